Background: an optimization exercise with open tools, aiming at small area. Do not read the settings as production practice. Where RTL was checked, it was by simulation tests only, not by an equivalence proof against the original. Runs are listed by start time; runs that overlapped did not see each other's results, and the first one shown may already differ from the original design. Some runs may be left out. An edit can pass the tests and still lose a function that they never use. The RTL of runs 3, 4 and 9 was laid out without a check of its function. Power figures rest on the tool's default switching activity, not on a simulated workload.

## run.sh

```bash
#!/bin/bash
# synth_recipe.tcl (not shown) runs the flow's synth.tcl, then flattens the netlist and writes it again
# the make line also repeats each setting of config.mk as NAME=value (left out here)
make -C /OpenROAD-flow-scripts/flow DESIGN_CONFIG=/design/flow/config.mk WORK_HOME=/design/flow/orfs CLKGATE_MAP_FILE= SYNTH_SCRIPT=/design/flow/synth_recipe.tcl finish
```

## config.mk

```make
export PLATFORM = sky130hd
export DESIGN_NAME = cpu_core
export DESIGN_NICKNAME = cpu_core
export VERILOG_FILES = /design/flow/design.v
export SDC_FILE = /design/flow/constraint.sdc
export NUM_CORES = 4
export LEC_CHECK = 0
export CAP_MARGIN = 20
export CORE_MARGIN = 2
export CORE_UTILIZATION = 40
export SLEW_MARGIN = 20
```

## constraint.sdc

```tcl
create_clock -name core_clock -period 11.0 [get_ports {clk}]
set_input_delay 2.2000 -clock core_clock [delete_from_list [all_inputs] [get_ports {clk}]]
set_output_delay 2.2000 -clock core_clock [all_outputs]
set_load 0.01 [all_outputs]
```

## design.v

```verilog
`timescale 1ns / 1ps
module MUX2x1(
    input [15:0] ch1,
    input [15:0] ch2,
    input sel,
    output reg [15:0] out
    );
	 always @(sel or ch1 or ch2) begin
		case(sel)
			1'b0 : out  = ch1;
			1'b1 : out  = ch2;
		endcase
	 end
endmodule
`timescale 1ns / 1ps
module MUX2x1_Br(
    input [5:0] ch1,
    input [5:0] ch2,
    input sel,
    output reg [5:0] out
    );
	 always @(sel or ch1 or ch2) begin
		case(sel)
			1'b0 : out  = ch1;
			1'b1 : out  = ch2;
		endcase
	 end
endmodule
`timescale 1ns / 1ps
module Program_Counter(
    input clk,
	 input rst,
	 input [5:0] target,
    output reg [5:0] pc_out
    );
	 always @(posedge clk or posedge rst)
		if(rst)begin
			pc_out <= 0;
		end
		else begin
			pc_out <= target;
	 end
endmodule
`timescale 1ns/1ps
module Register_File_main(
					input clk,
					input rst,
					input [3:0] read_add_1,
					input [3:0] read_add_2,
					input [3:0] wr_reg_add,
					input wr_en,
					input [15:0] wr_data,
					output [15:0] read_data_1,
					output [15:0] read_data_2
					);
					reg [15:0] reg_file [15:0];
					always @ (posedge clk or posedge rst) begin 
						if(rst) begin
							reg_file[0]  = 0;
							reg_file[1]  = 0;
							reg_file[2]  = 0;
							reg_file[3]  = 0;
							reg_file[4]  = 0;
							reg_file[5]  = 0;
							reg_file[6]  = 0;
							reg_file[7]  = 0;
							reg_file[8]  = 0;
							reg_file[9]  = 0;
							reg_file[10] = 0;
							reg_file[11] = 0;
							reg_file[12] = 0;
							reg_file[13] = 0;
							reg_file[14] = 0;
							reg_file[15] = 0;
						end
						else if (wr_en == 1) begin
							reg_file[wr_reg_add] = wr_data;
						end
					end
					assign read_data_1 = reg_file[read_add_1];
					assign read_data_2 = reg_file[read_add_2];
endmodule			
`timescale 1ns / 1ps
   module Control_Unit(
    input [3:0] opcode,
    output reg [2:0] alu_op,
    output reg reg_wr,
    output reg reg_dst,
    output reg alu_src,
    output reg jump,
	 output reg jeq,
	 output reg jr,
    output reg cmp,
	 output reg mov,
	 output reg li,
    output reg mem_rd,
    output reg mem_wr,
    output reg mem_to_reg
    );
	 always @(opcode)begin
		case(opcode)
			4'b0000 :	begin 
				alu_op		<= 3'b111;
				reg_wr 		<= 1'b0 ;	
				reg_dst 		<= 1'b0 ;	
				alu_src 		<= 1'b0 ;	
				jump	 		<= 1'b0 ;	
				jeq	 		<= 1'b0 ;
				jr		 		<= 1'b0 ;
				cmp	 		<= 1'b0 ;	
				mov 			<= 1'b0 ;
				li 			<= 1'b0 ;
				mem_rd 		<= 1'b0 ;	
				mem_wr 		<= 1'b0 ;	
				mem_to_reg 	<= 1'b0 ;	
				end
			4'b0001 :	begin	 
				alu_op		<= 3'b000;
				reg_wr 		<= 1'b1 ;	
				reg_dst 		<= 1'b0 ;	
				alu_src 		<= 1'b0 ;	
				jump	 		<= 1'b0 ;	
				jeq	 		<= 1'b0 ;
				jr		 		<= 1'b0 ;
				cmp	 		<= 1'b0 ;	
				mov 			<= 1'b0 ;
				li 			<= 1'b0 ;
				mem_rd 		<= 1'b0 ;	
				mem_wr 		<= 1'b0 ;	
				mem_to_reg 	<= 1'b0 ;	
				end
			4'b0010 :	begin	 
				alu_op		<= 3'b000;	
				reg_wr 		<= 1'b1 ;		
				reg_dst 		<= 1'b0 ;		
				alu_src 		<= 1'b1 ;		
				jump	 		<= 1'b0 ;		
				jeq	 		<= 1'b0 ;
				jr		 		<= 1'b0 ;
				cmp	 		<= 1'b0 ;	
				mov 			<= 1'b0 ;
				li 			<= 1'b0 ;
				mem_rd 		<= 1'b0 ;		
				mem_wr 		<= 1'b0 ;		
				mem_to_reg 	<= 1'b0 ;	
				end
			4'b0011 :	begin  
				alu_op		<= 3'b001;	
				reg_wr 		<= 1'b1 ;		
				reg_dst 		<= 1'b0 ;		
				alu_src 		<= 1'b0 ;		
				jump	 		<= 1'b0 ;		
				jeq	 		<= 1'b0 ;
				jr		 		<= 1'b0 ;
				cmp	 		<= 1'b0 ;	
				mov 			<= 1'b0 ;
				li 			<= 1'b0 ;
				mem_rd 		<= 1'b0 ;		
				mem_wr 		<= 1'b0 ;		
				mem_to_reg 	<= 1'b0 ;	
				end
			4'b0100 :   begin  
				alu_op		<= 3'b010;	
				reg_wr 		<= 1'b1 ;		
				reg_dst 		<= 1'b0 ;		
				alu_src 		<= 1'b0 ;		
				jump	 		<= 1'b0 ;		
				jeq	 		<= 1'b0 ;
				jr		 		<= 1'b0 ;
				cmp	 		<= 1'b0 ;	
				mov 			<= 1'b0 ;
				li 			<= 1'b0 ;				
				mem_rd 		<= 1'b0 ;		
				mem_wr 		<= 1'b0 ;		
				mem_to_reg 	<= 1'b0 ;	
				end
			4'b0101 :   begin  
				alu_op		<= 3'b011;
				reg_wr 		<= 1'b1 ;	
				reg_dst 		<= 1'b0 ;	
				alu_src 		<= 1'b0 ;	
				jump	 		<= 1'b0 ;	
				jeq	 		<= 1'b0 ;
				jr		 		<= 1'b0 ;
				cmp	 		<= 1'b0 ;	
				mov 			<= 1'b0 ;
				li 			<= 1'b0 ;
				mem_rd 		<= 1'b0 ;	
				mem_wr 		<= 1'b0 ;	
				mem_to_reg 	<= 1'b0 ;	
				end
			4'b0110 :	begin  
				alu_op		<= 3'b100;	
				reg_wr 		<= 1'b1 ;		
				reg_dst 		<= 1'b0 ;		
				alu_src 		<= 1'b0 ;		
				jump	 		<= 1'b0 ;		
				jeq	 		<= 1'b0 ;
				jr		 		<= 1'b0 ;
				cmp	 		<= 1'b0 ;	
				mov 			<= 1'b0 ;
				li 			<= 1'b0 ;				
				mem_rd 		<= 1'b0 ;		
				mem_wr 		<= 1'b0 ;		
				mem_to_reg 	<= 1'b0 ;		
				end
			4'b0111 :   begin  
				alu_op		<= 3'b111;
				reg_wr 		<= 1'b0 ;	
				reg_dst 		<= 1'b0 ;	
				alu_src 		<= 1'b0 ;	
				jump	 		<= 1'b0 ;	
				jeq	 		<= 1'b1 ;
				jr		 		<= 1'b0 ;
				cmp	 		<= 1'b0 ;	
				mov 			<= 1'b0 ;
				li 			<= 1'b0 ;
				mem_rd 		<= 1'b0 ;	
				mem_wr 		<= 1'b0 ;	
				mem_to_reg 	<= 1'b0 ;	
				end
			4'b1000 :   begin  
				alu_op		<= 3'b111;
				reg_wr 		<= 1'b1 ;	
				reg_dst 		<= 1'b0 ;	
				alu_src 		<= 1'b0 ;	
				jump	 		<= 1'b0 ;	
				jeq	 		<= 1'b0 ;
				jr		 		<= 1'b0 ;
				cmp	 		<= 1'b1 ;	
				mov 			<= 1'b0 ;
				li 			<= 1'b0 ;
				mem_rd 		<= 1'b0 ;	
				mem_wr 		<= 1'b0 ;	
				mem_to_reg 	<= 1'b0 ;	
				end
			4'b1001 :	begin  
				alu_op		<= 3'b111;
				reg_wr 		<= 1'b1 ;	
				reg_dst 		<= 1'b0 ;	
				alu_src 		<= 1'b0 ;	
				jump	 		<= 1'b0 ;	
				jeq	 		<= 1'b0 ;
				jr		 		<= 1'b0 ;
				cmp	 		<= 1'b0 ;	
				mov 			<= 1'b1 ;
				li 			<= 1'b0 ;
				mem_rd 		<= 1'b0 ;	
				mem_wr 		<= 1'b0 ;	
				mem_to_reg 	<= 1'b0 ;	
				end
			4'b1010 :   begin  
				alu_op		<= 3'b111;
				reg_wr 		<= 1'b0 ;	
				reg_dst 		<= 1'b0 ;	
				alu_src 		<= 1'b0 ;	
				jump	 		<= 1'b1 ;	
				jeq	 		<= 1'b0 ;	
				jr		 		<= 1'b0 ;
				cmp	 		<= 1'b0 ;
				mov 			<= 1'b0 ;
				li 			<= 1'b0 ;
				mem_rd 		<= 1'b0 ;	
				mem_wr 		<= 1'b0 ;	
				mem_to_reg 	<= 1'b0 ;	
				end
			4'b1011 :   begin  
				alu_op		<= 3'b111;
				reg_wr 		<= 1'b0 ;	
				reg_dst 		<= 1'b0 ;	
				alu_src 		<= 1'b0 ;	
				jump	 		<= 1'b0 ;	
				jeq	 		<= 1'b0 ;	
				jr		 		<= 1'b1 ;
				cmp	 		<= 1'b0 ;	
				mov 			<= 1'b0 ;
				li 			<= 1'b0 ;
				mem_rd 		<= 1'b0 ;	
				mem_wr 		<= 1'b0 ;	
				mem_to_reg 	<= 1'b0 ;	
				end
			4'b1100 :	begin  
				alu_op		<= 3'b000;
				reg_wr 		<= 1'b1 ;	
				reg_dst 		<= 1'b0 ;	
				alu_src 		<= 1'b1 ;	
				jump	 		<= 1'b0 ;	
				jeq	 		<= 1'b0 ;	
				jr		 		<= 1'b0 ;
				cmp	 		<= 1'b0 ;	
				mov 			<= 1'b0 ;
				li 			<= 1'b0 ;
				mem_rd 		<= 1'b1 ;	
				mem_wr 		<= 1'b0 ;	
				mem_to_reg 	<= 1'b1 ;	
				end
			4'b1101 :   begin  
				alu_op		<= 3'b000;
				reg_wr 		<= 1'b0 ;	
				reg_dst 		<= 1'b0 ;	
				alu_src 		<= 1'b1 ;	
				jump	 		<= 1'b0 ;	
				jeq	 		<= 1'b0 ;
				jr		 		<= 1'b0 ;
				cmp	 		<= 1'b0 ;	
				mov 			<= 1'b0 ;
				li 			<= 1'b0 ;
				mem_rd 		<= 1'b0 ;	
				mem_wr 		<= 1'b1 ;	
				mem_to_reg 	<= 1'b0 ;	
				end
			4'b1110 :   begin  
				alu_op		<= 3'b111;
				reg_wr 		<= 1'b1 ;	
				reg_dst 		<= 1'b0 ;	
				alu_src 		<= 1'b1 ;	
				jump	 		<= 1'b0 ;	
				jeq	 		<= 1'b0 ;
				jr		 		<= 1'b0 ;
				cmp	 		<= 1'b0 ;	
				mov 			<= 1'b0 ;
				li 			<= 1'b1 ;
				mem_rd 		<= 1'b0 ;	
				mem_wr 		<= 1'b0 ;	
				mem_to_reg 	<= 1'b0 ;	
				end
			4'b1111 :	begin  
				alu_op		<= 3'b111;
				reg_wr 		<= 1'b1 ;	
				reg_dst 		<= 1'b0 ;	
				alu_src 		<= 1'b0 ;	
				jump	 		<= 1'b0 ;	
				jeq	 		<= 1'b0 ;
				jr		 		<= 1'b0 ;
				cmp	 		<= 1'b0 ;	
				mov 			<= 1'b0 ;
				li 			<= 1'b0 ;
				mem_rd 		<= 1'b0 ;	
				mem_wr 		<= 1'b0 ;	
				mem_to_reg 	<= 1'b0 ;	
				end
			default :   begin 
				alu_op		<= 3'b111;	
				reg_wr 		<= 1'b0 ;	
				reg_dst 		<= 1'b0 ;	
				alu_src 		<= 1'b0 ;	
				jump	 		<= 1'b0 ;	
				jeq	 		<= 1'b0 ;
				jr		 		<= 1'b0 ;
				cmp	 		<= 1'b0 ;	
				mov 			<= 1'b0 ;
				li 			<= 1'b0 ;
				mem_rd 		<= 1'b0 ;	
				mem_wr 		<= 1'b0 ;	
				mem_to_reg 	<= 1'b0 ;	
				end        
		endcase
	 end
endmodule
`timescale 1ns / 1ps
module ALU_Main(
    input [15:0] d_in_1,
    input [15:0] d_in_2,
    input [2:0] alu_op,
    output reg z_flag,
    output reg [15:0] alu_out,
    output reg a_grt_b,
    output reg b_grt_a
    );
	 wire [15:0] d_out1;
	 wire [15:0] d_out2;
	 wire [15:0] d_out3; 
	 wire [15:0] d_out4; 
	 wire [15:0] d_out5; 
	 wire d_out6; 
	 wire d_out7; 
	 wire [15:0] d_out8; 
	 always @(d_in_1, d_in_2, alu_op,d_out1, d_out2, d_out3, d_out4, d_out5, d_out6, d_out7, d_out8) begin
			case(alu_op)
				3'b000 : begin 	alu_out[15:0] 	= d_out1	;  end
				3'b001 : begin 	alu_out 			= d_out2 ;	end
				3'b010 : begin 	alu_out[15:0] 	= d_out3 ;  end
				3'b011 : begin 	alu_out[15:0] 	= d_out4 ;  end
				3'b100 : begin 	alu_out[15:0] 	= d_out5 ;  end
				3'b101 : begin 	alu_out[0] 		= d_out6 ; alu_out[15:1]  = 0; end
				3'b110 : begin 	alu_out[0] 		= d_out7 ; alu_out[15:1]  = 0; end
				3'b111 : begin 	alu_out[15:0] 	= d_out8 ;  end
				default: begin 	alu_out[15:0] 	= 16'h0000;	end
			endcase 
		end
		assign d_out1 = d_in_1 + d_in_2;
		assign d_out2 = d_in_1 * d_in_2;
		assign d_out3 = d_in_1 & d_in_2;
		assign d_out4 = d_in_1 | d_in_2;
		assign d_out5 = d_in_1 / 2;
		assign d_out6 = d_in_1 > d_in_2;
		assign d_out7 = d_in_1 < d_in_2;
		assign d_out8 = d_in_1 - d_in_2;
		always @(d_out6 or d_out7) begin 
			if(d_out6 == 1)begin
				a_grt_b <= 1;
				b_grt_a <=0;
				z_flag <= 0;
			end
			else if(d_out7  == 1) begin
					a_grt_b <= 0;
					b_grt_a <=1;
					z_flag <= 0;
			end
			else begin
				a_grt_b <= 0;
				b_grt_a <=0;
				z_flag <= 1;
			end
		end
endmodule
`timescale 1ns / 1ps
module cpu_core(
    input clk,
    input rst,
	 output [5:0] pc_out,
	 input [15:0] instr_out,
	 input [15:0] mem_Data_in,
	 output mem_wr,
	 output mem_rd,
	 output [15:0] reg_Data_2,
	 output [5:0] data_mem_address
    );
	 wire [5:0] pc_target;
	 Program_Counter pc(clk,	rst,		pc_target,		pc_out);
	 wire  [5:0] pc_next;
	 assign pc_next = pc_out + 1;
	 wire [3:0] opcode,		reg_Rs,		reg_Rt,		reg_Rd;
	 wire [15:0] imm_offset;
	 wire [5:0] j_offset;
	 wire [3:0] jeq_offset;
	 wire [7:0] li_offset;
	 assign opcode 		=		instr_out	[15:12];
	 assign reg_Rd 		=		instr_out	[11:8];
	 assign reg_Rs 		=		instr_out	[7:4];
	 assign reg_Rt 		=		instr_out	[3:0];
	 assign imm_offset 	=		instr_out	[3:0]; 
	 assign li_offset		=		instr_out	[7:0];
	 assign j_offset 		=		instr_out	[5:0];
	 assign jeq_offset   = 		instr_out	[11:8];
	 reg [3:0] reg_Rd_mxd;
	 wire reg_dest;
	 wire [15:0] reg_write_Data, reg_Data_1, reg_Write_D, reg_Write_s1, reg_Write_s2;
	 always @(reg_dest or reg_Rd or reg_Rt) begin
		case(reg_dest)
			1'b0 : reg_Rd_mxd  = reg_Rd;
			1'b1 : reg_Rd_mxd  = reg_Rt;
		endcase
	 end
	 Register_File_main reg_file (clk,		rst,		reg_Rs,		reg_Rt,		reg_Rd_mxd,		reg_wr,		reg_Write_D,		reg_Data_1,		reg_Data_2);
	 wire [2:0] alu_op;
	 wire alu_src, op_jump, op_jeq, op_jr, op_cmp, op_mov, op_li, m2r;
	 Control_Unit cu(opcode,		alu_op,		reg_wr,		reg_dest,		alu_src,		op_jump,		op_jeq,		op_jr,	op_cmp,	op_mov,	op_li, 	mem_rd,		mem_wr,		m2r);
	 wire z_flag, agb, bga;
	 reg [15:0] imm_offset_se;
	 always @ (imm_offset) begin
		if(imm_offset[3] == 0) begin
			imm_offset_se <= {12'b000000000000,imm_offset};		 
			end
			else begin 
				imm_offset_se <= {12'b111111111111,imm_offset};	 
			end
	end
	 wire [15:0] alu_Out;
	 assign data_mem_address = alu_Out[5:0];
	 wire [15:0] alu_src_2;
	 MUX2x1 mxalusrc (reg_Data_2,	imm_offset_se,	alu_src,	alu_src_2);
	 ALU_Main alu ( reg_Data_1,	alu_src_2,		alu_op,	z_flag,	alu_Out,		agb,	bga);
	wire [5:0] jr_target, mxj_return;
	assign jr_target = reg_Data_1[5:0];  
	wire j_control;
	assign j_control = op_jump;
	wire [5:0] j_target;
	assign j_target = j_offset[5:0];
	wire jeq_ok;
	wire [5:0] mxjr_return;
	assign jeq_ok = op_jeq & z_flag;
	wire [5:0] jeq_target;
	assign jeq_target = {2'b00,jeq_offset};
	MUX2x1_Br mx_j_pc (pc_next, j_target, j_control, mxj_return);
	MUX2x1_Br mx_jr (mxj_return,	jr_target,	op_jr,	mxjr_return);
	MUX2x1_Br mx_jeq (mxjr_return,	jeq_target,	jeq_ok,	pc_target);
	MUX2x1 mxm2r (alu_Out,	mem_Data_in,	m2r,	reg_write_Data);
	reg [15:0] cmp_DS;
	always @(op_cmp or z_flag or agb or bga)begin
		if(z_flag)begin
			cmp_DS <= 16'hffff;
		end
		else if(agb)begin
			cmp_DS <= 16'h00ff;
		end
		else if(bga) begin
			cmp_DS <= 16'hff00;
		end
		else 
			cmp_DS <= 16'h0000;
	end
	MUX2x1 mxcmp (reg_write_Data,	cmp_DS,	op_cmp,	reg_Write_s1);
	reg  [15:0] li_offset_se;
	always @ (li_offset) begin
		if(li_offset[7] == 0) begin
			li_offset_se <= {4'b0000,li_offset};		 
			end
			else begin 
				li_offset_se <= {4'b1111,li_offset};	 
			end
	end
	MUX2x1 mxli (reg_Write_s1,	li_offset_se,	op_li,	reg_Write_s2);
	MUX2x1 mxmov (reg_Write_s2,	reg_Data_1,	op_mov,	reg_Write_D);
endmodule
```

==> summary.txt, run 1 <==
Run status: timing/DRC/antenna clean
Detail Route Antenna Nets: 0
Num ports: 64
H-tree level count: 1
Y dimension of the die: 240 µm
Layout Nets: 2864
Clock Latency Late Sink: 0.59 ns
Final worst path period need: 10.82 ns
Sort of element at the start of the critical path: primary input
Relative slew margins: 18.3%
TritonCTS clock tree: yes
GR Overflow Total: 0
Power density of the placed cells: 306 mW/mm²
Worst Path Max Fanout: 39
Max Fclk: 92.4 MHz
Multi-input combinational cell area: 0.0141 mm²
Wire length on met3: 9020 µm
Number of antenna violations at the first check in global routing: 1
Peak ir drop on the vdd network: 0.197 mV
Iteration-0 DRC count of the detailed router: 2368
Clock sink count: 262
Die X-Extent: 240 µm
Clock-pin slew of the registers on the worst-case setup and hold paths: 0.07 ns
Drt first pass iters: 5
Required time reported for the critical path endpoint: 8.80 ns
Sequential area share after synthesis: 29.4%
List of cells traversed by the critical path: buf_2 -> buf_12 -> nor3b_1 -> a32oi_1 -> o22ai_1 -> o32a_1 -> a21oi_4 -> inv_2 -> ha_1 -> fa_1 -> ha_1 -> ha_1 -> inv_1 -> fa_1 -> fa_1 -> o21ai_0 -> a221oi_1 -> o21ai_0 -> a21oi_1 -> nor2_1 -> clkdlybuf4s50_1
Hold Path Stages: 2
First-pass GRT wire length: 148000 µm
Synth Warn #: 9
Maximum number of buffers from clock root to sink: 3
Fraction of synthesis flops using an asynchronous set or reset pin: 100%
Placed Instances: 3356
Yosys top cell area share: 29.4%
Wire length the detailed router placed on met1: 40800 µm
Relative area change from synthesis to final layout: 13.2%
Core area: 0.0551 mm²
Total of endpoints with negative setup slack in the final report: 0
Worst r2r path cells: 31
WL per Instance: 29.7 µm
CTS buffer count: 30
Number of rows in the core area: 86
Post-layout instance count excluding filler cells: 3417
Skew final: 0.0156 ns
Footprint of the flip-flops and latches: 0.00656 mm²
Synth area leader: sky130_fd_sc_hd__dfrtp_1
Routed via count divided by cell count: 6.31
Overall fraction of global-route tracks in use: 35.2%
Count of flip-flops with a built-in enable after synthesis: 0
Filler Cells Inserted: 5431
Top sig layer: met4
Number of distinct standard cells referenced by the synthesized netlist: 108
Count of max-cap constraint violations: 0
RSZ-0062 raised after global routing: false
Overall die area: 0.0576 mm²
Number of global-route vias before repair: 21200
Routed Wire Length: 102000 µm
Average instance area after synthesis: 8.63 µm²
Max-slew violation count: 0
Total via count in the routed design: 21500
Final design instance area without fill: 0.0252 mm²
Number of standard cells after synthesis: 2583
Proportion of layout cells with a drive suffix above 1: 14.7%
Summed instance area of the synthesized netlist: 0.0223 mm²
Transition time at the pin with the least slew margin: 1.22 ns
Most common flop cell mapped by yosys: sky130_fd_sc_hd__dfrtp_1
Crit end category: output pin
Fin. Hold Viols: 0
Standby leakage power: 11.0 nW
Data arrival time at the worst-slack endpoint: 8.62 ns
Routability cong.: 0.984
Flip-flop and latch count after synthesis: 262
Final HPWL DP: 75700 µm
Hold bufs inserted after CTS: 0
Tightest Hold Check Type: reg -> reg
WS Path Type: in -> out
Largest cells by area after synthesis: sky130_fd_sc_hd__dfrtp_1 29%, sky130_fd_sc_hd__fa_1 7.4%, sky130_fd_sc_hd__ha_1 5.7%
TNS Setup: 0 ns
DRC: 0
Share of the clock period used by the worst path: 98.3%
Maximum number of pins on one net before global-route repair: 170
Total placed instance area: 0.0241 mm²
Initial core utilization: 40.5%
Cell with the largest stage delay on the worst path: sky130_fd_sc_hd__nor3b_1
Master cell of the clock root buffer: sky130_fd_sc_hd__clkbuf_16
Highest cell delay on the worst timing path: 0.68 ns
Count of port buffers added during placement: 63
Met2 routed WL: 44900 µm
==> critical path: cells and delay by family <==
family / cells / cell delay, ns
adder cells (fa/ha/maj): 6 / 2.31
buffers and inverters: 5 / 1.47
AND/OR/NAND/NOR: 2 / 0.88
AO/OA/AOI/OAI: 8 / 1.71
==> cell usage in the layout, fill, tap and decap left out, drive strengths merged, types with 11 or more instances in the layout <==
cell / instances
nand3: 46
nand2b: 25
o22ai: 17
nand3b: 12
and3: 12
clkbuf: 43
o211ai: 17
clkdlybuf4s50: 55
nand2: 302
a21o: 15
nor3: 32
o2bb2ai: 12
o31ai: 40
a21oi: 143
o21a: 15
a211oi: 11
ha: 102
xor2: 11
xnor2: 29
fa: 82
inv: 184
o21ai: 227
a32oi: 19
buf: 165
mux2: 101
and2: 22
a22o: 17
mux2i: 65
nor4: 14
or3: 15
dfrtp: 262
nor2: 247
a22oi: 42
a221oi: 36
a31oi: 25
nor2b: 33
==> cells in the mapped netlist, types with 17 or more instances <==
library cell / n
sky130_fd_sc_hd__nand2_1: 301
sky130_fd_sc_hd__dfrtp_1: 262
sky130_fd_sc_hd__nor2_1: 244
sky130_fd_sc_hd__o21ai_0: 217
sky130_fd_sc_hd__inv_1: 177
sky130_fd_sc_hd__a21oi_1: 139
sky130_fd_sc_hd__clkbuf_1: 110
sky130_fd_sc_hd__ha_1: 102
sky130_fd_sc_hd__mux2_2: 99
sky130_fd_sc_hd__fa_1: 82
sky130_fd_sc_hd__mux2i_1: 65
sky130_fd_sc_hd__nand3_1: 46
sky130_fd_sc_hd__a22oi_1: 42
sky130_fd_sc_hd__buf_2: 37
sky130_fd_sc_hd__a221oi_1: 35
sky130_fd_sc_hd__nor2b_1: 32
sky130_fd_sc_hd__nor3_1: 29
sky130_fd_sc_hd__o31ai_1: 29
sky130_fd_sc_hd__xnor2_1: 29
sky130_fd_sc_hd__nand2b_1: 25
sky130_fd_sc_hd__a31oi_1: 24
sky130_fd_sc_hd__buf_4: 22
sky130_fd_sc_hd__a32oi_1: 19
sky130_fd_sc_hd__and2_1: 19
sky130_fd_sc_hd__a22o_1: 17
sky130_fd_sc_hd__buf_6: 17
sky130_fd_sc_hd__o211ai_1: 17
sky130_fd_sc_hd__o22ai_1: 17
==> power breakdown <==
group | leakage (nW) | internal [mW] | switching [mW]
Combinational | 7.25 | 2.03 | 2.73
Sequential | 3.28 | 1.41 | 0.471
Clock | 0.509 | 0.646 | 0.438
==> layer usage <==
layer  vias up  GRT usage [%]
li1       9269              -
met5         -              0
met3       327           6.14
met4         0           20.8
met1     10700           45.4
met2      1257           55.4
==> cell families (layout without fill, tap and decap cells) <==
family	Yosys count	in the layout	synth area share (%)
and+or+nand+nor	815	815	17.1
AOI/OAI and AO/OA	726	726	22.0
buffers and inverters	377	462	7.55
DFF	262	262	29.4
adders and majority gates	184	184	13.1
muxes	174	174	8.83
xor gates and xnor gates	45	45	2.09
other	0	1	0
==> through the flow <==
step | worst slack [ns] | hold slack, ns | utilization [%] | total power [mW]
floorplan | 1.59 | 0.454 | - | 4.98
global placement | 0.232 | 0.483 | 43.7 | 6.46
detailed placement | 0.227 | 0.482 | 43.8 | 6.53
CTS | 0.247 | 0.497 | 45.7 | 7.64
global route | 0.0104 | 0.517 | 45.8 | 8.30
finish | 0.182 | 0.499 | 45.8 | 7.72
==> registers in the layout (all words and copies together), names as in the netlist <==
signal	cells
reg_file.reg_file	256
pc.pc_out	6
==> final timing paths <==
path / start / to / slack [ns]
max: instr_out[2] / data_mem_address[4] / 0.18
min: reg_file.reg_file[8][15]$_DFFE_PP0P_ / reg_file.reg_file[8][15]$_DFFE_PP0P_ / 0.50
max reg2reg: reg_file.reg_file[5][3]$_DFFE_PP0P_ / reg_file.reg_file[1][15]$_DFFE_PP0P_ / 3.00
min reg2reg: reg_file.reg_file[8][15]$_DFFE_PP0P_ / reg_file.reg_file[8][15]$_DFFE_PP0P_ / 0.50
max in group asynchronous: rst / reg_file.reg_file[0][12]$_DFFE_PP0P_ / 7.41
min in group asynchronous: rst / reg_file.reg_file[13][8]$_DFFE_PP0P_ / 2.13
==> what timing repair did <==
action	CTS	global route
gates resized for setup	0	1
buffers inserted	0	3
endpoints found under the setup margin	0	2
==> cell type report <==
cell class / count / share of cell area (%)
Clock buffer: 43 / 3.49
Antenna cell: 1 / 0.00992
Multi-Input combinational cell: 1944 / 55.9
Clock inverter: 11 / 0.650
Timing Repair Buffer: 220 / 7.36
Inverter: 188 / 2.88
Tap cell: 748 / 3.71
Sequential cell: 262 / 26.0
==> run 2: changes to the inputs <==
==> design.v (replaced) <==
module cpu_core(
    input clk,
    input rst,
    output [5:0] pc_out,
    input [15:0] instr_out,
    input [15:0] mem_Data_in,
    output mem_wr,
    output mem_rd,
    output [15:0] reg_Data_2,
    output [5:0] data_mem_address
    );
    wire [3:0] op = instr_out[15:12];
    wire [3:0] rd = instr_out[11:8];
    wire [3:0] rs = instr_out[7:4];
    wire [3:0] rt = instr_out[3:0];
    reg [5:0] pc;
    assign pc_out = pc;
    reg [15:0] rf [0:15];
    reg [15:0] valid;
    reg [15:0] A, B;
    integer i;
    always @* begin
        A = 16'h0000;
        B = 16'h0000;
        for (i = 0; i < 16; i = i + 1) begin
            A = A | ({16{valid[i] & (rs == i)}} & rf[i]);
            B = B | ({16{valid[i] & (rt == i)}} & rf[i]);
        end
    end
    wire op_add  = (op == 4'h1);
    wire op_addi = (op == 4'h2);
    wire op_mul  = (op == 4'h3);
    wire op_and  = (op == 4'h4);
    wire op_or   = (op == 4'h5);
    wire op_div  = (op == 4'h6);
    wire op_jeq  = (op == 4'h7);
    wire op_cmp  = (op == 4'h8);
    wire op_mov  = (op == 4'h9);
    wire op_jmp  = (op == 4'hA);
    wire op_jr   = (op == 4'hB);
    wire op_lw   = (op == 4'hC);
    wire op_sw   = (op == 4'hD);
    wire op_li   = (op == 4'hE);
    wire op_sub  = (op == 4'hF);
    wire use_imm = op_addi | op_lw | op_sw;
    wire do_sub  = op_sub | op_cmp | op_jeq;
    wire reg_wr  = op_add | op_addi | op_mul | op_and | op_or | op_div |
                   op_cmp | op_mov | op_lw | op_li | op_sub;
    wire [15:0] Y0 = use_imm ? {12'h000, rt} : B;
    wire [15:0] Y  = Y0 ^ {16{do_sub}};
    wire [16:0] S  = {1'b0, A} + {1'b0, Y} + {16'h0000, do_sub};
    wire eq = (S[15:0] == 16'h0000);    
    wire ge = S[16];                     
    wire gt = ge & ~eq;
    wire [15:0] P = A * B;
    reg [15:0] wd;
    always @* begin
        case (op)
            4'h1, 4'h2, 4'hF: wd = S[15:0];
            4'h3: wd = P;
            4'h4: wd = A & B;
            4'h5: wd = A | B;
            4'h6: wd = {1'b0, A[15:1]};
            4'h8: wd = {{8{eq | ~gt}}, {8{eq | gt}}};
            4'h9: wd = A;
            4'hC: wd = mem_Data_in;
            4'hE: wd = {4'h0, {4{instr_out[7]}}, instr_out[7:0]};
            default: wd = 16'hxxxx;
        endcase
    end
    always @(posedge clk) begin
        for (i = 0; i < 16; i = i + 1)
            if (reg_wr && rd == i) rf[i] <= wd;
    end
    always @(posedge clk or posedge rst) begin
        if (rst) valid <= 16'h0000;
        else if (reg_wr) valid[rd] <= 1'b1;
    end
    wire [5:0] pc_inc = pc + 6'd1;
    wire [5:0] pc_nx = (op_jeq & eq) ? {2'b00, rd} :
                       op_jr         ? A[5:0] :
                       op_jmp        ? instr_out[5:0] :
                                       pc_inc;
    always @(posedge clk or posedge rst) begin
        if (rst) pc <= 6'd0;
        else     pc <= pc_nx;
    end
    assign mem_rd = op_lw;
    assign mem_wr = op_sw;
    assign data_mem_address = S[5:0];
    assign reg_Data_2 = B;
endmodule
==> run 2 against run 1 <==
Final area decreased by 12%. Clock skew grew 0.027 ns. Still clean on timing, DRC and antenna. Critical path type is now in -> reg. Via count fell by 22%.
==> summary.txt, run 2 <==
Number of flip-flops under the largest register name: 256 (unchanged)
Standby leakage power: 8.68 nW (-21%)
Most frequent cell after synthesis: sky130_fd_sc_hd__edfxtp_1
Power density of the placed cells: 191 mW/mm² (-37%)
WL per Instance: 31.6 µm (+6.4%)
Number of standard cells after synthesis: 1781 (-31%)
Clock sink count: 278 (+6.1%)
Relative slew margins: 35.3% (+17 points)
Bufs and invs on worst path: 7 (+2)
Wire length the detailed router placed on met1: 31100 µm (-24%)
Number of buffers added for setup after CTS: 0 (unchanged)
Max-slew violation count: 0 (unchanged)
Maximum number of pins on one net before global-route repair: 30 (-82%)
Final HPWL DP: 58400 µm (-23%)
Overall fraction of global-route tracks in use: 33.5% (-1.7 points)
Placed Instances: 2511 (-25%)
Core area: 0.0457 mm² (-17%)
Crit end category: flop
Initial core utilization: 40.7% (+0.23 points)
Relative area change from synthesis to final layout: 19.1%
Wire length on met3: 9730 µm (+7.9%)
Clock-pin slew of the registers on the worst-case setup and hold paths: 0.06 ns (about the same)
H-tree level count: 1 (unchanged)
Total of endpoints with negative setup slack in the final report: 0 (unchanged)
Synth area leader: sky130_fd_sc_hd__edfxtp_1
Tightest Hold Check Type: reg -> reg
Final worst path period need: 10.42 ns (-0.397 ns)
Most common flop cell mapped by yosys: sky130_fd_sc_hd__edfxtp_1
Routed Wire Length: 81200 µm (-20%)
Master cell of the clock root buffer: sky130_fd_sc_hd__clkbuf_16
Die X-Extent: 220 µm (-8.5%)
Fraction of synthesis flops using an asynchronous set or reset pin: 7.91% (-92 points)
TritonCTS clock tree: yes
Total placed instance area: 0.0210 mm² (-13%)
Cell type with the highest occurrence count on the critical path: sky130_fd_sc_hd__fa_1
Number of gates resized after cts: 0 (unchanged)
Overall die area: 0.0482 mm² (-16%)
Average instance area after synthesis: 10.4 µm² (+21%)
Commonest cells post-synth: 256 x sky130_fd_sc_hd__edfxtp_1, 167 x sky130_fd_sc_hd__nand2_1, 156 x sky130_fd_sc_hd__inv_1, 143 x sky130_fd_sc_hd__a22oi_1, 126 x sky130_fd_sc_hd__nor2_1
Fin. Hold Viols: 0 (unchanged)
Flip-flop and latch count after synthesis: 278 (+6.1%)
Worst Path Max Fanout: 17 (-56%)
Worst slack on hold paths: 0.628 ns (+0.129 ns)
Clock Latency Late Sink: 0.61 ns (+0.02 ns)
RSZ-0062 raised after global routing: false
Routability cong.: 1.05 (+6.4%)
Detail Route Antenna Nets: 0 (unchanged)
Max Fclk: 96.0 MHz (+3.8%)
Summed instance area of the synthesized netlist: 0.0186 mm² (-17%)
Sort of element at the start of the critical path: primary input
Family with the most delay on the worst path: adder cells
Count of port buffers added during placement: 63 (unchanged)
DRC: 0 (unchanged)
TNS Setup: 0 ns (unchanged)
Run status: timing/DRC/antenna clean
Met2 routed WL: 34300 µm (-24%)
Number of distinct standard cells referenced by the synthesized netlist: 80 (-26%)
Y dimension of the die: 220 µm (-8.5%)
Routed via count divided by cell count: 6.59 (+4.4%)
Data arrival time at the worst-slack endpoint: 10.86 ns (+2.24 ns)
First-pass GRT wire length: 115000 µm (-22%)
Hold bufs inserted after CTS: 0 (unchanged)
Commonest non-fill, non-tap cell in the layout: sky130_fd_sc_hd__edfxtp_1
Reg-to-reg slack, setup: 2.73 ns (-0.27 ns)
Drt first pass iters: 8 (+3)
Transition time at the pin with the least slew margin: 0.968 ns (-0.253 ns)
Layout Nets: 2127 (-26%)
Iteration-0 DRC count of the detailed router: 2728 (+15%)
Highest cell delay on the worst timing path: 0.88 ns (+0.20 ns)
Final design instance area without fill: 0.0221 mm² (-12%)
Post-layout instance count excluding filler cells: 2568 (-25%)
Top sig layer: met4
CTS buffer count: 30 (unchanged)
Number of antenna violations at the first check in global routing: 1 (unchanged)
Largest cells by area after synthesis: sky130_fd_sc_hd__edfxtp_1 41%, sky130_fd_sc_hd__fa_1 8.7%, sky130_fd_sc_hd__a22oi_1 5.8%
Maximum number of buffers from clock root to sink: 3 (unchanged)
Total via count in the routed design: 16900 (-22%)
Share of the clock period used by the worst path: 94.7% (-3.6 points)
Commonest cells after routing, fill and taps aside: 256 x sky130_fd_sc_hd__edfxtp_1, 167 x sky130_fd_sc_hd__nand2_1, 161 x sky130_fd_sc_hd__buf_4
Synth Warn #: 2 (-7)
Sequential area share after synthesis: 44.3% (+15 points)
Number of global-route vias before repair: 16500 (-22%)
Required time reported for the critical path endpoint: 11.43 ns (+2.63 ns)
Filler Cells Inserted: 4204 (-23%)
Count of max-cap constraint violations: 0 (unchanged)
Proportion of layout cells with a drive suffix above 1: 13.2% (-1.4 points)
WS Path Type: in -> reg
Skew final: 0.0424 ns (+0.0269 ns)
Yosys top cell area share: 41.3% (+12 points)
Num ports: 64 (unchanged)
Final Util: 48.5% (+2.7 points)
Peak ir drop on the vdd network: 0.202 mV (+2.3%)
Count of flip-flops with a built-in enable after synthesis: 256 (+256)
GR Overflow Total: 0 (unchanged)
Cell with the largest stage delay on the worst path: sky130_fd_sc_hd__clkdlybuf4s50_1
Number of rows in the core area: 78 (-9.3%)
run 2: report_power, final:
group / switching [mW] / total [mW] / leakage (nW) / internal, mW
registers: 0.0789 / 1.38 / 2.56 / 1.30
logic: 1.06 / 1.74 / 5.60 / 0.678
clock network: 0.447 / 1.12 / 0.511 / 0.671
total: 1.59 / 4.24 / 8.68 / 2.65
run 2: area by class of cell:
cell class | count | area, µm² | share of cell area (%)
sequential | 278 | 8240 | 37.2
tap | 600 | 751 | 3.39
timing repair buffer | 228 | 1920 | 8.67
inverter | 163 | 612 | 2.76
clock inverter | 24 | 353 | 1.59
antenna | 1 | 2.50 | 0.0113
clock buffer | 32 | 758 | 3.42
multi-input combinational | 1242 | 9510 | 42.9
run 2: cells by family (layout without fill, tap and decap cells):
kind of cell	count (synthesis)	after routing	synth area share (%)
AND/OR/NAND/NOR	610	610	16.9
AO/OA/AOI/OAI	413	413	16.5
flip-flops	278	278	44.3
buffers and inverters	261	447	5.32
adder cells (fa/ha/maj)	150	150	13.4
XOR/XNOR	63	63	3.27
multiplexers	6	6	0.336
other	0	1	0
run 2: final timing paths:
kind                                            from                   end  cells past startpoint
worst max-delay path                    instr_out[3]   rf[7][15]$_DFFE_PP_                     29
worst min-delay path            valid[3]$_DFFE_PP0P_  valid[3]$_DFFE_PP0P_                      1
worst max register to register  valid[8]$_DFFE_PP0P_   rf[7][15]$_DFFE_PP_                     26
worst min register to register  valid[3]$_DFFE_PP0P_  valid[3]$_DFFE_PP0P_                      1
max in group asynchronous                        rst       pc[1]$_DFF_PP0_                      2
min in group asynchronous                        rst  valid[4]$_DFFE_PP0P_                      2
run 2: worst register-to-register path: cells and delay by family, from the launching register on:
family,cells,cell delay (ns)
xor gates and xnor gates,8,1.72
AOI/OAI and AO/OA,2,0.37
DFF,1,0.63
adders and majority gates,6,2.71
buffers and inverters,5,1.19
and+or+nand+nor,5,1.51
run 2: per-layer routing:
| layer | global-route usage, % | up-vias |
|---|---|---|
| li1 | - | 6945 |
| met3 | 9.04 | 358 |
| met5 | 0 | - |
| met2 | 50.1 | 1397 |
| met1 | 43.4 | 8211 |
| met4 | 20.4 | 0 |
run 2: through the flow:
| step | power, mW | worst slack [ns] |
|---|---|---|
| 5_1_grt | 4.43 | 0.293 |
| 4_1_cts | 4.22 | 0.731 |
| 3_3_place_gp | 3.08 | 0.201 |
| 3_5_place_dp | 3.10 | 0.118 |
| 6_report | 4.24 | 0.579 |
| 2_1_floorplan | 2.37 | 1.04 |
==> run 3: changes to the inputs <==
==> design.v (replaced) <==
module fa1(input a, input b, input c, output s, output co);
    assign s = a ^ b ^ c;
    assign co = (a & b) | (a & c) | (b & c);
endmodule
module aoi222(input a1, input a2, input b1, input b2, input c1, input c2, output y);
    assign y = ~((a1 & a2) | (b1 & b2) | (c1 & c2));
endmodule
module aoi22(input a1, input a2, input b1, input b2, output y);
    assign y = ~((a1 & a2) | (b1 & b2));
endmodule
module nand2m(input a, input b, output y);
    assign y = ~(a & b);
endmodule
module nand3m(input a, input b, input c, output y);
    assign y = ~(a & b & c);
endmodule
module and3m(input a, input b, input c, output y);
    assign y = a & b & c;
endmodule
module nand4m(input a, input b, input c, input d, output y);
    assign y = ~(a & b & c & d);
endmodule
module a21o(input a1, input a2, input b1, output y);
    assign y = (a1 & a2) | b1;
endmodule
module rd16(input [15:0] s, input [15:0] d, output y);
    wire t0, t1, t2, t3, t4, t5, v;
    aoi222 g0 (.a1(s[0]),  .a2(d[0]),  .b1(s[1]),  .b2(d[1]),  .c1(s[2]),  .c2(d[2]),  .y(t0));
    aoi222 g1 (.a1(s[3]),  .a2(d[3]),  .b1(s[4]),  .b2(d[4]),  .c1(s[5]),  .c2(d[5]),  .y(t1));
    aoi222 g2 (.a1(s[6]),  .a2(d[6]),  .b1(s[7]),  .b2(d[7]),  .c1(s[8]),  .c2(d[8]),  .y(t2));
    aoi222 g3 (.a1(s[9]),  .a2(d[9]),  .b1(s[10]), .b2(d[10]), .c1(s[11]), .c2(d[11]), .y(t3));
    aoi222 g4 (.a1(s[12]), .a2(d[12]), .b1(s[13]), .b2(d[13]), .c1(s[14]), .c2(d[14]), .y(t4));
    nand2m g5 (.a(s[15]), .b(d[15]), .y(t5));
    and3m  g6 (.a(t0), .b(t1), .c(t2), .y(v));
    nand4m g7 (.a(v), .b(t3), .c(t4), .d(t5), .y(y));
endmodule
module mul16lo(input [15:0] a, input [15:0] b, output [15:0] p);
    wire pp1 = ~(a[0] & b[0]);
    wire pp2 = ~(a[0] & b[1]);
    wire pp3 = ~(a[0] & b[2]);
    wire pp4 = ~(a[0] & b[3]);
    wire pp5 = ~(a[0] & b[4]);
    wire pp6 = ~(a[0] & b[5]);
    wire pp7 = ~(a[0] & b[6]);
    wire pp8 = ~(a[0] & b[7]);
    wire pp9 = ~(a[0] & b[8]);
    wire pp10 = ~(a[0] & b[9]);
    wire pp11 = ~(a[0] & b[10]);
    wire pp12 = ~(a[0] & b[11]);
    wire pp13 = ~(a[0] & b[12]);
    wire pp14 = ~(a[0] & b[13]);
    wire pp15 = ~(a[0] & b[14]);
    wire pp16 = ~(a[0] & b[15]);
    wire pp17 = ~(a[1] & b[0]);
    wire pp18 = ~(a[1] & b[1]);
    wire pp19 = ~(a[1] & b[2]);
    wire pp20 = ~(a[1] & b[3]);
    wire pp21 = ~(a[1] & b[4]);
    wire pp22 = ~(a[1] & b[5]);
    wire pp23 = ~(a[1] & b[6]);
    wire pp24 = ~(a[1] & b[7]);
    wire pp25 = ~(a[1] & b[8]);
    wire pp26 = ~(a[1] & b[9]);
    wire pp27 = ~(a[1] & b[10]);
    wire pp28 = ~(a[1] & b[11]);
    wire pp29 = ~(a[1] & b[12]);
    wire pp30 = ~(a[1] & b[13]);
    wire pp31 = ~(a[1] & b[14]);
    wire pp32 = ~(a[2] & b[0]);
    wire pp33 = ~(a[2] & b[1]);
    wire pp34 = ~(a[2] & b[2]);
    wire pp35 = ~(a[2] & b[3]);
    wire pp36 = ~(a[2] & b[4]);
    wire pp37 = ~(a[2] & b[5]);
    wire pp38 = ~(a[2] & b[6]);
    wire pp39 = ~(a[2] & b[7]);
    wire pp40 = ~(a[2] & b[8]);
    wire pp41 = ~(a[2] & b[9]);
    wire pp42 = ~(a[2] & b[10]);
    wire pp43 = ~(a[2] & b[11]);
    wire pp44 = ~(a[2] & b[12]);
    wire pp45 = ~(a[2] & b[13]);
    wire pp46 = ~(a[3] & b[0]);
    wire pp47 = ~(a[3] & b[1]);
    wire pp48 = ~(a[3] & b[2]);
    wire pp49 = ~(a[3] & b[3]);
    wire pp50 = ~(a[3] & b[4]);
    wire pp51 = ~(a[3] & b[5]);
    wire pp52 = ~(a[3] & b[6]);
    wire pp53 = ~(a[3] & b[7]);
    wire pp54 = ~(a[3] & b[8]);
    wire pp55 = ~(a[3] & b[9]);
    wire pp56 = ~(a[3] & b[10]);
    wire pp57 = ~(a[3] & b[11]);
    wire pp58 = ~(a[3] & b[12]);
    wire pp59 = ~(a[4] & b[0]);
    wire pp60 = ~(a[4] & b[1]);
    wire pp61 = ~(a[4] & b[2]);
    wire pp62 = ~(a[4] & b[3]);
    wire pp63 = ~(a[4] & b[4]);
    wire pp64 = ~(a[4] & b[5]);
    wire pp65 = ~(a[4] & b[6]);
    wire pp66 = ~(a[4] & b[7]);
    wire pp67 = ~(a[4] & b[8]);
    wire pp68 = ~(a[4] & b[9]);
    wire pp69 = ~(a[4] & b[10]);
    wire pp70 = ~(a[4] & b[11]);
    wire pp71 = ~(a[5] & b[0]);
    wire pp72 = ~(a[5] & b[1]);
    wire pp73 = ~(a[5] & b[2]);
    wire pp74 = ~(a[5] & b[3]);
    wire pp75 = ~(a[5] & b[4]);
    wire pp76 = ~(a[5] & b[5]);
    wire pp77 = ~(a[5] & b[6]);
    wire pp78 = ~(a[5] & b[7]);
    wire pp79 = ~(a[5] & b[8]);
    wire pp80 = ~(a[5] & b[9]);
    wire pp81 = ~(a[5] & b[10]);
    wire pp82 = ~(a[6] & b[0]);
    wire pp83 = ~(a[6] & b[1]);
    wire pp84 = ~(a[6] & b[2]);
    wire pp85 = ~(a[6] & b[3]);
    wire pp86 = ~(a[6] & b[4]);
    wire pp87 = ~(a[6] & b[5]);
    wire pp88 = ~(a[6] & b[6]);
    wire pp89 = ~(a[6] & b[7]);
    wire pp90 = ~(a[6] & b[8]);
    wire pp91 = ~(a[6] & b[9]);
    wire pp92 = ~(a[7] & b[0]);
    wire pp93 = ~(a[7] & b[1]);
    wire pp94 = ~(a[7] & b[2]);
    wire pp95 = ~(a[7] & b[3]);
    wire pp96 = ~(a[7] & b[4]);
    wire pp97 = ~(a[7] & b[5]);
    wire pp98 = ~(a[7] & b[6]);
    wire pp99 = ~(a[7] & b[7]);
    wire pp100 = ~(a[7] & b[8]);
    wire pp101 = ~(a[8] & b[0]);
    wire pp102 = ~(a[8] & b[1]);
    wire pp103 = ~(a[8] & b[2]);
    wire pp104 = ~(a[8] & b[3]);
    wire pp105 = ~(a[8] & b[4]);
    wire pp106 = ~(a[8] & b[5]);
    wire pp107 = ~(a[8] & b[6]);
    wire pp108 = ~(a[8] & b[7]);
    wire pp109 = ~(a[9] & b[0]);
    wire pp110 = ~(a[9] & b[1]);
    wire pp111 = ~(a[9] & b[2]);
    wire pp112 = ~(a[9] & b[3]);
    wire pp113 = ~(a[9] & b[4]);
    wire pp114 = ~(a[9] & b[5]);
    wire pp115 = ~(a[9] & b[6]);
    wire pp116 = ~(a[10] & b[0]);
    wire pp117 = ~(a[10] & b[1]);
    wire pp118 = ~(a[10] & b[2]);
    wire pp119 = ~(a[10] & b[3]);
    wire pp120 = ~(a[10] & b[4]);
    wire pp121 = ~(a[10] & b[5]);
    wire pp122 = ~(a[11] & b[0]);
    wire pp123 = ~(a[11] & b[1]);
    wire pp124 = ~(a[11] & b[2]);
    wire pp125 = ~(a[11] & b[3]);
    wire pp126 = ~(a[11] & b[4]);
    wire pp127 = ~(a[12] & b[0]);
    wire pp128 = ~(a[12] & b[1]);
    wire pp129 = ~(a[12] & b[2]);
    wire pp130 = ~(a[12] & b[3]);
    wire pp131 = ~(a[13] & b[0]);
    wire pp132 = ~(a[13] & b[1]);
    wire pp133 = ~(a[13] & b[2]);
    wire pp134 = ~(a[14] & b[0]);
    wire pp135 = ~(a[14] & b[1]);
    wire pp136 = ~(a[15] & b[0]);
    wire s137 = pp17 ^ pp2;
    wire c138 = pp17 | pp2;
    wire s139, c140;
    fa1 us139 (.a(pp18), .b(pp3), .c(pp32), .s(s139), .co(c140));
    wire s141 = c138 ^ s139;
    wire c142 = c138 | s139;
    wire s143, c144;
    fa1 us143 (.a(pp19), .b(pp33), .c(pp4), .s(s143), .co(c144));
    wire s145, c146;
    fa1 us145 (.a(pp46), .b(c140), .c(s143), .s(s145), .co(c146));
    wire s147 = c142 ^ s145;
    wire c148 = c142 | s145;
    wire s149, c150;
    fa1 us149 (.a(pp20), .b(pp34), .c(pp47), .s(s149), .co(c150));
    wire s151, c152;
    fa1 us151 (.a(pp5), .b(pp59), .c(c144), .s(s151), .co(c152));
    wire s153, c154;
    fa1 us153 (.a(s149), .b(c146), .c(s151), .s(s153), .co(c154));
    wire s155 = c148 ^ s153;
    wire c156 = c148 | s153;
    wire s157, c158;
    fa1 us157 (.a(pp21), .b(pp35), .c(pp48), .s(s157), .co(c158));
    wire s159, c160;
    fa1 us159 (.a(pp6), .b(pp60), .c(pp71), .s(s159), .co(c160));
    wire s161, c162;
    fa1 us161 (.a(c150), .b(s157), .c(s159), .s(s161), .co(c162));
    wire s163, c164;
    fa1 us163 (.a(c152), .b(s161), .c(c154), .s(s163), .co(c164));
    wire s165 = c156 ^ s163;
    wire c166 = c156 | s163;
    wire s167, c168;
    fa1 us167 (.a(pp22), .b(pp36), .c(pp49), .s(s167), .co(c168));
    wire s169, c170;
    fa1 us169 (.a(pp61), .b(pp7), .c(pp72), .s(s169), .co(c170));
    wire s171, c172;
    fa1 us171 (.a(pp82), .b(c158), .c(c160), .s(s171), .co(c172));
    wire s173, c174;
    fa1 us173 (.a(s167), .b(s169), .c(c162), .s(s173), .co(c174));
    wire s175, c176;
    fa1 us175 (.a(s171), .b(s173), .c(c164), .s(s175), .co(c176));
    wire s177 = c166 ^ s175;
    wire c178 = c166 | s175;
    wire s179, c180;
    fa1 us179 (.a(pp23), .b(pp37), .c(pp50), .s(s179), .co(c180));
    wire s181, c182;
    fa1 us181 (.a(pp62), .b(pp73), .c(pp8), .s(s181), .co(c182));
    wire s183, c184;
    fa1 us183 (.a(pp83), .b(pp92), .c(c168), .s(s183), .co(c184));
    wire s185, c186;
    fa1 us185 (.a(c170), .b(s179), .c(s181), .s(s185), .co(c186));
    wire s187, c188;
    fa1 us187 (.a(c172), .b(s183), .c(s185), .s(s187), .co(c188));
    wire s189, c190;
    fa1 us189 (.a(c174), .b(s187), .c(c176), .s(s189), .co(c190));
    wire s191 = c178 ^ s189;
    wire c192 = c178 | s189;
    wire s193, c194;
    fa1 us193 (.a(pp101), .b(pp24), .c(pp38), .s(s193), .co(c194));
    wire s195, c196;
    fa1 us195 (.a(pp51), .b(pp63), .c(pp74), .s(s195), .co(c196));
    wire s197, c198;
    fa1 us197 (.a(pp84), .b(pp9), .c(pp93), .s(s197), .co(c198));
    wire s199, c200;
    fa1 us199 (.a(c180), .b(c182), .c(s193), .s(s199), .co(c200));
    wire s201, c202;
    fa1 us201 (.a(s195), .b(s197), .c(c184), .s(s201), .co(c202));
    wire s203, c204;
    fa1 us203 (.a(c186), .b(s199), .c(c188), .s(s203), .co(c204));
    wire s205, c206;
    fa1 us205 (.a(s201), .b(s203), .c(c190), .s(s205), .co(c206));
    wire s207 = c192 ^ s205;
    wire c208 = c192 | s205;
    wire s209, c210;
    fa1 us209 (.a(pp10), .b(pp102), .c(pp109), .s(s209), .co(c210));
    wire s211, c212;
    fa1 us211 (.a(pp25), .b(pp39), .c(pp52), .s(s211), .co(c212));
    wire s213, c214;
    fa1 us213 (.a(pp64), .b(pp75), .c(pp85), .s(s213), .co(c214));
    wire s215, c216;
    fa1 us215 (.a(pp94), .b(c194), .c(c196), .s(s215), .co(c216));
    wire s217, c218;
    fa1 us217 (.a(c198), .b(s209), .c(s211), .s(s217), .co(c218));
    wire s219, c220;
    fa1 us219 (.a(s213), .b(c200), .c(s215), .s(s219), .co(c220));
    wire s221, c222;
    fa1 us221 (.a(s217), .b(c202), .c(s219), .s(s221), .co(c222));
    wire s223, c224;
    fa1 us223 (.a(c204), .b(s221), .c(c206), .s(s223), .co(c224));
    wire s225 = c208 ^ s223;
    wire c226 = c208 | s223;
    wire s227, c228;
    fa1 us227 (.a(pp103), .b(pp11), .c(pp110), .s(s227), .co(c228));
    wire s229, c230;
    fa1 us229 (.a(pp116), .b(pp26), .c(pp40), .s(s229), .co(c230));
    wire s231, c232;
    fa1 us231 (.a(pp53), .b(pp65), .c(pp76), .s(s231), .co(c232));
    wire s233, c234;
    fa1 us233 (.a(pp86), .b(pp95), .c(c210), .s(s233), .co(c234));
    wire s235, c236;
    fa1 us235 (.a(c212), .b(c214), .c(s227), .s(s235), .co(c236));
    wire s237, c238;
    fa1 us237 (.a(s229), .b(s231), .c(c216), .s(s237), .co(c238));
    wire s239, c240;
    fa1 us239 (.a(c218), .b(s233), .c(s235), .s(s239), .co(c240));
    wire s241, c242;
    fa1 us241 (.a(c220), .b(s237), .c(s239), .s(s241), .co(c242));
    wire s243, c244;
    fa1 us243 (.a(c222), .b(s241), .c(c224), .s(s243), .co(c244));
    wire s245 = c226 ^ s243;
    wire c246 = c226 | s243;
    wire s247, c248;
    fa1 us247 (.a(pp104), .b(pp111), .c(pp117), .s(s247), .co(c248));
    wire s249, c250;
    fa1 us249 (.a(pp12), .b(pp122), .c(pp27), .s(s249), .co(c250));
    wire s251, c252;
    fa1 us251 (.a(pp41), .b(pp54), .c(pp66), .s(s251), .co(c252));
    wire s253, c254;
    fa1 us253 (.a(pp77), .b(pp87), .c(pp96), .s(s253), .co(c254));
    wire s255, c256;
    fa1 us255 (.a(c228), .b(c230), .c(c232), .s(s255), .co(c256));
    wire s257, c258;
    fa1 us257 (.a(s247), .b(s249), .c(s251), .s(s257), .co(c258));
    wire s259, c260;
    fa1 us259 (.a(s253), .b(c234), .c(c236), .s(s259), .co(c260));
    wire s261, c262;
    fa1 us261 (.a(s255), .b(s257), .c(c238), .s(s261), .co(c262));
    wire s263, c264;
    fa1 us263 (.a(c240), .b(s259), .c(c242), .s(s263), .co(c264));
    wire s265, c266;
    fa1 us265 (.a(s261), .b(s263), .c(c244), .s(s265), .co(c266));
    wire s267 = c246 ^ s265;
    wire c268 = c246 | s265;
    wire s269, c270;
    fa1 us269 (.a(pp105), .b(pp112), .c(pp118), .s(s269), .co(c270));
    wire s271, c272;
    fa1 us271 (.a(pp123), .b(pp127), .c(pp13), .s(s271), .co(c272));
    wire s273, c274;
    fa1 us273 (.a(pp28), .b(pp42), .c(pp55), .s(s273), .co(c274));
    wire s275, c276;
    fa1 us275 (.a(pp67), .b(pp78), .c(pp88), .s(s275), .co(c276));
    wire s277, c278;
    fa1 us277 (.a(pp97), .b(c248), .c(c250), .s(s277), .co(c278));
    wire s279, c280;
    fa1 us279 (.a(c252), .b(c254), .c(s269), .s(s279), .co(c280));
    wire s281, c282;
    fa1 us281 (.a(s271), .b(s273), .c(s275), .s(s281), .co(c282));
    wire s283, c284;
    fa1 us283 (.a(c256), .b(c258), .c(s277), .s(s283), .co(c284));
    wire s285, c286;
    fa1 us285 (.a(s279), .b(s281), .c(c260), .s(s285), .co(c286));
    wire s287, c288;
    fa1 us287 (.a(s283), .b(c262), .c(s285), .s(s287), .co(c288));
    wire s289, c290;
    fa1 us289 (.a(c264), .b(s287), .c(c266), .s(s289), .co(c290));
    wire s291 = c268 ^ s289;
    wire c292 = c268 | s289;
    wire s293, c294;
    fa1 us293 (.a(pp106), .b(pp113), .c(pp119), .s(s293), .co(c294));
    wire s295, c296;
    fa1 us295 (.a(pp124), .b(pp128), .c(pp131), .s(s295), .co(c296));
    wire s297, c298;
    fa1 us297 (.a(pp14), .b(pp29), .c(pp43), .s(s297), .co(c298));
    wire s299, c300;
    fa1 us299 (.a(pp56), .b(pp68), .c(pp79), .s(s299), .co(c300));
    wire s301, c302;
    fa1 us301 (.a(pp89), .b(pp98), .c(c270), .s(s301), .co(c302));
    wire s303, c304;
    fa1 us303 (.a(c272), .b(c274), .c(c276), .s(s303), .co(c304));
    wire s305, c306;
    fa1 us305 (.a(s293), .b(s295), .c(s297), .s(s305), .co(c306));
    wire s307, c308;
    fa1 us307 (.a(s299), .b(c278), .c(c280), .s(s307), .co(c308));
    wire s309, c310;
    fa1 us309 (.a(c282), .b(s301), .c(s303), .s(s309), .co(c310));
    wire s311, c312;
    fa1 us311 (.a(s305), .b(c284), .c(s307), .s(s311), .co(c312));
    wire s313, c314;
    fa1 us313 (.a(s309), .b(c286), .c(s311), .s(s313), .co(c314));
    wire s315, c316;
    fa1 us315 (.a(c288), .b(s313), .c(c290), .s(s315), .co(c316));
    wire s317 = c292 ^ s315;
    wire c318 = c292 | s315;
    wire s319, c320;
    fa1 us319 (.a(pp107), .b(pp114), .c(pp120), .s(s319), .co(c320));
    wire s321, c322;
    fa1 us321 (.a(pp125), .b(pp129), .c(pp132), .s(s321), .co(c322));
    wire s323, c324;
    fa1 us323 (.a(pp134), .b(pp15), .c(pp30), .s(s323), .co(c324));
    wire s325, c326;
    fa1 us325 (.a(pp44), .b(pp57), .c(pp69), .s(s325), .co(c326));
    wire s327, c328;
    fa1 us327 (.a(pp80), .b(pp90), .c(pp99), .s(s327), .co(c328));
    wire s329, c330;
    fa1 us329 (.a(c294), .b(c296), .c(c298), .s(s329), .co(c330));
    wire s331, c332;
    fa1 us331 (.a(c300), .b(s319), .c(s321), .s(s331), .co(c332));
    wire s333, c334;
    fa1 us333 (.a(s323), .b(s325), .c(s327), .s(s333), .co(c334));
    wire s335, c336;
    fa1 us335 (.a(c302), .b(c304), .c(c306), .s(s335), .co(c336));
    wire s337, c338;
    fa1 us337 (.a(s329), .b(s331), .c(s333), .s(s337), .co(c338));
    wire s339, c340;
    fa1 us339 (.a(c308), .b(c310), .c(s335), .s(s339), .co(c340));
    wire s341, c342;
    fa1 us341 (.a(s337), .b(c312), .c(s339), .s(s341), .co(c342));
    wire s343, c344;
    fa1 us343 (.a(c314), .b(s341), .c(c316), .s(s343), .co(c344));
    wire s345 = c318 ^ s343;
    wire c346 = c318 | s343;
    wire x347 = pp100 ^ pp108;
    wire x348 = pp115 ^ pp121;
    wire x349 = pp126 ^ pp130;
    wire x350 = pp133 ^ pp135;
    wire x351 = pp136 ^ pp16;
    wire x352 = pp31 ^ pp45;
    wire x353 = pp58 ^ pp70;
    wire x354 = pp81 ^ pp91;
    wire x355 = x347 ^ x348;
    wire x356 = x349 ^ x350;
    wire x357 = x351 ^ x352;
    wire x358 = x353 ^ x354;
    wire x359 = c320 ^ c322;
    wire x360 = c324 ^ c326;
    wire x361 = c328 ^ x355;
    wire x362 = x356 ^ x357;
    wire x363 = x358 ^ x359;
    wire x364 = x360 ^ x361;
    wire x365 = x362 ^ c330;
    wire x366 = c332 ^ c334;
    wire x367 = x363 ^ x364;
    wire x368 = x365 ^ x366;
    wire x369 = x367 ^ c336;
    wire x370 = c338 ^ x368;
    wire x371 = x369 ^ x370;
    wire x372 = c340 ^ x371;
    wire x373 = x372 ^ c342;
    wire x374 = x373 ^ c344;
    wire x375 = x374 ^ c346;
    assign p = {x375, s345, s317, s291, s267, s245, s225, s207, s191, s177, s165, s155, s147, s141, s137, ~pp1};
endmodule
module cpu_core(
    input clk,
    input rst,
    output [5:0] pc_out,
    input [15:0] instr_out,
    input [15:0] mem_Data_in,
    output mem_wr,
    output mem_rd,
    output [15:0] reg_Data_2,
    output [5:0] data_mem_address
    );
    wire [3:0] op = instr_out[15:12];
    wire [3:0] rd = instr_out[11:8];
    wire [3:0] rs = instr_out[7:4];
    wire [3:0] rt = instr_out[3:0];
    genvar g, k;
    wire op_add  = (op == 4'h1);
    wire op_addi = (op == 4'h2);
    wire op_mul  = (op == 4'h3);
    wire op_and  = (op == 4'h4);
    wire op_or   = (op == 4'h5);
    wire op_div  = (op == 4'h6);
    wire op_jeq  = (op == 4'h7);
    wire op_cmp  = (op == 4'h8);
    wire op_mov  = (op == 4'h9);
    wire op_jmp  = (op == 4'hA);
    wire op_jr   = (op == 4'hB);
    wire op_lw   = (op == 4'hC);
    wire op_sw   = (op == 4'hD);
    wire op_li   = (op == 4'hE);
    wire op_sub  = (op == 4'hF);
    wire use_imm = op_addi | op_lw | op_sw;
    wire do_sub  = op_sub | op_cmp | op_jeq;
    wire reg_wr  = op_add | op_addi | op_mul | op_and | op_or | op_div |
                   op_cmp | op_mov | op_lw | op_li | op_sub;
    reg [15:0] rf [0:15];
    reg [15:0] valid;
    wire [15:0] sa, sb, we;
    generate for (g = 0; g < 16; g = g + 1) begin : dec
        assign sa[g] = valid[g] & (rs == g);
        assign sb[g] = valid[g] & (rt == g);
        assign we[g] = reg_wr & (rd == g);
    end endgenerate
    wire [15:0] A, B;
    generate for (k = 0; k < 16; k = k + 1) begin : rp
        wire [15:0] col;
        for (g = 0; g < 16; g = g + 1) begin : c
            assign col[g] = rf[g][k];
        end
        rd16 ra (.s(sa), .d(col), .y(A[k]));
        rd16 rb (.s(sb), .d(col), .y(B[k]));
    end endgenerate
    wire [15:0] Y;
    assign Y[3:0]  = use_imm ? rt : (B[3:0] ^ {4{do_sub}});
    assign Y[15:4] = use_imm ? 12'h000 : (B[15:4] ^ {12{do_sub}});
    wire [16:0] C;
    wire [15:0] S;
    assign C[0] = do_sub;
    generate for (g = 0; g < 16; g = g + 1) begin : add
        fa1 u (.a(A[g]), .b(Y[g]), .c(C[g]), .s(S[g]), .co(C[g+1]));
    end endgenerate
    wire eq = ~|S;           
    wire ge = C[16];         
    wire [15:0] P;
    mul16lo mu (.a(A), .b(B), .p(P));
    wire c_s   = op_add | op_addi | op_sub;
    wire c_and = op_and;
    wire c_x   = op_or | op_mov;       
    wire [15:0] K;                     
    assign K[7:0]   = ({8{op_li}} & instr_out[7:0]) | {8{op_cmp & ge}};
    assign K[11:8]  = {4{(op_li & instr_out[7]) | (op_cmp & (eq | ~ge))}};
    assign K[15:12] = {4{op_cmp & (eq | ~ge)}};
    wire [15:0] nK = ~K;
    wire [15:0] wd;
    generate for (k = 0; k < 16; k = k + 1) begin : wb
        wire t, u, v, w;
        a21o   ga (.a1(B[k]), .a2(c_and), .b1(c_x), .y(t));
        aoi222 gb (.a1(c_s), .a2(S[k]), .b1(op_mul), .b2(P[k]), .c1(op_lw), .c2(mem_Data_in[k]), .y(u));
        if (k < 15) begin : h
            aoi222 gc (.a1(op_div), .a2(A[k+1]), .b1(A[k]), .b2(t), .c1(op_or), .c2(B[k]), .y(v));
        end else begin : l
            aoi22  gc (.a1(A[k]), .a2(t), .b1(op_or), .b2(B[k]), .y(v));
        end
        nand3m gd (.a(u), .b(v), .c(nK[k]), .y(wd[k]));
    end endgenerate
    integer i;
    always @(posedge clk) begin
        for (i = 0; i < 16; i = i + 1)
            if (we[i]) rf[i] <= wd;
    end
    always @(posedge clk or posedge rst) begin
        if (rst) valid <= 16'h0000;
        else     valid <= valid | we;
    end
    reg [5:0] pc;
    assign pc_out = pc;
    wire [5:0] pc_inc = pc + 6'd1;
    wire s_jeq = op_jeq & eq;
    wire s_inc = ~(s_jeq | op_jr | op_jmp);
    wire [5:0] pc_nx = ({6{s_jeq}} & {2'b00, rd}) | ({6{op_jr}} & A[5:0]) |
                       ({6{op_jmp}} & instr_out[5:0]) | ({6{s_inc}} & pc_inc);
    always @(posedge clk or posedge rst) begin
        if (rst) pc <= 6'd0;
        else     pc <= pc_nx;
    end
    assign mem_rd = op_lw;
    assign mem_wr = op_sw;
    assign data_mem_address = S[5:0];
    assign reg_Data_2 = B;
endmodule
--- a/config.mk
+++ b/config.mk
@@ -10,2 +10,4 @@
 export CORE_UTILIZATION = 40
 export SLEW_MARGIN = 20
+export SYNTH_HIERARCHICAL = 1
+export SYNTH_MINIMUM_KEEP_SIZE = 0
==> run 3 against run 2 <==
Via count is 27% lower. Register-to-register slack worse by 0.79 ns. Final area decreased by 13%. Largest cell class is now sequential cells. Final cell count shrank 26%. First-iteration DRC count decreased by 16%. Sequential power fell by 4%. Die area down 15%. Synthesized area fell by 15%. Worst setup slack got worse by 0.33 ns. Synthesized cell count is 35% lower.
==> summary.txt, run 3 <==
Run status: timing/DRC/antenna clean
Drt first pass iters: 11 (+3)
Required time reported for the critical path endpoint: 11.19 ns (-0.24 ns)
Clock sink count: 278 (unchanged)
CTS buffer count: 29 (-3.3%)
GR Overflow Total: 0 (unchanged)
Num ports: 64 (unchanged)
Clock-pin slew of the registers on the worst-case setup and hold paths: 0.06 ns (about the same)
Summed instance area of the synthesized netlist: 0.0158 mm² (-15%)
Detail Route Antenna Nets: 0 (unchanged)
Transition time at the pin with the least slew margin: 1.11 ns (+0.146 ns)
Proportion of layout cells with a drive suffix above 1: 21.2% (+8.0 points)
Routability cong.: 0.933 (-11%)
Hold Crit Endpoint: valid[9]$_DFF_PP0_
GR Util met2: 38.1% (-12 points)
Initial core utilization: 40.7% (about the same)
Highest cell delay on the worst timing path: 0.56 ns (-0.32 ns)
Maximum number of pins on one net before global-route repair: 23 (-23%)
Crit end category: flop
Commonest non-fill, non-tap cell in the layout: sky130_fd_sc_hd__edfxtp_1
Commonest cells after routing, fill and taps aside: 256 x sky130_fd_sc_hd__edfxtp_1, 191 x sky130_fd_sc_hd__a222oi_1, 179 x sky130_fd_sc_hd__nand2_1
Routed via count divided by cell count: 6.46 (-1.9%)
Fin. Hold Viols: 0 (unchanged)
Synth area leader: sky130_fd_sc_hd__edfxtp_1
H-tree level count: 1 (unchanged)
Relative area change from synthesis to final layout: 21.5%
Max Fclk: 93.0 MHz (-3.0%)
Average instance area after synthesis: 13.5 µm² (+30%)
Total of endpoints with negative setup slack in the final report: 0 (unchanged)
Die X-Extent: 202 µm (-7.8%)
Final worst path period need: 10.75 ns (+0.327 ns)
Peak ir drop on the vdd network: 0.107 mV (-47%)
Count of flip-flops with a built-in enable after synthesis: 256 (unchanged)
Sort of element at the start of the critical path: primary input
Power density of the placed cells: 185 mW/mm² (-3.4%)
Y dimension of the die: 202 µm (-7.8%)
Overall die area: 0.0410 mm² (-15%)
Synth Warn #: 8 (+6)
Skew final: 0.0176 ns (-0.0248 ns)
Layout Nets: 1526 (-28%)
Antenna diodes: 0 (-1)
Relative slew margins: 25.5% (-9.8 points)
Max-slew violation count: 0 (unchanged)
Hold Crit Start: valid[9]$_DFF_PP0_
Fraction of synthesis flops using an asynchronous set or reset pin: 7.91% (unchanged)
Maximum number of buffers from clock root to sink: 3 (unchanged)
Yosys top cell area share: 48.8% (+7.4 points)
Flip-flop and latch count after synthesis: 278 (unchanged)
Hold Path Stages: 1 (unchanged)
Total placed instance area: 0.0182 mm² (-14%)
Reg-to-reg slack, setup: 1.94 ns (-0.79 ns)
Commonest cells post-synth: 256 x sky130_fd_sc_hd__edfxtp_1, 191 x sky130_fd_sc_hd__a222oi_1, 179 x sky130_fd_sc_hd__nand2_1, 107 x sky130_fd_sc_hd__fa_1, 71 x sky130_fd_sc_hd__and3_1
Master cell of the clock root buffer: sky130_fd_sc_hd__clkbuf_16
RSZ-0062 raised after global routing: false
Met3 track demand over resource in global routing: 4.19% (-4.9 points)
WS Path Type: in -> reg
Core area: 0.0387 mm² (-15%)
TritonCTS clock tree: yes
Count of max-cap constraint violations: 0 (unchanged)
Number of rows in the core area: 72 (-7.7%)
Beginning of the worst register-to-register path: valid[0]$_DFF_PP0_
Cell type with the highest occurrence count on the critical path: sky130_fd_sc_hd__fa_2
Final HPWL DP: 36200 µm (-38%)
Met1 Usage GRT: 33.8% (-9.6 points)
Iteration-0 DRC count of the detailed router: 2298 (-16%)
Overall fraction of global-route tracks in use: 24.1% (-9.5 points)
Largest cells by area after synthesis: sky130_fd_sc_hd__edfxtp_1 49%, sky130_fd_sc_hd__fa_1 14%, sky130_fd_sc_hd__a222oi_1 12%
Number of distinct standard cells referenced by the synthesized netlist: 51 (-36%)
Worst slack on hold paths: 0.485 ns (-0.142 ns)
Number of standard cells after synthesis: 1164 (-35%)
Number of global-route vias before repair: 12400 (-25%)
Tightest Hold Check Type: reg -> reg
Worst flop-to-flop path endpoint: rf[5][9]$_DFFE_PP_
Final design instance area without fill: 0.0192 mm² (-13%)
Share of the clock period used by the worst path: 97.7% (+3.0 points)
Sequential area share after synthesis: 52.3% (+8.0 points)
First-pass GRT wire length: 75900 µm (-34%)
Cell with the largest stage delay on the worst path: sky130_fd_sc_hd__fa_1
Worst r2r path cells: 29 (+12%)
Worst Path Max Fanout: 16 (-1)
Most congested layer reported by global routing: met2
Count of port buffers added during placement: 63 (unchanged)
Clock Latency Late Sink: 0.54 ns (-0.07 ns)
Most frequent cell after synthesis: sky130_fd_sc_hd__edfxtp_1
Most common flop cell mapped by yosys: sky130_fd_sc_hd__edfxtp_1
Total via count in the routed design: 12300 (-27%)
DRC: 0 (unchanged)
Standby leakage power: 6.40 nW (-26%)
Data arrival time at the worst-slack endpoint: 10.94 ns (+0.08 ns)
Number of flip-flops under the largest register name: 256 (unchanged)
Routed Wire Length: 49800 µm (-39%)
Number of antenna violations at the first check in global routing: 0 (-1)
WL per Instance: 26.1 µm (-17%)
[run 3: final cells by class]
| class | instances | area, µm² |
|---|---|---|
| Fill cell | 3354 | 19600 |
| Clock inverter | 16 | 138 |
| Tap cell | 518 | 648 |
| Timing Repair Buffer | 232 | 1980 |
| Inverter | 17 | 63.8 |
| Clock buffer | 33 | 741 |
| Multi-Input combinational cell | 812 | 7350 |
| Sequential cell | 278 | 8240 |
[run 3: power breakdown]
part	internal, mW	leakage [nW]	switching [mW]
Sequential	1.29	2.58	0.0336
Combinational	0.575	3.39	0.735
Clock	0.526	0.429	0.388
[run 3: critical path: cells and delay by family]
kind                     cells  cell delay [ns]
adder cells (fa/ha/maj)     16             5.92
XOR/XNOR                     1             0.22
AO/OA/AOI/OAI                3             0.65
AND/OR/NAND/NOR              8             1.36
buffers and inverters        3             0.57
[run 3: worst max path at each step]
stage / endpoint / from
CTS: rf[11][11]$_DFFE_PP_ / instr_out[6]
global placement: rf[3][11]$_DFFE_PP_ / instr_out[0]
finish: rf[5][9]$_DFFE_PP_ / instr_out[2]
detailed placement: rf[4][11]$_DFFE_PP_ / instr_out[1]
floorplan: rf[0][15]$_DFFE_PP_ / instr_out[5]
global route: rf[9][11]$_DFFE_PP_ / instr_out[2]
[run 3: through the flow]
step	power (mW)	TNS [ns]	setup slack [ns]	std cells	utilization [%]
2_1_floorplan	2.29	0	0.000661	1164	-
3_3_place_gp	2.60	-144.53	-0.697	1854	46.9
3_5_place_dp	2.62	-168.58	-0.817	1854	46.9
4_1_cts	3.55	0	0.000253	1905	49.3
5_1_grt	3.73	0	0.0197	1906	49.5
6_report	3.54	0	0.251	1906	49.5
[run 3: logic make-up after synthesis]
group / count (synthesis) / share of synthesized area, %
AND/OR/NAND/NOR: 382 / 11.9
multiplexers: 6 / 0.389
adder cells (fa/ha/maj): 122 / 14.8
AO/OA/AOI/OAI: 252 / 15.1
buffers and inverters: 75 / 2.75
XOR/XNOR: 49 / 2.81
flip-flops: 278 / 52.3
[run 3: modules after synthesis (local to each module, per instance), excerpt]
module    times used  area (µm²)  cells inside
a21o              16        7.51             1
nand2m            32        3.75             1
aoi22              1        12.5             1
mul16lo            1        1190           224
and3m             32        6.26             1
fa1              107        20.0             1
nand4m            32        6.26             1
nand3m            16        5.00             1
cpu_core           1        9780           513
aoi222           191        10.0             1
[run 3: timing repair]
| action | 4_1_cts | 5_1_grt |
|---|---|---|
| endpoints found under the setup margin | 182 | 166 |
| pin swaps | 14 | 13 |
| hold buffers | 0 | 0 |
| setup buffers | 1 | 0 |
| gates cloned | 1 | 0 |
| gates resized for setup | 21 | 17 |
[run 3: metal layers]
layer / part of all wire, % / vias up
met4: 2.7 / 0
li1: - / 5195
met5: 0 / -
met3: 10 / 119
met2: 46 / 775
met1: 41 / 6228
==> run 4: changes to the inputs <==
--- a/design.v
+++ b/design.v
@@ -470,9 +470,19 @@
     wire [16:0] C;
     wire [15:0] S;
+    wire [16:8] C0, C1;
+    wire [15:8] S0, S1;
     assign C[0] = do_sub;
-    generate for (g = 0; g < 16; g = g + 1) begin : add
+    assign C0[8] = 1'b0;
+    assign C1[8] = 1'b1;
+    generate for (g = 0; g < 8; g = g + 1) begin : addl
         fa1 u (.a(A[g]), .b(Y[g]), .c(C[g]), .s(S[g]), .co(C[g+1]));
     end endgenerate
-    wire eq = ~|S;           
+    generate for (g = 8; g < 16; g = g + 1) begin : addh
+        fa1 u0 (.a(A[g]), .b(Y[g]), .c(C0[g]), .s(S0[g]), .co(C0[g+1]));
+        fa1 u1 (.a(A[g]), .b(Y[g]), .c(C1[g]), .s(S1[g]), .co(C1[g+1]));
+    end endgenerate
+    assign S[15:8] = C[8] ? S1 : S0;
+    assign C[16]   = C[8] ? C1[16] : C0[16];
+    wire eq = (A == B);      
     wire ge = C[16];         
     wire [15:0] P;
--- a/config.mk
+++ b/config.mk
@@ -8,5 +8,8 @@
 export CAP_MARGIN = 20
 export CORE_MARGIN = 2
-export CORE_UTILIZATION = 40
+export CORE_UTILIZATION = 50
+export CTS_CLUSTER_DIAMETER = 80
+export CTS_CLUSTER_SIZE = 30
+export GPL_TIMING_DRIVEN = 0
 export SLEW_MARGIN = 20
 export SYNTH_HIERARCHICAL = 1
==> run 4 against run 3 <==
Still clean on timing, DRC and antenna. Synthesized cell count increased by 1.8%. Clock skew increased by 0.038 ns. Sequential share of layout area increased by 0.35 points. Global-route usage increased by 7.4 points. Routed wire length increased by 6.3%. Final cell count decreased by 6.9%. Critical path type unchanged.
==> summary.txt, run 4 <==
Overall fraction of global-route tracks in use: 31.5% (+7.4 points)
Clock-pin slew of the registers on the worst-case setup and hold paths: 0.11 ns (+0.05 ns)
Clock Latency Late Sink: 0.53 ns (about the same)
H-tree level count: 1 (unchanged)
Antenna diodes: 0 (unchanged)
Flip-flop and latch count after synthesis: 278 (unchanged)
Final HPWL DP: 35200 µm (-2.8%)
Relative slew margins: 24.2% (-1.3 points)
Count of port buffers added during placement: 63 (unchanged)
Drt first pass iters: 8 (-3)
Layout Nets: 1529 (+0.20%)
Share of the clock period used by the worst path: 98.3% (+0.62 points)
Highest cell delay on the worst timing path: 0.53 ns (-0.03 ns)
Routed via count divided by cell count: 7.04 (+9.0%)
Count of flip-flops with a built-in enable after synthesis: 256 (unchanged)
Worst slack on hold paths: 0.515 ns (+0.0296 ns)
Initial core utilization: 50.8% (+10 points)
Crit end category: flop
Number of distinct standard cells referenced by the synthesized netlist: 47 (-7.8%)
Max-slew violation count: 0 (unchanged)
Commonest cells after routing, fill and taps aside: 256 x sky130_fd_sc_hd__edfxtp_1, 191 x sky130_fd_sc_hd__a222oi_1, 174 x sky130_fd_sc_hd__nand2_1
Detail Route Antenna Nets: 0 (unchanged)
Data arrival time at the worst-slack endpoint: 11.11 ns (+0.17 ns)
Number of rows in the core area: 65 (-9.7%)
TritonCTS clock tree: yes
Overall die area: 0.0335 mm² (-18%)
Commonest cells post-synth: 256 x sky130_fd_sc_hd__edfxtp_1, 191 x sky130_fd_sc_hd__a222oi_1, 175 x sky130_fd_sc_hd__nand2_1, 115 x sky130_fd_sc_hd__fa_1, 62 x sky130_fd_sc_hd__and3_1
Worst flop-to-flop path endpoint: rf[3][15]$_DFFE_PP_
Maximum number of pins on one net before global-route repair: 32 (+39%)
Sequential area share after synthesis: 51.4% (-0.84 points)
Number of standard cells after synthesis: 1185 (+1.8%)
Routability cong.: 0.839 (-10%)
Yosys top cell area share: 48.0% (-0.78 points)
Total placed instance area: 0.0175 mm² (-3.6%)
Beginning of the worst register-to-register path: valid[0]$_DFF_PP0_
Run status: timing/DRC/antenna clean
Summed instance area of the synthesized netlist: 0.0160 mm² (+1.6%)
Count of max-cap constraint violations: 0 (unchanged)
Most common flop cell mapped by yosys: sky130_fd_sc_hd__edfxtp_1
Standby leakage power: 6.26 nW (-2.3%)
Power density of the placed cells: 186 mW/mm² (+0.78%)
Worst Path Max Fanout: 8 (-8)
TNS Setup: 0 ns (unchanged)
Post-layout instance count excluding filler cells: 1775 (-6.9%)
Num ports: 64 (unchanged)
Routed Wire Length: 53000 µm (+6.3%)
Maximum number of buffers from clock root to sink: 3 (unchanged)
WL per Instance: 29.8 µm (+14%)
Tightest Hold Check Type: reg -> reg
Synth area leader: sky130_fd_sc_hd__edfxtp_1
Clock sink count: 278 (unchanged)
Reg-to-reg slack, setup: 1.77 ns (-0.17 ns)
Final worst path period need: 10.82 ns (+0.0678 ns)
Average instance area after synthesis: 13.5 µm² (-0.17%)
Fraction of synthesis flops using an asynchronous set or reset pin: 7.91% (unchanged)
DRC: 0 (unchanged)
Y dimension of the die: 183 µm (-9.6%)
End point of the critical path: rf[3][15]$_DFFE_PP_
Largest cells by area after synthesis: sky130_fd_sc_hd__edfxtp_1 48%, sky130_fd_sc_hd__fa_1 14%, sky130_fd_sc_hd__a222oi_1 12%
Total of endpoints with negative setup slack in the final report: 0 (unchanged)
Synth Warn #: 8 (unchanged)
Number of global-route vias before repair: 12300 (-1.0%)
CTS buffer count: 15 (-48%)
Number of flip-flops under the largest register name: 256 (unchanged)
Transition time at the pin with the least slew margin: 1.13 ns (+0.0196 ns)
Number of antenna violations at the first check in global routing: 0 (unchanged)
Cell type with the highest occurrence count on the critical path: sky130_fd_sc_hd__fa_2
Fin. Hold Viols: 0 (unchanged)
Most frequent cell after synthesis: sky130_fd_sc_hd__edfxtp_1
Max Fclk: 92.5 MHz (-0.63%)
WS Path Type: in -> reg
Filler Cells Inserted: 2539 (-24%)
Skew final: 0.0556 ns (+0.0379 ns)
Die X-Extent: 183 µm (-9.6%)
Core area: 0.0316 mm² (-19%)
GR Overflow Total: 0 (unchanged)
Relative area change from synthesis to final layout: 18.6%
Final design instance area without fill: 0.0190 mm² (-0.80%)
Proportion of layout cells with a drive suffix above 1: 20.3% (-0.86 points)
Cell with the largest stage delay on the worst path: sky130_fd_sc_hd__fa_1
Required time reported for the critical path endpoint: 11.29 ns (+0.10 ns)
Sort of element at the start of the critical path: primary input
Commonest non-fill, non-tap cell in the layout: sky130_fd_sc_hd__edfxtp_1
Final Util: 60.2% (+11 points)
Worst setup path startpoint: instr_out[0]
Worst r2r path cells: 30 (+3.4%)
First-pass GRT wire length: 77100 µm (+1.5%)
Peak ir drop on the vdd network: 0.130 mV (+21%)
Placed Instances: 1671 (-9.9%)
Master cell of the clock root buffer: sky130_fd_sc_hd__clkbuf_16
Total via count in the routed design: 12500 (+1.5%)
Iteration-0 DRC count of the detailed router: 2306 (+0.35%)
run 4: cell types whose count changed after synthesis, moves of 5 or more:
cell	delta
sky130_fd_sc_hd__a41o_1	-6
sky130_fd_sc_hd__mux2_2	+7
sky130_fd_sc_hd__o21ai_1	+5
sky130_fd_sc_hd__and4_1	+5
sky130_fd_sc_hd__a31o_2	-9
sky130_fd_sc_hd__o21bai_1	+12
sky130_fd_sc_hd__and3_1	-9
sky130_fd_sc_hd__xor2_1	+15
sky130_fd_sc_hd__buf_2	-8
sky130_fd_sc_hd__nor2_1	+11
sky130_fd_sc_hd__nor3_1	-6
sky130_fd_sc_hd__fa_1	+8
run 4: critical path: cells and delay by family:
kind	cells	cell delay, ns
xor gates and xnor gates	5	0.93
and+or+nand+nor	6	1.18
adders and majority gates	14	5.22
AOI/OAI and AO/OA	2	0.77
buffers and inverters	5	0.79
run 4: what timing repair did:
item	CTS	global route
gates cloned	1	0
pin swaps	47	41
hold buffers	0	0
setup buffers	67	14
gates resized for setup	111	47
setup endpoints to repair	80	16
run 4: through the flow:
stage                     power [mW]  worst slack (ns)
after floorplan                 2.32            0.0878
after global placement          2.79             -2.42
after detailed placement        2.82             -2.36
after CTS                       3.55          0.000325
after global routing            3.74           -0.0439
final                           3.54             0.184
run 4: worst min path at each step:
stage	startpoint	to	slack, ns	cells past startpoint
floorplan	valid[10]$_DFF_PP0_	valid[10]$_DFF_PP0_	0.44	1
global placement	valid[15]$_DFF_PP0_	valid[15]$_DFF_PP0_	0.47	1
detailed placement	valid[14]$_DFF_PP0_	valid[14]$_DFF_PP0_	0.46	1
CTS	valid[14]$_DFF_PP0_	valid[14]$_DFF_PP0_	0.50	1
global route	valid[15]$_DFF_PP0_	valid[15]$_DFF_PP0_	0.53	1
finish	valid[14]$_DFF_PP0_	valid[14]$_DFF_PP0_	0.52	1
run 4: area by class of cell:
cell class / instances / area, µm² / share of cell area [%]
buffer: 48 / 373 / 1.96
multi-input combinational: 841 / 7780 / 40.9
clock buffer: 17 / 383 / 2.01
clock inverter: 8 / 138 / 0.724
sequential: 278 / 8240 / 43.4
tap: 402 / 503 / 2.65
timing repair buffer: 166 / 1540 / 8.08
inverter: 15 / 56.3 / 0.296
run 4: metal layers:
metal  share of wire [%]  global-route usage (%)  vias to the layer above
met4                 2.9                    11.3                        0
met5                   0                       0                        -
met3                  11                    4.03                      112
met2                  49                    52.7                      862
met1                  38                    42.6                     6343
li1                    -                       -                     5184
run 4: Yosys stat by module (local to each module, per instance), excerpt:
| module | cell area, µm² | copies in the design | flops+latches |
|---|---|---|---|
| a21o | 7.51 | 16 | 0 |
| and3m | 6.26 | 32 | 0 |
| aoi222 | 10.0 | 191 | 0 |
| cpu_core | 9880 | 1 | 278 |
| fa1 | 20.0 | 115 | 0 |
| mul16lo | 1190 | 1 | 0 |
| nand3m | 5.00 | 16 | 0 |
run 4: cell families after synthesis:
| logic type | synth area share (%) |
|---|---|
| AND/OR/NAND/NOR | 11.7 |
| flip-flops | 51.4 |
| AO/OA/AOI/OAI | 14.3 |
| adder cells (fa/ha/maj) | 15.5 |
| buffers and inverters | 2.28 |
| XOR/XNOR | 3.64 |
| multiplexers | 1.00 |
| other | 0.0469 |
run 4: report_power, final:
part           switching, mW  internal [mW]  leakage, nW  total, mW
sequential            0.0304           1.29         2.58       1.32
combinational          0.855          0.704         3.42       1.56
clock                  0.365          0.296        0.251      0.661
total                   1.25           2.29         6.26       3.54
==> run 5: changes to the inputs <==
--- a/design.v
+++ b/design.v
@@ -172,244 +172,315 @@
     wire pp135 = ~(a[14] & b[1]);
     wire pp136 = ~(a[15] & b[0]);
-    wire s137 = pp17 ^ pp2;
-    wire c138 = pp17 | pp2;
+    wire hs137 = ~(pp106 ^ pp113);
+    wire hc138 = pp106 | pp113;
     wire s139, c140;
-    fa1 us139 (.a(pp18), .b(pp3), .c(pp32), .s(s139), .co(c140));
-    wire s141 = c138 ^ s139;
-    wire c142 = c138 | s139;
-    wire s143, c144;
-    fa1 us143 (.a(pp19), .b(pp33), .c(pp4), .s(s143), .co(c144));
+    fa1 us139 (.a(pp107), .b(pp114), .c(pp120), .s(s139), .co(c140));
+    wire hs141 = ~(pp125 ^ pp129);
+    wire hc142 = pp125 | pp129;
+    wire hs143 = ~(pp10 ^ pp102);
+    wire hc144 = pp10 | pp102;
     wire s145, c146;
-    fa1 us145 (.a(pp46), .b(c140), .c(s143), .s(s145), .co(c146));
-    wire s147 = c142 ^ s145;
-    wire c148 = c142 | s145;
+    fa1 us145 (.a(pp103), .b(pp11), .c(pp110), .s(s145), .co(c146));
+    wire hs147 = ~(pp116 ^ pp26);
+    wire hc148 = pp116 | pp26;
     wire s149, c150;
-    fa1 us149 (.a(pp20), .b(pp34), .c(pp47), .s(s149), .co(c150));
+    fa1 us149 (.a(pp104), .b(pp111), .c(pp117), .s(s149), .co(c150));
     wire s151, c152;
-    fa1 us151 (.a(pp5), .b(pp59), .c(c144), .s(s151), .co(c152));
-    wire s153, c154;
-    fa1 us153 (.a(s149), .b(c146), .c(s151), .s(s153), .co(c154));
-    wire s155 = c148 ^ s153;
-    wire c156 = c148 | s153;
+    fa1 us151 (.a(pp12), .b(pp122), .c(pp27), .s(s151), .co(c152));
+    wire hs153 = ~(pp41 ^ pp54);
+    wire hc154 = pp41 | pp54;
+    wire s155, c156;
+    fa1 us155 (.a(pp105), .b(pp112), .c(pp118), .s(s155), .co(c156));
     wire s157, c158;
-    fa1 us157 (.a(pp21), .b(pp35), .c(pp48), .s(s157), .co(c158));
+    fa1 us157 (.a(pp123), .b(pp127), .c(pp13), .s(s157), .co(c158));
     wire s159, c160;
-    fa1 us159 (.a(pp6), .b(pp60), .c(pp71), .s(s159), .co(c160));
-    wire s161, c162;
-    fa1 us161 (.a(c150), .b(s157), .c(s159), .s(s161), .co(c162));
+    fa1 us159 (.a(pp28), .b(pp42), .c(pp55), .s(s159), .co(c160));
+    wire hs161 = ~(pp67 ^ pp78);
+    wire hc162 = pp67 | pp78;
     wire s163, c164;
-    fa1 us163 (.a(c152), .b(s161), .c(c154), .s(s163), .co(c164));
-    wire s165 = c156 ^ s163;
-    wire c166 = c156 | s163;
+    fa1 us163 (.a(pp119), .b(pp124), .c(pp128), .s(s163), .co(c164));
+    wire s165, c166;
+    fa1 us165 (.a(pp131), .b(pp14), .c(pp29), .s(s165), .co(c166));
     wire s167, c168;
-    fa1 us167 (.a(pp22), .b(pp36), .c(pp49), .s(s167), .co(c168));
+    fa1 us167 (.a(pp43), .b(pp56), .c(pp68), .s(s167), .co(c168));
     wire s169, c170;
-    fa1 us169 (.a(pp61), .b(pp7), .c(pp72), .s(s169), .co(c170));
+    fa1 us169 (.a(pp79), .b(pp89), .c(pp98), .s(s169), .co(c170));
     wire s171, c172;
-    fa1 us171 (.a(pp82), .b(c158), .c(c160), .s(s171), .co(c172));
+    fa1 us171 (.a(pp132), .b(pp134), .c(pp15), .s(s171), .co(c172));
     wire s173, c174;
-    fa1 us173 (.a(s167), .b(s169), .c(c162), .s(s173), .co(c174));
+    fa1 us173 (.a(pp30), .b(pp44), .c(pp57), .s(s173), .co(c174));
     wire s175, c176;
-    fa1 us175 (.a(s171), .b(s173), .c(c164), .s(s175), .co(c176));
-    wire s177 = c166 ^ s175;
-    wire c178 = c166 | s175;
-    wire s179, c180;
-    fa1 us179 (.a(pp23), .b(pp37), .c(pp50), .s(s179), .co(c180));
+    fa1 us175 (.a(pp69), .b(pp80), .c(pp90), .s(s175), .co(c176));
+    wire s177, c178;
+    fa1 us177 (.a(pp99), .b(hs141), .c(hc138), .s(s177), .co(c178));
+    wire hs179 = ~(pp22 ^ pp36);
+    wire hc180 = pp22 | pp36;
     wire s181, c182;
-    fa1 us181 (.a(pp62), .b(pp73), .c(pp8), .s(s181), .co(c182));
-    wire s183, c184;
-    fa1 us183 (.a(pp83), .b(pp92), .c(c168), .s(s183), .co(c184));
+    fa1 us181 (.a(pp23), .b(pp37), .c(pp50), .s(s181), .co(c182));
+    wire hs183 = ~(pp62 ^ pp73);
+    wire hc184 = pp62 | pp73;
     wire s185, c186;
-    fa1 us185 (.a(c170), .b(s179), .c(s181), .s(s185), .co(c186));
+    fa1 us185 (.a(pp101), .b(pp24), .c(pp38), .s(s185), .co(c186));
     wire s187, c188;
-    fa1 us187 (.a(c172), .b(s183), .c(s185), .s(s187), .co(c188));
-    wire s189, c190;
-    fa1 us189 (.a(c174), .b(s187), .c(c176), .s(s189), .co(c190));
-    wire s191 = c178 ^ s189;
-    wire c192 = c178 | s189;
+    fa1 us187 (.a(pp51), .b(pp63), .c(pp74), .s(s187), .co(c188));
+    wire hs189 = ~(pp84 ^ pp9);
+    wire hc190 = pp84 | pp9;
+    wire s191, c192;
+    fa1 us191 (.a(pp109), .b(pp25), .c(pp39), .s(s191), .co(c192));
     wire s193, c194;
-    fa1 us193 (.a(pp101), .b(pp24), .c(pp38), .s(s193), .co(c194));
+    fa1 us193 (.a(pp52), .b(pp64), .c(pp75), .s(s193), .co(c194));
     wire s195, c196;
-    fa1 us195 (.a(pp51), .b(pp63), .c(pp74), .s(s195), .co(c196));
+    fa1 us195 (.a(pp85), .b(pp94), .c(hs143), .s(s195), .co(c196));
     wire s197, c198;
-    fa1 us197 (.a(pp84), .b(pp9), .c(pp93), .s(s197), .co(c198));
+    fa1 us197 (.a(pp40), .b(pp53), .c(pp65), .s(s197), .co(c198));
     wire s199, c200;
-    fa1 us199 (.a(c180), .b(c182), .c(s193), .s(s199), .co(c200));
+    fa1 us199 (.a(pp76), .b(pp86), .c(pp95), .s(s199), .co(c200));
     wire s201, c202;
-    fa1 us201 (.a(s195), .b(s197), .c(c184), .s(s201), .co(c202));
+    fa1 us201 (.a(hs147), .b(hc144), .c(s145), .s(s201), .co(c202));
     wire s203, c204;
-    fa1 us203 (.a(c186), .b(s199), .c(c188), .s(s203), .co(c204));
+    fa1 us203 (.a(pp66), .b(pp77), .c(pp87), .s(s203), .co(c204));
     wire s205, c206;
-    fa1 us205 (.a(s201), .b(s203), .c(c190), .s(s205), .co(c206));
-    wire s207 = c192 ^ s205;
-    wire c208 = c192 | s205;
+    fa1 us205 (.a(pp96), .b(hs153), .c(hc148), .s(s205), .co(c206));
+    wire s207, c208;
+    fa1 us207 (.a(c146), .b(s149), .c(s151), .s(s207), .co(c208));
     wire s209, c210;
-    fa1 us209 (.a(pp10), .b(pp102), .c(pp109), .s(s209), .co(c210));
+    fa1 us209 (.a(pp88), .b(pp97), .c(hs161), .s(s209), .co(c210));
     wire s211, c212;
-    fa1 us211 (.a(pp25), .b(pp39), .c(pp52), .s(s211), .co(c212));
+    fa1 us211 (.a(hc154), .b(c150), .c(c152), .s(s211), .co(c212));
     wire s213, c214;
-    fa1 us213 (.a(pp64), .b(pp75), .c(pp85), .s(s213), .co(c214));
+    fa1 us213 (.a(s155), .b(s157), .c(s159), .s(s213), .co(c214));
     wire s215, c216;
-    fa1 us215 (.a(pp94), .b(c194), .c(c196), .s(s215), .co(c216));
+    fa1 us215 (.a(hs137), .b(hc162), .c(c156), .s(s215), .co(c216));
     wire s217, c218;
-    fa1 us217 (.a(c198), .b(s209), .c(s211), .s(s217), .co(c218));
+    fa1 us217 (.a(c158), .b(c160), .c(s163), .s(s217), .co(c218));
     wire s219, c220;
-    fa1 us219 (.a(s213), .b(c200), .c(s215), .s(s219), .co(c220));
+    fa1 us219 (.a(s165), .b(s167), .c(s169), .s(s219), .co(c220));
     wire s221, c222;
-    fa1 us221 (.a(s217), .b(c202), .c(s219), .s(s221), .co(c222));
+    fa1 us221 (.a(c164), .b(c166), .c(c168), .s(s221), .co(c222));
     wire s223, c224;
-    fa1 us223 (.a(c204), .b(s221), .c(c206), .s(s223), .co(c224));
-    wire s225 = c208 ^ s223;
-    wire c226 = c208 | s223;
-    wire s227, c228;
-    fa1 us227 (.a(pp103), .b(pp11), .c(pp110), .s(s227), .co(c228));
+    fa1 us223 (.a(c170), .b(s139), .c(s171), .s(s223), .co(c224));
+    wire s225, c226;
+    fa1 us225 (.a(s173), .b(s175), .c(s177), .s(s225), .co(c226));
+    wire hs227 = ~(pp20 ^ pp34);
+    wire hc228 = pp20 | pp34;
     wire s229, c230;
-    fa1 us229 (.a(pp116), .b(pp26), .c(pp40), .s(s229), .co(c230));
-    wire s231, c232;
-    fa1 us231 (.a(pp53), .b(pp65), .c(pp76), .s(s231), .co(c232));
+    fa1 us229 (.a(pp21), .b(pp35), .c(pp48), .s(s229), .co(c230));
+    wire hs231 = ~(pp6 ^ pp60);
+    wire hc232 = pp6 | pp60;
     wire s233, c234;
-    fa1 us233 (.a(pp86), .b(pp95), .c(c210), .s(s233), .co(c234));
+    fa1 us233 (.a(pp49), .b(pp61), .c(pp7), .s(s233), .co(c234));
     wire s235, c236;
-    fa1 us235 (.a(c212), .b(c214), .c(s227), .s(s235), .co(c236));
+    fa1 us235 (.a(pp72), .b(pp82), .c(hs179), .s(s235), .co(c236));
     wire s237, c238;
-    fa1 us237 (.a(s229), .b(s231), .c(c216), .s(s237), .co(c238));
+    fa1 us237 (.a(pp8), .b(pp83), .c(pp92), .s(s237), .co(c238));
     wire s239, c240;
-    fa1 us239 (.a(c218), .b(s233), .c(s235), .s(s239), .co(c240));
+    fa1 us239 (.a(hs183), .b(hc180), .c(s181), .s(s239), .co(c240));
     wire s241, c242;
-    fa1 us241 (.a(c220), .b(s237), .c(s239), .s(s241), .co(c242));
+    fa1 us241 (.a(pp93), .b(hs189), .c(hc184), .s(s241), .co(c242));
     wire s243, c244;
-    fa1 us243 (.a(c222), .b(s241), .c(c224), .s(s243), .co(c244));
-    wire s245 = c226 ^ s243;
-    wire c246 = c226 | s243;
+    fa1 us243 (.a(c182), .b(s185), .c(s187), .s(s243), .co(c244));
+    wire s245, c246;
+    fa1 us245 (.a(hc190), .b(c186), .c(c188), .s(s245), .co(c246));
     wire s247, c248;
-    fa1 us247 (.a(pp104), .b(pp111), .c(pp117), .s(s247), .co(c248));
+    fa1 us247 (.a(s191), .b(s193), .c(s195), .s(s247), .co(c248));
     wire s249, c250;
-    fa1 us249 (.a(pp12), .b(pp122), .c(pp27), .s(s249), .co(c250));
+    fa1 us249 (.a(c192), .b(c194), .c(s197), .s(s249), .co(c250));
     wire s251, c252;
-    fa1 us251 (.a(pp41), .b(pp54), .c(pp66), .s(s251), .co(c252));
+    fa1 us251 (.a(s199), .b(c196), .c(s201), .s(s251), .co(c252));
     wire s253, c254;
-    fa1 us253 (.a(pp77), .b(pp87), .c(pp96), .s(s253), .co(c254));
+    fa1 us253 (.a(c198), .b(c200), .c(s203), .s(s253), .co(c254));
     wire s255, c256;
-    fa1 us255 (.a(c228), .b(c230), .c(c232), .s(s255), .co(c256));
+    fa1 us255 (.a(s205), .b(c202), .c(s207), .s(s255), .co(c256));
     wire s257, c258;
-    fa1 us257 (.a(s247), .b(s249), .c(s251), .s(s257), .co(c258));
+    fa1 us257 (.a(c204), .b(c206), .c(s209), .s(s257), .co(c258));
     wire s259, c260;
-    fa1 us259 (.a(s253), .b(c234), .c(c236), .s(s259), .co(c260));
+    fa1 us259 (.a(s211), .b(c208), .c(s213), .s(s259), .co(c260));
     wire s261, c262;
-    fa1 us261 (.a(s255), .b(s257), .c(c238), .s(s261), .co(c262));
+    fa1 us261 (.a(c210), .b(c212), .c(s215), .s(s261), .co(c262));
     wire s263, c264;
-    fa1 us263 (.a(c240), .b(s259), .c(c242), .s(s263), .co(c264));
+    fa1 us263 (.a(c214), .b(s217), .c(s219), .s(s263), .co(c264));
     wire s265, c266;
-    fa1 us265 (.a(s261), .b(s263), .c(c244), .s(s265), .co(c266));
-    wire s267 = c246 ^ s265;
-    wire c268 = c246 | s265;
-    wire s269, c270;
-    fa1 us269 (.a(pp105), .b(pp112), .c(pp118), .s(s269), .co(c270));
+    fa1 us265 (.a(c216), .b(s221), .c(c218), .s(s265), .co(c266));
+    wire s267, c268;
+    fa1 us267 (.a(c220), .b(s223), .c(s225), .s(s267), .co(c268));
+    wire hs269 = ~(pp19 ^ pp33);
+    wire hc270 = pp19 | pp33;
     wire s271, c272;
-    fa1 us271 (.a(pp123), .b(pp127), .c(pp13), .s(s271), .co(c272));
+    fa1 us271 (.a(pp47), .b(pp5), .c(pp59), .s(s271), .co(c272));
     wire s273, c274;
-    fa1 us273 (.a(pp28), .b(pp42), .c(pp55), .s(s273), .co(c274));
+    fa1 us273 (.a(pp71), .b(hs231), .c(hc228), .s(s273), .co(c274));
     wire s275, c276;
-    fa1 us275 (.a(pp67), .b(pp78), .c(pp88), .s(s275), .co(c276));
+    fa1 us275 (.a(hc232), .b(c230), .c(s233), .s(s275), .co(c276));
     wire s277, c278;
-    fa1 us277 (.a(pp97), .b(c248), .c(c250), .s(s277), .co(c278));
+    fa1 us277 (.a(c234), .b(s237), .c(c236), .s(s277), .co(c278));
     wire s279, c280;
-    fa1 us279 (.a(c252), .b(c254), .c(s269), .s(s279), .co(c280));
+    fa1 us279 (.a(c238), .b(s241), .c(c240), .s(s279), .co(c280));
     wire s281, c282;
-    fa1 us281 (.a(s271), .b(s273), .c(s275), .s(s281), .co(c282));
+    fa1 us281 (.a(c242), .b(s245), .c(c244), .s(s281), .co(c282));
     wire s283, c284;
-    fa1 us283 (.a(c256), .b(c258), .c(s277), .s(s283), .co(c284));
+    fa1 us283 (.a(c246), .b(s249), .c(c248), .s(s283), .co(c284));
     wire s285, c286;
-    fa1 us285 (.a(s279), .b(s281), .c(c260), .s(s285), .co(c286));
+    fa1 us285 (.a(c250), .b(s253), .c(c252), .s(s285), .co(c286));
     wire s287, c288;
-    fa1 us287 (.a(s283), .b(c262), .c(s285), .s(s287), .co(c288));
+    fa1 us287 (.a(c254), .b(s257), .c(c256), .s(s287), .co(c288));
     wire s289, c290;
-    fa1 us289 (.a(c264), .b(s287), .c(c266), .s(s289), .co(c290));
-    wire s291 = c268 ^ s289;
-    wire c292 = c268 | s289;
-    wire s293, c294;
-    fa1 us293 (.a(pp106), .b(pp113), .c(pp119), .s(s293), .co(c294));
+    fa1 us289 (.a(c258), .b(c260), .c(s261), .s(s289), .co(c290));
+    wire s291, c292;
+    fa1 us291 (.a(c262), .b(c264), .c(s265), .s(s291), .co(c292));
+    wire hs293 = ~(pp18 ^ pp3);
+    wire hc294 = pp18 | pp3;
     wire s295, c296;
-    fa1 us295 (.a(pp124), .b(pp128), .c(pp131), .s(s295), .co(c296));
+    fa1 us295 (.a(pp4), .b(pp46), .c(hs269), .s(s295), .co(c296));
     wire s297, c298;
-    fa1 us297 (.a(pp14), .b(pp29), .c(pp43), .s(s297), .co(c298));
+    fa1 us297 (.a(hs227), .b(hc270), .c(s271), .s(s297), .co(c298));
     wire s299, c300;
-    fa1 us299 (.a(pp56), .b(pp68), .c(pp79), .s(s299), .co(c300));
+    fa1 us299 (.a(c272), .b(s229), .c(s273), .s(s299), .co(c300));
     wire s301, c302;
-    fa1 us301 (.a(pp89), .b(pp98), .c(c270), .s(s301), .co(c302));
+    fa1 us301 (.a(c274), .b(s235), .c(s275), .s(s301), .co(c302));
     wire s303, c304;
-    fa1 us303 (.a(c272), .b(c274), .c(c276), .s(s303), .co(c304));
+    fa1 us303 (.a(c276), .b(s239), .c(s277), .s(s303), .co(c304));
     wire s305, c306;
-    fa1 us305 (.a(s293), .b(s295), .c(s297), .s(s305), .co(c306));
+    fa1 us305 (.a(s243), .b(c278), .c(s279), .s(s305), .co(c306));
     wire s307, c308;
-    fa1 us307 (.a(s299), .b(c278), .c(c280), .s(s307), .co(c308));
+    fa1 us307 (.a(s247), .b(c280), .c(s281), .s(s307), .co(c308));
     wire s309, c310;
-    fa1 us309 (.a(c282), .b(s301), .c(s303), .s(s309), .co(c310));
+    fa1 us309 (.a(c282), .b(s251), .c(s283), .s(s309), .co(c310));
     wire s311, c312;
-    fa1 us311 (.a(s305), .b(c284), .c(s307), .s(s311), .co(c312));
+    fa1 us311 (.a(s255), .b(c284), .c(s285), .s(s311), .co(c312));
     wire s313, c314;
-    fa1 us313 (.a(s309), .b(c286), .c(s311), .s(s313), .co(c314));
+    fa1 us313 (.a(s259), .b(c286), .c(s287), .s(s313), .co(c314));
     wire s315, c316;
-    fa1 us315 (.a(c288), .b(s313), .c(c290), .s(s315), .co(c316));
-    wire s317 = c292 ^ s315;
-    wire c318 = c292 | s315;
-    wire s319, c320;
-    fa1 us319 (.a(pp107), .b(pp114), .c(pp120), .s(s319), .co(c320));
-    wire s321, c322;
-    fa1 us321 (.a(pp125), .b(pp129), .c(pp132), .s(s321), .co(c322));
-    wire s323, c324;
-    fa1 us323 (.a(pp134), .b(pp15), .c(pp30), .s(s323), .co(c324));
-    wire s325, c326;
-    fa1 us325 (.a(pp44), .b(pp57), .c(pp69), .s(s325), .co(c326));
-    wire s327, c328;
-    fa1 us327 (.a(pp80), .b(pp90), .c(pp99), .s(s327), .co(c328));
-    wire s329, c330;
-    fa1 us329 (.a(c294), .b(c296), .c(c298), .s(s329), .co(c330));
-    wire s331, c332;
-    fa1 us331 (.a(c300), .b(s319), .c(s321), .s(s331), .co(c332));
-    wire s333, c334;
-    fa1 us333 (.a(s323), .b(s325), .c(s327), .s(s333), .co(c334));
-    wire s335, c336;
-    fa1 us335 (.a(c302), .b(c304), .c(c306), .s(s335), .co(c336));
-    wire s337, c338;
-    fa1 us337 (.a(s329), .b(s331), .c(s333), .s(s337), .co(c338));
-    wire s339, c340;
-    fa1 us339 (.a(c308), .b(c310), .c(s335), .s(s339), .co(c340));
-    wire s341, c342;
-    fa1 us341 (.a(s337), .b(c312), .c(s339), .s(s341), .co(c342));
-    wire s343, c344;
-    fa1 us343 (.a(c314), .b(s341), .c(c316), .s(s343), .co(c344));
-    wire s345 = c318 ^ s343;
-    wire c346 = c318 | s343;
-    wire x347 = pp100 ^ pp108;
-    wire x348 = pp115 ^ pp121;
-    wire x349 = pp126 ^ pp130;
-    wire x350 = pp133 ^ pp135;
-    wire x351 = pp136 ^ pp16;
-    wire x352 = pp31 ^ pp45;
-    wire x353 = pp58 ^ pp70;
-    wire x354 = pp81 ^ pp91;
-    wire x355 = x347 ^ x348;
-    wire x356 = x349 ^ x350;
-    wire x357 = x351 ^ x352;
-    wire x358 = x353 ^ x354;
-    wire x359 = c320 ^ c322;
-    wire x360 = c324 ^ c326;
-    wire x361 = c328 ^ x355;
-    wire x362 = x356 ^ x357;
-    wire x363 = x358 ^ x359;
-    wire x364 = x360 ^ x361;
-    wire x365 = x362 ^ c330;
-    wire x366 = c332 ^ c334;
-    wire x367 = x363 ^ x364;
-    wire x368 = x365 ^ x366;
-    wire x369 = x367 ^ c336;
-    wire x370 = c338 ^ x368;
-    wire x371 = x369 ^ x370;
-    wire x372 = c340 ^ x371;
-    wire x373 = x372 ^ c342;
-    wire x374 = x373 ^ c344;
-    wire x375 = x374 ^ c346;
-    assign p = {x375, s345, s317, s291, s267, s245, s225, s207, s191, s177, s165, s155, s147, s141, s137, ~pp1};
+    fa1 us315 (.a(s263), .b(c288), .c(s289), .s(s315), .co(c316));
+    wire s317, c318;
+    fa1 us317 (.a(s267), .b(c290), .c(s291), .s(s317), .co(c318));
+    wire p319 = ~pp1;
+    wire g320 = ~(pp17 | pp2);
+    wire p321 = pp17 ^ pp2;
+    wire g322 = ~(pp32 | hs293);
+    wire p323 = pp32 ^ hs293;
+    wire g324 = ~(hc294 | s295);
+    wire p325 = hc294 ^ s295;
+    wire g326 = ~(c296 | s297);
+    wire p327 = c296 ^ s297;
+    wire g328 = ~(c298 | s299);
+    wire p329 = c298 ^ s299;
+    wire g330 = ~(c300 | s301);
+    wire p331 = c300 ^ s301;
+    wire g332 = ~(c302 | s303);
+    wire p333 = c302 ^ s303;
+    wire g334 = ~(c304 | s305);
+    wire p335 = c304 ^ s305;
+    wire g336 = ~(c306 | s307);
+    wire p337 = c306 ^ s307;
+    wire g338 = ~(c308 | s309);
+    wire p339 = c308 ^ s309;
+    wire g340 = ~(c310 | s311);
+    wire p341 = c310 ^ s311;
+    wire g342 = ~(c312 | s313);
+    wire p343 = c312 ^ s313;
+    wire g344 = ~(c314 | s315);
+    wire p345 = c314 ^ s315;
+    wire g346 = ~(c316 | s317);
+    wire p347 = c316 ^ s317;
+    wire G348 = g320 | (p321 & 1'b0);
+    wire P349 = p321 & p319;
+    wire G350 = g324 | (p325 & g322);
+    wire P351 = p325 & p323;
+    wire G352 = g328 | (p329 & g326);
+    wire P353 = p329 & p327;
+    wire G354 = g332 | (p333 & g330);
+    wire P355 = p333 & p331;
+    wire G356 = g336 | (p337 & g334);
+    wire P357 = p337 & p335;
+    wire G358 = g340 | (p341 & g338);
+    wire P359 = p341 & p339;
+    wire G360 = g344 | (p345 & g342);
+    wire P361 = p345 & p343;
+    wire G362 = g322 | (p323 & G348);
+    wire P363 = p323 & P349;
+    wire G364 = G350 | (P351 & G348);
+    wire P365 = P351 & P349;
+    wire G366 = g330 | (p331 & G352);
+    wire P367 = p331 & P353;
+    wire G368 = G354 | (P355 & G352);
+    wire P369 = P355 & P353;
+    wire G370 = g338 | (p339 & G356);
+    wire P371 = p339 & P357;
+    wire G372 = G358 | (P359 & G356);
+    wire P373 = P359 & P357;
+    wire G374 = g346 | (p347 & G360);
+    wire P375 = p347 & P361;
+    wire G376 = g326 | (p327 & G364);
+    wire P377 = p327 & P365;
+    wire G378 = G352 | (P353 & G364);
+    wire P379 = P353 & P365;
+    wire G380 = G366 | (P367 & G364);
+    wire P381 = P367 & P365;
+    wire G382 = G368 | (P369 & G364);
+    wire P383 = P369 & P365;
+    wire G384 = g342 | (p343 & G372);
+    wire P385 = p343 & P373;
+    wire G386 = G360 | (P361 & G372);
+    wire P387 = P361 & P373;
+    wire G388 = G374 | (P375 & G372);
+    wire P389 = P375 & P373;
+    wire G390 = g334 | (p335 & G382);
+    wire P391 = p335 & P383;
+    wire G392 = G356 | (P357 & G382);
+    wire P393 = P357 & P383;
+    wire G394 = G370 | (P371 & G382);
+    wire P395 = P371 & P383;
+    wire G396 = G372 | (P373 & G382);
+    wire P397 = P373 & P383;
+    wire G398 = G384 | (P385 & G382);
+    wire P399 = P385 & P383;
+    wire G400 = G386 | (P387 & G382);
+    wire P401 = P387 & P383;
+    wire G402 = G388 | (P389 & G382);
+    wire P403 = P389 & P383;
+    wire sum404 = p321 ^ 1'b0;
+    wire sum405 = p323 ^ G348;
+    wire sum406 = p325 ^ G362;
+    wire sum407 = p327 ^ G364;
+    wire sum408 = p329 ^ G376;
+    wire sum409 = p331 ^ G378;
+    wire sum410 = p333 ^ G380;
+    wire sum411 = p335 ^ G382;
+    wire sum412 = p337 ^ G390;
+    wire sum413 = p339 ^ G392;
+    wire sum414 = p341 ^ G394;
+    wire sum415 = p343 ^ G396;
+    wire sum416 = p345 ^ G398;
+    wire sum417 = p347 ^ G400;
+    wire x418 = pp100 ^ pp108;
+    wire x419 = pp115 ^ pp121;
+    wire x420 = pp126 ^ pp130;
+    wire x421 = pp133 ^ pp135;
+    wire x422 = pp136 ^ pp16;
+    wire x423 = pp31 ^ pp45;
+    wire x424 = pp58 ^ pp70;
+    wire x425 = pp81 ^ pp91;
+    wire x426 = x418 ^ x419;
+    wire x427 = x420 ^ x421;
+    wire x428 = x422 ^ x423;
+    wire x429 = x424 ^ x425;
+    wire x430 = hc142 ^ c140;
+    wire x431 = c172 ^ c174;
+    wire x432 = c176 ^ x426;
+    wire x433 = x427 ^ x428;
+    wire x434 = x429 ^ x430;
+    wire x435 = x431 ^ c178;
+    wire x436 = x432 ^ x433;
+    wire x437 = c222 ^ x434;
+    wire x438 = c224 ^ x435;
+    wire x439 = x436 ^ x437;
+    wire x440 = x438 ^ c226;
+    wire x441 = c266 ^ x439;
+    wire x442 = x440 ^ x441;
+    wire x443 = c268 ^ c292;
+    wire x444 = x442 ^ x443;
+    wire x445 = x444 ^ c318;
+    wire x446 = x445 ^ G402;
+    assign p = {~x446, sum417, sum416, sum415, sum414, sum413, sum412, sum411, sum410, sum409, sum408, sum407, sum406, sum405, sum404, p319};
 endmodule
 module cpu_core(
==> flow/run.sh (new file) <==
#!/bin/bash
set -euo pipefail
export BUFFER_PORTS_ARGS="-buffer_cell sky130_fd_sc_hd__buf_1"
export RECOVER_POWER=100
bash standard.sh > standard_flow.log 2>&1
==> standard.sh (new file) <==
#!/bin/bash
# synth_recipe.tcl (not shown) runs the flow's synth.tcl, then flattens the netlist and writes it again
# the make line also repeats each setting of config.mk as NAME=value (left out here)
make -C /OpenROAD-flow-scripts/flow DESIGN_CONFIG=/design/flow/config.mk WORK_HOME=/design/flow/orfs CLKGATE_MAP_FILE= SYNTH_SCRIPT=/design/flow/synth_recipe.tcl "${@:-finish}"
removed: run.sh
==> run 5 against run 4 <==
The layout now fails its checks (capacitance limit, slew limit). Register-to-register slack better by 0.41 ns. Global-route usage fell by 1.3 points. Die area up 2.5%. Synthesized cell count rose by 6.4%. Critical endpoint is now rf[3][9]$_DFFE_PP_. Largest cell class unchanged.
==> summary.txt, run 5 <==
Clock Latency Late Sink: 0.50 ns (-0.03 ns)
Final design instance area without fill: 0.0178 mm² (-6.5%)
Family with the most delay on the worst path: adder cells
Commonest cells post-synth: 256 x sky130_fd_sc_hd__edfxtp_1, 191 x sky130_fd_sc_hd__a222oi_1, 150 x sky130_fd_sc_hd__nand2_1, 105 x sky130_fd_sc_hd__fa_1, 64 x sky130_fd_sc_hd__and3_1
Transition time at the pin with the least slew margin: 2.10 ns (+0.962 ns)
Most frequent cell after synthesis: sky130_fd_sc_hd__edfxtp_1
Total power of the final layout: 3.38 mW (-4.6%)
Maximum number of buffers from clock root to sink: 3 (unchanged)
Relative slew margins: -40.2% (-64 points)
Core area: 0.0325 mm² (+2.8%)
Number of antenna violations at the first check in global routing: 1 (+1)
Final setup slack of the worst path: 0.261 ns (+0.0777 ns)
Number of flip-flops under the largest register name: 256 (unchanged)
Overall fraction of global-route tracks in use: 30.1% (-1.3 points)
DRC: 0 (unchanged)
Met1 Usage GRT: 40.1% (-2.5 points)
Crit end category: flop
Average instance area after synthesis: 13.0 µm² (-3.6%)
Number of gates resized after cts: 0 (-100%)
Cell with the largest stage delay on the worst path: sky130_fd_sc_hd__nand3_1
Y dimension of the die: 185 µm (+1.3%)
Layout Nets: 1528 (-0.065%)
Proportion of layout cells with a drive suffix above 1: 5.20% (-15 points)
Number of standard cells after synthesis: 1261 (+6.4%)
H-tree level count: 1 (unchanged)
Footprint of the flip-flops and latches: 0.00824 mm² (unchanged)
Hold bufs inserted after CTS: 0 (unchanged)
Relative area change from synthesis to final layout: 8.09%
TNS Setup: 0 ns (unchanged)
GR Overflow Total: 0 (unchanged)
Total of endpoints with negative setup slack in the final report: 0 (unchanged)
Placed Instances: 1787 (+6.9%)
Final HPWL DP: 35600 µm (+1.2%)
Standby leakage power: 5.88 nW (-6.1%)
Final Util: 54.7% (-5.5 points)
Number of global-route vias before repair: 12400 (+0.85%)
Synth area leader: sky130_fd_sc_hd__edfxtp_1
Max-slew violation count: 34 (+34)
Most common flop cell mapped by yosys: sky130_fd_sc_hd__edfxtp_1
Routed Wire Length: 51800 µm (-2.3%)
Most congested layer reported by global routing: met2
Met3 track demand over resource in global routing: 4.11% (+0.078 points)
Total via count in the routed design: 12400 (-0.66%)
Num ports: 64 (unchanged)
Worst slack on hold paths: 0.494 ns (-0.0212 ns)
Skew final: 0.0112 ns (-0.0443 ns)
Worst setup slack before clock tree synthesis: -0.0398 ns (+2.32 ns)
Clock-pin slew of the registers on the worst-case setup and hold paths: 0.10 ns (about the same)
Highest cell delay on the worst timing path: 0.74 ns (+0.21 ns)
Tightest Hold Check Type: reg -> reg
Post-layout instance count excluding filler cells: 1809 (+1.9%)
Summed instance area of the synthesized netlist: 0.0164 mm² (+2.6%)
Maximum number of pins on one net before global-route repair: 31 (-3.1%)
Data arrival time at the worst-slack endpoint: 10.74 ns (-0.37 ns)
Fin. Hold Viols: 0 (unchanged)
Iteration-0 DRC count of the detailed router: 2486 (+7.8%)
Hold Path Stages: 1 (unchanged)
GR Util met2: 50.6% (-2.0 points)
Run status: finished with violations
Worst Path Max Fanout: 16 (+8)
Max Fclk: 93.1 MHz (+0.72%)
Worst setup path startpoint: instr_out[0]
Largest cells by area after synthesis: sky130_fd_sc_hd__edfxtp_1 47%, sky130_fd_sc_hd__fa_1 13%, sky130_fd_sc_hd__a222oi_1 12%
Beginning of the worst register-to-register path: valid[3]$_DFF_PP0_
Master cell of the clock root buffer: sky130_fd_sc_hd__clkbuf_16
Fraction of synthesis flops using an asynchronous set or reset pin: 7.91% (unchanged)
Detail Route Antenna Nets: 0 (unchanged)
Sort of element at the start of the critical path: primary input
Commonest non-fill, non-tap cell in the layout: sky130_fd_sc_hd__edfxtp_1
Number of distinct standard cells referenced by the synthesized netlist: 50 (+6.4%)
Filler Cells Inserted: 2859 (+13%)
Share of the clock period used by the worst path: 97.6% (-0.71 points)
Count of max-cap constraint violations: 2 (+2)
Number of buffers added for setup after CTS: 0 (-100%)
Total placed instance area: 0.0175 mm² (about the same)
Worst r2r path cells: 19 (-37%)
Count of flip-flops with a built-in enable after synthesis: 256 (unchanged)
Sequential area share after synthesis: 50.1% (-1.3 points)
Number of rows in the core area: 66 (+1.5%)
WS Path Type: in -> reg
Hold Crit Endpoint: valid[2]$_DFF_PP0_
WL per Instance: 28.6 µm (-4.1%)
CTS buffer count: 14 (-1)
Synth Warn #: 8 (unchanged)
Count of port buffers added during placement: 63 (unchanged)
Initial core utilization: 50.6% (-0.13 points)
Peak ir drop on the vdd network: 0.126 mV (-2.6%)
RSZ-0062 raised after global routing: false
Worst flop-to-flop path endpoint: rf[3][9]$_DFFE_PP_
Die X-Extent: 185 µm (+1.3%)
First-pass GRT wire length: 75200 µm (-2.4%)
Final worst path period need: 10.74 ns (-0.0777 ns)
TritonCTS clock tree: yes
Hold Crit Start: valid[2]$_DFF_PP0_
Flip-flop and latch count after synthesis: 278 (unchanged)
Power density of the placed cells: 190 mW/mm² (+2.1%)
Required time reported for the critical path endpoint: 11.00 ns (-0.29 ns)
List of cells traversed by the critical path: clkbuf_1 -> nor2_1 -> and3_1 -> a222oi_1 -> and3_1 -> nand4_1 -> xnor2_1 -> o21ai_1 -> fa_1 -> fa_1 -> fa_1 -> fa_1 -> fa_1 -> fa_1 -> fa_1 -> fa_1 -> clkbuf_1 -> mux2i_1 -> o21bai_1 -> a21boi_0 -> nand3_1
Cell type with the highest occurrence count on the critical path: sky130_fd_sc_hd__fa_1
Multi-input combinational cell area: 0.00770 mm² (-0.92%)
Bufs and invs on worst path: 2 (-3)
Routed via count divided by cell count: 6.86 (-2.5%)
Layout check failures: capacitance limit, slew limit
Routability cong.: 0.872 (+3.9%)
Clock sink count: 278 (unchanged)
Commonest cells after routing, fill and taps aside: 256 x sky130_fd_sc_hd__edfxtp_1, 191 x sky130_fd_sc_hd__a222oi_1, 150 x sky130_fd_sc_hd__nand2_1
Drt first pass iters: 9 (+1)
Reg-to-reg slack, setup: 2.18 ns (+0.41 ns)
Overall die area: 0.0343 mm² (+2.5%)
Yosys top cell area share: 46.8% (-1.2 points)
[run 5: cell count changes after synthesis, sizes merged, moves of 6 or more]
cell	previous run	this run
ha	15	28
a21o	16	22
and2	6	33
xnor2	42	49
nand2	177	151
fa	115	105
inv	15	52
[run 5: power by group]
| group | internal (mW) | total, mW | leakage (nW) | switching [mW] |
|---|---|---|---|---|
| Clock | 0.262 | 0.603 | 0.217 | 0.341 |
| Combinational | 0.600 | 1.46 | 3.07 | 0.856 |
| Sequential | 1.29 | 1.32 | 2.58 | 0.0293 |
| Total | 2.15 | 3.38 | 5.88 | 1.23 |
[run 5: how the worst max path moves through the flow]
stage | cells after the start | slack [ns] | end
3_5_place_dp | 20 | -0.04 | rf[5][9]$_DFFE_PP_
6_report | 21 | 0.26 | rf[3][9]$_DFFE_PP_
5_1_grt | 20 | 0.06 | rf[8][9]$_DFFE_PP_
3_3_place_gp | 21 | 0.03 | rf[4][9]$_DFFE_PP_
2_1_floorplan | 14 | 2.36 | data_mem_address[5]
4_1_cts | 20 | 0.46 | rf[0][9]$_DFFE_PP_
[run 5: final cells by class]
cell class                      count  share of cell area [%]
Antenna cell                        1                  0.0141
Clock inverter                      5                   0.359
Inverter                           52                    1.10
Timing Repair Buffer               84                    1.86
Sequential cell                   278                    46.4
Tap cell                          442                    3.11
Buffer                             49                    1.66
Multi-Input combinational cell    882                    43.4
Clock buffer                       16                    2.13
[run 5: cell families after synthesis]
family | count (synthesis) | synth area share (%)
AND/OR/NAND/NOR | 390 | 12.0
flip-flops | 278 | 50.1
XOR/XNOR | 76 | 4.05
other | 2 | 0.0457
buffers and inverters | 101 | 2.98
AO/OA/AOI/OAI | 266 | 14.8
multiplexers | 15 | 0.975
adder cells (fa/ha/maj) | 133 | 14.9
[run 5: layer usage]
layer | part of all wire (%) | wire, µm | up-vias
met3 | 10 | 5340 | 123
met5 | 0 | 0 | -
met2 | 48 | 24900 | 746
met1 | 38 | 19900 | 6301
li1 | - | - | 5248
met4 | 3.1 | 1600 | 0
[run 5: per-module statistics from Yosys (local to each module, per instance), excerpt]
module,times used,flip-flops and latches,area [µm²]
nand2m,32,0,3.75
mul16lo,1,0,1870
nand3m,16,0,5.00
cpu_core,1,278,9880
a21o,16,0,7.51
and3m,32,0,6.26
aoi222,191,0,10.0
nand4m,32,0,6.26
aoi22,1,0,12.5
fa1,102,0,20.0
==> run 6: changes to the inputs <==
==> run.sh (new file) <==
#!/bin/bash
# synth_recipe.tcl (not shown) runs the flow's synth.tcl, then flattens the netlist and writes it again
# the make line also repeats each setting of config.mk as NAME=value (left out here)
make -C /OpenROAD-flow-scripts/flow DESIGN_CONFIG=/design/flow/config.mk WORK_HOME=/design/flow/orfs CLKGATE_MAP_FILE= SYNTH_SCRIPT=/design/flow/synth_recipe.tcl finish
removed: flow/run.sh
removed: standard.sh
==> run 6 against run 5 <==
Now clean on timing, DRC and antenna. Non-clock buffer count is 6 higher. Clock skew grew 0.0057 ns. Total power rose by 1.2%. Synthesized area unchanged. Hold slack improved by 0.0066 ns. Critical endpoint is now data_mem_address[5].
==> summary.txt, run 6 <==
Largest family of logic cells by synthesized area: adder cells
Initial core utilization: 50.6% (unchanged)
TritonCTS clock tree: yes
Number of antenna violations at the first check in global routing: 0 (-1)
DRC: 0 (unchanged)
Master cell of the clock root buffer: sky130_fd_sc_hd__clkbuf_16
Peak ir drop on the vdd network: 0.126 mV (about the same)
Drt first pass iters: 11 (+2)
Clock sink count: 278 (unchanged)
List of cells traversed by the critical path: clkdlybuf4s50_1 -> clkbuf_1 -> nor2_1 -> and3_1 -> a222oi_1 -> and3_1 -> nand4_1 -> fa_1 -> fa_1 -> fa_1 -> fa_1 -> fa_1 -> buf_4 -> clkdlybuf4s50_1
Final worst path period need: 10.70 ns (-0.0410 ns)
Count of flip-flops with a built-in enable after synthesis: 256 (unchanged)
Most common flop cell mapped by yosys: sky130_fd_sc_hd__edfxtp_1
Final setup slack of the worst path: 0.302 ns (+0.0410 ns)
Share of the clock period used by the worst path: 97.3% (-0.37 points)
Power density of the placed cells: 186 mW/mm² (-2.5%)
Fraction of synthesis flops using an asynchronous set or reset pin: 7.91% (unchanged)
Core area: 0.0325 mm² (unchanged)
Antenna diodes: 0 (-1)
CTS buffer count: 14 (unchanged)
Number of flip-flops under the largest register name: 256 (unchanged)
Cell with the largest stage delay on the worst path: sky130_fd_sc_hd__nand4_1
Clock Latency Late Sink: 0.50 ns (about the same)
Proportion of layout cells with a drive suffix above 1: 8.74% (+3.5 points)
Worst Path Max Fanout: 16 (unchanged)
Routability cong.: 0.867 (-0.62%)
GR Overflow Total: 0 (unchanged)
Routed via count divided by cell count: 6.83 (-0.50%)
Total via count in the routed design: 12400 (-0.17%)
Commonest cells after routing, fill and taps aside: 256 x sky130_fd_sc_hd__edfxtp_1, 191 x sky130_fd_sc_hd__a222oi_1, 150 x sky130_fd_sc_hd__nand2_1
H-tree level count: 1 (unchanged)
Relative slew margins: 25.9% (+66 points)
Number of standard cells after synthesis: 1261 (unchanged)
TNS Setup: 0 ns (unchanged)
Skew final: 0.0169 ns (+0.00569 ns)
Tightest Hold Check Type: reg -> reg
Number of rows in the core area: 66 (unchanged)
Overall fraction of global-route tracks in use: 30.2% (+0.11 points)
Most frequent cell after synthesis: sky130_fd_sc_hd__edfxtp_1
Post-Synth Simple-Gate Area: 12.0% (unchanged)
Relative area change from synthesis to final layout: 12.2%
Flip-flop and latch count after synthesis: 278 (unchanged)
Yosys top cell area share: 46.8% (unchanged)
Cell type with the highest occurrence count on the critical path: sky130_fd_sc_hd__fa_1
Highest cell delay on the worst timing path: 0.73 ns (about the same)
Detail Route Antenna Nets: 0 (unchanged)
Commonest cells post-synth: 256 x sky130_fd_sc_hd__edfxtp_1, 191 x sky130_fd_sc_hd__a222oi_1, 150 x sky130_fd_sc_hd__nand2_1, 105 x sky130_fd_sc_hd__fa_1, 64 x sky130_fd_sc_hd__and3_1
Number of global-route vias before repair: 12500 (+0.95%)
Synth area leader: sky130_fd_sc_hd__edfxtp_1
Post-synthesis adder-cell area fraction: 14.9% (unchanged)
Maximum number of pins on one net before global-route repair: 31 (unchanged)
Final design instance area without fill: 0.0184 mm² (+3.8%)
Y dimension of the die: 185 µm (unchanged)
Clock-pin slew of the registers on the worst-case setup and hold paths: 0.10 ns (about the same)
WL per Instance: 28.4 µm (-0.76%)
Max-slew violation count: 0 (-100%)
Multiplexer area fraction after synthesis: 0.975% (unchanged)
Maximum number of buffers from clock root to sink: 3 (unchanged)
Overall die area: 0.0343 mm² (unchanged)
Number of distinct standard cells referenced by the synthesized netlist: 50 (unchanged)
Average instance area after synthesis: 13.0 µm² (unchanged)
Iteration-0 DRC count of the detailed router: 2176 (-12%)
Transition time at the pin with the least slew margin: 1.11 ns (-0.983 ns)
Synth Warn #: 8 (unchanged)
Commonest non-fill, non-tap cell in the layout: sky130_fd_sc_hd__edfxtp_1
Sort of element at the start of the critical path: primary input
Worst slack on hold paths: 0.500 ns (+0.00660 ns)
Hold bufs inserted after CTS: 0 (unchanged)
Placed Instances: 1786 (-0.056%)
Routed Wire Length: 51500 µm (-0.43%)
Max Fclk: 93.5 MHz (+0.38%)
Layout Nets: 1534 (+0.39%)
Count of port buffers added during placement: 63 (unchanged)
Summed instance area of the synthesized netlist: 0.0164 mm² (unchanged)
Standby leakage power: 6.19 nW (+5.3%)
Final HPWL DP: 35900 µm (+0.71%)
Largest cells by area after synthesis: sky130_fd_sc_hd__edfxtp_1 47%, sky130_fd_sc_hd__fa_1 13%, sky130_fd_sc_hd__a222oi_1 12%
First-pass GRT wire length: 76200 µm (+1.3%)
Count of max-cap constraint violations: 0 (-2)
Required time reported for the critical path endpoint: 8.80 ns (-2.20 ns)
Compound-Gate Fraction of Synth Area: 14.8% (unchanged)
Crit end category: output pin
Total of endpoints with negative setup slack in the final report: 0 (unchanged)
Run status: timing/DRC/antenna clean
Num ports: 64 (unchanged)
Worst setup slack before clock tree synthesis: -0.348 ns (-0.308 ns)
Data arrival time at the worst-slack endpoint: 8.50 ns (-2.24 ns)
Total placed instance area: 0.0179 mm² (+2.3%)
Sequential area share after synthesis: 50.1% (unchanged)
Die X-Extent: 185 µm (unchanged)
WS Path Type: in -> out
Xor and xnor area share after synthesis: 4.05% (unchanged)
Fin. Hold Viols: 0 (unchanged)
Post-layout instance count excluding filler cells: 1815 (+0.33%)
RSZ-0062 raised after global routing: false
## run 6: worst paths after layout
| kind | startpoint | to | slack [ns] | cells past startpoint |
|---|---|---|---|---|
| max | instr_out[5] | data_mem_address[5] | 0.30 | 14 |
| min | valid[14]$_DFF_PP0_ | valid[14]$_DFF_PP0_ | 0.50 | 1 |
| max reg2reg | valid[6]$_DFF_PP0_ | rf[3][9]$_DFFE_PP_ | 2.76 | 18 |
| min reg2reg | valid[14]$_DFF_PP0_ | valid[14]$_DFF_PP0_ | 0.50 | 1 |
| max in group asynchronous | rst | valid[2]$_DFF_PP0_ | 8.23 | 2 |
| min in group asynchronous | rst | valid[10]$_DFF_PP0_ | 2.20 | 2 |
## run 6: Yosys stat by module (local to each module, per instance), excerpt
module / cell area (µm²) / copies in the design / flops+latches
aoi222: 10.0 / 191 / 0
a21o: 7.51 / 16 / 0
aoi22: 12.5 / 1 / 0
and3m: 6.26 / 32 / 0
nand4m: 6.26 / 32 / 0
nand2m: 3.75 / 32 / 0
fa1: 20.0 / 102 / 0
cpu_core: 9880 / 1 / 278
mul16lo: 1870 / 1 / 0
nand3m: 5.00 / 16 / 0
## run 6: metal layers
metal	wire length (µm)	share of wire [%]	global-route usage [%]	vias to the layer above
met5	0	0	0	-
met4	1630	3.2	11.0	0
met3	4640	9.0	3.48	115
met2	24800	48	51.0	727
met1	20400	40	40.5	6291
li1	-	-	-	5264
## run 6: where the power goes
group          leakage (nW)  switching [mW]  total [mW]  internal (mW)
logic                  3.39           0.849        1.51          0.661
clock network         0.213           0.331       0.589          0.258
registers              2.58          0.0294        1.32           1.29
total                  6.19            1.21        3.42           2.21
## run 6: metrics by stage
stage | util, % | power [mW]
3_3_place_gp | 54.3 | 2.82
2_1_floorplan | - | 2.38
5_1_grt | 56.8 | 3.61
4_1_cts | 56.6 | 3.42
3_5_place_dp | 55.2 | 2.84
6_report | 56.8 | 3.42
## run 6: kinds of logic after synthesis
group	Yosys count
simple gates	390
flops	278
compound gates	266
fa+ha+maj	133
buf+inv	101
xor+xnor	76
mux	15
other cells	2
## run 6: cell type report
class | instances | area (µm²)
fill | 2731 | 14000
sequential | 278 | 8240
multi-input combinational | 882 | 7810
timing repair buffer | 90 | 897
tap | 442 | 553
clock buffer | 15 | 375
buffer | 49 | 294
inverter | 52 | 195
clock inverter | 7 | 70.1
## run 6: repair_timing
action	4_1_cts	5_1_grt
setup endpoints to repair	0	65
resized for setup	0	4
setup buffers	0	7
## run 6: critical path: cells and delay by family
| family | cells | cell delay (ns) |
|---|---|---|
| fa+ha+maj | 5 | 2.44 |
| compound gates | 1 | 0.45 |
| simple gates | 4 | 1.77 |
| buf+inv | 4 | 1.63 |
==> run 7: changes to the inputs <==
--- a/design.v
+++ b/design.v
@@ -213,5 +213,5 @@
     fa1 us175 (.a(pp69), .b(pp80), .c(pp90), .s(s175), .co(c176));
     wire s177, c178;
-    fa1 us177 (.a(pp99), .b(hs141), .c(hc138), .s(s177), .co(c178));
+    fa1 us177 (.a(pp99), .b(hc138), .c(hs141), .s(s177), .co(c178));
     wire hs179 = ~(pp22 ^ pp36);
     wire hc180 = pp22 | pp36;
@@ -237,19 +237,19 @@
     fa1 us199 (.a(pp76), .b(pp86), .c(pp95), .s(s199), .co(c200));
     wire s201, c202;
-    fa1 us201 (.a(hs147), .b(hc144), .c(s145), .s(s201), .co(c202));
+    fa1 us201 (.a(hc144), .b(hs147), .c(s145), .s(s201), .co(c202));
     wire s203, c204;
     fa1 us203 (.a(pp66), .b(pp77), .c(pp87), .s(s203), .co(c204));
     wire s205, c206;
-    fa1 us205 (.a(pp96), .b(hs153), .c(hc148), .s(s205), .co(c206));
+    fa1 us205 (.a(pp96), .b(hc148), .c(hs153), .s(s205), .co(c206));
     wire s207, c208;
     fa1 us207 (.a(c146), .b(s149), .c(s151), .s(s207), .co(c208));
     wire s209, c210;
-    fa1 us209 (.a(pp88), .b(pp97), .c(hs161), .s(s209), .co(c210));
+    fa1 us209 (.a(pp88), .b(pp97), .c(hc154), .s(s209), .co(c210));
     wire s211, c212;
-    fa1 us211 (.a(hc154), .b(c150), .c(c152), .s(s211), .co(c212));
+    fa1 us211 (.a(hs161), .b(c150), .c(c152), .s(s211), .co(c212));
     wire s213, c214;
     fa1 us213 (.a(s155), .b(s157), .c(s159), .s(s213), .co(c214));
     wire s215, c216;
-    fa1 us215 (.a(hs137), .b(hc162), .c(c156), .s(s215), .co(c216));
+    fa1 us215 (.a(hc162), .b(hs137), .c(c156), .s(s215), .co(c216));
     wire s217, c218;
     fa1 us217 (.a(c158), .b(c160), .c(s163), .s(s217), .co(c218));
@@ -275,7 +275,7 @@
     fa1 us237 (.a(pp8), .b(pp83), .c(pp92), .s(s237), .co(c238));
     wire s239, c240;
-    fa1 us239 (.a(hs183), .b(hc180), .c(s181), .s(s239), .co(c240));
+    fa1 us239 (.a(hc180), .b(hs183), .c(s181), .s(s239), .co(c240));
     wire s241, c242;
-    fa1 us241 (.a(pp93), .b(hs189), .c(hc184), .s(s241), .co(c242));
+    fa1 us241 (.a(pp93), .b(hc184), .c(hs189), .s(s241), .co(c242));
     wire s243, c244;
     fa1 us243 (.a(c182), .b(s185), .c(s187), .s(s243), .co(c244));
@@ -309,5 +309,5 @@
     fa1 us271 (.a(pp47), .b(pp5), .c(pp59), .s(s271), .co(c272));
     wire s273, c274;
-    fa1 us273 (.a(pp71), .b(hs231), .c(hc228), .s(s273), .co(c274));
+    fa1 us273 (.a(pp71), .b(hc228), .c(hs231), .s(s273), .co(c274));
     wire s275, c276;
     fa1 us275 (.a(hc232), .b(c230), .c(s233), .s(s275), .co(c276));
@@ -333,5 +333,5 @@
     fa1 us295 (.a(pp4), .b(pp46), .c(hs269), .s(s295), .co(c296));
     wire s297, c298;
-    fa1 us297 (.a(hs227), .b(hc270), .c(s271), .s(s297), .co(c298));
+    fa1 us297 (.a(hc270), .b(hs227), .c(s271), .s(s297), .co(c298));
     wire s299, c300;
     fa1 us299 (.a(c272), .b(s229), .c(s273), .s(s299), .co(c300));
@@ -354,133 +354,82 @@
     wire s317, c318;
     fa1 us317 (.a(s267), .b(c290), .c(s291), .s(s317), .co(c318));
-    wire p319 = ~pp1;
-    wire g320 = ~(pp17 | pp2);
-    wire p321 = pp17 ^ pp2;
-    wire g322 = ~(pp32 | hs293);
-    wire p323 = pp32 ^ hs293;
-    wire g324 = ~(hc294 | s295);
-    wire p325 = hc294 ^ s295;
-    wire g326 = ~(c296 | s297);
-    wire p327 = c296 ^ s297;
-    wire g328 = ~(c298 | s299);
-    wire p329 = c298 ^ s299;
-    wire g330 = ~(c300 | s301);
-    wire p331 = c300 ^ s301;
-    wire g332 = ~(c302 | s303);
-    wire p333 = c302 ^ s303;
-    wire g334 = ~(c304 | s305);
-    wire p335 = c304 ^ s305;
-    wire g336 = ~(c306 | s307);
-    wire p337 = c306 ^ s307;
-    wire g338 = ~(c308 | s309);
-    wire p339 = c308 ^ s309;
-    wire g340 = ~(c310 | s311);
-    wire p341 = c310 ^ s311;
-    wire g342 = ~(c312 | s313);
-    wire p343 = c312 ^ s313;
-    wire g344 = ~(c314 | s315);
-    wire p345 = c314 ^ s315;
-    wire g346 = ~(c316 | s317);
-    wire p347 = c316 ^ s317;
-    wire G348 = g320 | (p321 & 1'b0);
-    wire P349 = p321 & p319;
-    wire G350 = g324 | (p325 & g322);
-    wire P351 = p325 & p323;
-    wire G352 = g328 | (p329 & g326);
-    wire P353 = p329 & p327;
-    wire G354 = g332 | (p333 & g330);
-    wire P355 = p333 & p331;
-    wire G356 = g336 | (p337 & g334);
-    wire P357 = p337 & p335;
-    wire G358 = g340 | (p341 & g338);
-    wire P359 = p341 & p339;
-    wire G360 = g344 | (p345 & g342);
-    wire P361 = p345 & p343;
-    wire G362 = g322 | (p323 & G348);
-    wire P363 = p323 & P349;
-    wire G364 = G350 | (P351 & G348);
-    wire P365 = P351 & P349;
-    wire G366 = g330 | (p331 & G352);
-    wire P367 = p331 & P353;
-    wire G368 = G354 | (P355 & G352);
-    wire P369 = P355 & P353;
-    wire G370 = g338 | (p339 & G356);
-    wire P371 = p339 & P357;
-    wire G372 = G358 | (P359 & G356);
-    wire P373 = P359 & P357;
-    wire G374 = g346 | (p347 & G360);
-    wire P375 = p347 & P361;
-    wire G376 = g326 | (p327 & G364);
-    wire P377 = p327 & P365;
-    wire G378 = G352 | (P353 & G364);
-    wire P379 = P353 & P365;
-    wire G380 = G366 | (P367 & G364);
-    wire P381 = P367 & P365;
-    wire G382 = G368 | (P369 & G364);
-    wire P383 = P369 & P365;
-    wire G384 = g342 | (p343 & G372);
-    wire P385 = p343 & P373;
-    wire G386 = G360 | (P361 & G372);
-    wire P387 = P361 & P373;
-    wire G388 = G374 | (P375 & G372);
-    wire P389 = P375 & P373;
-    wire G390 = g334 | (p335 & G382);
-    wire P391 = p335 & P383;
-    wire G392 = G356 | (P357 & G382);
-    wire P393 = P357 & P383;
-    wire G394 = G370 | (P371 & G382);
-    wire P395 = P371 & P383;
-    wire G396 = G372 | (P373 & G382);
-    wire P397 = P373 & P383;
-    wire G398 = G384 | (P385 & G382);
-    wire P399 = P385 & P383;
-    wire G400 = G386 | (P387 & G382);
-    wire P401 = P387 & P383;
-    wire G402 = G388 | (P389 & G382);
-    wire P403 = P389 & P383;
-    wire sum404 = p321 ^ 1'b0;
-    wire sum405 = p323 ^ G348;
-    wire sum406 = p325 ^ G362;
-    wire sum407 = p327 ^ G364;
-    wire sum408 = p329 ^ G376;
-    wire sum409 = p331 ^ G378;
-    wire sum410 = p333 ^ G380;
-    wire sum411 = p335 ^ G382;
-    wire sum412 = p337 ^ G390;
-    wire sum413 = p339 ^ G392;
-    wire sum414 = p341 ^ G394;
-    wire sum415 = p343 ^ G396;
-    wire sum416 = p345 ^ G398;
-    wire sum417 = p347 ^ G400;
-    wire x418 = pp100 ^ pp108;
-    wire x419 = pp115 ^ pp121;
-    wire x420 = pp126 ^ pp130;
-    wire x421 = pp133 ^ pp135;
-    wire x422 = pp136 ^ pp16;
-    wire x423 = pp31 ^ pp45;
-    wire x424 = pp58 ^ pp70;
-    wire x425 = pp81 ^ pp91;
-    wire x426 = x418 ^ x419;
-    wire x427 = x420 ^ x421;
-    wire x428 = x422 ^ x423;
-    wire x429 = x424 ^ x425;
-    wire x430 = hc142 ^ c140;
-    wire x431 = c172 ^ c174;
-    wire x432 = c176 ^ x426;
-    wire x433 = x427 ^ x428;
-    wire x434 = x429 ^ x430;
-    wire x435 = x431 ^ c178;
-    wire x436 = x432 ^ x433;
-    wire x437 = c222 ^ x434;
-    wire x438 = c224 ^ x435;
-    wire x439 = x436 ^ x437;
-    wire x440 = x438 ^ c226;
-    wire x441 = c266 ^ x439;
-    wire x442 = x440 ^ x441;
-    wire x443 = c268 ^ c292;
-    wire x444 = x442 ^ x443;
-    wire x445 = x444 ^ c318;
-    wire x446 = x445 ^ G402;
-    assign p = {~x446, sum417, sum416, sum415, sum414, sum413, sum412, sum411, sum410, sum409, sum408, sum407, sum406, sum405, sum404, p319};
+    wire hs319 = ~(pp17 ^ pp2);
+    wire hc320 = pp17 | pp2;
+    wire s321, c322;
+    fa1 us321 (.a(pp32), .b(hs293), .c(hc320), .s(s321), .co(c322));
+    wire s323, c324;
+    fa1 us323 (.a(hc294), .b(s295), .c(c322), .s(s323), .co(c324));
+    wire s325, c326;
+    fa1 us325 (.a(c296), .b(s297), .c(c324), .s(s325), .co(c326));
+    wire s327, c328;
+    fa1 us327 (.a(c298), .b(s299), .c(c326), .s(s327), .co(c328));
+    wire s329, c330;
+    fa1 us329 (.a(c300), .b(s301), .c(c328), .s(s329), .co(c330));
+    wire s331, c332;
+    fa1 us331 (.a(c302), .b(s303), .c(c330), .s(s331), .co(c332));
+    wire s333, c334;
+    fa1 us333 (.a(c304), .b(s305), .c(c332), .s(s333), .co(c334));
+    wire hs335 = ~(c306 ^ s307);
+    wire hc336 = c306 | s307;
+    wire s337, c338;
+    fa1 us337 (.a(c308), .b(s309), .c(hc336), .s(s337), .co(c338));
+    wire s339, c340;
+    fa1 us339 (.a(c310), .b(s311), .c(c338), .s(s339), .co(c340));
+    wire hs341 = c306 ^ s307;
+    wire hc342 = c306 & s307;
+    wire s343, c344;
+    fa1 us343 (.a(c308), .b(s309), .c(hc342), .s(s343), .co(c344));
+    wire s345, c346;
+    fa1 us345 (.a(c310), .b(s311), .c(c344), .s(s345), .co(c346));
+    wire ms347 = c334 ? hs335 : hs341;
+    wire ms348 = c334 ? s337 : s343;
+    wire ms349 = c334 ? s339 : s345;
+    wire mc350 = c334 ? c340 : c346;
+    wire hs351 = ~(c312 ^ s313);
+    wire hc352 = c312 | s313;
+    wire s353, c354;
+    fa1 us353 (.a(c314), .b(s315), .c(hc352), .s(s353), .co(c354));
+    wire s355, c356;
+    fa1 us355 (.a(c316), .b(s317), .c(c354), .s(s355), .co(c356));
+    wire hs357 = c312 ^ s313;
+    wire hc358 = c312 & s313;
+    wire s359, c360;
+    fa1 us359 (.a(c314), .b(s315), .c(hc358), .s(s359), .co(c360));
+    wire s361, c362;
+    fa1 us361 (.a(c316), .b(s317), .c(c360), .s(s361), .co(c362));
+    wire ms363 = mc350 ? hs351 : hs357;
+    wire ms364 = mc350 ? s353 : s359;
+    wire ms365 = mc350 ? s355 : s361;
+    wire mc366 = mc350 ? c356 : c362;
+    wire x367 = pp100 ^ pp108;
+    wire x368 = pp115 ^ pp121;
+    wire x369 = pp126 ^ pp130;
+    wire x370 = pp133 ^ pp135;
+    wire x371 = pp136 ^ pp16;
+    wire x372 = pp31 ^ pp45;
+    wire x373 = pp58 ^ pp70;
+    wire x374 = pp81 ^ pp91;
+    wire x375 = hc142 ^ x367;
+    wire x376 = x368 ^ x369;
+    wire x377 = x370 ^ x371;
+    wire x378 = x372 ^ x373;
+    wire x379 = x374 ^ c140;
+    wire x380 = c172 ^ c174;
+    wire x381 = c176 ^ x375;
+    wire x382 = x376 ^ x377;
+    wire x383 = x378 ^ c178;
+    wire x384 = x379 ^ x380;
+    wire x385 = x381 ^ x382;
+    wire x386 = c222 ^ x383;
+    wire x387 = x384 ^ c224;
+    wire x388 = x385 ^ x386;
+    wire x389 = c226 ^ x387;
+    wire x390 = c266 ^ x388;
+    wire x391 = x389 ^ x390;
+    wire x392 = c268 ^ c292;
+    wire x393 = x391 ^ x392;
+    wire x394 = x393 ^ c318;
+    wire x395 = x394 ^ mc366;
+    assign p = {x395, ~ms365, ~ms364, ~ms363, ~ms349, ~ms348, ~ms347, ~s333, ~s331, ~s329, ~s327, ~s325, ~s323, ~s321, ~hs319, ~pp1};
 endmodule
 module cpu_core(
@@ -555,5 +504,5 @@
     assign S[15:8] = C[8] ? S1 : S0;
     assign C[16]   = C[8] ? C1[16] : C0[16];
-    wire eq = (A == B);      
+    wire eq = ~|S;           
     wire ge = C[16];         
     wire [15:0] P;
==> flow/run.sh (new file) <==
#!/bin/bash
set -euo pipefail
export BUFFER_PORTS_ARGS="-buffer_cell sky130_fd_sc_hd__buf_1"
export RECOVER_POWER=100
export POST_GLOBAL_ROUTE_TCL="$PWD/flow/post_grt.tcl"
bash standard.sh > standard_flow.log 2>&1
==> flow/post_grt.tcl (new file) <==
# Runs at the end of global routing, after power recovery: repair the slew and
# capacitance limits again, then setup and hold, and write the route guides anew.
global_route -start_incremental
repair_design_helper
detailed_placement
global_route -end_incremental
estimate_parasitics -global_routing
global_route -start_incremental
repair_timing_helper
detailed_placement
global_route -end_incremental
estimate_parasitics -global_routing
report_check_types -max_slew -max_capacitance
report_worst_slack
write_guides $::env(RESULTS_DIR)/route.guide
==> standard.sh (new file) <==
#!/bin/bash
# synth_recipe.tcl (not shown) runs the flow's synth.tcl, then flattens the netlist and writes it again
# the make line also repeats each setting of config.mk as NAME=value (left out here)
make -C /OpenROAD-flow-scripts/flow DESIGN_CONFIG=/design/flow/config.mk WORK_HOME=/design/flow/orfs CLKGATE_MAP_FILE= SYNTH_SCRIPT=/design/flow/synth_recipe.tcl "${@:-finish}"
removed: run.sh
==> run 7 against run 6 <==
Still clean on timing, DRC and antenna. Via count fell by 1.9%. Largest cell class unchanged. Final area fell by 5.1%. Total power fell by 2.4%. Sequential cell count did not move. Synthesized cell count fell by 4.2%. First-iteration DRC count fell by 4.2%. Clock power rose by 2%. Synthesized area fell by 1.5%.
==> summary.txt, run 7 <==
Required time reported for the critical path endpoint: 11.14 ns (+2.34 ns)
Die X-Extent: 184 µm (-0.74%)
Sort of element at the start of the critical path: primary input
Max Fclk: 93.1 MHz (-0.43%)
Number of buffers added for setup after CTS: 0 (unchanged)
Fraction of synthesis flops using an asynchronous set or reset pin: 7.91% (unchanged)
Cell type with the highest occurrence count on the critical path: sky130_fd_sc_hd__fa_1
Standby leakage power: 5.52 nW (-11%)
Overall fraction of global-route tracks in use: 30.7% (+0.43 points)
Final worst path period need: 10.74 ns (+0.0465 ns)
Clk pwr share: 18.0% (+0.8 points)
Total via count in the routed design: 12200 (-1.9%)
Cell with the largest stage delay on the worst path: sky130_fd_sc_hd__clkbuf_1
Transition time at the pin with the least slew margin: 1.11 ns (+0.00202 ns)
Maximum number of buffers from clock root to sink: 3 (unchanged)
Initial core utilization: 51.0% (+0.40 points)
Sequential area share after synthesis: 50.9% (+0.76 points)
First-pass GRT wire length: 75900 µm (-0.39%)
Relative slew margins: 25.4% (-0.41 points)
Number of gates resized after cts: 7 (+7)
Skew final: 0.0229 ns (+0.00594 ns)
DRC: 0 (unchanged)
Master cell of the clock root buffer: sky130_fd_sc_hd__clkbuf_16
Multi-input combinational cell area: 0.00765 mm² (-2.1%)
Highest cell delay on the worst timing path: 0.63 ns (-0.10 ns)
Clock-pin slew of the registers on the worst-case setup and hold paths: 0.10 ns (about the same)
Count of max-cap constraint violations: 0 (unchanged)
Final design instance area without fill: 0.0175 mm² (-5.1%)
Routed via count divided by cell count: 7.11 (+4.1%)
Power density of the placed cells: 191 mW/mm² (+2.8%)
Clock sink count: 278 (unchanged)
Worst Path Max Fanout: 16 (unchanged)
Max-slew violation count: 0 (unchanged)
Summed instance area of the synthesized netlist: 0.0162 mm² (-1.5%)
TritonCTS clock tree: yes
Final setup slack of the worst path: 0.256 ns (-0.0465 ns)
TNS Setup: 0 ns (unchanged)
Total of endpoints with negative setup slack in the final report: 0 (unchanged)
Worst setup slack before clock tree synthesis: -0.653 ns (-0.306 ns)
Flip-flop and latch count after synthesis: 278 (unchanged)
Switching power share of the total: 36.8% (+1.4 points)
Data arrival time at the worst-slack endpoint: 10.88 ns (+2.38 ns)
Worst slack on hold paths: 0.507 ns (+0.00706 ns)
Detail Route Antenna Nets: 0 (unchanged)
H-tree level count: 1 (unchanged)
Sequential share of power: 39.6% (+1.0 points)
Number of flip-flops under the largest register name: 256 (unchanged)
Number of global-route vias before repair: 12300 (-1.7%)
GR Overflow Total: 0 (unchanged)
Count of flip-flops with a built-in enable after synthesis: 256 (unchanged)
Synth area leader: sky130_fd_sc_hd__edfxtp_1
Share of the clock period used by the worst path: 97.7% (+0.42 points)
Commonest cells after routing, fill and taps aside: 256 x sky130_fd_sc_hd__edfxtp_1, 191 x sky130_fd_sc_hd__a222oi_1, 147 x sky130_fd_sc_hd__nand2_1
Drt first pass iters: 9 (-2)
Commonest non-fill, non-tap cell in the layout: sky130_fd_sc_hd__edfxtp_1
Yosys top cell area share: 47.5% (+0.71 points)
Number of antenna violations at the first check in global routing: 0 (unchanged)
Total internal power: 2.11 mW (-4.6%)
Footprint of the flip-flops and latches: 0.00824 mm² (unchanged)
Final Util: 55.2% (-1.6 points)
Num ports: 64 (unchanged)
Largest cells by area after synthesis: sky130_fd_sc_hd__edfxtp_1 47%, sky130_fd_sc_hd__fa_1 14%, sky130_fd_sc_hd__a222oi_1 12%
Most common flop cell mapped by yosys: sky130_fd_sc_hd__edfxtp_1
Synth Warn #: 8 (unchanged)
Commonest cells post-synth: 256 x sky130_fd_sc_hd__edfxtp_1, 191 x sky130_fd_sc_hd__a222oi_1, 147 x sky130_fd_sc_hd__nand2_1, 117 x sky130_fd_sc_hd__fa_1, 62 x sky130_fd_sc_hd__and3_1
Overall die area: 0.0338 mm² (-1.5%)
Net switching power: 1.23 mW (+1.6%)
Combinational share of power: 42.4% (-1.8 points)
Number of distinct standard cells referenced by the synthesized netlist: 56 (+12%)
Relative area change from synthesis to final layout: 8.14%
Most frequent cell after synthesis: sky130_fd_sc_hd__edfxtp_1
Layout Nets: 1473 (-4.0%)
Count of port buffers added during placement: 63 (unchanged)
Routed Wire Length: 52000 µm (+0.98%)
Hold bufs inserted after CTS: 0 (unchanged)
Filler Cells Inserted: 2674 (-2.1%)
Final HPWL DP: 35800 µm (-0.14%)
Number of rows in the core area: 65 (-1.5%)
Y dimension of the die: 184 µm (-0.74%)
Total placed instance area: 0.0172 mm² (-4.0%)
Average instance area after synthesis: 13.4 µm² (+2.8%)
Iteration-0 DRC count of the detailed router: 2085 (-4.2%)
Peak ir drop on the vdd network: 0.135 mV (+6.5%)
WS Path Type: in -> reg
Core area: 0.0317 mm² (-2.3%)
Crit end category: flop
Tightest Hold Check Type: reg -> reg
Fin. Hold Viols: 0 (unchanged)
Routability cong.: 0.922 (+6.4%)
Maximum number of pins on one net before global-route repair: 32 (+3.2%)
Run status: timing/DRC/antenna clean
CTS buffer count: 14 (unchanged)
WL per Instance: 30.4 µm (+7.1%)
Proportion of layout cells with a drive suffix above 1: 6.65% (-2.1 points)
Antenna diodes: 0 (unchanged)
Number of standard cells after synthesis: 1208 (-4.2%)
Clock Latency Late Sink: 0.51 ns (about the same)
run 7: changes by cell type after synthesis, moves of 5 or more:
cell and delta:
sky130_fd_sc_hd__fa_1 +12, sky130_fd_sc_hd__ha_1 -9, sky130_fd_sc_hd__buf_4 -10, sky130_fd_sc_hd__xnor2_1 -13, sky130_fd_sc_hd__xor2_1 -16, sky130_fd_sc_hd__mux2i_1 +5
sky130_fd_sc_hd__a21o_1 -5, sky130_fd_sc_hd__nor2_1 +5, sky130_fd_sc_hd__inv_1 -11
run 7: logic make-up (layout without fill, tap and decap cells):
logic type,Yosys count,after routing,share of synthesized area [%]
compound gates,253,253,14.5
xor+xnor,50,50,2.93
fa+ha+maj,136,136,15.9
buf+inv,80,181,2.25
flops,278,278,50.9
mux,21,21,1.44
other cells,2,2,0.0464
simple gates,388,388,12.0
run 7: worst max-delay path: cells and delay by family:
family	cells	cell delay [ns]
XOR/XNOR	2	0.53
AO/OA/AOI/OAI	2	0.57
AND/OR/NAND/NOR	6	2.37
multiplexers	2	0.70
adder cells (fa/ha/maj)	8	3.15
buffers and inverters	5	1.33
run 7: metal layers:
layer  vias to the layer above  global-route usage, %  wire, µm
met3                       138                   4.99      4860
met4                         0                   11.5      1890
li1                       5073                      -         -
met2                       735                   52.7     25600
met5                         -                      0         0
met1                      6214                   39.2     19600
run 7: layout make-up:
class | count | share of cell area, %
inverters | 41 | 0.879
multi-input cells | 850 | 43.7
repair buffers | 79 | 1.78
clock buffers | 17 | 2.19
clock inverters | 5 | 0.365
flip-flops and latches | 278 | 47.1
plain buffers | 39 | 1.16
well taps | 402 | 2.87
run 7: through the flow:
stage | instances | total power, mW
2_1_floorplan | 1208 | 2.31
3_3_place_gp | 1673 | 2.72
3_5_place_dp | 1689 | 2.76
4_1_cts | 1711 | 3.36
6_report | 1711 | 3.34
run 7: worst paths after layout:
| kind | from | end | slack, ns | depth (start not counted) |
|---|---|---|---|---|
| setup / recovery | instr_out[1] | rf[15][15]$_DFFE_PP_ | 0.26 | 25 |
| hold / removal | valid[0]$_DFF_PP0_ | valid[0]$_DFF_PP0_ | 0.51 | 1 |
| setup reg to reg | valid[3]$_DFF_PP0_ | rf[15][15]$_DFFE_PP_ | 2.21 | 23 |
| hold reg to reg | valid[0]$_DFF_PP0_ | valid[0]$_DFF_PP0_ | 0.51 | 1 |
| max in group asynchronous | rst | valid[0]$_DFF_PP0_ | 8.59 | 2 |
| min in group asynchronous | rst | valid[12]$_DFF_PP0_ | 1.85 | 2 |
run 7: per-module statistics from Yosys, one instance, submodules excluded, excerpt:
module | cells | copies in the design | area (µm²)
aoi22 | 1 | 1 | 12.5
nand2m | 1 | 32 | 3.75
fa1 | 1 | 117 | 20.0
nand3m | 1 | 16 | 5.00
mul16lo | 246 | 1 | 1410
cpu_core | 525 | 1 | 9780
aoi222 | 1 | 191 | 10.0
and3m | 1 | 32 | 6.26
run 7: power by group through the flow:
| stage | Sequential [mW] | Combinational, mW | Clock, mW |
|---|---|---|---|
| 2_1_floorplan | 1.34 | 0.970 | 0 |
| 3_3_place_gp | 1.34 | 1.38 | 0 |
| 3_5_place_dp | 1.34 | 1.42 | 0 |
| 4_1_cts | 1.32 | 1.43 | 0.609 |
| 6_report | 1.32 | 1.42 | 0.601 |
==> run 8: changes to the inputs <==
==> flow/run.sh (replaced) <==
#!/bin/bash
set -euo pipefail
export BUFFER_PORTS_ARGS="-buffer_cell sky130_fd_sc_hd__buf_1"
export RECOVER_POWER=100
export REMOVE_ABC_BUFFERS=1
export POST_GLOBAL_ROUTE_TCL="$PWD/flow/post_grt.tcl"
bash standard.sh > standard_flow.log 2>&1
==> run 8 against run 7 <==
Final cell count down 1.6%. Sequential share of layout area grew 0.084 points. Sequential cell count stayed put. Routed wire length shrank 3.9%. Worst setup slack worse by 0.024 ns. Largest power group unchanged. Utilization fell by 0.099 points. Highest routed layer unchanged. Via count fell by 1.3%. Clock power up 2%.
==> summary.txt, run 8 <==
Run status: timing/DRC/antenna clean
Detail Route Antenna Nets: 0 (unchanged)
Die X-Extent: 184 µm (unchanged)
Routability cong.: 0.863 (-6.4%)
Routed via count divided by cell count: 7.13 (+0.38%)
Peak ir drop on the vdd network: 0.145 mV (+7.9%)
Overall fraction of global-route tracks in use: 29.7% (-0.97 points)
WL per Instance: 29.7 µm (-2.3%)
Post-Synth Simple-Gate Area: 12.0% (unchanged)
Total of endpoints with negative setup slack in the final report: 0 (unchanged)
Clock-pin slew of the registers on the worst-case setup and hold paths: 0.11 ns (about the same)
Most common flop cell mapped by yosys: sky130_fd_sc_hd__edfxtp_1
Maximum number of pins on one net before global-route repair: 32 (unchanged)
Largest cells by area after synthesis: sky130_fd_sc_hd__edfxtp_1 47%, sky130_fd_sc_hd__fa_1 14%, sky130_fd_sc_hd__a222oi_1 12%
Number of gates resized after cts: 0 (-7)
Total internal power: 2.08 mW (-1.2%)
CTS buffer count: 14 (unchanged)
Required time reported for the critical path endpoint: 11.07 ns (-0.07 ns)
Final setup slack of the worst path: 0.231 ns (-0.0245 ns)
WS Path Type: in -> reg
Share of the clock period used by the worst path: 97.9% (+0.22 points)
Synth Warn #: 8 (unchanged)
Number of distinct standard cells referenced by the synthesized netlist: 56 (unchanged)
Commonest cells after routing, fill and taps aside: 256 x sky130_fd_sc_hd__edfxtp_1, 191 x sky130_fd_sc_hd__a222oi_1, 147 x sky130_fd_sc_hd__nand2_1
Num ports: 64 (unchanged)
Core area: 0.0317 mm² (unchanged)
Layout Nets: 1445 (-1.9%)
Overall die area: 0.0338 mm² (unchanged)
Final HPWL DP: 34200 µm (-4.6%)
DRC: 0 (unchanged)
Commonest cells post-synth: 256 x sky130_fd_sc_hd__edfxtp_1, 191 x sky130_fd_sc_hd__a222oi_1, 147 x sky130_fd_sc_hd__nand2_1, 117 x sky130_fd_sc_hd__fa_1, 62 x sky130_fd_sc_hd__and3_1
Tightest Hold Check Type: reg -> reg
Final worst path period need: 10.77 ns (+0.0245 ns)
Relative area change from synthesis to final layout: 7.95%
Number of global-route vias before repair: 12100 (-1.8%)
Hold bufs inserted after CTS: 0 (unchanged)
Most frequent cell after synthesis: sky130_fd_sc_hd__edfxtp_1
Count of port buffers added during placement: 63 (unchanged)
Post-synthesis adder-cell area fraction: 15.9% (unchanged)
Worst setup slack before clock tree synthesis: -0.262 ns (+0.392 ns)
Summed instance area of the synthesized netlist: 0.0162 mm² (unchanged)
GR Overflow Total: 0 (unchanged)
Placed Instances: 1656 (-2.0%)
Clk pwr share: 18.7% (+0.7 points)
Multi-input combinational cell area: 0.00767 mm² (+0.26%)
Iteration-0 DRC count of the detailed router: 1891 (-9.3%)
Xor and xnor area share after synthesis: 2.93% (unchanged)
Sort of element at the start of the critical path: primary input
Final Util: 55.1% (-0.099 points)
Clock Latency Late Sink: 0.52 ns (about the same)
Max Fclk: 92.9 MHz (-0.23%)
Synth area leader: sky130_fd_sc_hd__edfxtp_1
Skew final: 0.0348 ns (+0.0120 ns)
Compound-Gate Fraction of Synth Area: 14.5% (unchanged)
Combinational share of power: 41.0% (-1.4 points)
Footprint of the flip-flops and latches: 0.00824 mm² (unchanged)
Relative slew margins: 25.2% (-0.23 points)
Net switching power: 1.19 mW (-2.9%)
Worst Path Max Fanout: 16 (unchanged)
Routed Wire Length: 50000 µm (-3.9%)
Sequential share of power: 40.3% (+0.7 points)
Y dimension of the die: 184 µm (unchanged)
Total via count in the routed design: 12000 (-1.3%)
TNS Setup: 0 ns (unchanged)
Count of max-cap constraint violations: 0 (unchanged)
Average instance area after synthesis: 13.4 µm² (unchanged)
TritonCTS clock tree: yes
Number of rows in the core area: 65 (unchanged)
Switching power share of the total: 36.4% (-0.41 points)
Filler Cells Inserted: 2690 (+0.60%)
Initial core utilization: 51.0% (unchanged)
Crit end category: flop
Max-slew violation count: 0 (unchanged)
Multiplexer area fraction after synthesis: 1.44% (unchanged)
Number of antenna violations at the first check in global routing: 0 (unchanged)
Post-layout instance count excluding filler cells: 1683 (-1.6%)
Antenna diodes: 0 (unchanged)
Maximum number of buffers from clock root to sink: 3 (unchanged)
Largest family of logic cells by synthesized area: adder cells
Drt first pass iters: 11 (+2)
Power density of the placed cells: 188 mW/mm² (-1.7%)
Clock sink count: 278 (unchanged)
Fin. Hold Viols: 0 (unchanged)
Fraction of synthesis flops using an asynchronous set or reset pin: 7.91% (unchanged)
Count of flip-flops with a built-in enable after synthesis: 256 (unchanged)
Commonest non-fill, non-tap cell in the layout: sky130_fd_sc_hd__edfxtp_1
Transition time at the pin with the least slew margin: 1.12 ns (+0.00340 ns)
Number of standard cells after synthesis: 1208 (unchanged)
Number of buffers added for setup after CTS: 0 (unchanged)
H-tree level count: 1 (unchanged)
Flip-flop and latch count after synthesis: 278 (unchanged)
First-pass GRT wire length: 74900 µm (-1.4%)
Data arrival time at the worst-slack endpoint: 10.84 ns (-0.04 ns)
Proportion of layout cells with a drive suffix above 1: 5.78% (-0.87 points)
Number of flip-flops under the largest register name: 256 (unchanged)
Master cell of the clock root buffer: sky130_fd_sc_hd__clkbuf_16
Standby leakage power: 5.53 nW (+0.16%)
Yosys top cell area share: 47.5% (unchanged)
Sequential area share after synthesis: 50.9% (unchanged)
==> run 8: cell counts after synthesis <==
No cell type changed its count.
==> run 8: metrics by stage <==
stage               area (µm²)  total power [mW]  hold WS, ns
floorplan                16000              2.26        0.449
global placement         16700              2.62        0.477
detailed placement       17100              2.68        0.479
CTS                      17500              3.29        0.502
finish                   17500              3.28        0.500
==> run 8: kinds of logic after synthesis <==
group / after synthesis
adder cells (fa/ha/maj): 136
AO/OA/AOI/OAI: 253
multiplexers: 21
AND/OR/NAND/NOR: 388
flip-flops: 278
XOR/XNOR: 50
buffers and inverters: 80
other: 2
==> run 8: final cells by class <==
type	count	area share, %
Inverter	41	0.881
Timing Repair Buffer	90	2.66
Tap cell	402	2.88
Clock inverter	5	0.351
Clock buffer	17	2.19
Sequential cell	278	47.2
Multi-Input combinational cell	850	43.9
==> run 8: routing by layer <==
| metal | global-route usage, % | part of all wire (%) |
|---|---|---|
| met1 | 40.7 | 40 |
| met2 | 49.8 | 48 |
| met3 | 3.39 | 8.8 |
| met4 | 9.60 | 3.1 |
| met5 | 0 | 0 |
==> run 8: critical path: stages <==
cell and delay (ns):
sky130_fd_sc_hd__clkbuf_1 0.34, sky130_fd_sc_hd__nor2b_1 0.35, sky130_fd_sc_hd__and3_1 0.91, sky130_fd_sc_hd__a222oi_1 0.27, sky130_fd_sc_hd__and3_1 0.29, sky130_fd_sc_hd__nand4_1 0.41, sky130_fd_sc_hd__clkbuf_1 0.62, sky130_fd_sc_hd__nand2_1 0.17
sky130_fd_sc_hd__fa_1 0.55, sky130_fd_sc_hd__fa_1 0.44, sky130_fd_sc_hd__fa_1 0.43, sky130_fd_sc_hd__fa_1 0.39, sky130_fd_sc_hd__fa_1 0.43, sky130_fd_sc_hd__fa_1 0.41, sky130_fd_sc_hd__fa_1 0.55, sky130_fd_sc_hd__mux2i_4 0.30
sky130_fd_sc_hd__mux2i_1 0.25, sky130_fd_sc_hd__xnor2_1 0.17, sky130_fd_sc_hd__xor3_1 0.39, sky130_fd_sc_hd__a222oi_1 0.35, sky130_fd_sc_hd__nand3_1 0.57
==> run 8: worst paths after layout <==
check	cells past startpoint	endpoint	from	slack [ns]
max	21	rf[2][15]$_DFFE_PP_	instr_out[1]	0.23
min	1	valid[8]$_DFF_PP0_	valid[8]$_DFF_PP0_	0.50
max reg2reg	21	rf[2][15]$_DFFE_PP_	valid[6]$_DFF_PP0_	2.25
min reg2reg	1	valid[8]$_DFF_PP0_	valid[8]$_DFF_PP0_	0.50
max in group asynchronous	2	pc[0]$_DFF_PP0_	rst	8.60
min in group asynchronous	2	valid[3]$_DFF_PP0_	rst	1.83
==> run 8: power by group through the flow <==
stage                     Combinational, mW  Clock [mW]  Sequential (mW)
after floorplan                       0.917           0             1.34
after global placement                 1.28           0             1.34
after detailed placement               1.34           0             1.34
after CTS                              1.34       0.623             1.32
final                                  1.34       0.613             1.32
==> run 8: per-module statistics from Yosys, one instance, submodules excluded, a selection <==
| module | times used | cell area (µm²) | cells | flops+latches |
|---|---|---|---|---|
| nand3m | 16 | 5.00 | 1 | 0 |
| cpu_core | 1 | 9780 | 525 | 278 |
| mul16lo | 1 | 1410 | 246 | 0 |
| aoi22 | 1 | 12.5 | 1 | 0 |
| a21o | 16 | 7.51 | 1 | 0 |
| fa1 | 117 | 20.0 | 1 | 0 |
| and3m | 32 | 6.26 | 1 | 0 |
| aoi222 | 191 | 10.0 | 1 | 0 |
| nand2m | 32 | 3.75 | 1 | 0 |
| nand4m | 32 | 6.26 | 1 | 0 |
==> run 9: changes to the inputs <==
--- a/design.v
+++ b/design.v
@@ -172,264 +172,244 @@
     wire pp135 = ~(a[14] & b[1]);
     wire pp136 = ~(a[15] & b[0]);
-    wire hs137 = ~(pp106 ^ pp113);
-    wire hc138 = pp106 | pp113;
+    wire s137 = pp17 ^ pp2;
+    wire c138 = pp17 | pp2;
     wire s139, c140;
-    fa1 us139 (.a(pp107), .b(pp114), .c(pp120), .s(s139), .co(c140));
-    wire hs141 = ~(pp125 ^ pp129);
-    wire hc142 = pp125 | pp129;
-    wire hs143 = ~(pp10 ^ pp102);
-    wire hc144 = pp10 | pp102;
+    fa1 us139 (.a(pp18), .b(pp3), .c(pp32), .s(s139), .co(c140));
+    wire s141 = c138 ^ s139;
+    wire c142 = c138 | s139;
+    wire s143, c144;
+    fa1 us143 (.a(pp19), .b(pp33), .c(pp4), .s(s143), .co(c144));
     wire s145, c146;
-    fa1 us145 (.a(pp103), .b(pp11), .c(pp110), .s(s145), .co(c146));
-    wire hs147 = ~(pp116 ^ pp26);
-    wire hc148 = pp116 | pp26;
+    fa1 us145 (.a(pp46), .b(c140), .c(s143), .s(s145), .co(c146));
+    wire s147 = c142 ^ s145;
+    wire c148 = c142 | s145;
     wire s149, c150;
-    fa1 us149 (.a(pp104), .b(pp111), .c(pp117), .s(s149), .co(c150));
+    fa1 us149 (.a(pp20), .b(pp34), .c(pp47), .s(s149), .co(c150));
     wire s151, c152;
-    fa1 us151 (.a(pp12), .b(pp122), .c(pp27), .s(s151), .co(c152));
-    wire hs153 = ~(pp41 ^ pp54);
-    wire hc154 = pp41 | pp54;
-    wire s155, c156;
-    fa1 us155 (.a(pp105), .b(pp112), .c(pp118), .s(s155), .co(c156));
+    fa1 us151 (.a(pp5), .b(pp59), .c(c144), .s(s151), .co(c152));
+    wire s153, c154;
+    fa1 us153 (.a(s149), .b(c146), .c(s151), .s(s153), .co(c154));
+    wire s155 = c148 ^ s153;
+    wire c156 = c148 | s153;
     wire s157, c158;
-    fa1 us157 (.a(pp123), .b(pp127), .c(pp13), .s(s157), .co(c158));
+    fa1 us157 (.a(pp21), .b(pp35), .c(pp48), .s(s157), .co(c158));
     wire s159, c160;
-    fa1 us159 (.a(pp28), .b(pp42), .c(pp55), .s(s159), .co(c160));
-    wire hs161 = ~(pp67 ^ pp78);
-    wire hc162 = pp67 | pp78;
+    fa1 us159 (.a(pp6), .b(pp60), .c(pp71), .s(s159), .co(c160));
+    wire s161, c162;
+    fa1 us161 (.a(c150), .b(s157), .c(s159), .s(s161), .co(c162));
     wire s163, c164;
-    fa1 us163 (.a(pp119), .b(pp124), .c(pp128), .s(s163), .co(c164));
-    wire s165, c166;
-    fa1 us165 (.a(pp131), .b(pp14), .c(pp29), .s(s165), .co(c166));
+    fa1 us163 (.a(c152), .b(s161), .c(c154), .s(s163), .co(c164));
+    wire s165 = c156 ^ s163;
+    wire c166 = c156 | s163;
     wire s167, c168;
-    fa1 us167 (.a(pp43), .b(pp56), .c(pp68), .s(s167), .co(c168));
+    fa1 us167 (.a(pp22), .b(pp36), .c(pp49), .s(s167), .co(c168));
     wire s169, c170;
-    fa1 us169 (.a(pp79), .b(pp89), .c(pp98), .s(s169), .co(c170));
+    fa1 us169 (.a(pp61), .b(pp7), .c(pp72), .s(s169), .co(c170));
     wire s171, c172;
-    fa1 us171 (.a(pp132), .b(pp134), .c(pp15), .s(s171), .co(c172));
+    fa1 us171 (.a(pp82), .b(c158), .c(c160), .s(s171), .co(c172));
     wire s173, c174;
-    fa1 us173 (.a(pp30), .b(pp44), .c(pp57), .s(s173), .co(c174));
+    fa1 us173 (.a(s167), .b(s169), .c(c162), .s(s173), .co(c174));
     wire s175, c176;
-    fa1 us175 (.a(pp69), .b(pp80), .c(pp90), .s(s175), .co(c176));
-    wire s177, c178;
-    fa1 us177 (.a(pp99), .b(hc138), .c(hs141), .s(s177), .co(c178));
-    wire hs179 = ~(pp22 ^ pp36);
-    wire hc180 = pp22 | pp36;
+    fa1 us175 (.a(s171), .b(s173), .c(c164), .s(s175), .co(c176));
+    wire s177 = c166 ^ s175;
+    wire c178 = c166 | s175;
+    wire s179, c180;
+    fa1 us179 (.a(pp23), .b(pp37), .c(pp50), .s(s179), .co(c180));
     wire s181, c182;
-    fa1 us181 (.a(pp23), .b(pp37), .c(pp50), .s(s181), .co(c182));
-    wire hs183 = ~(pp62 ^ pp73);
-    wire hc184 = pp62 | pp73;
+    fa1 us181 (.a(pp62), .b(pp73), .c(pp8), .s(s181), .co(c182));
+    wire s183, c184;
+    fa1 us183 (.a(pp83), .b(pp92), .c(c168), .s(s183), .co(c184));
     wire s185, c186;
-    fa1 us185 (.a(pp101), .b(pp24), .c(pp38), .s(s185), .co(c186));
+    fa1 us185 (.a(c170), .b(s179), .c(s181), .s(s185), .co(c186));
     wire s187, c188;
-    fa1 us187 (.a(pp51), .b(pp63), .c(pp74), .s(s187), .co(c188));
-    wire hs189 = ~(pp84 ^ pp9);
-    wire hc190 = pp84 | pp9;
-    wire s191, c192;
-    fa1 us191 (.a(pp109), .b(pp25), .c(pp39), .s(s191), .co(c192));
+    fa1 us187 (.a(c172), .b(s183), .c(s185), .s(s187), .co(c188));
+    wire s189, c190;
+    fa1 us189 (.a(c174), .b(s187), .c(c176), .s(s189), .co(c190));
+    wire s191 = c178 ^ s189;
+    wire c192 = c178 | s189;
     wire s193, c194;
-    fa1 us193 (.a(pp52), .b(pp64), .c(pp75), .s(s193), .co(c194));
+    fa1 us193 (.a(pp101), .b(pp24), .c(pp38), .s(s193), .co(c194));
     wire s195, c196;
-    fa1 us195 (.a(pp85), .b(pp94), .c(hs143), .s(s195), .co(c196));
+    fa1 us195 (.a(pp51), .b(pp63), .c(pp74), .s(s195), .co(c196));
     wire s197, c198;
-    fa1 us197 (.a(pp40), .b(pp53), .c(pp65), .s(s197), .co(c198));
+    fa1 us197 (.a(pp84), .b(pp9), .c(pp93), .s(s197), .co(c198));
     wire s199, c200;
-    fa1 us199 (.a(pp76), .b(pp86), .c(pp95), .s(s199), .co(c200));
+    fa1 us199 (.a(c180), .b(c182), .c(s193), .s(s199), .co(c200));
     wire s201, c202;
-    fa1 us201 (.a(hc144), .b(hs147), .c(s145), .s(s201), .co(c202));
+    fa1 us201 (.a(s195), .b(s197), .c(c184), .s(s201), .co(c202));
     wire s203, c204;
-    fa1 us203 (.a(pp66), .b(pp77), .c(pp87), .s(s203), .co(c204));
+    fa1 us203 (.a(c186), .b(s199), .c(c188), .s(s203), .co(c204));
     wire s205, c206;
-    fa1 us205 (.a(pp96), .b(hc148), .c(hs153), .s(s205), .co(c206));
-    wire s207, c208;
-    fa1 us207 (.a(c146), .b(s149), .c(s151), .s(s207), .co(c208));
+    fa1 us205 (.a(s201), .b(s203), .c(c190), .s(s205), .co(c206));
+    wire s207 = c192 ^ s205;
+    wire c208 = c192 | s205;
     wire s209, c210;
-    fa1 us209 (.a(pp88), .b(pp97), .c(hc154), .s(s209), .co(c210));
+    fa1 us209 (.a(pp10), .b(pp102), .c(pp109), .s(s209), .co(c210));
     wire s211, c212;
-    fa1 us211 (.a(hs161), .b(c150), .c(c152), .s(s211), .co(c212));
+    fa1 us211 (.a(pp25), .b(pp39), .c(pp52), .s(s211), .co(c212));
     wire s213, c214;
-    fa1 us213 (.a(s155), .b(s157), .c(s159), .s(s213), .co(c214));
+    fa1 us213 (.a(pp64), .b(pp75), .c(pp85), .s(s213), .co(c214));
     wire s215, c216;
-    fa1 us215 (.a(hc162), .b(hs137), .c(c156), .s(s215), .co(c216));
+    fa1 us215 (.a(pp94), .b(c194), .c(c196), .s(s215), .co(c216));
     wire s217, c218;
-    fa1 us217 (.a(c158), .b(c160), .c(s163), .s(s217), .co(c218));
+    fa1 us217 (.a(c198), .b(s209), .c(s211), .s(s217), .co(c218));
     wire s219, c220;
-    fa1 us219 (.a(s165), .b(s167), .c(s169), .s(s219), .co(c220));
+    fa1 us219 (.a(s213), .b(c200), .c(s215), .s(s219), .co(c220));
     wire s221, c222;
-    fa1 us221 (.a(c164), .b(c166), .c(c168), .s(s221), .co(c222));
+    fa1 us221 (.a(s217), .b(c202), .c(s219), .s(s221), .co(c222));
     wire s223, c224;
-    fa1 us223 (.a(c170), .b(s139), .c(s171), .s(s223), .co(c224));
-    wire s225, c226;
-    fa1 us225 (.a(s173), .b(s175), .c(s177), .s(s225), .co(c226));
-    wire hs227 = ~(pp20 ^ pp34);
-    wire hc228 = pp20 | pp34;
+    fa1 us223 (.a(c204), .b(s221), .c(c206), .s(s223), .co(c224));
+    wire s225 = c208 ^ s223;
+    wire c226 = c208 | s223;
+    wire s227, c228;
+    fa1 us227 (.a(pp103), .b(pp11), .c(pp110), .s(s227), .co(c228));
     wire s229, c230;
-    fa1 us229 (.a(pp21), .b(pp35), .c(pp48), .s(s229), .co(c230));
-    wire hs231 = ~(pp6 ^ pp60);
-    wire hc232 = pp6 | pp60;
+    fa1 us229 (.a(pp116), .b(pp26), .c(pp40), .s(s229), .co(c230));
+    wire s231, c232;
+    fa1 us231 (.a(pp53), .b(pp65), .c(pp76), .s(s231), .co(c232));
     wire s233, c234;
-    fa1 us233 (.a(pp49), .b(pp61), .c(pp7), .s(s233), .co(c234));
+    fa1 us233 (.a(pp86), .b(pp95), .c(c210), .s(s233), .co(c234));
     wire s235, c236;
-    fa1 us235 (.a(pp72), .b(pp82), .c(hs179), .s(s235), .co(c236));
+    fa1 us235 (.a(c212), .b(c214), .c(s227), .s(s235), .co(c236));
     wire s237, c238;
-    fa1 us237 (.a(pp8), .b(pp83), .c(pp92), .s(s237), .co(c238));
+    fa1 us237 (.a(s229), .b(s231), .c(c216), .s(s237), .co(c238));
     wire s239, c240;
-    fa1 us239 (.a(hc180), .b(hs183), .c(s181), .s(s239), .co(c240));
+    fa1 us239 (.a(c218), .b(s233), .c(s235), .s(s239), .co(c240));
     wire s241, c242;
-    fa1 us241 (.a(pp93), .b(hc184), .c(hs189), .s(s241), .co(c242));
+    fa1 us241 (.a(c220), .b(s237), .c(s239), .s(s241), .co(c242));
     wire s243, c244;
-    fa1 us243 (.a(c182), .b(s185), .c(s187), .s(s243), .co(c244));
-    wire s245, c246;
-    fa1 us245 (.a(hc190), .b(c186), .c(c188), .s(s245), .co(c246));
+    fa1 us243 (.a(c222), .b(s241), .c(c224), .s(s243), .co(c244));
+    wire s245 = c226 ^ s243;
+    wire c246 = c226 | s243;
     wire s247, c248;
-    fa1 us247 (.a(s191), .b(s193), .c(s195), .s(s247), .co(c248));
+    fa1 us247 (.a(pp104), .b(pp111), .c(pp117), .s(s247), .co(c248));
     wire s249, c250;
-    fa1 us249 (.a(c192), .b(c194), .c(s197), .s(s249), .co(c250));
+    fa1 us249 (.a(pp12), .b(pp122), .c(pp27), .s(s249), .co(c250));
     wire s251, c252;
-    fa1 us251 (.a(s199), .b(c196), .c(s201), .s(s251), .co(c252));
+    fa1 us251 (.a(pp41), .b(pp54), .c(pp66), .s(s251), .co(c252));
     wire s253, c254;
-    fa1 us253 (.a(c198), .b(c200), .c(s203), .s(s253), .co(c254));
+    fa1 us253 (.a(pp77), .b(pp87), .c(pp96), .s(s253), .co(c254));
     wire s255, c256;
-    fa1 us255 (.a(s205), .b(c202), .c(s207), .s(s255), .co(c256));
+    fa1 us255 (.a(c228), .b(c230), .c(c232), .s(s255), .co(c256));
     wire s257, c258;
-    fa1 us257 (.a(c204), .b(c206), .c(s209), .s(s257), .co(c258));
+    fa1 us257 (.a(s247), .b(s249), .c(s251), .s(s257), .co(c258));
     wire s259, c260;
-    fa1 us259 (.a(s211), .b(c208), .c(s213), .s(s259), .co(c260));
+    fa1 us259 (.a(s253), .b(c234), .c(c236), .s(s259), .co(c260));
     wire s261, c262;
-    fa1 us261 (.a(c210), .b(c212), .c(s215), .s(s261), .co(c262));
+    fa1 us261 (.a(s255), .b(s257), .c(c238), .s(s261), .co(c262));
     wire s263, c264;
-    fa1 us263 (.a(c214), .b(s217), .c(s219), .s(s263), .co(c264));
+    fa1 us263 (.a(c240), .b(s259), .c(c242), .s(s263), .co(c264));
     wire s265, c266;
-    fa1 us265 (.a(c216), .b(s221), .c(c218), .s(s265), .co(c266));
-    wire s267, c268;
-    fa1 us267 (.a(c220), .b(s223), .c(s225), .s(s267), .co(c268));
-    wire hs269 = ~(pp19 ^ pp33);
-    wire hc270 = pp19 | pp33;
+    fa1 us265 (.a(s261), .b(s263), .c(c244), .s(s265), .co(c266));
+    wire s267 = c246 ^ s265;
+    wire c268 = c246 | s265;
+    wire s269, c270;
+    fa1 us269 (.a(pp105), .b(pp112), .c(pp118), .s(s269), .co(c270));
     wire s271, c272;
-    fa1 us271 (.a(pp47), .b(pp5), .c(pp59), .s(s271), .co(c272));
+    fa1 us271 (.a(pp123), .b(pp127), .c(pp13), .s(s271), .co(c272));
     wire s273, c274;
-    fa1 us273 (.a(pp71), .b(hc228), .c(hs231), .s(s273), .co(c274));
+    fa1 us273 (.a(pp28), .b(pp42), .c(pp55), .s(s273), .co(c274));
     wire s275, c276;
-    fa1 us275 (.a(hc232), .b(c230), .c(s233), .s(s275), .co(c276));
+    fa1 us275 (.a(pp67), .b(pp78), .c(pp88), .s(s275), .co(c276));
     wire s277, c278;
-    fa1 us277 (.a(c234), .b(s237), .c(c236), .s(s277), .co(c278));
+    fa1 us277 (.a(pp97), .b(c248), .c(c250), .s(s277), .co(c278));
     wire s279, c280;
-    fa1 us279 (.a(c238), .b(s241), .c(c240), .s(s279), .co(c280));
+    fa1 us279 (.a(c252), .b(c254), .c(s269), .s(s279), .co(c280));
     wire s281, c282;
-    fa1 us281 (.a(c242), .b(s245), .c(c244), .s(s281), .co(c282));
+    fa1 us281 (.a(s271), .b(s273), .c(s275), .s(s281), .co(c282));
     wire s283, c284;
-    fa1 us283 (.a(c246), .b(s249), .c(c248), .s(s283), .co(c284));
+    fa1 us283 (.a(c256), .b(c258), .c(s277), .s(s283), .co(c284));
     wire s285, c286;
-    fa1 us285 (.a(c250), .b(s253), .c(c252), .s(s285), .co(c286));
+    fa1 us285 (.a(s279), .b(s281), .c(c260), .s(s285), .co(c286));
     wire s287, c288;
-    fa1 us287 (.a(c254), .b(s257), .c(c256), .s(s287), .co(c288));
+    fa1 us287 (.a(s283), .b(c262), .c(s285), .s(s287), .co(c288));
     wire s289, c290;
-    fa1 us289 (.a(c258), .b(c260), .c(s261), .s(s289), .co(c290));
-    wire s291, c292;
-    fa1 us291 (.a(c262), .b(c264), .c(s265), .s(s291), .co(c292));
-    wire hs293 = ~(pp18 ^ pp3);
-    wire hc294 = pp18 | pp3;
+    fa1 us289 (.a(c264), .b(s287), .c(c266), .s(s289), .co(c290));
+    wire s291 = c268 ^ s289;
+    wire c292 = c268 | s289;
+    wire s293, c294;
+    fa1 us293 (.a(pp106), .b(pp113), .c(pp119), .s(s293), .co(c294));
     wire s295, c296;
-    fa1 us295 (.a(pp4), .b(pp46), .c(hs269), .s(s295), .co(c296));
+    fa1 us295 (.a(pp124), .b(pp128), .c(pp131), .s(s295), .co(c296));
     wire s297, c298;
-    fa1 us297 (.a(hc270), .b(hs227), .c(s271), .s(s297), .co(c298));
+    fa1 us297 (.a(pp14), .b(pp29), .c(pp43), .s(s297), .co(c298));
     wire s299, c300;
-    fa1 us299 (.a(c272), .b(s229), .c(s273), .s(s299), .co(c300));
+    fa1 us299 (.a(pp56), .b(pp68), .c(pp79), .s(s299), .co(c300));
     wire s301, c302;
-    fa1 us301 (.a(c274), .b(s235), .c(s275), .s(s301), .co(c302));
+    fa1 us301 (.a(pp89), .b(pp98), .c(c270), .s(s301), .co(c302));
     wire s303, c304;
-    fa1 us303 (.a(c276), .b(s239), .c(s277), .s(s303), .co(c304));
+    fa1 us303 (.a(c272), .b(c274), .c(c276), .s(s303), .co(c304));
     wire s305, c306;
-    fa1 us305 (.a(s243), .b(c278), .c(s279), .s(s305), .co(c306));
+    fa1 us305 (.a(s293), .b(s295), .c(s297), .s(s305), .co(c306));
     wire s307, c308;
-    fa1 us307 (.a(s247), .b(c280), .c(s281), .s(s307), .co(c308));
+    fa1 us307 (.a(s299), .b(c278), .c(c280), .s(s307), .co(c308));
     wire s309, c310;
-    fa1 us309 (.a(c282), .b(s251), .c(s283), .s(s309), .co(c310));
+    fa1 us309 (.a(c282), .b(s301), .c(s303), .s(s309), .co(c310));
     wire s311, c312;
-    fa1 us311 (.a(s255), .b(c284), .c(s285), .s(s311), .co(c312));
+    fa1 us311 (.a(s305), .b(c284), .c(s307), .s(s311), .co(c312));
     wire s313, c314;
-    fa1 us313 (.a(s259), .b(c286), .c(s287), .s(s313), .co(c314));
+    fa1 us313 (.a(s309), .b(c286), .c(s311), .s(s313), .co(c314));
     wire s315, c316;
-    fa1 us315 (.a(s263), .b(c288), .c(s289), .s(s315), .co(c316));
-    wire s317, c318;
-    fa1 us317 (.a(s267), .b(c290), .c(s291), .s(s317), .co(c318));
-    wire hs319 = ~(pp17 ^ pp2);
-    wire hc320 = pp17 | pp2;
+    fa1 us315 (.a(c288), .b(s313), .c(c290), .s(s315), .co(c316));
+    wire s317 = c292 ^ s315;
+    wire c318 = c292 | s315;
+    wire s319, c320;
+    fa1 us319 (.a(pp107), .b(pp114), .c(pp120), .s(s319), .co(c320));
     wire s321, c322;
-    fa1 us321 (.a(pp32), .b(hs293), .c(hc320), .s(s321), .co(c322));
+    fa1 us321 (.a(pp125), .b(pp129), .c(pp132), .s(s321), .co(c322));
     wire s323, c324;
-    fa1 us323 (.a(hc294), .b(s295), .c(c322), .s(s323), .co(c324));
+    fa1 us323 (.a(pp134), .b(pp15), .c(pp30), .s(s323), .co(c324));
     wire s325, c326;
-    fa1 us325 (.a(c296), .b(s297), .c(c324), .s(s325), .co(c326));
+    fa1 us325 (.a(pp44), .b(pp57), .c(pp69), .s(s325), .co(c326));
     wire s327, c328;
-    fa1 us327 (.a(c298), .b(s299), .c(c326), .s(s327), .co(c328));
+    fa1 us327 (.a(pp80), .b(pp90), .c(pp99), .s(s327), .co(c328));
     wire s329, c330;
-    fa1 us329 (.a(c300), .b(s301), .c(c328), .s(s329), .co(c330));
+    fa1 us329 (.a(c294), .b(c296), .c(c298), .s(s329), .co(c330));
     wire s331, c332;
-    fa1 us331 (.a(c302), .b(s303), .c(c330), .s(s331), .co(c332));
+    fa1 us331 (.a(c300), .b(s319), .c(s321), .s(s331), .co(c332));
     wire s333, c334;
-    fa1 us333 (.a(c304), .b(s305), .c(c332), .s(s333), .co(c334));
-    wire hs335 = ~(c306 ^ s307);
-    wire hc336 = c306 | s307;
+    fa1 us333 (.a(s323), .b(s325), .c(s327), .s(s333), .co(c334));
+    wire s335, c336;
+    fa1 us335 (.a(c302), .b(c304), .c(c306), .s(s335), .co(c336));
     wire s337, c338;
-    fa1 us337 (.a(c308), .b(s309), .c(hc336), .s(s337), .co(c338));
+    fa1 us337 (.a(s329), .b(s331), .c(s333), .s(s337), .co(c338));
     wire s339, c340;
-    fa1 us339 (.a(c310), .b(s311), .c(c338), .s(s339), .co(c340));
-    wire hs341 = c306 ^ s307;
-    wire hc342 = c306 & s307;
+    fa1 us339 (.a(c308), .b(c310), .c(s335), .s(s339), .co(c340));
+    wire s341, c342;
+    fa1 us341 (.a(s337), .b(c312), .c(s339), .s(s341), .co(c342));
     wire s343, c344;
-    fa1 us343 (.a(c308), .b(s309), .c(hc342), .s(s343), .co(c344));
-    wire s345, c346;
-    fa1 us345 (.a(c310), .b(s311), .c(c344), .s(s345), .co(c346));
-    wire ms347 = c334 ? hs335 : hs341;
-    wire ms348 = c334 ? s337 : s343;
-    wire ms349 = c334 ? s339 : s345;
-    wire mc350 = c334 ? c340 : c346;
-    wire hs351 = ~(c312 ^ s313);
-    wire hc352 = c312 | s313;
-    wire s353, c354;
-    fa1 us353 (.a(c314), .b(s315), .c(hc352), .s(s353), .co(c354));
-    wire s355, c356;
-    fa1 us355 (.a(c316), .b(s317), .c(c354), .s(s355), .co(c356));
-    wire hs357 = c312 ^ s313;
-    wire hc358 = c312 & s313;
-    wire s359, c360;
-    fa1 us359 (.a(c314), .b(s315), .c(hc358), .s(s359), .co(c360));
-    wire s361, c362;
-    fa1 us361 (.a(c316), .b(s317), .c(c360), .s(s361), .co(c362));
-    wire ms363 = mc350 ? hs351 : hs357;
-    wire ms364 = mc350 ? s353 : s359;
-    wire ms365 = mc350 ? s355 : s361;
-    wire mc366 = mc350 ? c356 : c362;
-    wire x367 = pp100 ^ pp108;
-    wire x368 = pp115 ^ pp121;
-    wire x369 = pp126 ^ pp130;
-    wire x370 = pp133 ^ pp135;
-    wire x371 = pp136 ^ pp16;
-    wire x372 = pp31 ^ pp45;
-    wire x373 = pp58 ^ pp70;
-    wire x374 = pp81 ^ pp91;
-    wire x375 = hc142 ^ x367;
-    wire x376 = x368 ^ x369;
-    wire x377 = x370 ^ x371;
-    wire x378 = x372 ^ x373;
-    wire x379 = x374 ^ c140;
-    wire x380 = c172 ^ c174;
-    wire x381 = c176 ^ x375;
-    wire x382 = x376 ^ x377;
-    wire x383 = x378 ^ c178;
-    wire x384 = x379 ^ x380;
-    wire x385 = x381 ^ x382;
-    wire x386 = c222 ^ x383;
-    wire x387 = x384 ^ c224;
-    wire x388 = x385 ^ x386;
-    wire x389 = c226 ^ x387;
-    wire x390 = c266 ^ x388;
-    wire x391 = x389 ^ x390;
-    wire x392 = c268 ^ c292;
-    wire x393 = x391 ^ x392;
-    wire x394 = x393 ^ c318;
-    wire x395 = x394 ^ mc366;
-    assign p = {x395, ~ms365, ~ms364, ~ms363, ~ms349, ~ms348, ~ms347, ~s333, ~s331, ~s329, ~s327, ~s325, ~s323, ~s321, ~hs319, ~pp1};
+    fa1 us343 (.a(c314), .b(s341), .c(c316), .s(s343), .co(c344));
+    wire s345 = c318 ^ s343;
+    wire c346 = c318 | s343;
+    wire x347 = pp100 ^ pp108;
+    wire x348 = pp115 ^ pp121;
+    wire x349 = pp126 ^ pp130;
+    wire x350 = pp133 ^ pp135;
+    wire x351 = pp136 ^ pp16;
+    wire x352 = pp31 ^ pp45;
+    wire x353 = pp58 ^ pp70;
+    wire x354 = pp81 ^ pp91;
+    wire x355 = x347 ^ x348;
+    wire x356 = x349 ^ x350;
+    wire x357 = x351 ^ x352;
+    wire x358 = x353 ^ x354;
+    wire x359 = c320 ^ c322;
+    wire x360 = c324 ^ c326;
+    wire x361 = c328 ^ x355;
+    wire x362 = x356 ^ x357;
+    wire x363 = x358 ^ x359;
+    wire x364 = x360 ^ x361;
+    wire x365 = x362 ^ c330;
+    wire x366 = c332 ^ c334;
+    wire x367 = x363 ^ x364;
+    wire x368 = x365 ^ x366;
+    wire x369 = x367 ^ c336;
+    wire x370 = c338 ^ x368;
+    wire x371 = x369 ^ x370;
+    wire x372 = c340 ^ x371;
+    wire x373 = x372 ^ c342;
+    wire x374 = x373 ^ c344;
+    wire x375 = x374 ^ c346;
+    assign p = {x375, s345, s317, s291, s267, s245, s225, s207, s191, s177, s165, s155, s147, s141, s137, ~pp1};
 endmodule
 module cpu_core(
==> run 9 against run 8 <==
Final cell count is 2.2% higher. Via count increased by 1.9%. Routed wire length is 0.93% higher. Sequential cell count unchanged. Sequential share of layout area fell by 1.0 points. Count of clock-buffer cells in the layout down 2. Highest routed layer unchanged. Maximum frequency decreased by 0.50%. Worst setup slack got worse by 0.054 ns. Hold slack gained 0.013 ns.
==> summary.txt, run 9 <==
Worst setup slack before clock tree synthesis: -2.36 ns (-2.10 ns)
Detail Route Antenna Nets: 0 (unchanged)
Routed Wire Length: 50500 µm (+0.93%)
First-pass GRT wire length: 75600 µm (+1.0%)
Required time reported for the critical path endpoint: 11.26 ns (+0.19 ns)
Cell with the largest stage delay on the worst path: sky130_fd_sc_hd__fa_1
CP Depth: 31 (+48%)
Drt first pass iters: 10 (-1)
CTS buffer count: 14 (unchanged)
Footprint of the flip-flops and latches: 0.00824 mm² (unchanged)
Cell type with the highest occurrence count on the critical path: sky130_fd_sc_hd__fa_2
Flip-flop and latch count after synthesis: 278 (unchanged)
Most frequent cell after synthesis: sky130_fd_sc_hd__edfxtp_1
Clock Latency Late Sink: 0.52 ns (about the same)
Count of port buffers added during placement: 63 (unchanged)
Sort of element at the start of the critical path: primary input
Hold Path Stages: 1 (unchanged)
Commonest cells post-synth: 256 x sky130_fd_sc_hd__edfxtp_1, 191 x sky130_fd_sc_hd__a222oi_1, 174 x sky130_fd_sc_hd__nand2_1, 115 x sky130_fd_sc_hd__fa_1, 62 x sky130_fd_sc_hd__and3_1
Filler Cells Inserted: 2570 (-4.5%)
Sequential area share after synthesis: 51.7% (+0.83 points)
Family with the most delay on the worst path: adder cells
Number of rows in the core area: 65 (unchanged)
Fin. Hold Viols: 0 (unchanged)
Standby leakage power: 5.72 nW (+3.4%)
Crit end category: flop
Fraction of synthesis flops using an asynchronous set or reset pin: 7.91% (unchanged)
Summed instance area of the synthesized netlist: 0.0159 mm² (-1.6%)
Number of global-route vias before repair: 12100 (+0.66%)
TritonCTS clock tree: yes
Final Util: 56.7% (+1.7 points)
Top sig layer: met4
Post-layout instance count excluding filler cells: 1720 (+2.2%)
Overall fraction of global-route tracks in use: 30.3% (+0.55 points)
DRC: 0 (unchanged)
Commonest cells after routing, fill and taps aside: 256 x sky130_fd_sc_hd__edfxtp_1, 191 x sky130_fd_sc_hd__a222oi_1, 174 x sky130_fd_sc_hd__nand2_1
WL per Instance: 29.3 µm (-1.2%)
Multi-input combinational cell area: 0.00755 mm² (-1.5%)
Relative slew margins: 26.2% (+1.0 points)
Peak ir drop on the vdd network: 0.172 mV (+18%)
Number of flip-flops under the largest register name: 256 (unchanged)
Total via count in the routed design: 12200 (+1.9%)
Most common flop cell mapped by yosys: sky130_fd_sc_hd__edfxtp_1
WS Path Type: in -> reg
Final worst path period need: 10.82 ns (+0.0538 ns)
Worst flop-to-flop path endpoint: rf[8][15]$_DFFE_PP_
Clock-pin slew of the registers on the worst-case setup and hold paths: 0.11 ns (about the same)
Y dimension of the die: 182 µm (-0.79%)
H-tree level count: 1 (unchanged)
Number of gates resized after cts: 66 (+66)
Relative area change from synthesis to final layout: 12.1%
Bufs and invs on worst path: 4 (+2)
Routed via count divided by cell count: 7.12 (-0.25%)
Maximum number of pins on one net before global-route repair: 31 (-3.1%)
Synth area leader: sky130_fd_sc_hd__edfxtp_1
Share of the clock period used by the worst path: 98.4% (+0.49 points)
Maximum number of buffers from clock root to sink: 3 (unchanged)
End point of the critical path: rf[8][15]$_DFFE_PP_
Worst Path Max Fanout: 8 (-8)
Final HPWL DP: 33900 µm (-0.99%)
Run status: timing/DRC/antenna clean
Total of endpoints with negative setup slack in the final report: 0 (unchanged)
Skew final: 0.0360 ns (+0.00113 ns)
Core area: 0.0315 mm² (-0.77%)
Wire length on met3: 4940 µm (+12%)
Worst setup path startpoint: instr_out[2]
Max Fclk: 92.4 MHz (-0.50%)
Count of max-cap constraint violations: 0 (unchanged)
Average instance area after synthesis: 13.5 µm² (+0.39%)
Reg-to-reg slack, setup: 1.77 ns (-0.48 ns)
Number of distinct standard cells referenced by the synthesized netlist: 52 (-7.1%)
Final design instance area without fill: 0.0179 mm² (+2.2%)
Hold bufs inserted after CTS: 0 (unchanged)
Proportion of layout cells with a drive suffix above 1: 15.3% (+9.5 points)
Overall die area: 0.0333 mm² (-1.6%)
Power density of the placed cells: 180 mW/mm² (-4.2%)
Synth Warn #: 8 (unchanged)
Final setup slack of the worst path: 0.178 ns (-0.0538 ns)
Number of antenna violations at the first check in global routing: 0 (unchanged)
Wire length the detailed router placed on met1: 19400 µm (-3.1%)
Tightest Hold Check Type: reg -> reg
Routability cong.: 0.865 (+0.21%)
Worst r2r path cells: 30 (+43%)
Max-slew violation count: 0 (unchanged)
Yosys top cell area share: 48.3% (+0.77 points)
Beginning of the worst register-to-register path: valid[6]$_DFF_PP0_
Antenna diodes: 0 (unchanged)
Total placed instance area: 0.0167 mm² (-2.0%)
TNS Setup: 0 ns (unchanged)
Master cell of the clock root buffer: sky130_fd_sc_hd__clkbuf_16
Number of standard cells after synthesis: 1184 (-2.0%)
Highest cell delay on the worst timing path: 0.48 ns (-0.43 ns)
Commonest non-fill, non-tap cell in the layout: sky130_fd_sc_hd__edfxtp_1
Largest cells by area after synthesis: sky130_fd_sc_hd__edfxtp_1 48%, sky130_fd_sc_hd__fa_1 14%, sky130_fd_sc_hd__a222oi_1 12%
Die X-Extent: 182 µm (-0.79%)
Count of flip-flops with a built-in enable after synthesis: 256 (unchanged)
Number of buffers added for setup after CTS: 59 (+59)
Transition time at the pin with the least slew margin: 1.10 ns (-0.0150 ns)
Num ports: 64 (unchanged)
Clock sink count: 278 (unchanged)
Data arrival time at the worst-slack endpoint: 11.08 ns (+0.24 ns)
Placed Instances: 1619 (-2.2%)
Iteration-0 DRC count of the detailed router: 2122 (+12%)
Met2 routed WL: 24700 µm (+2.8%)
Layout Nets: 1478 (+2.3%)
GR Overflow Total: 0 (unchanged)
Initial core utilization: 50.6% (-0.43 points)
-- run 9: changes by cell type after synthesis, moves of 3 or more --
cell	change
sky130_fd_sc_hd__nand2_1	+27
sky130_fd_sc_hd__inv_1	-26
sky130_fd_sc_hd__and2_1	-24
sky130_fd_sc_hd__buf_4	+12
sky130_fd_sc_hd__mux2i_1	-5
sky130_fd_sc_hd__ha_1	-4
sky130_fd_sc_hd__xnor2_1	+3
-- run 9: cell type report --
type                            count  area share (%)
Multi-Input combinational cell    837            42.3
Clock inverter                      5           0.336
Tap cell                          402            2.82
Clock buffer                       15            2.10
Sequential cell                   278            46.1
Timing Repair Buffer              168            6.00
Inverter                           15           0.315
-- run 9: worst min path at each step --
stage,startpoint,to
6_report,valid[15]$_DFF_PP0_,valid[15]$_DFF_PP0_
3_3_place_gp,valid[8]$_DFF_PP0_,valid[8]$_DFF_PP0_
2_1_floorplan,valid[0]$_DFF_PP0_,valid[0]$_DFF_PP0_
4_1_cts,valid[10]$_DFF_PP0_,valid[10]$_DFF_PP0_
3_5_place_dp,valid[10]$_DFF_PP0_,valid[10]$_DFF_PP0_
-- run 9: Yosys stat by module (local to each module, per instance), excerpt --
| module | cells | copies in the design | cell area [µm²] |
|---|---|---|---|
| nand2m | 1 | 32 | 3.75 |
| aoi222 | 1 | 191 | 10.0 |
| aoi22 | 1 | 1 | 12.5 |
| fa1 | 1 | 115 | 20.0 |
| cpu_core | 525 | 1 | 9780 |
| nand3m | 1 | 16 | 5.00 |
| a21o | 1 | 16 | 7.51 |
| and3m | 1 | 32 | 6.26 |
| nand4m | 1 | 32 | 6.26 |
| mul16lo | 224 | 1 | 1190 |
-- run 9: where the power goes --
part / internal (mW) / switching (mW) / total, mW / leakage (nW)
logic: 0.511 / 0.781 / 1.29 / 2.92
registers: 1.29 / 0.0309 / 1.32 / 2.58
clock network: 0.259 / 0.338 / 0.597 / 0.210
-- run 9: kinds of logic after synthesis --
family / synth area share (%)
buf+inv: 2.32
compound gates: 14.7
other cells: 0.0472
flops: 51.7
xor+xnor: 2.78
fa+ha+maj: 15.6
mux: 1.01
simple gates: 11.8
-- run 9: stage by stage --
stage / hold slack (ns) / total power [mW]
after detailed placement: 0.487 / 2.55
after floorplan: 0.449 / 2.14
after CTS: 0.511 / 3.18
after global placement: 0.483 / 2.52
final: 0.514 / 3.21
-- run 9: per-layer routing --
layer	global-route usage [%]	up-vias
met1	40.5	6295
met5	0	-
li1	-	5072
met3	4.77	108
met2	51.1	765
met4	9.39	0
==> run 10: changes to the inputs <==
==> design.v: back to that of run 7 <==
--- a/config.mk
+++ b/config.mk
@@ -9,7 +9,9 @@
 export CORE_MARGIN = 2
 export CORE_UTILIZATION = 50
-export CTS_CLUSTER_DIAMETER = 80
-export CTS_CLUSTER_SIZE = 30
+export CTS_BUF_LIST = sky130_fd_sc_hd__clkbuf_8
+export CTS_CLUSTER_DIAMETER = 60
+export CTS_CLUSTER_SIZE = 18
 export GPL_TIMING_DRIVEN = 0
+export SETUP_SLACK_MARGIN = 0.1
 export SLEW_MARGIN = 20
 export SYNTH_HIERARCHICAL = 1
==> run 10 against run 9 <==
Count of clock-buffer cells in the layout grew 8. Sequential power about the same. Die area rose by 1.6%. Critical path depth is 8 lower. Sequential share of layout area grew 1.1 points. Final area fell by 2.3%. Routed wire length shrank 0.90%. Clock power is 3% lower. Synthesized cell count increased by 2.0%. Non-clock buffer count decreased by 77. Via count is 2.0% lower. Largest power group is now combinational logic. Highest routed layer unchanged.
==> summary.txt, run 10 <==
Run status: timing/DRC/antenna clean
Post-layout instance count excluding filler cells: 1699 (-1.2%)
Detail Route Antenna Nets: 0 (unchanged)
Y dimension of the die: 184 µm (+0.79%)
Synth Warn #: 8 (unchanged)
Proportion of layout cells with a drive suffix above 1: 6.48% (-8.8 points)
Hold Crit Start: valid[8]$_DFF_PP0_
Beginning of the worst register-to-register path: valid[0]$_DFF_PP0_
Number of antenna violations at the first check in global routing: 0 (unchanged)
Worst setup slack before clock tree synthesis: -0.262 ns (+2.10 ns)
Number of flip-flops under the largest register name: 256 (unchanged)
Share of the clock period used by the worst path: 97.5% (-0.90 points)
Average instance area after synthesis: 13.4 µm² (-0.39%)
Clock-pin slew of the registers on the worst-case setup and hold paths: 0.11 ns (about the same)
Die X-Extent: 184 µm (+0.79%)
Compound-Gate Fraction of Synth Area: 14.5% (-0.24 points)
Number of gates resized after cts: 0 (-100%)
Most frequent cell after synthesis: sky130_fd_sc_hd__edfxtp_1
Largest family of logic cells by synthesized area: adder cells
Clock Latency Late Sink: 0.59 ns (+0.07 ns)
H-tree level count: 1 (unchanged)
Relative area change from synthesis to final layout: 7.79%
Count of port buffers added during placement: 63 (unchanged)
Post-synthesis adder-cell area fraction: 15.9% (+0.31 points)
Most common flop cell mapped by yosys: sky130_fd_sc_hd__edfxtp_1
DRC: 0 (unchanged)
Sort of element at the start of the critical path: primary input
Yosys top cell area share: 47.5% (-0.77 points)
Commonest non-fill, non-tap cell in the layout: sky130_fd_sc_hd__edfxtp_1
Multiplexer area fraction after synthesis: 1.44% (+0.43 points)
Routed Wire Length: 50000 µm (-0.90%)
Xor and xnor area share after synthesis: 2.93% (+0.15 points)
GR Overflow Total: 0 (unchanged)
Number of global-route vias before repair: 12200 (+0.45%)
Routed via count divided by cell count: 7.06 (-0.75%)
Fin. Hold Viols: 0 (unchanged)
Tightest Hold Check Type: reg -> reg
Drt first pass iters: 9 (-1)
Master cell of the clock root buffer: sky130_fd_sc_hd__clkbuf_8
Total power of the final layout: 3.24 mW (+1.1%)
Sequential area share after synthesis: 50.9% (-0.83 points)
Placed Instances: 1656 (+2.3%)
Worst Path Max Fanout: 16 (+8)
CTS buffer count: 23 (+9)
Footprint of the flip-flops and latches: 0.00824 mm² (unchanged)
Number of rows in the core area: 65 (unchanged)
Total of endpoints with negative setup slack in the final report: 0 (unchanged)
Iteration-0 DRC count of the detailed router: 1769 (-17%)
Largest cells by area after synthesis: sky130_fd_sc_hd__edfxtp_1 47%, sky130_fd_sc_hd__fa_1 14%, sky130_fd_sc_hd__a222oi_1 12%
Maximum number of pins on one net before global-route repair: 23 (-26%)
Data arrival time at the worst-slack endpoint: 10.85 ns (-0.23 ns)
Num ports: 64 (unchanged)
Filler Cells Inserted: 2701 (+5.1%)
Clock sink count: 278 (unchanged)
Number of standard cells after synthesis: 1208 (+2.0%)
TritonCTS clock tree: yes
Worst r2r path cells: 21 (-30%)
Overall fraction of global-route tracks in use: 29.8% (-0.49 points)
Skew final: 0.0538 ns (+0.0178 ns)
Antenna diodes: 0 (unchanged)
Required time reported for the critical path endpoint: 11.12 ns (-0.14 ns)
WL per Instance: 29.4 µm (+0.33%)
Count of max-cap constraint violations: 0 (unchanged)
Worst flop-to-flop path endpoint: rf[2][15]$_DFFE_PP_
Final HPWL DP: 34200 µm (+1.0%)
Crit end category: flop
Final worst path period need: 10.72 ns (-0.0985 ns)
Hold bufs inserted after CTS: 0 (unchanged)
Commonest cells post-synth: 256 x sky130_fd_sc_hd__edfxtp_1, 191 x sky130_fd_sc_hd__a222oi_1, 147 x sky130_fd_sc_hd__nand2_1, 117 x sky130_fd_sc_hd__fa_1, 62 x sky130_fd_sc_hd__and3_1
Summed instance area of the synthesized netlist: 0.0162 mm² (+1.6%)
Final setup slack of the worst path: 0.276 ns (+0.0985 ns)
Fraction of synthesis flops using an asynchronous set or reset pin: 7.91% (unchanged)
Peak ir drop on the vdd network: 0.110 mV (-36%)
TNS Setup: 0 ns (unchanged)
Number of buffers added for setup after CTS: 0 (-100%)
Relative slew margins: 26.8% (+0.55 points)
WS Path Type: in -> reg
Overall die area: 0.0338 mm² (+1.6%)
Transition time at the pin with the least slew margin: 1.09 ns (-0.00825 ns)
Hold Crit Endpoint: valid[8]$_DFF_PP0_
Hold Path Stages: 1 (unchanged)
Count of flip-flops with a built-in enable after synthesis: 256 (unchanged)
Multi-input combinational cell area: 0.00765 mm² (+1.2%)
Number of distinct standard cells referenced by the synthesized netlist: 56 (+7.7%)
Maximum number of buffers from clock root to sink: 3 (unchanged)
Total via count in the routed design: 12000 (-2.0%)
Post-Synth Simple-Gate Area: 12.0% (+0.24 points)
First-pass GRT wire length: 74900 µm (-0.89%)
Routability cong.: 0.863 (-0.21%)
Synth area leader: sky130_fd_sc_hd__edfxtp_1
Flip-flop and latch count after synthesis: 278 (unchanged)
Power density of the placed cells: 186 mW/mm² (+3.5%)
Layout Nets: 1455 (-1.6%)
Core area: 0.0317 mm² (+0.78%)
Standby leakage power: 5.53 nW (-3.2%)
Reg-to-reg slack, setup: 2.16 ns (+0.39 ns)
Commonest cells after routing, fill and taps aside: 256 x sky130_fd_sc_hd__edfxtp_1, 191 x sky130_fd_sc_hd__a222oi_1, 147 x sky130_fd_sc_hd__nand2_1
Max-slew violation count: 0 (unchanged)
Initial core utilization: 51.0% (+0.43 points)
Max Fclk: 93.2 MHz (+0.92%)
run 10: changes by cell type in the layout (fill, tap and decap cells not counted), sizes merged, moves of 3 or more:
cell,change
buf,-77
inv,+32
and2,+26
nand2,-26
clkbuf,+8
mux2i,+6
ha,+4
clkinv,+3
run 10: critical path: stages:
cell and delay, ns:
sky130_fd_sc_hd__clkbuf_1 0.40, sky130_fd_sc_hd__nor2b_1 0.20, sky130_fd_sc_hd__and3_1 0.57, sky130_fd_sc_hd__a222oi_1 0.47, sky130_fd_sc_hd__and3_1 0.38, sky130_fd_sc_hd__nand4_1 0.64
sky130_fd_sc_hd__buf_6 0.40, sky130_fd_sc_hd__and2_1 0.15, sky130_fd_sc_hd__ha_1 0.27, sky130_fd_sc_hd__inv_1 0.04, sky130_fd_sc_hd__fa_1 0.47, sky130_fd_sc_hd__fa_1 0.42
sky130_fd_sc_hd__fa_1 0.40, sky130_fd_sc_hd__fa_1 0.39, sky130_fd_sc_hd__fa_1 0.43, sky130_fd_sc_hd__fa_1 0.41, sky130_fd_sc_hd__fa_1 0.55, sky130_fd_sc_hd__mux2i_4 0.30
sky130_fd_sc_hd__mux2i_1 0.25, sky130_fd_sc_hd__xnor2_1 0.17, sky130_fd_sc_hd__xor3_1 0.38, sky130_fd_sc_hd__a222oi_1 0.34, sky130_fd_sc_hd__nand3_1 0.59
run 10: through the flow:
step | hold WS (ns) | util [%] | area [µm²]
6_report | 0.501 | 55.0 | 17400
4_1_cts | 0.501 | 55.2 | 17500
3_5_place_dp | 0.479 | 53.8 | 17100
3_3_place_gp | 0.477 | 52.7 | 16700
2_1_floorplan | 0.449 | - | 16000
run 10: kinds of logic after synthesis:
kind of cell	after synthesis
AO/OA/AOI/OAI	253
multiplexers	21
buffers and inverters	80
other	2
adder cells (fa/ha/maj)	136
flip-flops	278
XOR/XNOR	50
AND/OR/NAND/NOR	388
run 10: worst max path at each step:
| stage | from | endpoint | slack (ns) | cells after the start |
|---|---|---|---|---|
| 2_1_floorplan | instr_out[0] | rf[0][10]$_DFFE_PP_ | 1.92 | 21 |
| 3_3_place_gp | instr_out[0] | rf[1][9]$_DFFE_PP_ | -0.66 | 22 |
| 3_5_place_dp | instr_out[0] | rf[4][10]$_DFFE_PP_ | -0.26 | 23 |
| 4_1_cts | instr_out[0] | rf[11][10]$_DFFE_PP_ | 0.32 | 23 |
| 6_report | instr_out[0] | rf[2][15]$_DFFE_PP_ | 0.28 | 23 |
run 10: power by group:
| part | switching [mW] | internal [mW] |
|---|---|---|
| Combinational | 0.810 | 0.529 |
| Clock | 0.371 | 0.211 |
| Sequential | 0.0297 | 1.29 |
| Total | 1.21 | 2.03 |
run 10: routing by layer:
metal / part of all wire, % / routed length [µm] / track usage, % / vias to the layer above
li1: - / - / - / 5040
met1: 39 / 19700 / 39.7 / 6147
met2: 48 / 24100 / 50.0 / 710
met3: 9.6 / 4810 / 5.17 / 103
met4: 2.8 / 1420 / 9.12 / 0
met5: 0 / 0 / 0 / -
run 10: Yosys stat by module (local to each module, per instance), excerpt:
module	flip-flops and latches	area, µm²	cells
a21o	0	7.51	1
and3m	0	6.26	1
aoi222	0	10.0	1
cpu_core	278	9780	525
fa1	0	20.0	1
nand2m	0	3.75	1
run 10: area by class of cell:
cell class | count | share of cell area (%)
Sequential cell | 278 | 47.2
Multi-Input combinational cell | 850 | 43.8
Tap cell | 402 | 2.88
Timing Repair Buffer | 91 | 2.71
Clock buffer | 23 | 1.81
Inverter | 41 | 0.882
Clock inverter | 14 | 0.660
==> run 11: changes to the inputs <==
--- a/config.mk
+++ b/config.mk
@@ -9,9 +9,8 @@
 export CORE_MARGIN = 2
 export CORE_UTILIZATION = 50
-export CTS_BUF_LIST = sky130_fd_sc_hd__clkbuf_8
-export CTS_CLUSTER_DIAMETER = 60
-export CTS_CLUSTER_SIZE = 18
+export CTS_CLUSTER_DIAMETER = 80
+export CTS_CLUSTER_SIZE = 30
 export GPL_TIMING_DRIVEN = 0
-export SETUP_SLACK_MARGIN = 0.1
+export PLACE_DENSITY = 0.75
 export SLEW_MARGIN = 20
 export SYNTH_HIERARCHICAL = 1
==> run 11 against run 10 <==
Global-route usage is 1.8 points lower. Hold slack improved by 0.0030 ns. Clock power is 8.9% lower. Total power shrank 2.6%. Maximum frequency increased by 0.43%. First-iteration DRC count up 44%. Worst setup slack better by 0.046 ns. Clock skew fell by 0.032 ns. Highest routed layer unchanged.
==> summary.txt, run 11 <==
Run status: timing/DRC/antenna clean
Commonest cells after routing, fill and taps aside: 256 x sky130_fd_sc_hd__edfxtp_1, 191 x sky130_fd_sc_hd__a222oi_1, 147 x sky130_fd_sc_hd__nand2_1
Relative slew margins: 25.1% (-1.6 points)
Cell type with the highest occurrence count on the critical path: sky130_fd_sc_hd__fa_1
H-tree level count: 1 (unchanged)
WL per Instance: 28.0 µm (-4.7%)
Highest cell delay on the worst timing path: 0.83 ns (+0.19 ns)
Final HPWL DP: 33100 µm (-3.0%)
Most frequent cell after synthesis: sky130_fd_sc_hd__edfxtp_1
Routed Wire Length: 47000 µm (-5.9%)
Total placed instance area: 0.0170 mm² (-0.10%)
Routed via count divided by cell count: 7.28 (+3.1%)
Commonest non-fill, non-tap cell in the layout: sky130_fd_sc_hd__edfxtp_1
Overall die area: 0.0338 mm² (unchanged)
Core area: 0.0317 mm² (unchanged)
Die X-Extent: 184 µm (unchanged)
Proportion of layout cells with a drive suffix above 1: 4.24% (-2.2 points)
Clock Latency Late Sink: 0.49 ns (-0.10 ns)
Standby leakage power: 5.43 nW (-1.8%)
Required time reported for the critical path endpoint: 11.01 ns (-0.11 ns)
TNS Setup: 0 ns (unchanged)
Synth Warn #: 8 (unchanged)
Largest cells by area after synthesis: sky130_fd_sc_hd__edfxtp_1 47%, sky130_fd_sc_hd__fa_1 14%, sky130_fd_sc_hd__a222oi_1 12%
WS Path Type: in -> reg
Power density of the placed cells: 183 mW/mm² (-1.6%)
Data arrival time at the worst-slack endpoint: 10.69 ns (-0.16 ns)
Overall fraction of global-route tracks in use: 28.0% (-1.8 points)
Average instance area after synthesis: 13.4 µm² (unchanged)
Clock sink count: 278 (unchanged)
Count of max-cap constraint violations: 0 (unchanged)
Maximum number of pins on one net before global-route repair: 31 (+35%)
Routability cong.: 0.926 (+7.3%)
Y dimension of the die: 184 µm (unchanged)
Layout Nets: 1443 (-0.82%)
Cell with the largest stage delay on the worst path: sky130_fd_sc_hd__and3_1
Drt first pass iters: 10 (+1)
Fraction of synthesis flops using an asynchronous set or reset pin: 7.91% (unchanged)
CTS buffer count: 13 (-43%)
Sequential area share after synthesis: 50.9% (unchanged)
Crit end category: flop
Sort of element at the start of the critical path: primary input
Master cell of the clock root buffer: sky130_fd_sc_hd__clkbuf_16
Total power of the final layout: 3.16 mW (-2.6%)
Number of distinct standard cells referenced by the synthesized netlist: 56 (unchanged)
Number of buffers added for setup after CTS: 0 (unchanged)
Final design instance area without fill: 0.0173 mm² (-1.0%)
Iteration-0 DRC count of the detailed router: 2541 (+44%)
Number of flip-flops under the largest register name: 256 (unchanged)
List of cells traversed by the critical path: clkbuf_1 -> nor2b_1 -> and3_1 -> a222oi_1 -> and3_1 -> nand4_1 -> buf_8 -> xnor2_1 -> o21ai_0 -> fa_1 -> fa_1 -> fa_1 -> fa_1 -> fa_1 -> fa_1 -> fa_1 -> fa_1 -> nor3b_1 -> o211a_1 -> nand3b_1 -> a21o_1 -> a21boi_0 -> nand3_1
Number of antenna violations at the first check in global routing: 0 (unchanged)
Final worst path period need: 10.68 ns (-0.0461 ns)
Count of flip-flops with a built-in enable after synthesis: 256 (unchanged)
Transition time at the pin with the least slew margin: 1.12 ns (+0.0245 ns)
Yosys top cell area share: 47.5% (unchanged)
Detail Route Antenna Nets: 0 (unchanged)
Hold bufs inserted after CTS: 0 (unchanged)
Number of rows in the core area: 65 (unchanged)
Flip-flop and latch count after synthesis: 278 (unchanged)
Max-slew violation count: 0 (unchanged)
Num ports: 64 (unchanged)
Share of the clock period used by the worst path: 97.1% (-0.42 points)
Tightest Hold Check Type: reg -> reg
Filler Cells Inserted: 2622 (-2.9%)
Max Fclk: 93.7 MHz (+0.43%)
Number of standard cells after synthesis: 1208 (unchanged)
Commonest cells post-synth: 256 x sky130_fd_sc_hd__edfxtp_1, 191 x sky130_fd_sc_hd__a222oi_1, 147 x sky130_fd_sc_hd__nand2_1, 117 x sky130_fd_sc_hd__fa_1, 62 x sky130_fd_sc_hd__and3_1
Skew final: 0.0215 ns (-0.0323 ns)
First-pass GRT wire length: 72000 µm (-3.9%)
Initial core utilization: 51.0% (unchanged)
Peak ir drop on the vdd network: 0.110 mV (about the same)
TritonCTS clock tree: yes
DRC: 0 (unchanged)
Fin. Hold Viols: 0 (unchanged)
Summed instance area of the synthesized netlist: 0.0162 mm² (unchanged)
Relative area change from synthesis to final layout: 6.70%
Final setup slack of the worst path: 0.322 ns (+0.0461 ns)
Most common flop cell mapped by yosys: sky130_fd_sc_hd__edfxtp_1
Synth area leader: sky130_fd_sc_hd__edfxtp_1
Total via count in the routed design: 12200 (+1.8%)
Worst setup slack before clock tree synthesis: 0.0365 ns (+0.298 ns)
Count of port buffers added during placement: 63 (unchanged)
GR Overflow Total: 0 (unchanged)
Number of gates resized after cts: 0 (unchanged)
Worst Path Max Fanout: 16 (unchanged)
Number of global-route vias before repair: 12400 (+1.5%)
Clock-pin slew of the registers on the worst-case setup and hold paths: 0.10 ns (about the same)
Total of endpoints with negative setup slack in the final report: 0 (unchanged)
Antenna diodes: 0 (unchanged)
Maximum number of buffers from clock root to sink: 3 (unchanged)
Final Util: 54.4% (-0.56 points)
## run 11: cell count changes in the layout (fill, tap and decap cells not counted), moves of 2 or more
cell / previous run / this run
sky130_fd_sc_hd__nor2_4: 5 / 0
sky130_fd_sc_hd__clkbuf_8: 23 / 0
sky130_fd_sc_hd__inv_12: 2 / 0
sky130_fd_sc_hd__clkbuf_16: 0 / 13
sky130_fd_sc_hd__buf_6: 11 / 6
sky130_fd_sc_hd__inv_8: 2 / 0
sky130_fd_sc_hd__clkinv_4: 0 / 2
sky130_fd_sc_hd__clkbuf_1: 14 / 22
sky130_fd_sc_hd__inv_1: 45 / 41
sky130_fd_sc_hd__buf_1: 59 / 57
sky130_fd_sc_hd__nor2_1: 35 / 41
sky130_fd_sc_hd__clkinv_2: 3 / 0
## run 11: cell type report
class	count	area [µm²]	share of cell area [%]
Tap cell	402	503	2.91
Clock inverter	3	26.3	0.152
Multi-Input combinational cell	850	7610	44.0
Sequential cell	278	8240	47.7
Clock buffer	14	329	1.91
Timing Repair Buffer	89	413	2.39
Inverter	41	154	0.891
## run 11: worst max-delay path: cells and delay by family
family,cells,cell delay [ns]
adder cells (fa/ha/maj),8,3.49
buffers and inverters,2,0.56
XOR/XNOR,1,0.13
AND/OR/NAND/NOR,7,2.90
AO/OA/AOI/OAI,5,1.37
## run 11: cells by family after synthesis
family / synth area share, %
DFF: 50.9
buffers and inverters: 2.25
and+or+nand+nor: 12.0
xor gates and xnor gates: 2.93
AOI/OAI and AO/OA: 14.5
muxes: 1.44
other: 0.0464
adders and majority gates: 15.9
## run 11: power by group
group / total, mW / switching (mW) / internal [mW]
registers: 1.32 / 0.0306 / 1.29
clock network: 0.530 / 0.309 / 0.221
logic: 1.31 / 0.788 / 0.518
## run 11: stage by stage
step           cells  hold slack (ns)
2_1_floorplan   1169            0.449
3_3_place_gp    1634            0.476
3_5_place_dp    1656            0.481
4_1_cts         1673            0.506
6_report        1677            0.505
## run 11: Yosys stat by module (local to each module, per instance), excerpt
| module | times used | area [µm²] | cells inside |
|---|---|---|---|
| a21o | 16 | 7.51 | 1 |
| and3m | 32 | 6.26 | 1 |
| aoi22 | 1 | 12.5 | 1 |
| aoi222 | 191 | 10.0 | 1 |
| cpu_core | 1 | 9780 | 525 |
| fa1 | 117 | 20.0 | 1 |
| mul16lo | 1 | 1410 | 246 |
| nand2m | 32 | 3.75 | 1 |
| nand3m | 16 | 5.00 | 1 |
| nand4m | 32 | 6.26 | 1 |
## run 11: worst paths after layout
kind | from | endpoint | slack (ns) | depth (start not counted)
min in group asynchronous | rst | valid[6]$_DFF_PP0_ | 1.84 | 2
min reg2reg | valid[8]$_DFF_PP0_ | valid[8]$_DFF_PP0_ | 0.50 | 1
min | valid[8]$_DFF_PP0_ | valid[8]$_DFF_PP0_ | 0.50 | 1
max reg2reg | valid[3]$_DFF_PP0_ | rf[4][10]$_DFFE_PP_ | 2.18 | 21
max in group asynchronous | rst | pc[1]$_DFF_PP0_ | 8.63 | 2
max | instr_out[1] | rf[4][10]$_DFFE_PP_ | 0.32 | 23
## run 11: routing by layer
layer  up-vias  part of all wire (%)  GRT usage, %
li1       5018                     -             -
met5         -                     0             0
met2       887                    48          46.6
met4         0                   3.6          11.4
met1      6174                    36          36.8
met3       133                    12          4.30
==> run 12: changes to the inputs <==
--- a/config.mk
+++ b/config.mk
@@ -9,8 +9,10 @@
 export CORE_MARGIN = 2
 export CORE_UTILIZATION = 50
-export CTS_CLUSTER_DIAMETER = 80
-export CTS_CLUSTER_SIZE = 30
+export CTS_BUF_LIST = sky130_fd_sc_hd__clkbuf_8
+export CTS_CLUSTER_DIAMETER = 60
+export CTS_CLUSTER_SIZE = 18
 export GPL_TIMING_DRIVEN = 0
 export PLACE_DENSITY = 0.75
+export SETUP_SLACK_MARGIN = 0.1
 export SLEW_MARGIN = 20
 export SYNTH_HIERARCHICAL = 1
==> run 12 against run 11 <==
Clock skew rose by 0.0067 ns. First-iteration DRC count shrank 2.4%. Via count rose by 0.72%. Critical path type unchanged.
==> summary.txt, run 12 <==
Yosys top cell area share: 47.5% (unchanged)
Overall die area: 0.0338 mm² (unchanged)
Fin. Hold Viols: 0 (unchanged)
Die X-Extent: 184 µm (unchanged)
Count of max-cap constraint violations: 0 (unchanged)
Run status: timing/DRC/antenna clean
Data arrival time at the worst-slack endpoint: 10.72 ns (+0.03 ns)
Master cell of the clock root buffer: sky130_fd_sc_hd__clkbuf_8
Routed Wire Length: 47200 µm (+0.38%)
Standby leakage power: 5.47 nW (+0.60%)
Worst flop-to-flop path endpoint: rf[4][10]$_DFFE_PP_
Most common flop cell mapped by yosys: sky130_fd_sc_hd__edfxtp_1
Hold Path Stages: 1 (unchanged)
Sequential area share after synthesis: 50.9% (unchanged)
Skew final: 0.0282 ns (+0.00666 ns)
Largest cells by area after synthesis: sky130_fd_sc_hd__edfxtp_1 47%, sky130_fd_sc_hd__fa_1 14%, sky130_fd_sc_hd__a222oi_1 12%
Synth area leader: sky130_fd_sc_hd__edfxtp_1
CTS buffer count: 21 (+8)
Num ports: 64 (unchanged)
Total via count in the routed design: 12300 (+0.72%)
Hold Crit Start: valid[15]$_DFF_PP0_
Final worst path period need: 10.66 ns (-0.0189 ns)
Count of port buffers added during placement: 63 (unchanged)
Proportion of layout cells with a drive suffix above 1: 5.19% (+0.95 points)
Drt first pass iters: 13 (+3)
Relative area change from synthesis to final layout: 6.92%
Final setup slack of the worst path: 0.341 ns (+0.0189 ns)
Number of flip-flops under the largest register name: 256 (unchanged)
Total of endpoints with negative setup slack in the final report: 0 (unchanged)
Sort of element at the start of the critical path: primary input
Commonest cells after routing, fill and taps aside: 256 x sky130_fd_sc_hd__edfxtp_1, 191 x sky130_fd_sc_hd__a222oi_1, 147 x sky130_fd_sc_hd__nand2_1
Detail Route Antenna Nets: 0 (unchanged)
Flip-flop and latch count after synthesis: 278 (unchanged)
Summed instance area of the synthesized netlist: 0.0162 mm² (unchanged)
First-pass GRT wire length: 72300 µm (+0.39%)
Y dimension of the die: 184 µm (unchanged)
Iteration-0 DRC count of the detailed router: 2480 (-2.4%)
Worst setup slack before clock tree synthesis: 0.0365 ns (unchanged)
Synth Warn #: 8 (unchanged)
Multi-input combinational cell area: 0.00761 mm² (unchanged)
Peak ir drop on the vdd network: 0.110 mV (about the same)
Layout Nets: 1451 (+0.55%)
WL per Instance: 27.9 µm (-0.57%)
Tightest Hold Check Type: reg -> reg
GR Overflow Total: 0 (unchanged)
Number of antenna violations at the first check in global routing: 0 (unchanged)
Number of global-route vias before repair: 12400 (+0.54%)
Max Fclk: 93.8 MHz (+0.18%)
Routed via count divided by cell count: 7.27 (-0.23%)
Hold Crit Endpoint: valid[15]$_DFF_PP0_
Antenna diodes: 0 (unchanged)
Max-slew violation count: 0 (unchanged)
Power density of the placed cells: 183 mW/mm² (about the same)
Relative slew margins: 23.9% (-1.2 points)
Crit end category: flop
Fraction of synthesis flops using an asynchronous set or reset pin: 7.91% (unchanged)
Number of standard cells after synthesis: 1208 (unchanged)
H-tree level count: 1 (unchanged)
Beginning of the worst register-to-register path: valid[3]$_DFF_PP0_
Initial core utilization: 51.0% (unchanged)
Worst Path Max Fanout: 16 (unchanged)
Reg-to-reg slack, setup: 2.15 ns (-0.03 ns)
Most frequent cell after synthesis: sky130_fd_sc_hd__edfxtp_1
Core area: 0.0317 mm² (unchanged)
Required time reported for the critical path endpoint: 11.06 ns (+0.05 ns)
Number of rows in the core area: 65 (unchanged)
Footprint of the flip-flops and latches: 0.00824 mm² (unchanged)
Overall fraction of global-route tracks in use: 28.1% (+0.11 points)
Number of distinct standard cells referenced by the synthesized netlist: 56 (unchanged)
WS Path Type: in -> reg
Commonest non-fill, non-tap cell in the layout: sky130_fd_sc_hd__edfxtp_1
Filler Cells Inserted: 2626 (+0.15%)
Clock-pin slew of the registers on the worst-case setup and hold paths: 0.11 ns (about the same)
Count of flip-flops with a built-in enable after synthesis: 256 (unchanged)
Number of gates resized after cts: 0 (unchanged)
Routability cong.: 0.926 (unchanged)
Commonest cells post-synth: 256 x sky130_fd_sc_hd__edfxtp_1, 191 x sky130_fd_sc_hd__a222oi_1, 147 x sky130_fd_sc_hd__nand2_1, 117 x sky130_fd_sc_hd__fa_1, 62 x sky130_fd_sc_hd__and3_1
Maximum number of buffers from clock root to sink: 3 (unchanged)
Worst slack on hold paths: 0.513 ns (+0.00828 ns)
Average instance area after synthesis: 13.4 µm² (unchanged)
TritonCTS clock tree: yes
Clock sink count: 278 (unchanged)
Worst r2r path cells: 21 (unchanged)
Maximum number of pins on one net before global-route repair: 23 (-26%)
Final HPWL DP: 33100 µm (unchanged)
DRC: 0 (unchanged)
Clock Latency Late Sink: 0.55 ns (+0.06 ns)
Share of the clock period used by the worst path: 96.9% (-0.17 points)
Hold bufs inserted after CTS: 0 (unchanged)
Transition time at the pin with the least slew margin: 1.14 ns (+0.0183 ns)
Number of buffers added for setup after CTS: 0 (unchanged)
## run 12: per-stage QoR
| step | util (%) | power [mW] | std cells | instance area, µm² | setup TNS [ns] |
|---|---|---|---|---|---|
| final | 54.6 | 3.17 | 1693 | 17300 | 0 |
| after CTS | 55.0 | 3.17 | 1689 | 17400 | 0 |
| after detailed placement | 53.7 | 2.64 | 1656 | 17000 | 0 |
| after global placement | 52.7 | 2.58 | 1634 | 16700 | -18.72 |
| after floorplan | - | 2.26 | 1169 | 16000 | 0 |
## run 12: critical path: stages
cell	delay [ns]
sky130_fd_sc_hd__buf_1	0.38
sky130_fd_sc_hd__nor2_1	0.16
sky130_fd_sc_hd__and3_1	0.51
sky130_fd_sc_hd__a222oi_1	0.52
sky130_fd_sc_hd__and3_1	0.34
sky130_fd_sc_hd__nand4_1	0.50
sky130_fd_sc_hd__buf_8	0.36
sky130_fd_sc_hd__xnor2_1	0.16
sky130_fd_sc_hd__o21ai_0	0.13
sky130_fd_sc_hd__fa_1	0.45
sky130_fd_sc_hd__fa_1	0.41
sky130_fd_sc_hd__fa_1	0.41
sky130_fd_sc_hd__fa_1	0.40
sky130_fd_sc_hd__fa_1	0.41
sky130_fd_sc_hd__fa_1	0.39
sky130_fd_sc_hd__fa_1	0.39
sky130_fd_sc_hd__fa_1	0.64
sky130_fd_sc_hd__nor3b_1	0.25
sky130_fd_sc_hd__o211a_1	0.23
sky130_fd_sc_hd__nand3b_1	0.09
sky130_fd_sc_hd__a21o_1	0.22
sky130_fd_sc_hd__a21boi_0	0.50
sky130_fd_sc_hd__nand3_1	0.65
## run 12: layout make-up
type,instances,area share (%)
repair buffers,89,2.39
clock inverters,12,0.586
flip-flops and latches,278,47.6
clock buffers,21,1.67
inverters,41,0.889
multi-input cells,850,44.0
well taps,402,2.91
## run 12: cells by family (layout without fill, tap and decap cells)
family	after synthesis	after routing	synth area share [%]
buffers and inverters	80	163	2.25
XOR/XNOR	50	50	2.93
multiplexers	21	21	1.44
other	2	2	0.0464
adder cells (fa/ha/maj)	136	136	15.9
AND/OR/NAND/NOR	388	388	12.0
flip-flops	278	278	50.9
AO/OA/AOI/OAI	253	253	14.5
## run 12: per-layer routing
metal	vias up	routed length [µm]	track usage [%]
met3	131	6080	5.05
met1	6161	16900	36.7
met5	-	0	0
li1	5035	-	-
met4	0	1720	10.8
met2	973	22500	46.7
## run 12: power by group
group	total, mW	switching (mW)	internal [mW]
combinational	1.30	0.786	0.517
clock	0.539	0.330	0.209
sequential	1.32	0.0307	1.29
## run 12: worst max-delay path by stage
| stage | slack (ns) | end | from | cells past startpoint |
|---|---|---|---|---|
| 2_1_floorplan | 1.92 | rf[0][10]$_DFFE_PP_ | instr_out[0] | 21 |
| 3_3_place_gp | -0.30 | rf[3][10]$_DFFE_PP_ | instr_out[3] | 22 |
| 3_5_place_dp | 0.04 | rf[0][10]$_DFFE_PP_ | instr_out[3] | 23 |
| 4_1_cts | 0.56 | rf[6][15]$_DFFE_PP_ | instr_out[3] | 22 |
| 6_report | 0.34 | rf[4][10]$_DFFE_PP_ | instr_out[3] | 23 |
## run 12: Yosys stat by module (local to each module, per instance), excerpt
module	flops+latches	times used	cells inside
aoi222	0	191	1
a21o	0	16	1
mul16lo	0	1	246
and3m	0	32	1
fa1	0	117	1
aoi22	0	1	1
cpu_core	278	1	525
nand3m	0	16	1
nand2m	0	32	1
==> run 13: changes to the inputs <==
--- a/config.mk
+++ b/config.mk
@@ -9,10 +9,8 @@
 export CORE_MARGIN = 2
 export CORE_UTILIZATION = 50
-export CTS_BUF_LIST = sky130_fd_sc_hd__clkbuf_8
-export CTS_CLUSTER_DIAMETER = 60
-export CTS_CLUSTER_SIZE = 18
+export CTS_CLUSTER_DIAMETER = 80
+export CTS_CLUSTER_SIZE = 30
 export GPL_TIMING_DRIVEN = 0
-export PLACE_DENSITY = 0.75
-export SETUP_SLACK_MARGIN = 0.1
+export PLACE_DENSITY = 0.8
 export SLEW_MARGIN = 20
 export SYNTH_HIERARCHICAL = 1
==> run 13 against run 12 <==
Synthesized cell count is the same. First-iteration DRC count increased by 5.9%. Largest cell class unchanged. Non-clock buffer count up 2. Combinational power is 3% higher. Maximum frequency decreased by 0.63%. Sequential power barely moved. Synthesized area unchanged. Register-to-register slack about the same. Routed wire length up 2.1%.
==> summary.txt, run 13 <==
Fraction of synthesis flops using an asynchronous set or reset pin: 7.91% (unchanged)
WS Path Type: in -> reg
Clock Latency Late Sink: 0.51 ns (-0.04 ns)
Hold bufs inserted after CTS: 0 (unchanged)
Final worst path period need: 10.73 ns (+0.0671 ns)
Sequential area share after synthesis: 50.9% (unchanged)
Fin. Hold Viols: 0 (unchanged)
CTS buffer count: 14 (-33%)
Total via count in the routed design: 12400 (+1.1%)
Skew final: 0.0480 ns (+0.0198 ns)
Maximum number of buffers from clock root to sink: 3 (unchanged)
Clock sink count: 278 (unchanged)
Cell type with the highest occurrence count on the critical path: sky130_fd_sc_hd__fa_1
Count of port buffers added during placement: 63 (unchanged)
DRC: 0 (unchanged)
Count of max-cap constraint violations: 0 (unchanged)
Hold Path Stages: 1 (unchanged)
Hold Crit Endpoint: valid[12]$_DFF_PP0_
Hold Crit Start: valid[12]$_DFF_PP0_
Final HPWL DP: 33000 µm (-0.42%)
Run status: timing/DRC/antenna clean
Largest cells by area after synthesis: sky130_fd_sc_hd__edfxtp_1 47%, sky130_fd_sc_hd__fa_1 14%, sky130_fd_sc_hd__a222oi_1 12%
Num ports: 64 (unchanged)
Yosys top cell area share: 47.5% (unchanged)
Number of gates resized after cts: 0 (unchanged)
Max-slew violation count: 0 (unchanged)
Highest cell delay on the worst timing path: 0.63 ns (-0.02 ns)
List of cells traversed by the critical path: clkbuf_1 -> nor2b_1 -> and3_1 -> a222oi_1 -> and3_1 -> nand4_1 -> clkbuf_2 -> and2_0 -> ha_1 -> inv_1 -> fa_1 -> fa_1 -> fa_1 -> fa_1 -> fa_1 -> fa_1 -> fa_1 -> mux2i_2 -> mux2i_1 -> xnor2_1 -> xor3_1 -> a222oi_1 -> nand3_1
Number of antenna violations at the first check in global routing: 0 (unchanged)
Overall die area: 0.0338 mm² (unchanged)
Clock-pin slew of the registers on the worst-case setup and hold paths: 0.11 ns (about the same)
Reg-to-reg slack, setup: 2.16 ns (about the same)
Detail Route Antenna Nets: 0 (unchanged)
Number of rows in the core area: 65 (unchanged)
Peak ir drop on the vdd network: 0.115 mV (+5.0%)
Die X-Extent: 184 µm (unchanged)
Tightest Hold Check Type: reg -> reg
Standby leakage power: 5.48 nW (+0.32%)
Cell with the largest stage delay on the worst path: sky130_fd_sc_hd__nand4_1
Summed instance area of the synthesized netlist: 0.0162 mm² (unchanged)
Worst flop-to-flop path endpoint: rf[7][15]$_DFFE_PP_
Drt first pass iters: 11 (-2)
Commonest cells after routing, fill and taps aside: 256 x sky130_fd_sc_hd__edfxtp_1, 191 x sky130_fd_sc_hd__a222oi_1, 147 x sky130_fd_sc_hd__nand2_1
Number of global-route vias before repair: 12600 (+1.2%)
Worst r2r path cells: 21 (unchanged)
GR Overflow Total: 0 (unchanged)
Total placed instance area: 0.0171 mm² (+0.33%)
Most common flop cell mapped by yosys: sky130_fd_sc_hd__edfxtp_1
Sort of element at the start of the critical path: primary input
Beginning of the worst register-to-register path: valid[3]$_DFF_PP0_
Synth Warn #: 8 (unchanged)
Layout Nets: 1446 (-0.34%)
Share of the clock period used by the worst path: 97.5% (+0.61 points)
Commonest non-fill, non-tap cell in the layout: sky130_fd_sc_hd__edfxtp_1
Crit end category: flop
Y dimension of the die: 184 µm (unchanged)
Proportion of layout cells with a drive suffix above 1: 4.29% (-0.90 points)
Overall fraction of global-route tracks in use: 28.4% (+0.33 points)
Core area: 0.0317 mm² (unchanged)
Required time reported for the critical path endpoint: 11.04 ns (-0.02 ns)
First-pass GRT wire length: 72600 µm (+0.36%)
Commonest cells post-synth: 256 x sky130_fd_sc_hd__edfxtp_1, 191 x sky130_fd_sc_hd__a222oi_1, 147 x sky130_fd_sc_hd__nand2_1, 117 x sky130_fd_sc_hd__fa_1, 62 x sky130_fd_sc_hd__and3_1
Most frequent cell after synthesis: sky130_fd_sc_hd__edfxtp_1
Master cell of the clock root buffer: sky130_fd_sc_hd__clkbuf_16
WL per Instance: 28.6 µm (+2.6%)
Power density of the placed cells: 188 mW/mm² (+2.8%)
Routed via count divided by cell count: 7.38 (+1.6%)
Transition time at the pin with the least slew margin: 1.18 ns (+0.0405 ns)
Final design instance area without fill: 0.0174 mm² (+0.27%)
H-tree level count: 1 (unchanged)
TritonCTS clock tree: yes
Data arrival time at the worst-slack endpoint: 10.76 ns (+0.04 ns)
Relative area change from synthesis to final layout: 7.21%
Initial core utilization: 51.0% (unchanged)
Number of standard cells after synthesis: 1208 (unchanged)
Iteration-0 DRC count of the detailed router: 2626 (+5.9%)
Maximum number of pins on one net before global-route repair: 32 (+39%)
Number of flip-flops under the largest register name: 256 (unchanged)
Worst Path Max Fanout: 16 (unchanged)
Synth area leader: sky130_fd_sc_hd__edfxtp_1
Flip-flop and latch count after synthesis: 278 (unchanged)
Routed Wire Length: 48200 µm (+2.1%)
Relative slew margins: 21.3% (-2.7 points)
Max Fclk: 93.2 MHz (-0.63%)
Number of distinct standard cells referenced by the synthesized netlist: 56 (unchanged)
Worst slack on hold paths: 0.514 ns (+0.00103 ns)
Antenna diodes: 0 (unchanged)
Number of buffers added for setup after CTS: 0 (unchanged)
Count of flip-flops with a built-in enable after synthesis: 256 (unchanged)
Total of endpoints with negative setup slack in the final report: 0 (unchanged)
Average instance area after synthesis: 13.4 µm² (unchanged)
Routability cong.: 0.885 (-4.4%)
[run 13: per-module statistics from Yosys (local to each module, per instance), a selection]
| module | cells | flip-flops and latches |
|---|---|---|
| a21o | 1 | 0 |
| mul16lo | 246 | 0 |
| and3m | 1 | 0 |
| aoi22 | 1 | 0 |
| nand2m | 1 | 0 |
| nand3m | 1 | 0 |
| cpu_core | 525 | 278 |
| nand4m | 1 | 0 |
| aoi222 | 1 | 0 |
| fa1 | 1 | 0 |
[run 13: critical path: cells and delay by family]
kind	cells	cell delay, ns
multiplexers	2	0.67
AO/OA/AOI/OAI	2	0.72
buffers and inverters	3	0.95
adder cells (fa/ha/maj)	8	3.28
XOR/XNOR	2	0.56
AND/OR/NAND/NOR	6	2.35
[run 13: cell type report]
type	instances	area [µm²]
fillers	2598	14400
flip-flops and latches	278	8240
multi-input cells	850	7580
well taps	402	503
repair buffers	91	414
clock buffers	18	397
inverters	41	154
clock inverters	4	62.6
[run 13: where the power goes]
group	switching, mW	internal (mW)
clock network	0.334	0.269
registers	0.0309	1.29
logic	0.813	0.524
total	1.18	2.09
[run 13: worst max path at each step]
| stage | slack (ns) | from | depth (start not counted) | end |
|---|---|---|---|---|
| after floorplan | 1.92 | instr_out[0] | 21 | rf[0][10]$_DFFE_PP_ |
| after global placement | -0.36 | instr_out[3] | 22 | rf[0][9]$_DFFE_PP_ |
| after detailed placement | 0.07 | instr_out[1] | 23 | rf[8][9]$_DFFE_PP_ |
| after CTS | 0.56 | instr_out[1] | 23 | rf[11][9]$_DFFE_PP_ |
| final | 0.27 | instr_out[5] | 23 | rf[7][15]$_DFFE_PP_ |
[run 13: routing by layer]
layer,GRT usage [%],wire length (µm),vias to the layer above,share of wire (%)
met5,0,0,-,0
met4,14.9,2690,0,5.6
met3,6.02,6820,200,14
met2,45.3,22500,1104,47
met1,36.7,16200,6099,34
li1,-,-,5028,-
[run 13: cell families (layout without fill, tap and decap cells)]
family	count (synthesis)	count (layout)	share of synthesized area, %
AND/OR/NAND/NOR	388	388	12.0
flip-flops	278	278	50.9
AO/OA/AOI/OAI	253	253	14.5
adder cells (fa/ha/maj)	136	136	15.9
buffers and inverters	80	154	2.25
XOR/XNOR	50	50	2.93
multiplexers	21	21	1.44
other	2	2	0.0464
[run 13: stage by stage]
stage | setup TNS, ns | cells | util, % | power (mW) | setup slack [ns]
after floorplan | 0 | 1169 | - | 2.26 | 1.92
after global placement | -21.64 | 1634 | 52.7 | 2.58 | -0.364
final | 0 | 1684 | 54.7 | 3.26 | 0.274
after CTS | 0 | 1683 | 55.4 | 3.25 | 0.555
after detailed placement | 0 | 1661 | 53.9 | 2.66 | 0.0694

==> separate check: timing with driven ports <==
The results above use ideal ports. As a check the final layouts listed here were re-extracted and re-timed, cells and wires unchanged.
Step 1, drivers: a clkbuf_16 drives clk and a buf_2 each remaining input, both assumed.
Step 2 times the ports against the registers' clock, not the clock port: input delays grow and output delays shrink by t, the midpoint of the rising clock arrivals with the driver on.
Three values: ideal ports, drivers, drivers and shift; two values: the first two.
run | shift t [ns] | slack for setup (ns) | latest minus earliest clock arrival (ns)
run 1 | 0.639 | 0.182 / 0.161 / 0.098 | 0.016 / 0.015
run 2 | 0.641 | 0.579 / 0.599 / -0.043 | 0.043 / 0.043
run 3 | 0.582 | 0.251 / 0.276 / -0.306 | 0.017 / 0.018
run 4 | 0.544 | 0.184 / 0.199 / -0.345 | 0.056 / 0.056
run 5 | 0.546 | 0.261 / 0.289 / -0.257 | 0.011 / 0.011
run 6 | 0.538 | 0.302 / 0.275 / -0.117 | 0.017 / 0.017
run 7 | 0.540 | 0.256 / 0.275 / -0.265 | 0.023 / 0.023
run 8 | 0.549 | 0.231 / 0.256 / -0.293 | 0.035 / 0.034
run 9 | 0.543 | 0.178 / 0.196 / -0.347 | 0.036 / 0.036
run 10 | 0.607 | 0.276 / 0.299 / -0.309 | 0.053 / 0.053
run 11 | 0.530 | 0.322 / 0.347 / -0.183 | 0.022 / 0.021
run 12 | 0.583 | 0.341 / 0.364 / -0.219 | 0.028 / 0.028
run 13 | 0.534 | 0.274 / 0.293 / -0.241 | 0.048 / 0.048
The setup slack of run 2, which loses most, moves by +0.020 ns with the drivers and by -0.622 ns with both steps.
